Background: an optimization exercise with open tools, aiming at small area. Do not read the settings as production practice.
Where RTL was checked, it was by simulation tests only, not by an equivalence proof against the original.
Runs are listed by start time; runs that overlapped did not see each other's results, and the first one shown may already differ from the original design.
The series may have gaps, and a smaller design here may also do less where the tests do not look.
The RTL of runs 9, 13, 15 and 20 was laid out without a check of its function.
Power figures rest on the tool's default switching activity, not on a simulated workload.

==> design/flow/design.v <==
module security
		#(
			parameter	MAIN_MEM_ADDR = 14,
			parameter	CACHE_ADDR = 7,
			parameter 	PREG_PROTECT_LOW = 384,
			parameter 	PREG_PROTECT_HIGH = 767
		)
		(
			input clock,
			input reset,
			input [MAIN_MEM_ADDR-1:0]	mainmem_address,
			input [CACHE_ADDR-1:0]		cache_address,
			input 						MemoryAccess,
			input 						cache_hit,
			input 						cache_miss,
			output	reg					IRQ,
			output	reg					VVV_STATE
		);
localparam	IDLE = 3'b000,
			FIRST_V = 3'b001,
			FIRST_A = 3'b010,			
			SECOND_V_VH = 3'b011,
			SECOND_V_AM = 3'b100,			
			SECOND_A_VM = 3'b101,
			SECOND_A_AH = 3'b110,
			ATTACK = 3'b111;
reg	 [2:0]	REG_STATES	[0:(2**CACHE_ADDR)-1];
reg	 [2:0]	next_state;
reg		VVV_STATE_Reached;
wire [2:0]	state;
wire		attack_space;
integer i;
always @(posedge clock, posedge reset)
begin
	if (reset)
		for(i=0;i<(2**CACHE_ADDR);i=i+1)
			REG_STATES[i] <= 0;
	else
		if (MemoryAccess) 
			REG_STATES[cache_address] <= next_state;
end 
assign state = REG_STATES[cache_address];
always @(posedge clock, posedge reset)
begin
	if (reset) begin
		IRQ 				<= 0;
		VVV_STATE			<= 0;
	end
	else
	begin
		IRQ					<= (next_state == ATTACK);
		VVV_STATE			<= VVV_STATE_Reached;
	end		
end 
assign attack_space = (mainmem_address < PREG_PROTECT_LOW) | (mainmem_address > PREG_PROTECT_HIGH);
always @*
begin
	VVV_STATE_Reached = 1'b0;
	case (state)
	IDLE: begin
			if (MemoryAccess) 
				if (attack_space)
					next_state = FIRST_A;
				else
					next_state = FIRST_V;
			else
				next_state = state;
	end
	FIRST_A: begin
				if (MemoryAccess) 
					if (attack_space)
						if (cache_hit)
							next_state = SECOND_A_AH;
						else
							next_state = IDLE;
					else
						if (cache_miss)
							next_state = SECOND_A_VM;
						else
							next_state = IDLE;
				else
					next_state = state;		
	end
	FIRST_V: begin
				if (MemoryAccess) 
					if (attack_space)
						if (cache_miss)
							next_state = SECOND_V_AM;
						else
							next_state = IDLE;
					else
						if (cache_hit)
							next_state = SECOND_V_VH;
						else
							next_state = IDLE;
				else
					next_state = state;			
	end
	SECOND_V_VH: begin
					if (MemoryAccess) 
						if (attack_space)
							if (cache_miss)
								next_state = ATTACK;
							else
								next_state = IDLE;
						else
							if (cache_hit) begin
								next_state = ATTACK;
								end
							else
								next_state = IDLE;
					else
						next_state = state;		
	end
	SECOND_V_AM:begin
					if (MemoryAccess) 
						if (attack_space)
							next_state = IDLE;
						else
							if (cache_miss)
								next_state = ATTACK;
							else
								next_state = IDLE;
					else
						next_state = state;		
	end
	SECOND_A_VM:begin
					if (MemoryAccess) 
						if (attack_space)
							if (cache_miss)
								next_state = ATTACK;
							else
								next_state = IDLE;
						else
							next_state = ATTACK;						
				else
					next_state = state;		
	end
	SECOND_A_AH:begin
					if (MemoryAccess) 
						if (attack_space)						
							next_state = IDLE;
					else
						if (cache_miss)
							next_state = ATTACK;
						else
							next_state = IDLE;
				else
					next_state = state;		
	end
	ATTACK: next_state = IDLE;	
	default: next_state = IDLE;
	endcase
end
endmodule
==> design/flow/run.sh <==
#!/bin/bash
# synth_recipe.tcl (not shown) runs the flow's synth.tcl, then flattens the netlist and writes it again
# the make line also repeats each setting of config.mk as NAME=value (left out here)
make -C /OpenROAD-flow-scripts/flow DESIGN_CONFIG=/design/flow/config.mk WORK_HOME=/design/flow/orfs CLKGATE_MAP_FILE= SYNTH_SCRIPT=/design/flow/synth_recipe.tcl finish
==> design/flow/config.mk <==
export PLATFORM = sky130hd
export DESIGN_NAME = security
export DESIGN_NICKNAME = security
export VERILOG_FILES = /design/flow/design.v
export SDC_FILE = /design/flow/constraint.sdc
export NUM_CORES = 4
export LEC_CHECK = 0
export CAP_MARGIN = 20
export CORE_MARGIN = 2
export CORE_UTILIZATION = 40
export SLEW_MARGIN = 20
==> design/flow/constraint.sdc <==
create_clock -name core_clock -period 6.0 [get_ports {clock}]
set_input_delay 1.2000 -clock core_clock [delete_from_list [all_inputs] [get_ports {clock}]]
set_output_delay 1.2000 -clock core_clock [all_outputs]
set_load 0.01 [all_outputs]
==> results of run 1 <==
==> flip-flops by register name, summed over array words and instances, names as in the netlist <==
name	cells
IRQ	1
REG_STATES	384
==> kinds of logic (layout without fill, tap and decap cells) <==
kind of cell	after synthesis	count (layout)	share of synthesized area
AOI/OAI and AO/OA	642	642	0.214
xor gates and xnor gates	1	1	0.000437
buffers and inverters	223	267	0.0535
DFF	385	385	0.481
muxes	45	45	0.0248
other	1	3	0.000187
and+or+nand+nor	982	982	0.226
==> per-layer routing <==
metal | up-vias | GRT usage | part of all wire
met1 | 9427 | 0.436 | 0.39
met4 | 4 | 0.178 | 0.064
li1 | 8358 | - | -
met2 | 1247 | 0.478 | 0.42
met3 | 319 | 0.0904 | 0.12
met5 | - | 0 | 0.00030
==> through the flow <==
stage / instances / setup TNS, ns
CTS: 2994 / 0
global route: 2995 / 0
detailed placement: 2917 / 0
finish: 2997 / 0
global placement: 2917 / 0
floorplan: 2279 / -144.74
==> critical path, delay by kind of cell <==
kind                   cells  cell delay (ns)
AO/OA/AOI/OAI              4             0.91
buffers and inverters      5             1.52
multiplexers               1             0.36
AND/OR/NAND/NOR            5             1.73
==> layout by cell type, fill, tap and decap left out, drive strengths merged, types with 6 or more instances in the layout <==
| master | netlist | routed |
|---|---|---|
| a211oi | 6 | 6 |
| a21oi | 60 | 60 |
| a221oi | 7 | 7 |
| a22o | 6 | 6 |
| a22oi | 62 | 62 |
| a31oi | 135 | 135 |
| a32oi | 15 | 15 |
| and2 | 7 | 7 |
| and3 | 15 | 15 |
| and3b | 8 | 8 |
| and4 | 6 | 6 |
| and4b | 8 | 8 |
| buf | 103 | 169 |
| clkbuf | 111 | 72 |
| clkdlybuf4s50 | 0 | 12 |
| dfrtp | 385 | 385 |
| inv | 9 | 8 |
| mux2 | 37 | 37 |
| mux2i | 8 | 8 |
| nand2 | 365 | 365 |
| nand3 | 104 | 104 |
| nand3b | 9 | 9 |
| nand4 | 27 | 27 |
| nor2 | 316 | 316 |
| nor2b | 14 | 14 |
| nor3 | 20 | 20 |
| nor3b | 15 | 15 |
| nor4 | 18 | 18 |
| nor4b | 11 | 11 |
| nor4bb | 7 | 7 |
| o211ai | 12 | 12 |
| o21ai | 146 | 146 |
| o221ai | 6 | 6 |
| o22ai | 12 | 12 |
| o31ai | 110 | 110 |
| o32ai | 8 | 8 |
| o41ai | 22 | 22 |
| or4 | 6 | 6 |
==> area by class of cell <==
cell class | instances | area share
clock buffer | 72 | 0.0579
antenna | 2 | 0.000217
multi-input combinational | 1671 | 0.411
timing repair buffer | 181 | 0.0737
tap | 672 | 0.0364
sequential | 385 | 0.417
clock inverter | 5 | 0.00217
inverter | 9 | 0.00162
==> worst paths after layout <==
kind	cells past startpoint	to	startpoint
setup / recovery	15	REG_STATES[54][0]$_DFFE_PP0P_	cache_address[5]
hold / removal	2	REG_STATES[36][1]$_DFFE_PP0P_	REG_STATES[36][1]$_DFFE_PP0P_
setup reg to reg	12	REG_STATES[54][0]$_DFFE_PP0P_	REG_STATES[121][1]$_DFFE_PP0P_
hold reg to reg	2	REG_STATES[36][1]$_DFFE_PP0P_	REG_STATES[36][1]$_DFFE_PP0P_
max in group asynchronous	3	REG_STATES[102][0]$_DFFE_PP0P_	reset
min in group asynchronous	3	REG_STATES[104][0]$_DFFE_PP0P_	reset
==> report_power, final <==
part / internal [mW] / switching (mW) / leakage (nW) / total [mW]
logic: 0.441 / 0.831 / 3.57 / 1.27
clock network: 1.55 / 1.12 / 0.682 / 2.67
registers: 2.89 / 0.198 / 5.21 / 3.09
total: 4.88 / 2.14 / 9.47 / 7.03
==> results.sh, run 1 <==
export IMPL_status="no timing/DRC/antenna violations"
export IMPL_hold_buffers=0
export IMPL_synthTopCellsByCount="dfrtp_1, nand2_1, nor2_1"
export IMPL_via_per_inst=6.46
export IMPL_cts_made_buffers=44
export IMPL_grt_overflow_total=0
export IMPL_skew_ns=0.0202
export IMPL_vias=19400
export IMPL_rows=82
export IMPL_hold_viol_final=0
export IMPL_pin_count=28
export IMPL_yosysTopAreaCellShare=0.481
export IMPL_synth_edf_count=0
export IMPL_dr_pass1_iters=9
export IMPL_hp_class="flip-flop to flip-flop"
export IMPL_post_cts_resized=0
export IMPL_fmaxAchievable_mhz=186
export IMPL_netlist_instances=2279
export IMPL_period_share=0.897
export IMPL_clock_latency_ns=0.58
export IMPL_dpl_hpwl_mm=58.4
export IMPL_rrSetupSlack_ns=1.86
export IMPL_placeableCoreArea_mm2=0.0498
export IMPL_htree_levels=2
export IMPL_fin_crit_ns=5.38
export IMPL_seq_area_mm2=0.00963
export IMPL_arrival_ns=5.86
export IMPL_p_leak_nw=9.47
export IMPL_total_power_mw=7.03
export IMPL_design_area_mm2=0.0231
export IMPL_cts_setup_buffers=0
export IMPL_seq_area_frac_synth=0.481
export IMPL_slowest_delay_ns=0.70
export IMPL_critPathMaxFanout=58
export IMPL_rsz0062_at_grt="false"
export IMPL_final_nets=2318
export IMPL_avgSynthCellArea_um2=8.79
export IMPL_critPathRequiredTime_ns=6.48
export IMPL_clock_sinks=385
export IMPL_setup_viol=0
export IMPL_synth_cell_types=79
export IMPL_max_slew_worst_pin_slew_ns=1.22
export IMPL_multi_input_area_mm2=0.00950
export IMPL_postPlaceCellArea_mm2=0.0217
export IMPL_power_density_mw_per_mm2=304
export IMPL_cp_start_kind="input port"
export IMPL_ys_top_cells_by_area="dfrtp_1, nand2_1, nor2_1, a31oi_1, o31ai_1"
export IMPL_wl_per_cell_um=28.7
export IMPL_drive_gt1_frac=0.131
export IMPL_fp_dieH_um=228
export IMPL_ctsLongestPathBuffers=3
export IMPL_netlist_area_mm2=0.0200
export IMPL_cp_cell_sequence="buf_2, buf_4, buf_4, mux2_2, a22oi_1, o32ai_1, nor4_1, nand4_1, nor3_1, a21oi_1, and2_1, nand4b_1, buf_12, buf_12, a31oi_1"
export IMPL_drtIter0Drc=2639
export IMPL_yosys_register_bits=385
export IMPL_irDropWorstVdd_mv=0.189
export IMPL_initial_core_util=0.403
export IMPL_grt_total_usage=0.326
export IMPL_finalMaxSlewViolations=0
export IMPL_cap_violations=0
export IMPL_yosysTopAreaCell="dfrtp_1"
export IMPL_ys_warnings_count=2
export IMPL_critPathCaptureType="flip-flop"
export IMPL_drc=0
export IMPL_grt_pass1_vias=18500
export IMPL_grt_first_pass_wirelength_mm=127
export IMPL_crit_type="input port to flip-flop"
export IMPL_portBuffers=19
export IMPL_drt_antenna_violating_nets=0
export IMPL_final_setup_worst_slack_ns=0.620
export IMPL_antenna_found_initial=4
export IMPL_cts_tree="built"
export IMPL_die_w_um=228
export IMPL_postLayoutCoreUtil=0.464
export IMPL_path_clk_slew_ns=0.06
export IMPL_pre_cts_ws_ns=0.314
export IMPL_hold_slack_ns=0.473
export IMPL_synth_flop_cell="dfrtp_1"
export IMPL_fill_cells=4791
export IMPL_area_growth_pct=15.3
export IMPL_slowest_stage="nor3_1"
export IMPL_dieArea_mm2=0.0519
export IMPL_synthArstFlopShare=1.00
export IMPL_wirelength_mm=86.0
export IMPL_grt_start_max_net_pins=149
export IMPL_cts_root_buffer="clkbuf_16"
export IMPL_gp_congestion=0.969
export IMPL_yosysMostFrequentCell="dfrtp_1"
export IMPL_slew_headroom=0.180
==> inputs of run 2 (changes only) <==
==> design/flow/design.v (replaced) <==
module security
		#(
			parameter	MAIN_MEM_ADDR = 14,
			parameter	CACHE_ADDR = 7,
			parameter 	PREG_PROTECT_LOW = 384,
			parameter 	PREG_PROTECT_HIGH = 767
		)
		(
			input clock,
			input reset,
			input [MAIN_MEM_ADDR-1:0]	mainmem_address,
			input [CACHE_ADDR-1:0]		cache_address,
			input 						MemoryAccess,
			input 						cache_hit,
			input 						cache_miss,
			output	reg					IRQ,
			output	wire				VVV_STATE
		);
localparam	NLINES = 2**CACHE_ADDR;
localparam	IDLE      = 3'b000,
			FIRST_A   = 3'b001,
			FIRST_V   = 3'b010,
			SECOND_VVH = 3'b011,
			SECOND_XAM = 3'b100,	 
			SECOND_AVM = 3'b101,
			ATTACK    = 3'b111;
assign VVV_STATE = 1'b0;
wire attack_space = (mainmem_address < PREG_PROTECT_LOW) | (mainmem_address > PREG_PROTECT_HIGH);
localparam	HI = CACHE_ADDR - CACHE_ADDR/2;
localparam	LO = CACHE_ADDR/2;
wire [(2**HI)-1:0] rsel;
wire [(2**LO)-1:0] csel;
wire [NLINES-1:0]  sel;
genvar gi, gj;
generate
	for (gi = 0; gi < 2**HI; gi = gi + 1) begin : g_row
		assign rsel[gi] = (MemoryAccess & (cache_address[CACHE_ADDR-1:LO] == gi)) | reset;
	end
	for (gj = 0; gj < 2**LO; gj = gj + 1) begin : g_col
		assign csel[gj] = (cache_address[LO-1:0] == gj) | reset;
	end
	for (gi = 0; gi < 2**HI; gi = gi + 1) begin : g_sr
		for (gj = 0; gj < 2**LO; gj = gj + 1) begin : g_sc
			assign sel[gi*(2**LO)+gj] = rsel[gi] & csel[gj];
		end
	end
endgenerate
reg [3*NLINES-1:0] REG_STATES;
reg [2:0] state;
reg [2:0] next_state;
wire [2:0] d = reset ? IDLE : next_state;
integer i;
always @* begin
	state = 3'b000;
	for (i = 0; i < NLINES; i = i + 1)
		state = state | (REG_STATES[3*i +: 3] & {3{sel[i]}});
end
generate
	for (gi = 0; gi < NLINES; gi = gi + 1) begin : g_line
		always @(posedge clock)
			if (sel[gi])
				REG_STATES[3*gi +: 3] <= d;
	end
endgenerate
always @* begin
	case (state)
	IDLE:       next_state = attack_space ? FIRST_A : FIRST_V;
	FIRST_A:    next_state = attack_space ? (cache_hit  ? SECOND_XAM : IDLE)
	                                      : (cache_miss ? SECOND_AVM : IDLE);
	FIRST_V:    next_state = attack_space ? (cache_miss ? SECOND_XAM : IDLE)
	                                      : (cache_hit  ? SECOND_VVH : IDLE);
	SECOND_VVH: next_state = (attack_space ? cache_miss : cache_hit) ? ATTACK : IDLE;
	SECOND_XAM: next_state = (!attack_space & cache_miss) ? ATTACK : IDLE;
	SECOND_AVM: next_state = (!attack_space | cache_miss) ? ATTACK : IDLE;
	default:    next_state = IDLE;
	endcase
end
always @(posedge clock, posedge reset)
	if (reset)
		IRQ <= 1'b0;
	else
		IRQ <= (next_state == ATTACK);
endmodule
==> run 2 against run 1 <==
- still clean
- design area is 17% lower
- die area is 19% lower
- synthesized cell count is 50% lower
- setup slack better by 0.14 ns
- flip-flop and latch count stayed put
- area after synthesis is 20% lower
- critical path type unchanged
- critical endpoint is now REG_STATES[65]$_DFFE_PP_
==> results.sh, run 2 <==
export IMPL_hold_buffers=0
export IMPL_placeableCoreArea_mm2=0.0397
export IMPL_antenna_found_initial=2
export IMPL_swShare=0.248
export IMPL_finalMaxSlewViolations=0
export IMPL_met3_usage=0.0682
export IMPL_setup_viol=0
export IMPL_synthArstFlopShare=0.00260
export IMPL_cts_tree="built"
export IMPL_yosys_register_bits=385
export IMPL_cts_setup_buffers=0
export IMPL_critPathRequiredTime_ns=6.40
export IMPL_largest_register="REG_STATES"
export IMPL_period_share=0.873
export IMPL_synth_edf_count=384
export IMPL_drt_antenna_violating_nets=0
export IMPL_synth_top_family_by_area="compound AO/OA/AOI/OAI gates"
export IMPL_synth_compound_area_frac=0.133
export IMPL_cts_root_buffer="clkbuf_16"
export IMPL_hp_class="input port to async pin"
export IMPL_drc=0
export IMPL_drtIter0Drc=1951
export IMPL_startpoint="cache_address[0]"
export IMPL_slew_headroom=0.215
export IMPL_critPathCaptureType="flip-flop"
export IMPL_netlist_instances=1134
export IMPL_dieArea_mm2=0.0418
export IMPL_dp_cells=1759
export IMPL_yosysTopAreaCellShare=0.717
export IMPL_total_power_mw=6.14
export IMPL_dr_pass1_iters=6
export IMPL_synth_cell_types=80
export IMPL_layout_cells_most_common="edfxtp_1"
export IMPL_fp_dieH_um=205
export IMPL_yosys_area_share_adder=0.000622
export IMPL_worstRegToRegCells=13
export IMPL_synthSimpleGateAreaFrac=0.112
export IMPL_via_per_inst=6.50
export IMPL_pin_count=28
export IMPL_netlist_area_mm2=0.0161
export IMPL_rsz0062_at_grt="false"
export IMPL_grt_overflow_total=0
export IMPL_synthMuxAreaShare=0.0135
export IMPL_grt_total_usage=0.296
export IMPL_pwr_share_seq=0.505
export IMPL_power_share_combinational=0.105
export IMPL_die_w_um=205
export IMPL_fin_cells=1829
export IMPL_avgSynthCellArea_um2=14.2
export IMPL_crit_type="input port to flip-flop"
export IMPL_clock_sinks=385
export IMPL_busiest_layer="met2"
export IMPL_grt_start_max_net_pins=64
export IMPL_cap_violations=0
export IMPL_p_int_mw=4.62
export IMPL_hold_viol_final=0
export IMPL_rows=73
export IMPL_post_cts_resized=0
export IMPL_p_leak_nw=6.68
export IMPL_vias=11900
export IMPL_postLayoutCoreUtil=0.485
export IMPL_irDropWorstVdd_mv=0.171
export IMPL_area_growth_pct=19.9
export IMPL_drive_gt1_frac=0.187
export IMPL_final_nets=1303
export IMPL_synth_xor_area_share=0.000545
export IMPL_fin_crit_ns=5.24
export IMPL_htree_levels=2
export IMPL_seq_area_frac_synth=0.719
export IMPL_rrSetupSlack_ns=2.29
export IMPL_clock_latency_ns=0.57
export IMPL_reg_top3="REG_STATES (384), IRQ (1)"
export IMPL_yosysTopAreaCell="edfxtp_1"
export IMPL_path_clk_slew_ns=0.06
export IMPL_yosysMostFrequentCell="edfxtp_1"
export IMPL_clock_power_share=0.390
export IMPL_skew_ns=0.0243
export IMPL_cp_start_kind="input port"
export IMPL_wirelength_mm=61.3
export IMPL_grtUsageMet1=0.423
export IMPL_dpl_hpwl_mm=43.4
export IMPL_p_sw_mw=1.52
export IMPL_fin_tns_setup_ns=0
export IMPL_reg2reg_from="REG_STATES[120]$_DFFE_PP_"
export IMPL_ys_warnings_count=1
export IMPL_ctsLongestPathBuffers=3
export IMPL_fmaxAchievable_mhz=191
export IMPL_status="no timing/DRC/antenna violations"
export IMPL_initial_core_util=0.405
export IMPL_arrival_ns=5.63
export IMPL_endpoint="REG_STATES[65]$_DFFE_PP_"
export IMPL_fill_cells=3420
export IMPL_gp_congestion=0.976
export IMPL_pre_cts_ws_ns=0.363
export IMPL_grt_pass1_vias=11100
export IMPL_final_setup_worst_slack_ns=0.763
export IMPL_final_cell_mix="edfxtp_1, nor2_1, buf_4"
export IMPL_reg2reg_to="REG_STATES[276]$_DFFE_PP_"
export IMPL_synthTopCellsByCount="edfxtp_1, nor2_1, nand3_1"
export IMPL_max_slew_worst_pin_slew_ns=1.18
export IMPL_critPathMaxFanout=33
export IMPL_grtUsageMet2=0.430
export IMPL_antennaDiodeCount=0
export IMPL_synth_flop_cell="edfxtp_1"
export IMPL_power_density_mw_per_mm2=318
export IMPL_grt_first_pass_wirelength_mm=85.6
export IMPL_largest_reg_flops=384
export IMPL_wl_per_cell_um=33.5
export IMPL_portBuffers=19
export IMPL_ys_top_cells_by_area="edfxtp_1, nor2_1, nand3_1, a22oi_1, o21ai_0"
export IMPL_cts_made_buffers=41
-- run 2: cell types whose count changed after synthesis, moves of 18 or more --
cell      before  now
dfrtp_1      385    1
o21ai_0      145   62
edfxtp_1       0  384
nor2_1       316  142
o41ai_1       22    3
buf_4         22    4
buf_2         70   21
o31ai_1      110    4
clkbuf_1     111   38
nand2_1      364   14
a31oi_1      135    5
mux2_2        35    3
-- run 2: worst min path at each step --
stage	to	cells past startpoint	start	slack, ns
final	IRQ$_DFF_PP0_	3	reset	0.95
after global routing	IRQ$_DFF_PP0_	3	reset	0.99
after CTS	IRQ$_DFF_PP0_	3	reset	0.91
after detailed placement	IRQ$_DFF_PP0_	6	REG_STATES[284]$_DFFE_PP_	1.13
after global placement	IRQ$_DFF_PP0_	6	REG_STATES[284]$_DFFE_PP_	1.11
after floorplan	IRQ$_DFF_PP0_	5	REG_STATES[82]$_DFFE_PP_	0.93
-- run 2: logic make-up (layout without fill, tap and decap cells) --
family / count (synthesis) / count (layout)
AO/OA/AOI/OAI: 298 / 298
XOR/XNOR: 1 / 1
adder cells (fa/ha/maj): 1 / 1
buffers and inverters: 73 / 243
flip-flops: 385 / 385
multiplexers: 20 / 20
other: 1 / 1
AND/OR/NAND/NOR: 355 / 355
-- run 2: power groups by stage --
stage / registers [mW] / logic [mW] / clock network (mW)
final: 3.10 / 0.644 / 2.40
after global placement: 3.15 / 0.612 / 0
after floorplan: 3.13 / 0.291 / 0
after global routing: 3.11 / 0.653 / 2.52
after detailed placement: 3.16 / 0.615 / 0
after CTS: 3.10 / 0.617 / 2.42
-- run 2: worst max-delay path, cell delays in order --
cell and delay [ns]:
buf_2 0.43, buf_4 0.32, nand3b_1 0.21, nand2_1 0.49, nand3_1 0.43, nand4_1 0.22, nor4_1 0.56, nand4_1 0.25
nor4_4 0.31, buf_4 0.22, nor2b_1 0.18, a32oi_1 0.11, o32ai_4 0.26, buf_12 0.20, buf_12 0.19
-- run 2: layer usage --
layer / part of all wire / up-vias
li1: - / 4840
met1: 0.40 / 5946
met2: 0.43 / 934
met3: 0.12 / 164
met4: 0.051 / 4
met5: 0.00047 / -
-- run 2: final cells by class --
type | count | area [um2] | area share
tap | 525 | 657 | 0.0341
inverter | 5 | 18.8 | 0.000973
clock buffer | 54 | 1100 | 0.0568
sequential | 385 | 11600 | 0.599
timing repair buffer | 168 | 1590 | 0.0823
multi-input combinational | 676 | 4240 | 0.220
clock inverter | 16 | 130 | 0.00675
-- run 2: stage by stage --
stage          area [um2]  hold WS (ns)
6_report            19300         0.948
5_1_grt             19300         0.991
4_1_cts             19300         0.912
3_5_place_dp        18100          1.13
3_3_place_gp        18100          1.11
2_1_floorplan       16100         0.927
==> inputs of run 3 (changes only) <==
--- a/design/flow/design.v
+++ b/design/flow/design.v
@@ -28,32 +28,47 @@
 wire attack_space = (mainmem_address < PREG_PROTECT_LOW) | (mainmem_address > PREG_PROTECT_HIGH);
 localparam	HI = CACHE_ADDR - CACHE_ADDR/2;
 localparam	LO = CACHE_ADDR/2;
-wire [(2**HI)-1:0] rsel;
-wire [(2**LO)-1:0] csel;
+localparam	NAOI = (NLINES + 2) / 3;
+wire [(2**HI)-1:0] rsel_n;
+wire [(2**LO)-1:0] csel_n;
 wire [NLINES-1:0]  sel;
-genvar gi, gj;
+wire [3*NLINES-1:0] REG_STATES_w;
+wire [3*NAOI-1:0]  rd_n;
+genvar gi, gj, gb;
 generate
 	for (gi = 0; gi < 2**HI; gi = gi + 1) begin : g_row
-		assign rsel[gi] = (MemoryAccess & (cache_address[CACHE_ADDR-1:LO] == gi)) | reset;
+		assign rsel_n[gi] = ~((MemoryAccess & (cache_address[CACHE_ADDR-1:LO] == gi)) | reset);
 	end
 	for (gj = 0; gj < 2**LO; gj = gj + 1) begin : g_col
-		assign csel[gj] = (cache_address[LO-1:0] == gj) | reset;
+		assign csel_n[gj] = ~((cache_address[LO-1:0] == gj) | reset);
 	end
 	for (gi = 0; gi < 2**HI; gi = gi + 1) begin : g_sr
 		for (gj = 0; gj < 2**LO; gj = gj + 1) begin : g_sc
-			assign sel[gi*(2**LO)+gj] = rsel[gi] & csel[gj];
+			security_nor2 u_sel (.a(rsel_n[gi]), .b(csel_n[gj]), .y(sel[gi*(2**LO)+gj]));
+		end
+	end
+	for (gb = 0; gb < 3; gb = gb + 1) begin : g_rb
+		for (gi = 0; gi < NAOI; gi = gi + 1) begin : g_ra
+			security_aoi222 u_rd (
+				.a1(sel[3*gi]),
+				.a2(REG_STATES_w[3*(3*gi)+gb]),
+				.b1((3*gi+1 < NLINES) ? sel[(3*gi+1) % NLINES] : 1'b0),
+				.b2((3*gi+1 < NLINES) ? REG_STATES_w[3*((3*gi+1) % NLINES)+gb] : 1'b0),
+				.c1((3*gi+2 < NLINES) ? sel[(3*gi+2) % NLINES] : 1'b0),
+				.c2((3*gi+2 < NLINES) ? REG_STATES_w[3*((3*gi+2) % NLINES)+gb] : 1'b0),
+				.y(rd_n[gb*NAOI+gi]));
 		end
 	end
 endgenerate
 reg [3*NLINES-1:0] REG_STATES;
+assign REG_STATES_w = REG_STATES;
 reg [2:0] state;
 reg [2:0] next_state;
 wire [2:0] d = reset ? IDLE : next_state;
-integer i;
 always @* begin
-	state = 3'b000;
-	for (i = 0; i < NLINES; i = i + 1)
-		state = state | (REG_STATES[3*i +: 3] & {3{sel[i]}});
+	state[0] = ~&rd_n[0*NAOI +: NAOI];
+	state[1] = ~&rd_n[1*NAOI +: NAOI];
+	state[2] = ~&rd_n[2*NAOI +: NAOI];
 end
 generate
 	for (gi = 0; gi < NLINES; gi = gi + 1) begin : g_line
@@ -81,3 +96,9 @@
 	else
 		IRQ <= (next_state == ATTACK);
 endmodule
+module security_nor2 (input a, input b, output y);
+assign y = ~(a | b);
+endmodule
+module security_aoi222 (input a1, input a2, input b1, input b2, input c1, input c2, output y);
+assign y = ~((a1 & a2) | (b1 & b2) | (c1 & c2));
+endmodule
--- a/design/flow/config.mk
+++ b/design/flow/config.mk
@@ -9,3 +9,5 @@
 export CORE_MARGIN = 2
 export CORE_UTILIZATION = 40
 export SLEW_MARGIN = 20
+export SYNTH_HIERARCHICAL = 1
+export SYNTH_MINIMUM_KEEP_SIZE = 0
==> run 3 against run 2 <==
- still clean on timing, DRC and antenna
- cell count shrank 26%
- combinational power is 48% lower
- utilization decreased by 0.88 points
- wire length shrank 51%
- via count down 33%
- critical endpoint is now REG_STATES[53]$_DFFE_PP_
- highest routed layer is now met4
==> results.sh, run 3 <==
export IMPL_status="no timing/DRC/antenna violations"
export IMPL_power_share_combinational=0.058
export IMPL_vias=7996
export IMPL_yosysMostFrequentCell="edfxtp_1"
export IMPL_critPathRequiredTime_ns=6.22
export IMPL_ys_warnings_count=7
export IMPL_layout_cells_most_common="edfxtp_1"
export IMPL_multi_input_area_mm2=0.00257
export IMPL_p_leak_nw=5.45
export IMPL_antennaDiodeCount=0
export IMPL_rsz0062_at_grt="false"
export IMPL_seq_area_mm2=0.0116
export IMPL_cts_made_buffers=40
export IMPL_largest_register="REG_STATES"
export IMPL_hold_viol_final=0
export IMPL_grt_pass1_vias=7783
export IMPL_wl_per_cell_um=22.3
export IMPL_fp_dieH_um=192
export IMPL_final_nets=893
export IMPL_yosysTopAreaCell="edfxtp_1"
export IMPL_grt_first_pass_wirelength_mm=46.1
export IMPL_clock_latency_ns=0.53
export IMPL_post_cts_resized=0
export IMPL_worstRegToRegCells=8
export IMPL_cap_violations=0
export IMPL_rows=68
export IMPL_critPathMaxFanout=65
export IMPL_wirelength_mm=30.1
export IMPL_ctsLongestPathBuffers=3
export IMPL_path_clk_slew_ns=0.06
export IMPL_placeableCoreArea_mm2=0.0346
export IMPL_drive_gt1_frac=0.123
export IMPL_die_w_um=192
export IMPL_area_growth_pct=17.0
export IMPL_finalMaxSlewViolations=0
export IMPL_grt_start_max_net_pins=89
export IMPL_crit_type="input port to flip-flop"
export IMPL_critPathCaptureType="flip-flop"
export IMPL_dr_pass1_iters=7
export IMPL_cp_start_kind="input port"
export IMPL_dieArea_mm2=0.0368
export IMPL_synthArstFlopShare=0.00260
export IMPL_antenna_found_initial=0
export IMPL_synth_edf_count=384
export IMPL_drtIter0Drc=1117
export IMPL_gp_congestion=0.776
export IMPL_power_density_mw_per_mm2=351
export IMPL_pwr_share_seq=0.533
export IMPL_fin_tns_setup_ns=0
export IMPL_p_sw_mw=1.23
export IMPL_postLayoutCoreUtil=0.477
export IMPL_arrival_ns=5.47
export IMPL_irDropWorstVdd_mv=0.217
export IMPL_cts_root_buffer="clkbuf_16"
export IMPL_reg_top3="REG_STATES (384), IRQ (1)"
export IMPL_htree_levels=2
export IMPL_fmaxAchievable_mhz=191
export IMPL_grt_overflow_total=0
export IMPL_ys_top_cells_by_area="edfxtp_1, a222oi_1, nor2_1, nand4_1, a21oi_1"
export IMPL_hold_buffers=0
export IMPL_synth_flop_cell="edfxtp_1"
export IMPL_initial_core_util=0.407
export IMPL_dpl_hpwl_mm=18.2
export IMPL_netlist_area_mm2=0.0141
export IMPL_whs_path_depth=6
export IMPL_p_int_mw=4.56
export IMPL_synthTopCellsByCount="edfxtp_1, nor2_1, a222oi_1"
export IMPL_pin_count=28
export IMPL_drt_antenna_violating_nets=0
export IMPL_cts_tree="built"
export IMPL_avgSynthCellArea_um2=18.3
export IMPL_via_per_inst=5.92
export IMPL_period_share=0.874
export IMPL_drc=0
export IMPL_slew_headroom=0.505
export IMPL_portBuffers=19
export IMPL_clock_power_share=0.409
export IMPL_largest_reg_flops=384
export IMPL_netlist_instances=769
export IMPL_max_slew_worst_pin_slew_ns=0.736
export IMPL_setup_viol=0
export IMPL_final_cell_mix="edfxtp_1, nor2_1, a222oi_1"
export IMPL_clock_sinks=385
export IMPL_grt_total_usage=0.164
export IMPL_seq_area_frac_synth=0.819
export IMPL_fin_crit_ns=5.24
export IMPL_yosys_register_bits=385
export IMPL_synth_cell_types=37
export IMPL_skew_ns=0.0220
export IMPL_cts_setup_buffers=0
export IMPL_swShare=0.213
export IMPL_fill_cells=2829
export IMPL_hp_class="flip-flop to flip-flop"
export IMPL_yosysTopAreaCellShare=0.818
## run 3: cell count changes after synthesis, moves of 18 or more
cell / delta
clkbuf_1: -33
nand3_1: -83
a22oi_1: -56
o21ai_0: -59
a222oi_1: +122
buf_2: -20
a21oi_1: -24
a32oi_1: -18
## run 3: worst paths after layout
check,slack (ns),start,end
min in group asynchronous,0.96,reset,IRQ$_DFF_PP0_
setup reg to reg,2.59,REG_STATES[369]$_DFFE_PP_,REG_STATES[53]$_DFFE_PP_
setup / recovery,0.76,cache_address[1],REG_STATES[53]$_DFFE_PP_
hold reg to reg,0.92,REG_STATES[212]$_DFFE_PP_,IRQ$_DFF_PP0_
hold / removal,0.92,REG_STATES[212]$_DFFE_PP_,IRQ$_DFF_PP0_
max in group asynchronous,4.81,reset,IRQ$_DFF_PP0_
## run 3: metrics by stage
step | setup slack [ns] | hold WS [ns] | total power [mW] | cells | area [um2]
floorplan | 0.0193 | 0.773 | 3.34 | 775 | 14200
detailed placement | 0.317 | 0.905 | 3.48 | 1280 | 15300
global placement | 0.365 | 0.910 | 3.47 | 1280 | 15300
global route | 0.453 | 0.985 | 5.99 | 1350 | 16500
finish | 0.757 | 0.916 | 5.80 | 1350 | 16500
CTS | 0.814 | 0.916 | 5.85 | 1350 | 16500
## run 3: final cells by class
| class | instances | share of cell area |
|---|---|---|
| clock buffer | 48 | 0.0625 |
| clock inverter | 22 | 0.0133 |
| inverter | 4 | 0.000910 |
| multi-input combinational | 378 | 0.155 |
| sequential | 385 | 0.700 |
| tap | 455 | 0.0345 |
| timing repair buffer | 58 | 0.0331 |
## run 3: metal layers
| layer | share of wire | global-route usage | routed length, um | vias up |
|---|---|---|---|---|
| li1 | - | - | - | 3598 |
| met1 | 0.46 | 0.240 | 13800 | 4092 |
| met2 | 0.46 | 0.253 | 13700 | 264 |
| met3 | 0.068 | 0.0334 | 2050 | 42 |
| met4 | 0.016 | 0.0399 | 484 | 0 |
| met5 | 0 | 0 | 0 | - |
## run 3: logic make-up (layout without fill, tap and decap cells)
kind of cell	count (synthesis)	in the layout	share of synthesized area
compound gates	168	168	0.109
fa+ha+maj	1	1	0.000798
buf+inv	12	132	0.00408
flops	385	385	0.819
mux	1	1	0.000798
other cells	1	7	0.000266
simple gates	201	201	0.0657
## run 3: power groups by stage
stage	registers, mW	logic, mW	clock network [mW]
final	3.09	0.335	2.37
after global routing	3.10	0.365	2.53
after CTS	3.09	0.336	2.42
after detailed placement	3.14	0.336	0
after global placement	3.14	0.329	0
after floorplan	3.13	0.207	0
## run 3: Yosys stat by module (local to each module, per instance)
module           flops+latches  cell area (um2)  cells  copies in the design
security_nor2                0             3.75      1                   128
security_aoi222              0             10.0      1                   129
security                   385            12300    512                     1
## run 3: worst max-delay path, cell delays in order
cell and delay, ns:
clkdlybuf4s50_1 0.65, inv_1 0.16, a31oi_2 0.19, buf_4 0.33
nor2_1 0.19, a222oi_1 0.43, nand4_1 0.20, nor4_1 0.70
nand3_1 0.43, and3_1 0.30, o211ai_1 0.24, o311ai_4 0.18
buf_12 0.23
==> inputs of run 4 (changes only) <==
--- a/design/flow/config.mk
+++ b/design/flow/config.mk
@@ -8,6 +8,10 @@
 export CAP_MARGIN = 20
 export CORE_MARGIN = 2
 export CORE_UTILIZATION = 40
+export CTS_BUF_LIST = sky130_fd_sc_hd__clkbuf_8
+export CTS_CLUSTER_DIAMETER = 60
+export CTS_CLUSTER_SIZE = 12
+export GPL_TIMING_DRIVEN = 0
 export SLEW_MARGIN = 20
 export SYNTH_HIERARCHICAL = 1
 export SYNTH_MINIMUM_KEEP_SIZE = 0
==> run 4 against run 3 <==
- utilization decreased by 1.3 points
- die area unchanged
- critical endpoint is now REG_STATES[26]$_DFFE_PP_
- flip-flop and latch count unchanged
- non-clock buffer count decreased by 3
- setup slack got worse by 0.48 ns
- highest routed layer unchanged
- count of clock-buffer cells in the layout decreased by 9
- sequential power about the same
- area after synthesis unchanged
==> results.sh, run 4 <==
export IMPL_arrival_ns=6.02
export IMPL_fill_cells=2881
export IMPL_synth_xor_area_share=0
export IMPL_dr_pass1_iters=5
export IMPL_synthSimpleGateAreaFrac=0.0657
export IMPL_synth_top_family_by_area="compound AO/OA/AOI/OAI gates"
export IMPL_setup_viol=0
export IMPL_hp_class="flip-flop to flip-flop"
export IMPL_ys_top_cells_by_area="edfxtp_1, a222oi_1, nor2_1, nand4_1, a21oi_1"
export IMPL_endpoint="REG_STATES[26]$_DFFE_PP_"
export IMPL_fmaxAchievable_mhz=175
export IMPL_reg2reg_to="REG_STATES[26]$_DFFE_PP_"
export IMPL_final_cell_mix="edfxtp_1, nor2_1, a222oi_1"
export IMPL_cts_tree="built"
export IMPL_design_area_mm2=0.0160
export IMPL_area_growth_pct=13.8
export IMPL_postLayoutCoreUtil=0.463
export IMPL_critPathRequiredTime_ns=6.30
export IMPL_cp_start_kind="input port"
export IMPL_drtIter0Drc=1017
export IMPL_reg2reg_from="REG_STATES[342]$_DFFE_PP_"
export IMPL_ctsLongestPathBuffers=3
export IMPL_crit_type="input port to flip-flop"
export IMPL_dieArea_mm2=0.0368
export IMPL_yosysTopAreaCell="edfxtp_1"
export IMPL_netlist_area_mm2=0.0141
export IMPL_portBuffers=16
export IMPL_seq_area_frac_synth=0.819
export IMPL_vias=7935
export IMPL_gp_congestion=0.731
export IMPL_slew_headroom=0.457
export IMPL_critPathCaptureType="flip-flop"
export IMPL_grt_pass1_vias=7693
export IMPL_grt_first_pass_wirelength_mm=46.2
export IMPL_irDropWorstVdd_mv=0.144
export IMPL_initial_core_util=0.407
export IMPL_pin_count=28
export IMPL_reg_top3="REG_STATES (384), IRQ (1)"
export IMPL_synthArstFlopShare=0.00260
export IMPL_placeableCoreArea_mm2=0.0346
export IMPL_rrSetupSlack_ns=2.25
export IMPL_cts_made_buffers=38
export IMPL_cts_root_buffer="clkbuf_8"
export IMPL_synthTopCellsByCount="edfxtp_1, nor2_1, a222oi_1"
export IMPL_largest_reg_flops=384
export IMPL_fp_dieH_um=192
export IMPL_final_setup_worst_slack_ns=0.281
export IMPL_clock_latency_ns=0.57
export IMPL_htree_levels=2
export IMPL_antenna_found_initial=1
export IMPL_max_slew_worst_pin_slew_ns=0.813
export IMPL_yosys_area_share_adder=0.000799
export IMPL_path_clk_slew_ns=0.08
export IMPL_drive_gt1_frac=0.128
export IMPL_hold_viol_final=0
export IMPL_synth_compound_area_frac=0.109
export IMPL_worstRegToRegCells=10
export IMPL_drc=0
export IMPL_layout_cells_most_common="edfxtp_1"
export IMPL_ys_warnings_count=7
export IMPL_synth_edf_count=384
export IMPL_yosys_register_bits=385
export IMPL_yosysTopAreaCellShare=0.818
export IMPL_pre_cts_ws_ns=-1.03
export IMPL_grt_overflow_total=0
export IMPL_via_per_inst=6.00
export IMPL_clock_sinks=385
export IMPL_status="no timing/DRC/antenna violations"
export IMPL_critPathMaxFanout=21
export IMPL_grt_start_max_net_pins=68
export IMPL_multi_input_area_mm2=0.00272
export IMPL_die_w_um=192
export IMPL_synth_flop_cell="edfxtp_1"
export IMPL_synthMuxAreaShare=0.000799
export IMPL_fin_crit_ns=5.72
export IMPL_postPlaceCellArea_mm2=0.0152
export IMPL_wirelength_mm=30.4
export IMPL_netlist_instances=769
export IMPL_skew_ns=0.0278
export IMPL_p_leak_nw=5.18
export IMPL_grt_total_usage=0.164
export IMPL_startpoint="cache_address[1]"
export IMPL_largest_register="REG_STATES"
export IMPL_synth_cell_types=37
export IMPL_wl_per_cell_um=23.0
export IMPL_yosysMostFrequentCell="edfxtp_1"
export IMPL_cap_violations=0
export IMPL_period_share=0.953
export IMPL_avgSynthCellArea_um2=18.3
export IMPL_finalMaxSlewViolations=0
export IMPL_final_nets=889
export IMPL_dpl_hpwl_mm=18.4
export IMPL_rows=68
export IMPL_power_density_mw_per_mm2=304
export IMPL_seq_area_mm2=0.0116
export IMPL_drt_antenna_violating_nets=0
run 4: how the worst min path moves through the flow:
stage,cells after the start,start,to
after floorplan,6,REG_STATES[212]$_DFFE_PP_,IRQ$_DFF_PP0_
after global placement,6,REG_STATES[212]$_DFFE_PP_,IRQ$_DFF_PP0_
after detailed placement,6,REG_STATES[212]$_DFFE_PP_,IRQ$_DFF_PP0_
after CTS,2,reset,IRQ$_DFF_PP0_
after global routing,2,reset,IRQ$_DFF_PP0_
final,6,REG_STATES[230]$_DFFE_PP_,IRQ$_DFF_PP0_
run 4: cells by family (layout without fill, tap and decap cells):
logic type | Yosys count | in the layout
AOI/OAI and AO/OA | 168 | 169
adders and majority gates | 1 | 1
buffers and inverters | 12 | 103
DFF | 385 | 385
muxes | 1 | 1
other | 1 | 8
and+or+nand+nor | 201 | 201
run 4: area by class of cell:
cell class,instances,area share
timing repair buffer,47,0.0342
tap,455,0.0355
antenna,1,0.000156
inverter,4,0.000936
clock buffer,39,0.0335
multi-input combinational,379,0.170
sequential,385,0.720
buffer,8,0.00265
clock inverter,5,0.00328
run 4: routing by layer:
metal	vias to the layer above	part of all wire	track usage
li1	3564	-	-
met1	4080	0.45	0.239
met2	244	0.47	0.252
met3	47	0.062	0.0336
met4	0	0.018	0.0459
met5	-	0	0
run 4: stage by stage:
stage          instances  hold slack, ns  total power, mW  TNS (ns)
5_1_grt             1322           0.987             5.06    -0.342
2_1_floorplan        775           0.773             3.34         0
3_5_place_dp        1260           0.885             3.47   -278.10
3_3_place_gp        1246           0.876             3.45  -1339.93
4_1_cts             1308           0.843             4.91         0
6_report            1323           0.909             4.88         0
run 4: critical path: stages:
cell and delay (ns):
clkdlybuf4s50_1 0.66, inv_1 0.35, o31a_4 0.41, nor2_1 0.21, a222oi_1 0.48, nand4_1 0.24, nor4_2 0.50, nand3_1 0.36
and3_1 0.28, o211ai_1 0.39, o311ai_4 0.32, buf_8 0.25, buf_6 0.17, buf_8 0.16
run 4: power by group:
| part | leakage [nW] | switching, mW | internal (mW) | total (mW) |
|---|---|---|---|---|
| sequential | 3.78 | 0.0277 | 3.05 | 3.08 |
| clock | 0.305 | 0.820 | 0.630 | 1.45 |
| combinational | 1.10 | 0.242 | 0.106 | 0.348 |
run 4: what timing repair did:
action                     CTS  global route
setup buffers                4            13
resized for setup            5            17
setup endpoints to repair  288           254
pin swaps                    2             5
hold buffers                 0             0
gates cloned                 0             1
run 4: per-module statistics from Yosys (local to each module, per instance):
module	cell area [um2]	copies in the design
security_nor2	3.75	128
security_aoi222	10.0	129
security	12300	1
==> inputs of run 5 (changes only) <==
--- a/design/flow/config.mk
+++ b/design/flow/config.mk
@@ -7,10 +7,10 @@
 export LEC_CHECK = 0
 export CAP_MARGIN = 20
 export CORE_MARGIN = 2
-export CORE_UTILIZATION = 40
+export CORE_UTILIZATION = 55
 export CTS_BUF_LIST = sky130_fd_sc_hd__clkbuf_8
-export CTS_CLUSTER_DIAMETER = 60
-export CTS_CLUSTER_SIZE = 12
+export CTS_CLUSTER_DIAMETER = 50
+export CTS_CLUSTER_SIZE = 16
 export GPL_TIMING_DRIVEN = 0
 export SLEW_MARGIN = 20
 export SYNTH_HIERARCHICAL = 1
==> run 5 against run 4 <==
- still clean
- clock power is 5% higher
- combinational power shrank 3%
- power is 1.3% higher
- die area down 27%
- maximum frequency up 0.27%
- setup slack better by 0.015 ns
- cell count is 9.5% lower
==> results.sh, run 5 <==
export IMPL_reg2reg_from="REG_STATES[81]$_DFFE_PP_"
export IMPL_rrSetupSlack_ns=2.24
export IMPL_rsz0062_at_grt="false"
export IMPL_critPathCaptureType="flip-flop"
export IMPL_ctsLongestPathBuffers=3
export IMPL_placeableCoreArea_mm2=0.0252
export IMPL_setup_viol=0
export IMPL_pwr_share_seq=0.624
export IMPL_rows=58
export IMPL_seq_area_mm2=0.0116
export IMPL_final_nets=874
export IMPL_largest_reg_flops=384
export IMPL_fin_crit_ns=5.70
export IMPL_area_growth_pct=12.4
export IMPL_wl_per_cell_um=25.6
export IMPL_largest_register="REG_STATES"
export IMPL_critPathMaxFanout=21
export IMPL_fill_cells=1749
export IMPL_status="no timing/DRC/antenna violations"
export IMPL_swShare=0.226
export IMPL_hold_viol_final=0
export IMPL_drt_antenna_violating_nets=0
export IMPL_synthArstFlopShare=0.00260
export IMPL_yosysMostFrequentCell="edfxtp_1"
export IMPL_slowest_delay_ns=0.66
export IMPL_cp_start_kind="input port"
export IMPL_skew_ns=0.0284
export IMPL_cpMostUsedCell="buf_8"
export IMPL_yosysTopAreaCell="edfxtp_1"
export IMPL_htree_levels=2
export IMPL_power_share_combinational=0.068
export IMPL_reg2reg_to="REG_STATES[70]$_DFFE_PP_"
export IMPL_critPathRequiredTime_ns=6.39
export IMPL_topRoutingLayerUsed="met5"
export IMPL_dpl_hpwl_mm=19.1
export IMPL_hold_slack_ns=0.833
export IMPL_layout_cells_most_common="edfxtp_1"
export IMPL_initial_core_util=0.560
export IMPL_dieArea_mm2=0.0269
export IMPL_cts_made_buffers=34
export IMPL_finalMaxSlewViolations=0
export IMPL_avgSynthCellArea_um2=18.3
export IMPL_route_met3_wl_mm=2.06
export IMPL_portBuffers=16
export IMPL_power_density_mw_per_mm2=312
export IMPL_reg_top3="REG_STATES (384), IRQ (1)"
export IMPL_netlist_instances=769
export IMPL_yosys_register_bits=385
export IMPL_worstRegToRegCells=11
export IMPL_slew_headroom=0.375
export IMPL_cap_violations=0
export IMPL_crit_type="input port to flip-flop"
export IMPL_p_int_mw=3.83
export IMPL_ys_warnings_count=7
export IMPL_synthTopCellsByCount="edfxtp_1, nor2_1, a222oi_1"
export IMPL_via_per_inst=6.66
export IMPL_cp_num_cells=16
export IMPL_drc=0
export IMPL_fp_dieH_um=164
export IMPL_wirelength_met1_mm=13.1
export IMPL_hold_buffers=0
export IMPL_cts_root_buffer="clkbuf_8"
export IMPL_period_share=0.951
export IMPL_grt_total_usage=0.230
export IMPL_die_w_um=164
export IMPL_clock_power_share=0.308
export IMPL_endpoint="REG_STATES[70]$_DFFE_PP_"
export IMPL_cts_tree="built"
export IMPL_multi_input_area_mm2=0.00267
export IMPL_synth_edf_count=384
export IMPL_p_sw_mw=1.12
export IMPL_dr_pass1_iters=8
export IMPL_critical_path_top_delay_family="buffers and inverters"
export IMPL_fmaxAchievable_mhz=175
export IMPL_final_cell_mix="edfxtp_1, nor2_1, a222oi_1"
export IMPL_startpoint="cache_address[2]"
export IMPL_cp_cell_sequence="clkdlybuf4s50_1, inv_1, a31oi_4, buf_16, nor2_1, a222oi_1, nand4_1, nor4_1, nand3_1, a21oi_1, a21oi_1, nor3_4, buf_8, buf_8, buf_8, buf_8"
export IMPL_pre_cts_ws_ns=-0.919
export IMPL_netlist_area_mm2=0.0141
export IMPL_grt_first_pass_wirelength_mm=46.0
export IMPL_yosysTopAreaCellShare=0.818
export IMPL_synth_flop_cell="edfxtp_1"
export IMPL_grt_overflow_total=0
export IMPL_drive_gt1_frac=0.117
export IMPL_arrival_ns=6.10
export IMPL_clock_sinks=385
export IMPL_ys_top_cells_by_area="edfxtp_1, a222oi_1, nor2_1, nand4_1, a21oi_1"
export IMPL_grt_pass1_vias=7783
export IMPL_max_slew_worst_pin_slew_ns=0.934
export IMPL_wirelength_mm=30.7
export IMPL_clock_latency_ns=0.55
export IMPL_vias=7970
export IMPL_hp_class="input port to async pin"
export IMPL_irDropWorstVdd_mv=0.247
export IMPL_drtIter0Drc=1262
export IMPL_synth_cell_types=37
export IMPL_path_clk_slew_ns=0.09
export IMPL_pin_count=28
export IMPL_gp_congestion=0.773
export IMPL_seq_area_frac_synth=0.819
export IMPL_p_leak_nw=5.17
export IMPL_met2_length_mm=14.6
export IMPL_cp_buffers_inverters=7
export IMPL_final_setup_worst_slack_ns=0.296
export IMPL_antenna_found_initial=2
export IMPL_grt_start_max_net_pins=70
export IMPL_slowest_stage="clkdlybuf4s50_1"
## run 5: cell counts after synthesis
No cell type changed its count.
## run 5: cell families after synthesis
| group | Yosys count | synth area share |
|---|---|---|
| AOI/OAI and AO/OA | 168 | 0.109 |
| adders and majority gates | 1 | 0.000798 |
| buffers and inverters | 12 | 0.00408 |
| DFF | 385 | 0.819 |
| muxes | 1 | 0.000798 |
| other | 1 | 0.000266 |
| and+or+nand+nor | 201 | 0.0657 |
## run 5: worst min-delay path by stage
stage / startpoint / to / slack, ns / cells past startpoint
CTS: reset / IRQ$_DFF_PP0_ / 0.80 / 2
global placement: REG_STATES[212]$_DFFE_PP_ / IRQ$_DFF_PP0_ / 0.88 / 6
floorplan: REG_STATES[212]$_DFFE_PP_ / IRQ$_DFF_PP0_ / 0.77 / 6
finish: reset / IRQ$_DFF_PP0_ / 0.83 / 2
global route: reset / IRQ$_DFF_PP0_ / 0.86 / 2
detailed placement: REG_STATES[212]$_DFFE_PP_ / IRQ$_DFF_PP0_ / 0.91 / 6
## run 5: cell type report
type | count | area share
flip-flops and latches | 385 | 0.729
multi-input cells | 378 | 0.168
clock buffers | 37 | 0.0321
repair buffers | 37 | 0.0305
well taps | 330 | 0.0260
clock inverters | 17 | 0.0103
plain buffers | 8 | 0.00268
inverters | 4 | 0.000947
diodes | 1 | 0.000158
## run 5: layer usage
layer	up-vias	GRT usage
li1	3552	-
met1	4050	0.330
met2	311	0.363
met3	55	0.0424
met4	2	0.0718
met5	-	0
## run 5: repair_timing
item / CTS / global route
pin swaps: 1 / 1
gates resized for setup: 2 / 12
buffers inserted: 4 / 0
setup endpoints to repair: 171 / 50
## run 5: Yosys stat by module, one instance, submodules excluded
module           flops+latches  copies in the design  area [um2]
security_aoi222              0                   129        10.0
security                   385                     1       12300
security_nor2                0                   128        3.75
## run 5: through the flow
| stage | power (mW) | TNS, ns | area [um2] | cells | util |
|---|---|---|---|---|---|
| floorplan | 3.34 | 0 | 14200 | 775 | - |
| global placement | 3.44 | -1379.47 | 14700 | 1121 | 0.585 |
| detailed placement | 3.47 | -211.83 | 15100 | 1138 | 0.599 |
| CTS | 4.97 | 0 | 15800 | 1196 | 0.627 |
| global route | 5.12 | 0 | 15900 | 1196 | 0.629 |
| finish | 4.95 | 0 | 15900 | 1197 | 0.630 |
## run 5: power groups by stage
stage / registers (mW) / logic, mW / clock network (mW)
5_1_grt: 3.09 / 0.363 / 1.66
3_5_place_dp: 3.15 / 0.327 / 0
4_1_cts: 3.09 / 0.332 / 1.56
6_report: 3.09 / 0.338 / 1.52
2_1_floorplan: 3.13 / 0.207 / 0
3_3_place_gp: 3.14 / 0.301 / 0
## run 5: worst reg2reg max path: cells and delay by family, from the launching register on
family | cells | cell delay (ns)
AOI/OAI and AO/OA | 3 | 0.75
buffers and inverters | 4 | 0.86
DFF | 1 | 0.40
and+or+nand+nor | 4 | 1.60
==> inputs of run 6 (changes only) <==
==> design/flow/flow/run.sh (new file) <==
#!/bin/bash
# Own layout flow: the standard flow (standard.sh, standard synthesis unchanged) with
# - input/output port buffers of the smallest buffer cell (resized later by repair_design),
# - clock tree from clkbuf_8 cells without dummy loads,
# - power (area) recovery on paths with positive slack after global routing.
set -euo pipefail
export BUFFER_PORTS_ARGS="-buffer_cell sky130_fd_sc_hd__buf_1"
export CTS_ARGS="-sink_clustering_enable -repair_clock_nets -buf_list sky130_fd_sc_hd__clkbuf_8 -sink_clustering_size 16 -sink_clustering_max_diameter 50 -dont_use_dummy_load"
export RECOVER_POWER=100
bash standard.sh > standard_flow.log 2>&1
==> design/flow/standard.sh (new file) <==
#!/bin/bash
# synth_recipe.tcl (not shown) runs the flow's synth.tcl, then flattens the netlist and writes it again
# the make line also repeats each setting of config.mk as NAME=value (left out here)
make -C /OpenROAD-flow-scripts/flow DESIGN_CONFIG=/design/flow/config.mk WORK_HOME=/design/flow/orfs CLKGATE_MAP_FILE= SYNTH_SCRIPT=/design/flow/synth_recipe.tcl "${@:-finish}"
removed: design/flow/run.sh
==> run 6 against run 5 <==
- clock power fell by 16%
- global-route usage shrank 0.57 points
- sequential share of layout area is 2.0 points higher
- die area unchanged
- area after synthesis is the same
- count of clock-buffer cells in the layout is 2 lower
==> results.sh, run 6 <==
export IMPL_synth_edf_count=384
export IMPL_max_slew_worst_pin_slew_ns=0.962
export IMPL_power_density_mw_per_mm2=304
export IMPL_layout_cells_most_common="edfxtp_1"
export IMPL_rsz0062_at_grt="false"
export IMPL_fmaxAchievable_mhz=180
export IMPL_slew_headroom=0.355
export IMPL_initial_core_util=0.560
export IMPL_synthTopCellsByCount="edfxtp_1, nor2_1, a222oi_1"
export IMPL_dieArea_mm2=0.0269
export IMPL_portBuffers=16
export IMPL_critPathCaptureType="flip-flop"
export IMPL_cp_cell_sequence="clkbuf_1, clkbuf_1, a21oi_1, nor2_1, a222oi_1, nand4_1, nor4_1, and3_1, clkbuf_1, o21ai_0, o21a_1, nor3_4, buf_8, buf_8, buf_8, buf_6, buf_8"
export IMPL_netlist_area_mm2=0.0141
export IMPL_drt_antenna_violating_nets=0
export IMPL_final_nets=874
export IMPL_path_clk_slew_ns=0.07
export IMPL_fin_crit_ns=5.56
export IMPL_vias=7955
export IMPL_netlist_instances=769
export IMPL_hp_class="input port to async pin"
export IMPL_crit_type="input port to flip-flop"
export IMPL_gp_congestion=0.757
export IMPL_drc=0
export IMPL_cp_start_kind="input port"
export IMPL_ys_warnings_count=7
export IMPL_grt_overflow_total=0
export IMPL_yosys_register_bits=385
export IMPL_cts_tree="built"
export IMPL_pin_count=28
export IMPL_grt_total_usage=0.224
export IMPL_cpMostUsedCell="buf_8"
export IMPL_ctsLongestPathBuffers=3
export IMPL_fin_tns_setup_ns=0
export IMPL_seq_area_frac_synth=0.819
export IMPL_reg_top3="REG_STATES (384), IRQ (1)"
export IMPL_yosysTopAreaCellShare=0.818
export IMPL_reg2reg_to="REG_STATES[128]$_DFFE_PP_"
export IMPL_period_share=0.926
export IMPL_ys_top_cells_by_area="edfxtp_1, a222oi_1, nor2_1, nand4_1, a21oi_1"
export IMPL_area_growth_pct=9.38
export IMPL_die_w_um=164
export IMPL_setup_viol=0
export IMPL_largest_reg_flops=384
export IMPL_worstRegToRegCells=10
export IMPL_hold_viol_final=0
export IMPL_postLayoutCoreUtil=0.613
export IMPL_largest_register="REG_STATES"
export IMPL_antenna_found_initial=1
export IMPL_hold_slack_ns=0.831
export IMPL_wl_per_cell_um=25.3
export IMPL_slowest_stage="a21oi_1"
export IMPL_placeableCoreArea_mm2=0.0252
export IMPL_fin_cells=1176
export IMPL_yosysMostFrequentCell="edfxtp_1"
export IMPL_p_leak_nw=4.98
export IMPL_cts_root_buffer="clkbuf_8"
export IMPL_synth_flop_cell="edfxtp_1"
export IMPL_status="no timing/DRC/antenna violations"
export IMPL_irDropWorstVdd_mv=0.180
export IMPL_rrSetupSlack_ns=2.34
export IMPL_critPathRequiredTime_ns=6.36
export IMPL_grt_start_max_net_pins=73
export IMPL_dpl_hpwl_mm=18.8
export IMPL_drtIter0Drc=1029
export IMPL_yosysTopAreaCell="edfxtp_1"
export IMPL_reg2reg_from="REG_STATES[369]$_DFFE_PP_"
export IMPL_skew_ns=0.0427
export IMPL_avgSynthCellArea_um2=18.3
export IMPL_rows=58
export IMPL_via_per_inst=6.76
export IMPL_clock_sinks=385
export IMPL_arrival_ns=5.91
export IMPL_synthArstFlopShare=0.00260
export IMPL_fp_dieH_um=164
export IMPL_htree_levels=2
export IMPL_grt_pass1_vias=7955
export IMPL_cp_buffers_inverters=8
export IMPL_dp_cells=1138
export IMPL_slowest_delay_ns=0.77
export IMPL_fill_cells=1829
export IMPL_drive_gt1_frac=0.0863
export IMPL_wirelength_mm=29.7
export IMPL_critPathMaxFanout=20
export IMPL_critical_path_top_delay_family="buffers and inverters"
export IMPL_cap_violations=0
export IMPL_cts_made_buffers=35
export IMPL_clock_latency_ns=0.54
export IMPL_antennaDiodeCount=0
export IMPL_final_cell_mix="edfxtp_1, nor2_1, a222oi_1"
export IMPL_grt_first_pass_wirelength_mm=45.4
export IMPL_dr_pass1_iters=8
export IMPL_finalMaxSlewViolations=0
export IMPL_synth_cell_types=37
==> run 6: cell counts after synthesis <==
No cell type changed its count.
==> run 6: through the flow <==
| step | power, mW | setup slack (ns) | area (um2) |
|---|---|---|---|
| after detailed placement | 3.47 | -0.734 | 15000 |
| after floorplan | 3.34 | 0.0193 | 14200 |
| after CTS | 4.72 | 0.00337 | 15400 |
| final | 4.69 | 0.444 | 15400 |
| after global placement | 3.44 | -3.60 | 14600 |
| after global routing | 4.85 | 0.0721 | 15400 |
==> run 6: cells by family after synthesis <==
family | Yosys count | share of synthesized area
buffers and inverters | 12 | 0.00408
adder cells (fa/ha/maj) | 1 | 0.000798
AND/OR/NAND/NOR | 201 | 0.0657
multiplexers | 1 | 0.000798
flip-flops | 385 | 0.819
other | 1 | 0.000266
AO/OA/AOI/OAI | 168 | 0.109
==> run 6: area by class of cell <==
cell class,instances,area (um2),area share
clock buffer,35,482,0.0312
sequential,385,11600,0.749
buffer,8,41.3,0.00268
inverter,4,15.0,0.000973
tap,330,413,0.0268
multi-input combinational,378,2600,0.168
timing repair buffer,36,319,0.0207
==> run 6: timing repair <==
action,in CTS,in global routing
pin swaps,0,1
endpoints found under the setup margin,45,79
gates resized for setup,2,8
buffers inserted,0,3
hold buffers,0,0
==> run 6: worst max path at each step <==
| stage | depth (start not counted) | startpoint | end | slack, ns |
|---|---|---|---|---|
| floorplan | 11 | reset | REG_STATES[101]$_DFFE_PP_ | 0.02 |
| global placement | 10 | reset | REG_STATES[84]$_DFFE_PP_ | -3.60 |
| detailed placement | 16 | reset | REG_STATES[61]$_DFFE_PP_ | -0.73 |
| CTS | 17 | reset | REG_STATES[31]$_DFFE_PP_ | 0.003 |
| global route | 14 | reset | REG_STATES[128]$_DFFE_PP_ | 0.07 |
| finish | 17 | reset | REG_STATES[31]$_DFFE_PP_ | 0.44 |
==> run 6: power breakdown <==
group	internal, mW	total, mW	leakage [nW]	switching, mW
clock	0.524	1.28	0.252	0.755
sequential	3.06	3.08	3.78	0.0295
combinational	0.0879	0.322	0.949	0.234
total	3.67	4.69	4.98	1.02
==> run 6: layer usage <==
layer  GRT usage  part of all wire  up-vias
met5           0                 0        -
met4      0.0730             0.026        0
met3      0.0399             0.062       58
met2       0.359              0.48      274
met1       0.316              0.43     4102
li1            -                 -     3521
==> run 6: modules after synthesis (local to each module, per instance) <==
module / area, um2 / copies in the design / cells / flip-flops and latches
security: 12300 / 1 / 512 / 385
security_aoi222: 10.0 / 129 / 1 / 0
security_nor2: 3.75 / 128 / 1 / 0
==> inputs of run 7 (changes only) <==
--- a/design/flow/design.v
+++ b/design/flow/design.v
@@ -28,6 +28,7 @@
 wire attack_space = (mainmem_address < PREG_PROTECT_LOW) | (mainmem_address > PREG_PROTECT_HIGH);
 localparam	HI = CACHE_ADDR - CACHE_ADDR/2;
 localparam	LO = CACHE_ADDR/2;
+localparam	NAOI3 = NLINES / 3;
 localparam	NAOI = (NLINES + 2) / 3;
 wire [(2**HI)-1:0] rsel_n;
 wire [(2**LO)-1:0] csel_n;
@@ -48,15 +49,21 @@
 		end
 	end
 	for (gb = 0; gb < 3; gb = gb + 1) begin : g_rb
-		for (gi = 0; gi < NAOI; gi = gi + 1) begin : g_ra
+		for (gi = 0; gi < NAOI3; gi = gi + 1) begin : g_ra
 			security_aoi222 u_rd (
-				.a1(sel[3*gi]),
-				.a2(REG_STATES_w[3*(3*gi)+gb]),
-				.b1((3*gi+1 < NLINES) ? sel[(3*gi+1) % NLINES] : 1'b0),
-				.b2((3*gi+1 < NLINES) ? REG_STATES_w[3*((3*gi+1) % NLINES)+gb] : 1'b0),
-				.c1((3*gi+2 < NLINES) ? sel[(3*gi+2) % NLINES] : 1'b0),
-				.c2((3*gi+2 < NLINES) ? REG_STATES_w[3*((3*gi+2) % NLINES)+gb] : 1'b0),
+				.a1(sel[3*gi]),   .a2(REG_STATES_w[3*(3*gi)+gb]),
+				.b1(sel[3*gi+1]), .b2(REG_STATES_w[3*(3*gi+1)+gb]),
+				.c1(sel[3*gi+2]), .c2(REG_STATES_w[3*(3*gi+2)+gb]),
 				.y(rd_n[gb*NAOI+gi]));
+		end
+		if (NLINES % 3 == 2) begin : g_r2
+			security_aoi22 u_rd (
+				.a1(sel[NLINES-2]), .a2(REG_STATES_w[3*(NLINES-2)+gb]),
+				.b1(sel[NLINES-1]), .b2(REG_STATES_w[3*(NLINES-1)+gb]),
+				.y(rd_n[gb*NAOI+NAOI3]));
+		end
+		if (NLINES % 3 == 1) begin : g_r1
+			assign rd_n[gb*NAOI+NAOI3] = ~(sel[NLINES-1] & REG_STATES_w[3*(NLINES-1)+gb]);
 		end
 	end
 endgenerate
@@ -99,6 +106,9 @@
 module security_nor2 (input a, input b, output y);
 assign y = ~(a | b);
 endmodule
+module security_aoi22 (input a1, input a2, input b1, input b2, output y);
+assign y = ~((a1 & a2) | (b1 & b2));
+endmodule
 module security_aoi222 (input a1, input a2, input b1, input b2, input c1, input c2, output y);
 assign y = ~((a1 & a2) | (b1 & b2) | (c1 & c2));
 endmodule
==> design/flow/config.mk (replaced) <==
export PLATFORM = sky130hd
export DESIGN_NAME = security
export DESIGN_NICKNAME = security
export VERILOG_FILES = /design/flow/design.v
export SDC_FILE = /design/flow/constraint.sdc
export NUM_CORES = 4
export LEC_CHECK = 0
export CAP_MARGIN = 10
export CORE_MARGIN = 2
export CORE_UTILIZATION = 55
export CTS_BUF_LIST = sky130_fd_sc_hd__clkbuf_8
export CTS_CLUSTER_DIAMETER = 50
export CTS_CLUSTER_SIZE = 16
export GPL_TIMING_DRIVEN = 0
export SLEW_MARGIN = 10
export SYNTH_HIERARCHICAL = 1
export SYNTH_MINIMUM_KEEP_SIZE = 0
==> run 7 against run 6 <==
- still clean on timing, DRC and antenna
- setup slack got worse by 0.25 ns
- register-to-register slack lost 0.11 ns
- non-clock buffer count is 7 lower
- sequential power is essentially flat
- largest power group unchanged
==> results.sh, run 7 <==
export IMPL_yosys_register_bits=385
export IMPL_cp_cell_sequence="clkbuf_1, clkbuf_1, a31oi_1, nor2_1, a222oi_1, nand4_1, nor4_1, nand3_1, and3_1, o211ai_1, o311ai_4, buf_8, clkbuf_4"
export IMPL_cp_start_kind="input port"
export IMPL_slowest_stage="a31oi_1"
export IMPL_wirelength_mm=30.0
export IMPL_power_share_combinational=0.068
export IMPL_synthTopCellsByCount="edfxtp_1, nor2_1, a222oi_1"
export IMPL_pwr_share_seq=0.669
export IMPL_p_leak_nw=4.88
export IMPL_finalMaxSlewViolations=0
export IMPL_ys_top_cells_by_area="edfxtp_1, a222oi_1, nor2_1, nand4_1, a21oi_1"
export IMPL_placeableCoreArea_mm2=0.0252
export IMPL_largest_reg_flops=384
export IMPL_final_nets=857
export IMPL_setup_viol=0
export IMPL_via_per_inst=6.75
export IMPL_clock_power_share=0.263
export IMPL_synthArstFlopShare=0.00260
export IMPL_htree_levels=1
export IMPL_drt_antenna_violating_nets=0
export IMPL_power_density_mw_per_mm2=302
export IMPL_grt_first_pass_wirelength_mm=45.7
export IMPL_wl_per_cell_um=25.8
export IMPL_cpMostUsedCell="clkbuf_1"
export IMPL_clock_latency_ns=0.60
export IMPL_portBuffers=16
export IMPL_drive_gt1_frac=0.0808
export IMPL_cts_tree="built"
export IMPL_layout_cells_most_common="edfxtp_1"
export IMPL_grt_total_usage=0.226
export IMPL_total_power_mw=4.61
export IMPL_critical_path_top_delay_family="compound AO/OA/AOI/OAI gates"
export IMPL_area_growth_pct=8.08
export IMPL_period_share=0.968
export IMPL_hold_buffers=0
export IMPL_p_sw_mw=1.01
export IMPL_vias=7854
export IMPL_yosysTopAreaCellShare=0.817
export IMPL_die_w_um=164
export IMPL_status="no timing/DRC/antenna violations"
export IMPL_hp_class="input port to async pin"
export IMPL_grt_overflow_total=0
export IMPL_yosysMostFrequentCell="edfxtp_1"
export IMPL_seq_area_frac_synth=0.819
export IMPL_antenna_found_initial=5
export IMPL_grt_start_max_net_pins=67
export IMPL_arrival_ns=6.09
export IMPL_irDropWorstVdd_mv=0.187
export IMPL_cap_violations=0
export IMPL_critPathMaxFanout=24
export IMPL_grt_pass1_vias=7805
export IMPL_drc=0
export IMPL_ctsLongestPathBuffers=3
export IMPL_dpl_hpwl_mm=18.6
export IMPL_slowest_delay_ns=0.78
export IMPL_netlist_area_mm2=0.0141
export IMPL_swShare=0.220
export IMPL_cp_buffers_inverters=4
export IMPL_dp_cells=1128
export IMPL_cts_root_buffer="clkbuf_8"
export IMPL_dr_pass1_iters=8
export IMPL_slew_headroom=0.296
export IMPL_critPathCaptureType="flip-flop"
export IMPL_fmaxAchievable_mhz=172
export IMPL_dieArea_mm2=0.0270
export IMPL_hold_viol_final=0
export IMPL_crit_type="input port to flip-flop"
export IMPL_ys_warnings_count=7
export IMPL_fin_crit_ns=5.81
export IMPL_critPathRequiredTime_ns=6.28
export IMPL_max_slew_worst_pin_slew_ns=1.05
export IMPL_synth_edf_count=384
export IMPL_clock_sinks=385
export IMPL_initial_core_util=0.560
export IMPL_yosysTopAreaCell="edfxtp_1"
export IMPL_final_cell_mix="edfxtp_1, nor2_1, a222oi_1"
export IMPL_synth_cell_types=38
export IMPL_netlist_instances=769
export IMPL_synth_flop_cell="edfxtp_1"
export IMPL_multi_input_area_mm2=0.00259
export IMPL_drtIter0Drc=1267
export IMPL_p_int_mw=3.60
export IMPL_seq_area_mm2=0.0116
export IMPL_pin_count=28
export IMPL_avgSynthCellArea_um2=18.3
export IMPL_gp_congestion=0.769
export IMPL_rows=58
export IMPL_fp_dieH_um=164
export IMPL_largest_register="REG_STATES"
export IMPL_rsz0062_at_grt="false"
export IMPL_fin_cells=1164
export IMPL_skew_ns=0.0452
export IMPL_fill_cells=1829
export IMPL_reg_top3="REG_STATES (384), IRQ (1)"
export IMPL_path_clk_slew_ns=0.09
export IMPL_cts_made_buffers=31
-- run 7: cells by family after synthesis --
logic type	count (synthesis)	synth area share
buffers and inverters	12	0.00408
DFF	385	0.819
and+or+nand+nor	201	0.0656
AOI/OAI and AO/OA	168	0.109
muxes	1	0.000798
other	1	0.000266
adders and majority gates	1	0.000798
-- run 7: worst register-to-register path, stage by stage, from the launching register on --
cell and delay, ns:
edfxtp_1 0.38, a222oi_1 0.48, nand4_1 0.22, nor4_1 0.62, nand3_1 0.40, and3_1 0.30, o211ai_1 0.28, o311ai_4 0.27
buf_8 0.24, clkbuf_4 0.26
-- run 7: routing by layer --
metal / share of wire / track usage
met5: 0 / 0
met4: 0.015 / 0.0502
met3: 0.072 / 0.0389
met2: 0.48 / 0.360
met1: 0.44 / 0.334
-- run 7: final timing paths --
kind	depth (start not counted)	slack [ns]	endpoint	from
min in group core_clock	6	0.87	IRQ$_DFF_PP0_	REG_STATES[212]$_DFFE_PP_
max in group asynchronous	2	4.94	IRQ$_DFF_PP0_	reset
worst max-delay path	13	0.19	REG_STATES[317]$_DFFE_PP_	reset
worst min-delay path	2	0.83	IRQ$_DFF_PP0_	reset
worst min register to register	6	0.87	IRQ$_DFF_PP0_	REG_STATES[212]$_DFFE_PP_
worst max register to register	9	2.23	REG_STATES[317]$_DFFE_PP_	REG_STATES[333]$_DFFE_PP_
-- run 7: power groups by stage --
| stage | combinational (mW) | clock, mW | sequential, mW |
|---|---|---|---|
| 2_1_floorplan | 0.207 | 0 | 3.13 |
| 3_3_place_gp | 0.295 | 0 | 3.14 |
| 3_5_place_dp | 0.313 | 0 | 3.15 |
| 4_1_cts | 0.313 | 1.24 | 3.09 |
| 5_1_grt | 0.341 | 1.34 | 3.09 |
| 6_report | 0.314 | 1.21 | 3.08 |
-- run 7: final cells by class --
cell class,count,area share
Multi-Input combinational cell,372,0.170
Antenna cell,5,0.000820
Clock buffer,31,0.0280
Buffer,8,0.00271
Sequential cell,385,0.758
Inverter,4,0.000985
Tap cell,330,0.0271
Timing Repair Buffer,29,0.0125
-- run 7: what timing repair did --
action	in CTS	in global routing
resized for setup	0	4
endpoints found under the setup margin	0	108
setup buffers	0	0
-- run 7: stage by stage --
| stage | setup WS, ns | hold WS [ns] | cell area (um2) | setup TNS (ns) | util |
|---|---|---|---|---|---|
| floorplan | 0.0193 | 0.773 | 14200 | 0 | - |
| global placement | -3.54 | 0.884 | 14600 | -1289.32 | 0.581 |
| detailed placement | -0.478 | 0.879 | 14900 | -89.36 | 0.591 |
| CTS | 0.127 | 0.788 | 15300 | 0 | 0.608 |
| global route | 0.0720 | 0.831 | 15200 | 0 | 0.605 |
| finish | 0.190 | 0.827 | 15200 | 0 | 0.606 |
-- run 7: per-module statistics from Yosys, one instance, submodules excluded --
module,area [um2],times used
security,12300,1
security_aoi222,10.0,126
security_aoi22,12.5,3
security_nor2,3.75,128
==> inputs of run 8 (changes only) <==
==> design/flow/flow/run.sh (replaced) <==
#!/bin/bash
# Own layout flow: the standard flow (standard.sh, standard synthesis unchanged) with
# - input/output port buffers of the smallest buffer cell (resized later by repair_design),
# - clock tree from clkbuf_4 and clkbuf_8 cells without dummy loads,
# - power (area) recovery on paths with positive slack after global routing.
set -euo pipefail
export BUFFER_PORTS_ARGS="-buffer_cell sky130_fd_sc_hd__buf_1"
export CTS_ARGS="-sink_clustering_enable -repair_clock_nets -buf_list {sky130_fd_sc_hd__clkbuf_4 sky130_fd_sc_hd__clkbuf_8} -sink_clustering_size 8 -sink_clustering_max_diameter 40 -dont_use_dummy_load"
export RECOVER_POWER=100
bash standard.sh > standard_flow.log 2>&1
==> run 8 against run 7 <==
- power increased by 9.6%
- global-route usage is 0.54 points higher
- via count is 1.7% higher
- wire length rose by 1.4%
- first-iteration DRC count down 2.8%
- worst hold slack improved by 0.022 ns
- die area is the same
- utilization is 1.4 points higher
- critical endpoint is now REG_STATES[87]$_DFFE_PP_
- largest cell class unchanged
- highest routed layer unchanged
==> results.sh, run 8 <==
export IMPL_status="no timing/DRC/antenna violations"
export IMPL_critPathMaxFanout=66
export IMPL_synth_cell_types=38
export IMPL_drt_antenna_violating_nets=0
export IMPL_netlist_instances=769
export IMPL_path_clk_slew_ns=0.05
export IMPL_grt_pass1_vias=8006
export IMPL_irDropWorstVdd_mv=0.189
export IMPL_wl_per_cell_um=25.6
export IMPL_yosysTopAreaCell="edfxtp_1"
export IMPL_initial_core_util=0.560
export IMPL_dr_pass1_iters=6
export IMPL_pwr_share_seq=0.612
export IMPL_rsz0062_at_grt="false"
export IMPL_rrSetupSlack_ns=2.29
export IMPL_synthTopCellsByCount="edfxtp_1, nor2_1, a222oi_1"
export IMPL_grt_overflow_total=0
export IMPL_crit_type="input port to flip-flop"
export IMPL_period_share=0.960
export IMPL_reg2reg_from="REG_STATES[333]$_DFFE_PP_"
export IMPL_antenna_found_initial=5
export IMPL_cts_setup_buffers=0
export IMPL_ys_warnings_count=7
export IMPL_yosysMostFrequentCell="edfxtp_1"
export IMPL_clock_sinks=385
export IMPL_gp_congestion=0.769
export IMPL_netlist_area_mm2=0.0141
export IMPL_synth_edf_count=384
export IMPL_cp_start_kind="input port"
export IMPL_drc=0
export IMPL_clock_power_share=0.326
export IMPL_fin_crit_ns=5.76
export IMPL_ys_top_cells_by_area="edfxtp_1, a222oi_1, nor2_1, nand4_1, a21oi_1"
export IMPL_skew_ns=0.0324
export IMPL_fp_dieH_um=164
export IMPL_hp_class="input port to async pin"
export IMPL_final_setup_worst_slack_ns=0.243
export IMPL_final_nets=881
export IMPL_grt_total_usage=0.232
export IMPL_power_density_mw_per_mm2=324
export IMPL_synth_flop_cell="edfxtp_1"
export IMPL_setup_viol=0
export IMPL_htree_levels=2
export IMPL_p_sw_mw=1.10
export IMPL_yosysTopAreaCellShare=0.817
export IMPL_via_per_inst=6.72
export IMPL_layout_cells_most_common="edfxtp_1"
export IMPL_hold_viol_final=0
export IMPL_critPathRequiredTime_ns=6.35
export IMPL_dpl_hpwl_mm=18.6
export IMPL_drive_gt1_frac=0.107
export IMPL_p_leak_nw=5.06
export IMPL_seq_area_frac_synth=0.819
export IMPL_synthArstFlopShare=0.00260
export IMPL_area_growth_pct=10.6
export IMPL_pre_cts_ws_ns=-0.478
export IMPL_die_w_um=164
export IMPL_grt_start_max_net_pins=67
export IMPL_largest_reg_flops=384
export IMPL_pin_count=28
export IMPL_postPlaceCellArea_mm2=0.0149
export IMPL_final_cell_mix="edfxtp_1, nor2_1, a222oi_1"
export IMPL_rows=58
export IMPL_critPathCaptureType="flip-flop"
export IMPL_avgSynthCellArea_um2=18.3
export IMPL_design_area_mm2=0.0156
export IMPL_drtIter0Drc=1231
export IMPL_cap_violations=0
export IMPL_fmaxAchievable_mhz=174
export IMPL_swShare=0.218
export IMPL_placeableCoreArea_mm2=0.0252
export IMPL_reg_top3="REG_STATES (384), IRQ (1)"
export IMPL_p_int_mw=3.95
export IMPL_cts_root_buffer="clkbuf_8"
export IMPL_reg2reg_to="REG_STATES[87]$_DFFE_PP_"
export IMPL_vias=7985
export IMPL_power_share_combinational=0.062
export IMPL_clock_latency_ns=0.58
export IMPL_dieArea_mm2=0.0270
export IMPL_finalMaxSlewViolations=0
export IMPL_cts_made_buffers=55
export IMPL_yosys_register_bits=385
export IMPL_cts_tree="built"
export IMPL_largest_register="REG_STATES"
export IMPL_wirelength_mm=30.5
export IMPL_slew_headroom=0.272
export IMPL_fin_tns_setup_ns=0
export IMPL_portBuffers=16
export IMPL_ctsLongestPathBuffers=3
export IMPL_worstRegToRegCells=7
export IMPL_grt_first_pass_wirelength_mm=46.5
export IMPL_arrival_ns=6.11
export IMPL_max_slew_worst_pin_slew_ns=1.09
run 8: Yosys stat by module, one instance, submodules excluded:
module,area [um2],flops+latches,cells,copies in the design
security_aoi222,10.0,0,1,126
security_aoi22,12.5,0,1,3
security_nor2,3.75,0,1,128
security,12300,385,512,1
run 8: worst max path at each step:
stage	startpoint	to	slack (ns)	cells past startpoint
finish	reset	REG_STATES[87]$_DFFE_PP_	0.24	11
CTS	reset	REG_STATES[87]$_DFFE_PP_	0.1	11
global placement	reset	REG_STATES[315]$_DFFE_PP_	-3.54	10
global route	reset	REG_STATES[26]$_DFFE_PP_	0.02	12
floorplan	reset	REG_STATES[101]$_DFFE_PP_	0.02	11
detailed placement	reset	REG_STATES[57]$_DFFE_PP_	-0.48	11
run 8: per-stage QoR:
stage	hold slack, ns	cells	utilization	power [mW]
final	0.849	1188	0.620	5.05
after global routing	0.875	1183	0.619	5.24
after CTS	0.822	1183	0.621	5.10
after detailed placement	0.879	1128	0.591	3.46
after global placement	0.884	1115	0.581	3.44
after floorplan	0.773	769	-	3.34
run 8: logic make-up after synthesis:
family / Yosys count / synth area share
buffers and inverters: 12 / 0.00408
multiplexers: 1 / 0.000798
flip-flops: 385 / 0.819
AND/OR/NAND/NOR: 201 / 0.0656
other: 1 / 0.000266
AO/OA/AOI/OAI: 168 / 0.109
adder cells (fa/ha/maj): 1 / 0.000798
run 8: power by group through the flow:
stage | registers, mW | logic [mW] | clock network [mW]
after floorplan | 3.13 | 0.207 | 0
after global placement | 3.14 | 0.295 | 0
after detailed placement | 3.15 | 0.313 | 0
after CTS | 3.09 | 0.313 | 1.69
after global routing | 3.10 | 0.341 | 1.80
final | 3.09 | 0.314 | 1.65
run 8: area by class of cell:
| class | count | area (um2) |
|---|---|---|
| Sequential cell | 385 | 11600 |
| Timing Repair Buffer | 29 | 216 |
| Inverter | 4 | 15.0 |
| Buffer | 8 | 42.5 |
| Antenna cell | 5 | 12.5 |
| Tap cell | 330 | 413 |
| Clock buffer | 55 | 757 |
| Fill cell | 1789 | 9580 |
| Multi-Input combinational cell | 372 | 2590 |
run 8: layer usage:
metal / GRT usage / wire length [um]
met1: 0.336 / 13400
met2: 0.364 / 14500
met3: 0.0465 / 2050
met4: 0.0642 / 533
met5: 0 / 0
run 8: what timing repair did:
item                       4_1_cts  5_1_grt
gates resized for setup          0        4
hold buffers                     0        0
setup endpoints to repair        0      108
run 8: worst max-delay path: stages:
cell and delay, ns:
clkbuf_1 0.26, clkbuf_1 0.37, a31oi_1 0.77, nor2_1 0.29, a222oi_1 0.56, nand4_1 0.22, nor4_1 0.61, nand3_1 0.40
o21ai_0 0.34, a32o_4 0.71, buf_16 0.32
==> inputs of run 9 (changes only) <==
==> design/flow/design.v (replaced) <==
module security
		#(
			parameter	MAIN_MEM_ADDR = 14,
			parameter	CACHE_ADDR = 7,
			parameter 	PREG_PROTECT_LOW = 384,
			parameter 	PREG_PROTECT_HIGH = 767
		)
		(
			input clock,
			input reset,
			input [MAIN_MEM_ADDR-1:0]	mainmem_address,
			input [CACHE_ADDR-1:0]		cache_address,
			input 						MemoryAccess,
			input 						cache_hit,
			input 						cache_miss,
			output	reg					IRQ,
			output	wire				VVV_STATE
		);
localparam	NLINES = 128;
localparam	IDLE       = 3'd0,
			FIRST_A    = 3'd1,
			FIRST_V    = 3'd2,
			SECOND_VVH = 3'd3,
			SECOND_XAM = 3'd4,	 
			SECOND_AVM = 3'd5,
			ATTACK     = 3'd7;
assign VVV_STATE = 1'b0;
wire attack_space = (mainmem_address < PREG_PROTECT_LOW) | (mainmem_address > PREG_PROTECT_HIGH);
wire [6:0] ca_n;
wire [7:0]  rsel_n;
wire [15:0] csel_n;
wire [NLINES-1:0] sel;
genvar gi, gj, gb;
generate
	for (gi = 0; gi < 7; gi = gi + 1) begin : g_inv
		security_inv u_inv (.a(cache_address[gi]), .y(ca_n[gi]));
	end
	for (gi = 0; gi < 8; gi = gi + 1) begin : g_row
		security_aoi41 u_dec (
			.a1(MemoryAccess),
			.a2(gi[2] ? cache_address[6] : ca_n[6]),
			.a3(gi[1] ? cache_address[5] : ca_n[5]),
			.a4(gi[0] ? cache_address[4] : ca_n[4]),
			.b(reset), .y(rsel_n[gi]));
	end
	for (gj = 0; gj < 16; gj = gj + 1) begin : g_col
		security_aoi41 u_dec (
			.a1(gj[3] ? cache_address[3] : ca_n[3]),
			.a2(gj[2] ? cache_address[2] : ca_n[2]),
			.a3(gj[1] ? cache_address[1] : ca_n[1]),
			.a4(gj[0] ? cache_address[0] : ca_n[0]),
			.b(reset), .y(csel_n[gj]));
	end
	for (gi = 0; gi < 8; gi = gi + 1) begin : g_sr
		for (gj = 0; gj < 16; gj = gj + 1) begin : g_sc
			security_nor2 u_sel (.a(rsel_n[gi]), .b(csel_n[gj]), .y(sel[gi*16+gj]));
		end
	end
endgenerate
reg  [3*NLINES-1:0] REG_STATES;
wire [3*NLINES-1:0] q = REG_STATES;
wire [2:0] state;
generate
	for (gb = 0; gb < 3; gb = gb + 1) begin : g_rb
		wire [42:0] t0;
		wire [10:0] t1;
		wire [2:0]  t2;
		for (gi = 0; gi < 42; gi = gi + 1) begin : g_ra
			security_aoi222 u_rd (
				.a1(sel[3*gi]),   .a2(q[3*(3*gi)+gb]),
				.b1(sel[3*gi+1]), .b2(q[3*(3*gi+1)+gb]),
				.c1(sel[3*gi+2]), .c2(q[3*(3*gi+2)+gb]),
				.y(t0[gi]));
		end
		security_aoi22 u_rd2 (
			.a1(sel[126]), .a2(q[3*126+gb]),
			.b1(sel[127]), .b2(q[3*127+gb]),
			.y(t0[42]));
		for (gi = 0; gi < 10; gi = gi + 1) begin : g_o1
			security_nand4 u_o1 (.a(t0[4*gi]), .b(t0[4*gi+1]), .c(t0[4*gi+2]), .d(t0[4*gi+3]), .y(t1[gi]));
		end
		security_nand3 u_o1b (.a(t0[40]), .b(t0[41]), .c(t0[42]), .y(t1[10]));
		security_nor4 u_o2a (.a(t1[0]), .b(t1[1]), .c(t1[2]),  .d(t1[3]), .y(t2[0]));
		security_nor4 u_o2b (.a(t1[4]), .b(t1[5]), .c(t1[6]),  .d(t1[7]), .y(t2[1]));
		security_nor3 u_o2c (.a(t1[8]), .b(t1[9]), .c(t1[10]), .y(t2[2]));
		security_nand3 u_o3 (.a(t2[0]), .b(t2[1]), .c(t2[2]), .y(state[gb]));
	end
endgenerate
reg [2:0] next_state;
always @* begin
	case (state)
	IDLE:       next_state = attack_space ? FIRST_A : FIRST_V;
	FIRST_A:    next_state = attack_space ? (cache_hit  ? SECOND_XAM : IDLE)
	                                      : (cache_miss ? SECOND_AVM : IDLE);
	FIRST_V:    next_state = attack_space ? (cache_miss ? SECOND_XAM : IDLE)
	                                      : (cache_hit  ? SECOND_VVH : IDLE);
	SECOND_VVH: next_state = (attack_space ? cache_miss : cache_hit) ? ATTACK : IDLE;
	SECOND_XAM: next_state = (!attack_space & cache_miss) ? ATTACK : IDLE;
	SECOND_AVM: next_state = (!attack_space | cache_miss) ? ATTACK : IDLE;
	default:    next_state = IDLE;
	endcase
end
wire [2:0] d = reset ? IDLE : next_state;
generate
	for (gi = 0; gi < NLINES; gi = gi + 1) begin : g_line
		always @(posedge clock)
			if (sel[gi])
				REG_STATES[3*gi +: 3] <= d;
	end
endgenerate
always @(posedge clock, posedge reset)
	if (reset)
		IRQ <= 1'b0;
	else
		IRQ <= (next_state == ATTACK);
endmodule
module security_inv (input a, output y);
assign y = ~a;
endmodule
module security_nor2 (input a, input b, output y);
assign y = ~(a | b);
endmodule
module security_nor3 (input a, input b, input c, output y);
assign y = ~(a | b | c);
endmodule
module security_nor4 (input a, input b, input c, input d, output y);
assign y = ~(a | b | c | d);
endmodule
module security_nand3 (input a, input b, input c, output y);
assign y = ~(a & b & c);
endmodule
module security_nand4 (input a, input b, input c, input d, output y);
assign y = ~(a & b & c & d);
endmodule
module security_aoi41 (input a1, input a2, input a3, input a4, input b, output y);
assign y = ~((a1 & a2 & a3 & a4) | b);
endmodule
module security_aoi22 (input a1, input a2, input b1, input b2, output y);
assign y = ~((a1 & a2) | (b1 & b2));
endmodule
module security_aoi222 (input a1, input a2, input b1, input b2, input c1, input c2, output y);
assign y = ~((a1 & a2) | (b1 & b2) | (c1 & c2));
endmodule
==> design/flow/flow/run.sh (replaced) <==
#!/bin/bash
# Own layout flow: the standard flow (standard.sh, standard synthesis unchanged) with
# - every combinational cell downsized to its smallest drive strength before floorplanning
#   (flow/downsize.tcl, a PRE_FLOORPLAN hook); repair sizes up what timing needs,
# - input/output port buffers of the smallest buffer cell (resized later by repair_design),
# - clock tree from clkbuf_8 cells without dummy loads,
# - power (area) recovery on paths with positive slack after global routing.
set -euo pipefail
here="$(cd "$(dirname "${BASH_SOURCE[0]}")" && pwd)"
export PRE_FLOORPLAN_TCL="$here/downsize.tcl"
export BUFFER_PORTS_ARGS="-buffer_cell sky130_fd_sc_hd__buf_1"
export CTS_ARGS="-sink_clustering_enable -repair_clock_nets -buf_list sky130_fd_sc_hd__clkbuf_8 -sink_clustering_size 16 -sink_clustering_max_diameter 50 -dont_use_dummy_load"
export RECOVER_POWER=100
bash standard.sh > standard_flow.log 2>&1
==> design/flow/flow/downsize.tcl (new file) <==
# PRE_FLOORPLAN hook: give every combinational cell of the synthesized netlist the
# smallest-area drive strength of its function. Registers, tie cells, clock cells,
# buffers and delay cells are left as synthesis made them. The later repair steps
# (repair_design, repair_timing) size cells back up where timing, slew or load need it.
set db [ord::get_db]
set block [ord::get_db_block]
array set best {}
foreach lib [$db getLibs] {
  foreach m [$lib getMasters] {
    set n [$m getName]
    if { [regexp {^(sky130_fd_sc_hd__[a-z0-9]+)_([0-9]+)$} $n -> base drv] } {
      if { [lsearch -exact $::env(DONT_USE_CELLS) $n] >= 0 } { continue }
      set a [expr { [$m getWidth] * [$m getHeight] }]
      if { ![info exists best($base)] || $a < [lindex $best($base) 1] } {
        set best($base) [list $n $a]
      }
    }
  }
}
set swapped 0
set saved 0
foreach inst [$block getInsts] {
  set m [$inst getMaster]
  set name [$m getName]
  if { ![regexp {^(sky130_fd_sc_hd__([a-z0-9]+))_([0-9]+)$} $name -> base func drv] } { continue }
  if { [regexp {^(df|edf|sdf|sedf|dl|conb|clk|buf|tap|fill|decap|diode|probe|lpflow|ebuf|einv)} $func] } {
    continue
  }
  if { ![info exists best($base)] } { continue }
  set a [expr { [$m getWidth] * [$m getHeight] }]
  if { [lindex $best($base) 1] < $a } {
    replace_cell [$inst getName] [lindex $best($base) 0]
    incr swapped
    set saved [expr { $saved + $a - [lindex $best($base) 1] }]
  }
}
puts "downsize: $swapped instances downsized, [format %.1f [expr { $saved / 1e6 }]] um2 saved"
==> run 9 against run 8 <==
- setup slack about the same
- still clean
- synthesized cell count shrank 1.7%
- highest routed layer unchanged
- utilization up 1.2 points
- flip-flop and latch count unchanged
- largest power group unchanged
- wire length increased by 3.3%
- critical endpoint is now REG_STATES[42]$_DFFE_PP_
==> results.sh, run 9 <==
export IMPL_postPlaceCellArea_mm2=0.0151
export IMPL_htree_levels=2
export IMPL_max_slew_worst_pin_slew_ns=1.11
export IMPL_critPathCaptureType="flip-flop"
export IMPL_crit_type="input port to flip-flop"
export IMPL_dr_pass1_iters=6
export IMPL_power_share_combinational=0.075
export IMPL_cp_cell_sequence="buf_2, inv_1, a41oi_4, nor2_1, a222oi_1, nand4_1, nor4_1, nand3_1, clkbuf_1, maj3_1, a21oi_1, o41a_1, a211oi_4, buf_8, buf_8, buf_8"
export IMPL_p_sw_mw=1.06
export IMPL_reg_top3="REG_STATES (384), IRQ (1)"
export IMPL_period_share=0.960
export IMPL_final_nets=878
export IMPL_power_density_mw_per_mm2=298
export IMPL_hp_class="input port to async pin"
export IMPL_cts_tree="built"
export IMPL_pin_count=28
export IMPL_clock_latency_ns=0.55
export IMPL_final_cell_mix="edfxtp_1, nor2_1, a222oi_1"
export IMPL_total_power_mw=4.74
export IMPL_fin_cells=1180
export IMPL_placeableCoreArea_mm2=0.0252
export IMPL_arrival_ns=6.02
export IMPL_netlist_instances=756
export IMPL_ctsLongestPathBuffers=3
export IMPL_pwr_share_seq=0.650
export IMPL_drtIter0Drc=1025
export IMPL_pre_cts_ws_ns=-1.22
export IMPL_rows=58
export IMPL_ys_warnings_count=7
export IMPL_grt_overflow_total=0
export IMPL_hold_viol_final=0
export IMPL_drive_gt1_frac=0.128
export IMPL_largest_register="REG_STATES"
export IMPL_grt_pass1_vias=7872
export IMPL_grt_start_max_net_pins=43
export IMPL_setup_viol=0
export IMPL_finalMaxSlewViolations=0
export IMPL_via_per_inst=6.82
export IMPL_portBuffers=19
export IMPL_cp_buffers_inverters=6
export IMPL_final_setup_worst_slack_ns=0.243
export IMPL_cts_made_buffers=35
export IMPL_die_w_um=164
export IMPL_fp_dieH_um=164
export IMPL_multi_input_area_mm2=0.00290
export IMPL_grt_total_usage=0.237
export IMPL_fin_tns_setup_ns=0
export IMPL_slowest_delay_ns=0.63
export IMPL_dpl_hpwl_mm=20.3
export IMPL_slew_headroom=0.263
export IMPL_layout_cells_most_common="edfxtp_1"
export IMPL_largest_reg_flops=384
export IMPL_antenna_found_initial=0
export IMPL_p_leak_nw=5.05
export IMPL_drt_antenna_violating_nets=0
export IMPL_grt_first_pass_wirelength_mm=47.0
export IMPL_skew_ns=0.0381
export IMPL_cts_root_buffer="clkbuf_8"
export IMPL_critPathMaxFanout=22
export IMPL_design_area_mm2=0.0159
export IMPL_fmaxAchievable_mhz=174
export IMPL_dieArea_mm2=0.0269
export IMPL_antennaDiodeCount=0
export IMPL_critPathRequiredTime_ns=6.26
export IMPL_hold_buffers=0
export IMPL_seq_area_mm2=0.0116
export IMPL_hold_slack_ns=1.03
export IMPL_fin_crit_ns=5.76
export IMPL_clock_sinks=385
export IMPL_postLayoutCoreUtil=0.632
export IMPL_cpMostUsedCell="buf_8"
export IMPL_swShare=0.224
export IMPL_cap_violations=0
export IMPL_vias=8053
export IMPL_status="no timing/DRC/antenna violations"
export IMPL_path_clk_slew_ns=0.07
export IMPL_fill_cells=1761
export IMPL_irDropWorstVdd_mv=0.189
export IMPL_rsz0062_at_grt="false"
export IMPL_gp_congestion=0.749
export IMPL_initial_core_util=0.559
export IMPL_drc=0
export IMPL_wirelength_mm=31.5
export IMPL_wl_per_cell_um=26.7
export IMPL_critical_path_top_delay_family="compound AO/OA/AOI/OAI gates"
export IMPL_clock_power_share=0.274
export IMPL_p_int_mw=3.68
export IMPL_cp_start_kind="input port"
export IMPL_dp_cells=1126
export IMPL_slowest_stage="a41oi_4"
[run 9: area by class of cell]
class	instances	share of cell area
Tap cell	330	0.0260
Clock buffer	35	0.0303
Buffer	4	0.00134
Inverter	11	0.00260
Timing Repair Buffer	59	0.0308
Multi-Input combinational cell	356	0.182
Sequential cell	385	0.727
[run 9: worst paths after layout]
| path | start | end | slack (ns) | cells after the start |
|---|---|---|---|---|
| max reg2reg | REG_STATES[36]$_DFFE_PP_ | REG_STATES[42]$_DFFE_PP_ | 2.16 | 12 |
| min | reset | IRQ$_DFF_PP0_ | 1.03 | 2 |
| max in group asynchronous | reset | IRQ$_DFF_PP0_ | 4.80 | 2 |
| max | cache_address[1] | REG_STATES[42]$_DFFE_PP_ | 0.24 | 16 |
| min in group core_clock | cache_hit | IRQ$_DFF_PP0_ | 1.19 | 4 |
| min reg2reg | REG_STATES[333]$_DFFE_PP_ | IRQ$_DFF_PP0_ | 1.21 | 6 |
[run 9: timing repair]
item | 4_1_cts | 5_1_grt
gates resized for setup | 15 | 13
pin swaps | 5 | 3
setup buffers | 12 | 7
endpoints found under the hold margin | 0 | 0
endpoints found under the setup margin | 366 | 180
[run 9: power by group through the flow]
stage,registers [mW],logic (mW),clock network [mW]
after CTS,3.08,0.343,1.33
after global placement,3.14,0.296,0
after detailed placement,3.14,0.325,0
after global routing,3.09,0.383,1.42
final,3.08,0.356,1.30
after floorplan,3.13,0.198,0
[run 9: per-layer routing]
layer | share of wire | track usage | vias up
met1 | 0.42 | 0.337 | 4125
met2 | 0.48 | 0.374 | 306
li1 | - | - | 3554
met5 | 0 | 0 | -
met3 | 0.069 | 0.0439 | 68
met4 | 0.033 | 0.0869 | 0
==> inputs of run 10 (changes only) <==
==> design/flow/design.v: back to that of run 7 <==
==> run 10 against run 9 <==
- still clean
- utilization fell by 1.7 points
- flip-flop and latch count did not move
- design area fell by 3.0%
- clock skew rose by 0.0070 ns
- largest power group unchanged
==> results.sh, run 10 <==
export IMPL_ys_top_cells_by_area="edfxtp_1, a222oi_1, nor2_1, nand4_1, a21oi_1"
export IMPL_synthTopCellsByCount="edfxtp_1, nor2_1, a222oi_1"
export IMPL_clock_sinks=385
export IMPL_hold_viol_final=0
export IMPL_status="no timing/DRC/antenna violations"
export IMPL_largest_register="REG_STATES"
export IMPL_p_int_mw=3.66
export IMPL_netlist_instances=769
export IMPL_synth_top_family_by_area="compound AO/OA/AOI/OAI gates"
export IMPL_seq_area_frac_synth=0.819
export IMPL_pwr_share_seq=0.659
export IMPL_grt_pass1_vias=7853
export IMPL_cts_tree="built"
export IMPL_fin_crit_ns=5.72
export IMPL_drive_gt1_frac=0.0802
export IMPL_crit_type="input port to flip-flop"
export IMPL_hp_class="input port to async pin"
export IMPL_ctsLongestPathBuffers=3
export IMPL_cap_violations=0
export IMPL_arrival_ns=6.01
export IMPL_critPathMaxFanout=17
export IMPL_fp_dieH_um=164
export IMPL_hold_buffers=0
export IMPL_fin_cells=1180
export IMPL_drc=0
export IMPL_yosysTopAreaCellShare=0.817
export IMPL_grt_first_pass_wirelength_mm=46.8
export IMPL_cp_start_kind="input port"
export IMPL_max_slew_worst_pin_slew_ns=0.945
export IMPL_layout_cells_most_common="edfxtp_1"
export IMPL_final_setup_worst_slack_ns=0.283
export IMPL_rows=58
export IMPL_yosysTopAreaCell="edfxtp_1"
export IMPL_antenna_found_initial=2
export IMPL_skew_ns=0.0452
export IMPL_dieArea_mm2=0.0268
export IMPL_clock_power_share=0.273
export IMPL_period_share=0.953
export IMPL_via_per_inst=6.81
export IMPL_synth_cell_types=38
export IMPL_wirelength_mm=31.0
export IMPL_hold_slack_ns=0.940
export IMPL_portBuffers=16
export IMPL_design_area_mm2=0.0154
export IMPL_power_density_mw_per_mm2=303
export IMPL_cts_made_buffers=35
export IMPL_startpoint="reset"
export IMPL_grt_total_usage=0.233
export IMPL_fin_tns_setup_ns=0
export IMPL_p_leak_nw=4.98
export IMPL_grt_overflow_total=0
export IMPL_pre_cts_ws_ns=-1.04
export IMPL_finalMaxSlewViolations=0
export IMPL_synth_flop_cell="edfxtp_1"
export IMPL_final_nets=876
export IMPL_ys_warnings_count=7
export IMPL_swShare=0.217
export IMPL_yosysMostFrequentCell="edfxtp_1"
export IMPL_gp_congestion=0.745
export IMPL_dp_cells=1129
export IMPL_htree_levels=2
export IMPL_critPathCaptureType="flip-flop"
export IMPL_setup_viol=0
export IMPL_critPathRequiredTime_ns=6.29
export IMPL_dr_pass1_iters=6
export IMPL_synth_edf_count=384
export IMPL_cts_root_buffer="clkbuf_8"
export IMPL_pin_count=28
export IMPL_synth_compound_area_frac=0.109
export IMPL_largest_reg_flops=384
export IMPL_grt_start_max_net_pins=75
export IMPL_initial_core_util=0.560
export IMPL_synthMuxAreaShare=0.000798
export IMPL_clock_latency_ns=0.54
export IMPL_wl_per_cell_um=26.2
export IMPL_drt_antenna_violating_nets=0
export IMPL_path_clk_slew_ns=0.07
export IMPL_synthArstFlopShare=0.00260
export IMPL_synth_chip_area_mm2=0.0141
export IMPL_irDropWorstVdd_mv=0.222
export IMPL_yosys_area_share_adder=0.000798
export IMPL_vias=8040
export IMPL_reg_top3="REG_STATES (384), IRQ (1)"
export IMPL_final_cell_mix="edfxtp_1, nor2_1, a222oi_1"
export IMPL_yosys_register_bits=385
export IMPL_placeableCoreArea_mm2=0.0251
export IMPL_die_w_um=164
export IMPL_slew_headroom=0.367
export IMPL_postPlaceCellArea_mm2=0.0149
export IMPL_rsz0062_at_grt="false"
export IMPL_reg2reg_from="REG_STATES[36]$_DFFE_PP_"
export IMPL_power_share_combinational=0.068
export IMPL_drtIter0Drc=1233
export IMPL_p_sw_mw=1.02
export IMPL_synthSimpleGateAreaFrac=0.0656
export IMPL_fmaxAchievable_mhz=175
export IMPL_synth_xor_area_share=0
export IMPL_dpl_hpwl_mm=19.7
run 10: power by group through the flow:
stage          Combinational [mW]  Clock (mW)  Sequential [mW]
2_1_floorplan               0.206           0             3.13
3_3_place_gp                0.294           0             3.14
3_5_place_dp                0.312           0             3.15
4_1_cts                     0.324        1.32             3.09
5_1_grt                     0.345        1.41             3.10
6_report                    0.317        1.28             3.09
run 10: through the flow:
| step | power, mW | util |
|---|---|---|
| 2_1_floorplan | 3.34 | - |
| 6_report | 4.68 | 0.615 |
| 3_3_place_gp | 3.44 | 0.582 |
| 3_5_place_dp | 3.46 | 0.593 |
| 4_1_cts | 4.73 | 0.618 |
| 5_1_grt | 4.85 | 0.614 |
run 10: worst max-delay path, cell delays in order:
cell	delay, ns
clkbuf_1	0.27
clkbuf_1	0.35
a21oi_1	0.69
nor2_1	0.27
a222oi_1	0.47
nand4_1	0.23
nor4_1	0.69
nand3_1	0.44
a21oi_1	0.26
a21oi_1	0.10
nor3_4	0.45
buf_16	0.22
clkbuf_2	0.33
run 10: what timing repair did:
| item | 4_1_cts | 5_1_grt |
|---|---|---|
| gates resized for setup | 7 | 2 |
| endpoints found under the setup margin | 227 | 104 |
| setup buffers | 12 | 2 |
| pin swaps | 0 | 1 |
run 10: path summary, 6_finish.rpt:
check | slack [ns] | endpoint | depth (start not counted)
max in group asynchronous | 4.80 | IRQ$_DFF_PP0_ | 2
max reg2reg | 2.22 | REG_STATES[94]$_DFFE_PP_ | 9
max | 0.28 | REG_STATES[94]$_DFFE_PP_ | 13
min | 0.94 | IRQ$_DFF_PP0_ | 2
min in group core_clock | 1.08 | IRQ$_DFF_PP0_ | 6
min reg2reg | 1.08 | IRQ$_DFF_PP0_ | 6
run 10: cells by family after synthesis:
family	after synthesis
AOI/OAI and AO/OA	168
adders and majority gates	1
buffers and inverters	12
DFF	385
muxes	1
other	1
and+or+nand+nor	201
run 10: per-module statistics from Yosys, one instance, submodules excluded:
module	cells	flip-flops and latches	times used
security	512	385	1
security_aoi22	1	0	3
security_aoi222	1	0	126
security_nor2	1	0	128
run 10: final cells by class:
class / instances / area (um2)
clock buffers: 35 / 482
repair buffers: 44 / 375
well taps: 330 / 413
fillers: 1897 / 9680
diodes: 2 / 5.00
flip-flops and latches: 385 / 11600
inverters: 4 / 15.0
multi-input cells: 372 / 2540
plain buffers: 8 / 42.5
run 10: metal layers:
| layer | GRT usage | share of wire | vias up |
|---|---|---|---|
| li1 | - | - | 3532 |
| met4 | 0.0586 | 0.015 | 0 |
| met5 | 0 | 0 | - |
| met2 | 0.361 | 0.47 | 342 |
| met3 | 0.0447 | 0.078 | 39 |
| met1 | 0.345 | 0.43 | 4127 |
==> inputs of run 11 (changes only) <==
==> design/flow/flow/run.sh (replaced) <==
#!/bin/bash
# Own layout flow: the standard flow (standard.sh, standard synthesis unchanged) with
# - input/output port buffers of the smallest buffer cell (resized later by repair_design),
# - clock tree from clkbuf_16 cells without dummy loads,
# - power (area) recovery on paths with positive slack after global routing.
set -euo pipefail
export BUFFER_PORTS_ARGS="-buffer_cell sky130_fd_sc_hd__buf_1"
export CTS_ARGS="-sink_clustering_enable -repair_clock_nets -buf_list sky130_fd_sc_hd__clkbuf_16 -sink_clustering_size 30 -sink_clustering_max_diameter 80 -dont_use_dummy_load"
export RECOVER_POWER=100
bash standard.sh > standard_flow.log 2>&1
removed: design/flow/flow/downsize.tcl
==> run 11 against run 10 <==
- cell count shrank 2.5%
- via count down 3.8%
- sequential power about the same
- synthesized cell count stayed put
- maximum frequency decreased by 0.69%
- setup slack lost 0.040 ns
- first-iteration DRC count decreased by 3.6%
- sequential share of layout area up 0.86 points
- register-to-register slack better by 0.10 ns
- critical endpoint is now REG_STATES[329]$_DFFE_PP_
==> results.sh, run 11 <==
export IMPL_status="no timing/DRC/antenna violations"
export IMPL_startpoint="reset"
export IMPL_reg2reg_from="REG_STATES[19]$_DFFE_PP_"
export IMPL_synthTopCellsByCount="edfxtp_1, nor2_1, a222oi_1"
export IMPL_avgSynthCellArea_um2=18.3
export IMPL_yosysTopAreaCellShare=0.817
export IMPL_irDropWorstVdd_mv=0.259
export IMPL_die_w_um=164
export IMPL_fill_cells=1820
export IMPL_drtIter0Drc=1189
export IMPL_ys_warnings_count=7
export IMPL_final_nets=843
export IMPL_final_setup_worst_slack_ns=0.243
export IMPL_yosysTopAreaCell="edfxtp_1"
export IMPL_placeableCoreArea_mm2=0.0252
export IMPL_grt_pass1_vias=7609
export IMPL_wl_per_cell_um=25.7
export IMPL_ys_top_cells_by_area="edfxtp_1, a222oi_1, nor2_1, nand4_1, a21oi_1"
export IMPL_dr_pass1_iters=5
export IMPL_slew_headroom=0.307
export IMPL_drc=0
export IMPL_clock_sinks=385
export IMPL_max_slew_worst_pin_slew_ns=1.03
export IMPL_reg_top3="REG_STATES (384), IRQ (1)"
export IMPL_fmaxAchievable_mhz=174
export IMPL_fin_crit_ns=5.76
export IMPL_reg2reg_to="REG_STATES[100]$_DFFE_PP_"
export IMPL_netlist_instances=769
export IMPL_initial_core_util=0.560
export IMPL_area_growth_pct=8.11
export IMPL_cts_setup_buffers=0
export IMPL_seq_area_frac_synth=0.819
export IMPL_clock_latency_ns=0.51
export IMPL_p_leak_nw=4.87
export IMPL_hold_viol_final=0
export IMPL_endpoint="REG_STATES[329]$_DFFE_PP_"
export IMPL_cts_root_buffer="clkbuf_16"
export IMPL_synthArstFlopShare=0.00260
export IMPL_critPathRequiredTime_ns=6.22
export IMPL_critPathMaxFanout=24
export IMPL_netlist_area_mm2=0.0141
export IMPL_cts_tree="built"
export IMPL_pin_count=28
export IMPL_wirelength_mm=29.5
export IMPL_cap_violations=0
export IMPL_yosys_register_bits=385
export IMPL_largest_register="REG_STATES"
export IMPL_ctsLongestPathBuffers=3
export IMPL_setup_viol=0
export IMPL_period_share=0.959
export IMPL_rrSetupSlack_ns=2.32
export IMPL_arrival_ns=5.97
export IMPL_worstRegToRegCells=10
export IMPL_synth_flop_cell="edfxtp_1"
export IMPL_dieArea_mm2=0.0270
export IMPL_dpl_hpwl_mm=18.6
export IMPL_cp_start_kind="input port"
export IMPL_grt_total_usage=0.223
export IMPL_finalMaxSlewViolations=0
export IMPL_yosysMostFrequentCell="edfxtp_1"
export IMPL_crit_type="input port to flip-flop"
export IMPL_critPathCaptureType="flip-flop"
export IMPL_rsz0062_at_grt="false"
export IMPL_portBuffers=16
export IMPL_cts_made_buffers=17
export IMPL_synth_edf_count=384
export IMPL_hp_class="input port to async pin"
export IMPL_grt_overflow_total=0
export IMPL_path_clk_slew_ns=0.10
export IMPL_rows=58
export IMPL_vias=7738
export IMPL_drt_antenna_violating_nets=0
export IMPL_layout_cells_most_common="edfxtp_1"
export IMPL_fin_cells=1150
export IMPL_drive_gt1_frac=0.0650
export IMPL_antenna_found_initial=5
export IMPL_fin_tns_setup_ns=0
export IMPL_gp_congestion=0.769
export IMPL_grt_first_pass_wirelength_mm=45.1
export IMPL_fp_dieH_um=164
export IMPL_skew_ns=0.0597
export IMPL_via_per_inst=6.73
export IMPL_synth_cell_types=38
export IMPL_final_cell_mix="edfxtp_1, nor2_1, a222oi_1"
export IMPL_largest_reg_flops=384
export IMPL_grt_start_max_net_pins=67
export IMPL_power_density_mw_per_mm2=303
export IMPL_pre_cts_ws_ns=-0.478
export IMPL_htree_levels=1
export IMPL_dp_cells=1128
==> run 11: critical path, cell delays in order <==
cell	delay, ns
clkbuf_1	0.26
clkbuf_1	0.37
a31oi_1	0.75
nor2_1	0.29
a222oi_1	0.53
nand4_1	0.21
nor4_1	0.60
nand3_1	0.39
and3_1	0.30
o211ai_1	0.29
o311ai_4	0.26
buf_8	0.24
clkbuf_4	0.26
==> run 11: layout make-up <==
class / instances / area [um2] / area share
inverter: 4 / 15.0 / 0.000984
buffer: 8 / 41.3 / 0.00271
timing repair buffer: 29 / 196 / 0.0129
antenna: 5 / 12.5 / 0.000820
tap: 330 / 413 / 0.0271
clock buffer: 17 / 425 / 0.0279
sequential: 385 / 11600 / 0.758
multi-input combinational: 372 / 2590 / 0.170
==> run 11: power breakdown <==
| part | switching [mW] | internal, mW |
|---|---|---|
| combinational | 0.229 | 0.0833 |
| clock | 0.722 | 0.512 |
| sequential | 0.0298 | 3.05 |
==> run 11: Yosys stat by module, one instance, submodules excluded <==
module,times used,cells inside,area [um2]
security_aoi22,3,1,12.5
security_aoi222,126,1,10.0
security_nor2,128,1,3.75
security,1,512,12300
==> run 11: repair_timing <==
action	CTS	global route
hold buffers	0	0
resized for setup	0	4
endpoints found under the setup margin	0	111
==> run 11: worst min-delay path by stage <==
stage / to
5_1_grt: IRQ$_DFF_PP0_
2_1_floorplan: IRQ$_DFF_PP0_
3_3_place_gp: IRQ$_DFF_PP0_
6_report: IRQ$_DFF_PP0_
3_5_place_dp: IRQ$_DFF_PP0_
4_1_cts: IRQ$_DFF_PP0_
==> run 11: layer usage <==
| metal | up-vias | wire (um) | GRT usage |
|---|---|---|---|
| met2 | 267 | 14100 | 0.359 |
| met5 | - | 0 | 0 |
| met3 | 28 | 2080 | 0.0366 |
| met4 | 0 | 398 | 0.0407 |
| li1 | 3480 | - | - |
| met1 | 3963 | 12900 | 0.330 |
==> run 11: through the flow <==
step | instance area (um2) | hold slack [ns] | power, mW | util
finish | 15300 | 0.892 | 4.63 | 0.606
global route | 15200 | 0.901 | 4.80 | 0.605
CTS | 15300 | 0.886 | 4.66 | 0.608
detailed placement | 14900 | 0.879 | 3.46 | 0.591
global placement | 14600 | 0.884 | 3.44 | 0.581
floorplan | 14200 | 0.773 | 3.34 | -
==> run 11: cell families after synthesis <==
family,count (synthesis),synth area share
flip-flops,385,0.819
AND/OR/NAND/NOR,201,0.0656
AO/OA/AOI/OAI,168,0.109
buffers and inverters,12,0.00408
multiplexers,1,0.000798
adder cells (fa/ha/maj),1,0.000798
other,1,0.000266
==> inputs of run 12 (changes only) <==
==> design/flow/flow/run.sh (replaced) <==
#!/bin/bash
# Own layout flow: the standard flow (standard.sh, standard synthesis unchanged) with
# - input/output port buffers of the smallest buffer cell (resized later by repair_design),
# - clock tree from clkbuf_8 cells without dummy loads,
# - power (area) recovery on paths with positive slack after global routing.
set -euo pipefail
export BUFFER_PORTS_ARGS="-buffer_cell sky130_fd_sc_hd__buf_1"
export CTS_ARGS="-sink_clustering_enable -repair_clock_nets -buf_list sky130_fd_sc_hd__clkbuf_8 -sink_clustering_size 18 -sink_clustering_max_diameter 50 -dont_use_dummy_load"
export RECOVER_POWER=100
bash standard.sh > standard_flow.log 2>&1
==> run 12 against run 11 <==
- still clean on timing, DRC and antenna
- synthesized cell count unchanged
- clock skew fell by 0.019 ns
- critical path depth unchanged
- design area decreased by 0.17%
- critical endpoint is now REG_STATES[362]$_DFFE_PP_
- largest cell class unchanged
- highest routed layer unchanged
==> results.sh, run 12 <==
export IMPL_postLayoutCoreUtil=0.605
export IMPL_clock_sinks=385
export IMPL_path_clk_slew_ns=0.09
export IMPL_slew_headroom=0.279
export IMPL_cts_made_buffers=30
export IMPL_cap_violations=0
export IMPL_slowest_stage="a31oi_1"
export IMPL_netlist_area_mm2=0.0141
export IMPL_hold_slack_ns=0.828
export IMPL_rsz0062_at_grt="false"
export IMPL_vias=7850
export IMPL_largest_register="REG_STATES"
export IMPL_arrival_ns=6.00
export IMPL_drt_antenna_violating_nets=0
export IMPL_clock_latency_ns=0.60
export IMPL_finalMaxSlewViolations=0
export IMPL_drtIter0Drc=1253
export IMPL_startpoint="reset"
export IMPL_cp_cell_sequence="clkbuf_1, clkbuf_1, a31oi_1, nor2_1, a222oi_1, nand4_1, nor4_1, nand3_1, and3_1, o211ai_1, o311ai_4, buf_8, clkbuf_4"
export IMPL_synth_compound_area_frac=0.109
export IMPL_dr_pass1_iters=7
export IMPL_area_growth_pct=7.93
export IMPL_power_density_mw_per_mm2=301
export IMPL_setup_viol=0
export IMPL_design_area_mm2=0.0152
export IMPL_fin_tns_setup_ns=0
export IMPL_final_nets=856
export IMPL_synth_edf_count=384
export IMPL_hp_class="input port to async pin"
export IMPL_cts_root_buffer="clkbuf_8"
export IMPL_htree_levels=1
export IMPL_dp_cells=1128
export IMPL_skew_ns=0.0402
export IMPL_p_leak_nw=4.87
export IMPL_reg2reg_from="REG_STATES[333]$_DFFE_PP_"
export IMPL_fp_dieH_um=164
export IMPL_irDropWorstVdd_mv=0.201
export IMPL_pin_count=28
export IMPL_portBuffers=16
export IMPL_grt_pass1_vias=7763
export IMPL_critPathMaxFanout=24
export IMPL_ctsLongestPathBuffers=3
export IMPL_slowest_delay_ns=0.78
export IMPL_critPathCaptureType="flip-flop"
export IMPL_dpl_hpwl_mm=18.6
export IMPL_yosysTopAreaCell="edfxtp_1"
export IMPL_synth_flop_cell="edfxtp_1"
export IMPL_layout_cells_most_common="edfxtp_1"
export IMPL_synth_top_family_by_area="compound AO/OA/AOI/OAI gates"
export IMPL_total_power_mw=4.58
export IMPL_cts_tree="built"
export IMPL_largest_reg_flops=384
export IMPL_hold_buffers=0
export IMPL_synthSimpleGateAreaFrac=0.0656
export IMPL_avgSynthCellArea_um2=18.3
export IMPL_synth_xor_area_share=0
export IMPL_initial_core_util=0.560
export IMPL_ys_top_cells_by_area="edfxtp_1, a222oi_1, nor2_1, nand4_1, a21oi_1"
export IMPL_grt_first_pass_wirelength_mm=45.4
export IMPL_max_slew_worst_pin_slew_ns=1.08
export IMPL_wl_per_cell_um=25.6
export IMPL_rows=58
export IMPL_drc=0
export IMPL_synthTopCellsByCount="edfxtp_1, nor2_1, a222oi_1"
export IMPL_yosys_register_bits=385
export IMPL_seq_area_frac_synth=0.819
export IMPL_critPathRequiredTime_ns=6.28
export IMPL_via_per_inst=6.75
export IMPL_grt_total_usage=0.225
export IMPL_netlist_instances=769
export IMPL_fin_crit_ns=5.72
export IMPL_yosysMostFrequentCell="edfxtp_1"
export IMPL_fill_cells=1836
export IMPL_placeableCoreArea_mm2=0.0252
export IMPL_die_w_um=164
export IMPL_fmaxAchievable_mhz=175
export IMPL_pre_cts_ws_ns=-0.478
export IMPL_reg_top3="REG_STATES (384), IRQ (1)"
export IMPL_ys_warnings_count=7
export IMPL_yosysTopAreaCellShare=0.817
export IMPL_yosys_area_share_adder=0.000798
export IMPL_antenna_found_initial=5
export IMPL_final_cell_mix="edfxtp_1, nor2_1, a222oi_1"
export IMPL_synth_cell_types=38
export IMPL_cpMostUsedCell="clkbuf_1"
export IMPL_cp_start_kind="input port"
export IMPL_grt_overflow_total=0
export IMPL_synthArstFlopShare=0.00260
export IMPL_crit_type="input port to flip-flop"
export IMPL_final_setup_worst_slack_ns=0.282
export IMPL_gp_congestion=0.769
export IMPL_dieArea_mm2=0.0270
export IMPL_grt_start_max_net_pins=67
export IMPL_drive_gt1_frac=0.0797
export IMPL_hold_viol_final=0
export IMPL_postPlaceCellArea_mm2=0.0149
export IMPL_period_share=0.953
export IMPL_fin_cells=1163
export IMPL_status="no timing/DRC/antenna violations"
export IMPL_wirelength_mm=29.8
export IMPL_synthMuxAreaShare=0.000798
[run 12: cell counts after synthesis]
Identical to the previous run, type by type.
[run 12: worst paths after layout]
kind / to / slack (ns) / cells after the start
max: REG_STATES[362]$_DFFE_PP_ / 0.28 / 13
min: IRQ$_DFF_PP0_ / 0.83 / 2
max reg2reg: REG_STATES[362]$_DFFE_PP_ / 2.30 / 9
min reg2reg: IRQ$_DFF_PP0_ / 0.88 / 6
max in group asynchronous: IRQ$_DFF_PP0_ / 4.94 / 2
min in group core_clock: IRQ$_DFF_PP0_ / 0.88 / 6
[run 12: worst max-delay path, delay by kind of cell]
kind / cells / cell delay [ns]
AOI/OAI and AO/OA: 4 / 1.90
buffers and inverters: 4 / 1.14
and+or+nand+nor: 5 / 1.74
[run 12: repair_timing]
item                                    4_1_cts  5_1_grt
setup buffers                                 0        0
gates resized for setup                       0        4
endpoints found under the setup margin        0      108
[run 12: kinds of logic (layout without fill, tap and decap cells)]
family / after synthesis / in the layout
adder cells (fa/ha/maj): 1 / 1
other: 1 / 6
multiplexers: 1 / 1
buffers and inverters: 12 / 71
AO/OA/AOI/OAI: 168 / 168
AND/OR/NAND/NOR: 201 / 201
flip-flops: 385 / 385
[run 12: cell type report]
type | count | area, um2 | share of cell area
buffer | 8 | 41.3 | 0.00271
tap | 330 | 413 | 0.0271
clock buffer | 30 | 413 | 0.0271
inverter | 4 | 15.0 | 0.000986
antenna | 5 | 12.5 | 0.000822
multi-input combinational | 372 | 2590 | 0.170
sequential | 385 | 11600 | 0.759
timing repair buffer | 29 | 183 | 0.0120
[run 12: per-layer routing]
metal | track usage | wire length [um] | vias up
met5 | 0 | 0 | -
met4 | 0.0522 | 549 | 0
met3 | 0.0379 | 2060 | 47
met2 | 0.359 | 14100 | 292
met1 | 0.331 | 13000 | 4019
li1 | - | - | 3492
[run 12: Yosys stat by module (local to each module, per instance)]
module / times used / flops+latches
security: 1 / 385
security_aoi22: 3 / 0
security_aoi222: 126 / 0
security_nor2: 128 / 0
[run 12: power by group]
part,internal (mW),leakage [nW],total (mW),switching [mW]
clock network,0.445,0.216,1.18,0.738
registers,3.05,3.78,3.08,0.0300
logic,0.0833,0.877,0.313,0.230
==> inputs of run 13 (changes only) <==
--- a/design/flow/design.v
+++ b/design/flow/design.v
@@ -18,12 +18,12 @@
 		);
 localparam	NLINES = 2**CACHE_ADDR;
 localparam	IDLE      = 3'b000,
-			FIRST_A   = 3'b001,
-			FIRST_V   = 3'b010,
-			SECOND_VVH = 3'b011,
-			SECOND_XAM = 3'b100,	 
-			SECOND_AVM = 3'b101,
-			ATTACK    = 3'b111;
+			FIRST_A   = 3'd2,
+			FIRST_V   = 3'd3,
+			SECOND_VVH = 3'd1,
+			SECOND_XAM = 3'd4,	 
+			SECOND_AVM = 3'd5,
+			ATTACK    = 3'd6;
 assign VVV_STATE = 1'b0;
 wire attack_space = (mainmem_address < PREG_PROTECT_LOW) | (mainmem_address > PREG_PROTECT_HIGH);
 localparam	HI = CACHE_ADDR - CACHE_ADDR/2;
==> run 13 against run 12 <==
- via count unchanged
- clock skew grew 0.017 ns
- highest routed layer unchanged
- area after synthesis fell by 0.26%
- critical endpoint is now REG_STATES[64]$_DFFE_PP_
- largest power group unchanged
- combinational power rose by 5%
- flip-flop and latch count unchanged
- design area grew 2.4%
- maximum frequency grew 3.9%
- still clean
- wire length grew 0.42%
==> results.sh, run 13 <==
export IMPL_wl_per_cell_um=25.5
export IMPL_netlist_instances=757
export IMPL_initial_core_util=0.559
export IMPL_yosys_area_share_adder=0
export IMPL_hold_viol_final=0
export IMPL_netlist_area_mm2=0.0141
export IMPL_grt_total_usage=0.228
export IMPL_dieArea_mm2=0.0269
export IMPL_skew_ns=0.0576
export IMPL_rsz0062_at_grt="false"
export IMPL_critPathMaxFanout=18
export IMPL_synth_edf_count=384
export IMPL_period_share=0.917
export IMPL_fill_cells=1818
export IMPL_die_w_um=164
export IMPL_cap_violations=0
export IMPL_htree_levels=2
export IMPL_rows=58
export IMPL_drive_gt1_frac=0.109
export IMPL_synth_compound_area_frac=0.108
export IMPL_hold_buffers=0
export IMPL_setup_viol=0
export IMPL_final_cell_mix="edfxtp_1, nor2_1, a222oi_1"
export IMPL_grt_start_max_net_pins=34
export IMPL_slew_headroom=0.424
export IMPL_dpl_hpwl_mm=19.3
export IMPL_drt_antenna_violating_nets=0
export IMPL_yosysTopAreaCellShare=0.819
export IMPL_vias=7850
export IMPL_gp_congestion=0.768
export IMPL_critPathCaptureType="flip-flop"
export IMPL_antenna_found_initial=0
export IMPL_finalMaxSlewViolations=0
export IMPL_cp_cell_sequence="clkbuf_1, clkbuf_1, a31oi_1, buf_4, nor2_1, a222oi_1, nand4_2, nor4_2, nand3_2, nor2_2, nor2_1, a211oi_4, buf_8, buf_8, buf_8, buf_6"
export IMPL_fmaxAchievable_mhz=182
export IMPL_cts_made_buffers=35
export IMPL_ctsLongestPathBuffers=3
export IMPL_synthMuxAreaShare=0.000800
export IMPL_postPlaceCellArea_mm2=0.0151
export IMPL_avgSynthCellArea_um2=18.6
export IMPL_pin_count=28
export IMPL_cpMostUsedCell="buf_8"
export IMPL_irDropWorstVdd_mv=0.211
export IMPL_yosys_register_bits=385
export IMPL_status="no timing/DRC/antenna violations"
export IMPL_drc=0
export IMPL_cts_setup_buffers=0
export IMPL_slowest_stage="a31oi_1"
export IMPL_synth_cell_types=35
export IMPL_hp_class="input port to async pin"
export IMPL_largest_register="REG_STATES"
export IMPL_placeableCoreArea_mm2=0.0252
export IMPL_cp_buffers_inverters=7
export IMPL_critical_path_top_delay_family="compound AO/OA/AOI/OAI gates"
export IMPL_arrival_ns=5.87
export IMPL_yosysMostFrequentCell="edfxtp_1"
export IMPL_design_area_mm2=0.0156
export IMPL_fp_dieH_um=164
export IMPL_synthTopCellsByCount="edfxtp_1, nor2_1, a222oi_1"
export IMPL_crit_type="input port to flip-flop"
export IMPL_seq_area_frac_synth=0.821
export IMPL_reg_top3="REG_STATES (384), IRQ (1)"
export IMPL_post_cts_resized=0
export IMPL_antennaDiodeCount=0
export IMPL_cts_root_buffer="clkbuf_8"
export IMPL_power_density_mw_per_mm2=300
export IMPL_grt_first_pass_wirelength_mm=45.6
export IMPL_p_leak_nw=4.99
export IMPL_grt_pass1_vias=7821
export IMPL_final_nets=869
export IMPL_yosysTopAreaCell="edfxtp_1"
export IMPL_area_growth_pct=10.8
export IMPL_layout_cells_most_common="edfxtp_1"
export IMPL_drtIter0Drc=1244
export IMPL_synth_top_family_by_area="compound AO/OA/AOI/OAI gates"
export IMPL_synth_flop_cell="edfxtp_1"
export IMPL_cp_start_kind="input port"
export IMPL_fin_crit_ns=5.50
export IMPL_clock_latency_ns=0.54
export IMPL_critPathRequiredTime_ns=6.37
export IMPL_synth_xor_area_share=0
export IMPL_synthArstFlopShare=0.00260
export IMPL_via_per_inst=6.70
export IMPL_cts_tree="built"
export IMPL_grt_overflow_total=0
export IMPL_synthSimpleGateAreaFrac=0.0680
export IMPL_path_clk_slew_ns=0.08
export IMPL_postLayoutCoreUtil=0.619
export IMPL_dr_pass1_iters=6
export IMPL_ys_top_cells_by_area="edfxtp_1, a222oi_1, nor2_1, nand4_1, nor4_2"
export IMPL_slowest_delay_ns=0.57
export IMPL_largest_reg_flops=384
export IMPL_ys_warnings_count=7
export IMPL_wirelength_mm=29.9
export IMPL_portBuffers=19
export IMPL_max_slew_worst_pin_slew_ns=0.860
export IMPL_clock_sinks=385
run 13: changes by cell type in the layout (fill, tap and decap cells not counted), moves of 4 or more:
cell      before  now
clkbuf_1       6   10
a21oi_1       17    9
diode_2        5    0
a21oi_2        0    5
clkbuf_8      30   35
buf_12         1    7
run 13: layout make-up:
class / instances / area [um2] / share of cell area
timing repair buffer: 49 / 490 / 0.0314
buffer: 3 / 16.3 / 0.00104
tap: 330 / 413 / 0.0265
multi-input combinational: 366 / 2630 / 0.169
clock buffer: 35 / 482 / 0.0309
inverter: 3 / 11.3 / 0.000722
sequential: 385 / 11600 / 0.741
run 13: final timing paths:
path | startpoint | end | slack (ns) | cells after the start
worst max-delay path | reset | REG_STATES[64]$_DFFE_PP_ | 0.50 | 16
worst min-delay path | reset | IRQ$_DFF_PP0_ | 0.74 | 2
worst max register to register | REG_STATES[288]$_DFFE_PP_ | REG_STATES[64]$_DFFE_PP_ | 2.23 | 11
worst min register to register | REG_STATES[211]$_DFFE_PP_ | IRQ$_DFF_PP0_ | 0.85 | 5
max in group asynchronous | reset | IRQ$_DFF_PP0_ | 5.03 | 2
min in group core_clock | REG_STATES[211]$_DFFE_PP_ | IRQ$_DFF_PP0_ | 0.85 | 5
run 13: cells by family (layout without fill, tap and decap cells):
kind of cell           after synthesis  in the layout
other                                1              1
AND/OR/NAND/NOR                    201            201
AO/OA/AOI/OAI                      163            163
multiplexers                         1              1
flip-flops                         385            385
buffers and inverters                6             90
run 13: metal layers:
| metal | routed length, um | global-route usage | part of all wire | vias to the layer above |
|---|---|---|---|---|
| met4 | 515 | 0.0694 | 0.017 | 0 |
| li1 | - | - | - | 3510 |
| met1 | 12700 | 0.321 | 0.43 | 4021 |
| met5 | 0 | 0 | 0 | - |
| met2 | 14800 | 0.369 | 0.49 | 281 |
| met3 | 1880 | 0.0389 | 0.063 | 38 |
run 13: per-stage QoR:
stage / setup slack [ns] / hold slack [ns] / TNS, ns / std cells / total power, mW
after floorplan: -0.0982 / 0.709 / -12.57 / 757 / 3.35
after global placement: -4.05 / 0.818 / -1377.04 / 1106 / 3.45
after detailed placement: -0.366 / 0.860 / -23.41 / 1125 / 3.47
after CTS: 0.177 / 0.719 / 0 / 1160 / 4.73
after global routing: 0.0940 / 0.732 / 0 / 1171 / 4.86
final: 0.498 / 0.737 / 0 / 1171 / 4.68
run 13: where the power goes:
group	total, mW	internal (mW)	switching (mW)	leakage, nW
logic	0.329	0.0939	0.235	0.960
clock network	1.27	0.523	0.747	0.252
registers	3.09	3.06	0.0301	3.78
run 13: modules after synthesis, one instance, submodules excluded:
module | cells | times used
security_aoi222 | 1 | 126
security | 500 | 1
security_aoi22 | 1 | 3
security_nor2 | 1 | 128
==> inputs of run 14 (changes only) <==
--- a/design/flow/design.v
+++ b/design/flow/design.v
@@ -18,12 +18,12 @@
 		);
 localparam	NLINES = 2**CACHE_ADDR;
 localparam	IDLE      = 3'b000,
-			FIRST_A   = 3'd2,
-			FIRST_V   = 3'd3,
-			SECOND_VVH = 3'd1,
-			SECOND_XAM = 3'd4,	 
-			SECOND_AVM = 3'd5,
-			ATTACK    = 3'd6;
+			FIRST_A   = 3'b001,
+			FIRST_V   = 3'b010,
+			SECOND_VVH = 3'b011,
+			SECOND_XAM = 3'b100,	 
+			SECOND_AVM = 3'b101,
+			ATTACK    = 3'b111;
 assign VVV_STATE = 1'b0;
 wire attack_space = (mainmem_address < PREG_PROTECT_LOW) | (mainmem_address > PREG_PROTECT_HIGH);
 localparam	HI = CACHE_ADDR - CACHE_ADDR/2;
==> design/flow/flow/run.sh (replaced) <==
#!/bin/bash
# Own layout flow: the standard flow (standard.sh, standard synthesis unchanged) with
# - synthesis buffers removed at floorplan instead of pre-placement timing repair
#   (sizing is left to the placement-aware repair steps),
# - input/output port buffers of the smallest buffer cell (resized later by repair_design),
# - clock tree from clkbuf_8 cells without dummy loads,
# - power (area) recovery on paths with positive slack after global routing.
set -euo pipefail
export REMOVE_ABC_BUFFERS=1
export BUFFER_PORTS_ARGS="-buffer_cell sky130_fd_sc_hd__buf_1"
export CTS_ARGS="-sink_clustering_enable -repair_clock_nets -buf_list sky130_fd_sc_hd__clkbuf_8 -sink_clustering_size 18 -sink_clustering_max_diameter 50 -dont_use_dummy_load"
export RECOVER_POWER=100
bash standard.sh > standard_flow.log 2>&1
==> run 14 against run 13 <==
- still clean
- wire length up 2.1%
- largest power group unchanged
- power down 1.5%
- first-iteration DRC count is 21% higher
- sequential power barely moved
- clock skew up 0.015 ns
- maximum frequency down 4.2%
- cell count is 1.3% lower
- clock power fell by 5%
- count of clock-buffer cells in the layout is 4 lower
- synthesized cell count up 1.6%
==> results.sh, run 14 <==
export IMPL_hold_viol_final=0
export IMPL_finalMaxSlewViolations=0
export IMPL_seq_area_frac_synth=0.819
export IMPL_gp_congestion=0.724
export IMPL_critPathRequiredTime_ns=6.37
export IMPL_max_slew_worst_pin_slew_ns=1.00
export IMPL_yosysTopAreaCellShare=0.817
export IMPL_ys_top_cells_by_area="edfxtp_1, a222oi_1, nor2_1, nand4_1, a21oi_1"
export IMPL_p_leak_nw=4.89
export IMPL_area_growth_pct=8.50
export IMPL_cap_violations=0
export IMPL_fp_dieH_um=164
export IMPL_largest_reg_flops=384
export IMPL_post_cts_resized=0
export IMPL_drc=0
export IMPL_path_clk_slew_ns=0.07
export IMPL_synthTopCellsByCount="edfxtp_1, nor2_1, a222oi_1"
export IMPL_final_nets=854
export IMPL_yosysTopAreaCell="edfxtp_1"
export IMPL_setup_viol=0
export IMPL_yosysMostFrequentCell="edfxtp_1"
export IMPL_synth_flop_cell="edfxtp_1"
export IMPL_die_w_um=164
export IMPL_cts_made_buffers=31
export IMPL_reg2reg_to="REG_STATES[50]$_DFFE_PP_"
export IMPL_cts_root_buffer="clkbuf_8"
export IMPL_grt_start_max_net_pins=78
export IMPL_layout_cells_most_common="edfxtp_1"
export IMPL_period_share=0.957
export IMPL_slowest_stage="a31oi_4"
export IMPL_wl_per_cell_um=26.4
export IMPL_reg_top3="REG_STATES (384), IRQ (1)"
export IMPL_dr_pass1_iters=6
export IMPL_placeableCoreArea_mm2=0.0252
export IMPL_clock_latency_ns=0.61
export IMPL_grt_first_pass_wirelength_mm=46.1
export IMPL_crit_type="input port to flip-flop"
export IMPL_hold_buffers=0
export IMPL_irDropWorstVdd_mv=0.217
export IMPL_fin_cells=1156
export IMPL_initial_core_util=0.560
export IMPL_skew_ns=0.0731
export IMPL_antenna_found_initial=0
export IMPL_htree_levels=1
export IMPL_synth_edf_count=384
export IMPL_hold_slack_ns=0.827
export IMPL_avgSynthCellArea_um2=18.3
export IMPL_vias=8024
export IMPL_fmaxAchievable_mhz=174
export IMPL_drtIter0Drc=1506
export IMPL_wirelength_mm=30.5
export IMPL_slowest_delay_ns=0.80
export IMPL_cp_start_kind="input port"
export IMPL_status="no timing/DRC/antenna violations"
export IMPL_drive_gt1_frac=0.0799
export IMPL_cpMostUsedCell="nor2_1"
export IMPL_rsz0062_at_grt="false"
export IMPL_rows=58
export IMPL_power_density_mw_per_mm2=301
export IMPL_clock_sinks=385
export IMPL_portBuffers=19
export IMPL_fin_crit_ns=5.74
export IMPL_rrSetupSlack_ns=2.20
export IMPL_yosys_register_bits=385
export IMPL_grt_overflow_total=0
export IMPL_critPathMaxFanout=24
export IMPL_grt_total_usage=0.229
export IMPL_ys_warnings_count=7
export IMPL_ctsLongestPathBuffers=3
export IMPL_drt_antenna_violating_nets=0
export IMPL_total_power_mw=4.61
export IMPL_worstRegToRegCells=8
export IMPL_via_per_inst=6.94
export IMPL_final_cell_mix="edfxtp_1, nor2_1, a222oi_1"
export IMPL_netlist_area_mm2=0.0141
export IMPL_dpl_hpwl_mm=19.1
export IMPL_synthArstFlopShare=0.00260
export IMPL_postLayoutCoreUtil=0.608
export IMPL_slew_headroom=0.330
export IMPL_synth_cell_types=38
export IMPL_cp_cell_sequence="clkbuf_1, inv_1, a31oi_4, nor2_1, a222oi_1, nand4_1, nor4_2, nand3_2, nor2_1, a21oi_1, o311ai_0, buf_8, clkbuf_4"
export IMPL_critPathCaptureType="flip-flop"
export IMPL_grt_pass1_vias=7852
export IMPL_antennaDiodeCount=0
export IMPL_arrival_ns=6.12
export IMPL_cts_tree="built"
export IMPL_reg2reg_from="REG_STATES[352]$_DFFE_PP_"
export IMPL_hp_class="input port to async pin"
export IMPL_dieArea_mm2=0.0270
export IMPL_netlist_instances=769
export IMPL_pin_count=28
export IMPL_dp_cells=1125
export IMPL_cts_setup_buffers=0
export IMPL_largest_register="REG_STATES"
[run 14: cell count changes after synthesis, sizes merged, moves of 2 or more]
cell and delta:
nor2 +2, clkbuf +3, o21ai +3, and2 +2, buf +2, nand2 -2, a21oi +3, nor3b -3
and3b -2, o211ai +2, a41oi -3
[run 14: cell families (layout without fill, tap and decap cells)]
family,count (synthesis),count (layout),share of synthesized area
AOI/OAI and AO/OA,168,168,0.109
adders and majority gates,1,1,0.000798
buffers and inverters,12,69,0.00408
DFF,385,385,0.819
muxes,1,1,0.000798
other,1,1,0.000266
and+or+nand+nor,201,201,0.0656
[run 14: stage by stage]
stage | TNS (ns) | instance area (um2) | worst slack, ns
6_report | 0 | 15300 | 0.255
5_1_grt | 0 | 15300 | 0.0618
4_1_cts | 0 | 15300 | 0.0209
3_5_place_dp | -116.95 | 14900 | -0.590
3_3_place_gp | -2280.42 | 14600 | -6.93
2_1_floorplan | -293.38 | 14100 | -1.29
[run 14: report_power, final]
part | switching (mW) | internal (mW)
clock network | 0.749 | 0.458
registers | 0.0309 | 3.05
logic | 0.234 | 0.0879
[run 14: Yosys stat by module, one instance, submodules excluded]
module	cell area, um2	flip-flops and latches	times used	cells inside
security	12300	385	1	512
security_aoi22	12.5	0	3	1
security_aoi222	10.0	0	126	1
security_nor2	3.75	0	128	1
[run 14: critical path: cells and delay by family]
family | cells | cell delay (ns)
AOI/OAI and AO/OA | 4 | 2.16
buffers and inverters | 4 | 1.16
and+or+nand+nor | 5 | 1.57
[run 14: worst max-delay path by stage]
stage	end	cells after the start	startpoint	slack [ns]
after CTS	REG_STATES[337]$_DFFE_PP_	13	reset	0.02
after global placement	REG_STATES[137]$_DFFE_PP_	9	reset	-6.93
after detailed placement	REG_STATES[307]$_DFFE_PP_	13	reset	-0.59
after global routing	REG_STATES[337]$_DFFE_PP_	13	cache_address[1]	0.06
after floorplan	REG_STATES[101]$_DFFE_PP_	10	cache_address[1]	-1.29
final	REG_STATES[50]$_DFFE_PP_	13	cache_address[1]	0.26
[run 14: area by class of cell]
cell class / instances / area [um2]
multi-input combinational: 372 / 2570
fill: 1789 / 9870
sequential: 385 / 11600
tap: 330 / 413
timing repair buffer: 34 / 329
clock buffer: 31 / 427
inverter: 4 / 15.0
[run 14: per-layer routing]
metal / global-route usage / wire (um) / vias to the layer above
met3: 0.0316 / 2260 / 40
li1: - / - / 3491
met5: 0 / 0 / -
met2: 0.350 / 14300 / 370
met4: 0.0638 / 556 / 0
met1: 0.349 / 13400 / 4123
==> inputs of run 15 (changes only) <==
--- a/design/flow/design.v
+++ b/design/flow/design.v
@@ -18,12 +18,12 @@
 		);
 localparam	NLINES = 2**CACHE_ADDR;
 localparam	IDLE      = 3'b000,
-			FIRST_A   = 3'b001,
-			FIRST_V   = 3'b010,
-			SECOND_VVH = 3'b011,
-			SECOND_XAM = 3'b100,	 
-			SECOND_AVM = 3'b101,
-			ATTACK    = 3'b111;
+			FIRST_A   = 3'd2,
+			FIRST_V   = 3'd3,
+			SECOND_VVH = 3'd1,
+			SECOND_XAM = 3'd4,	 
+			SECOND_AVM = 3'd5,
+			ATTACK    = 3'd6;
 assign VVV_STATE = 1'b0;
 wire attack_space = (mainmem_address < PREG_PROTECT_LOW) | (mainmem_address > PREG_PROTECT_HIGH);
 localparam	HI = CACHE_ADDR - CACHE_ADDR/2;
==> run 15 against run 14 <==
- power shrank 0.17%
- sequential share of layout area shrank 0.71 points
- register-to-register slack worse by 0.12 ns
- clock skew shrank 0.0023 ns
- global-route usage shrank 0.58 points
- largest power group unchanged
==> results.sh, run 15 <==
export IMPL_status="no timing/DRC/antenna violations"
export IMPL_synth_edf_count=384
export IMPL_portBuffers=19
export IMPL_synth_flop_cell="edfxtp_1"
export IMPL_dieArea_mm2=0.0269
export IMPL_ctsLongestPathBuffers=3
export IMPL_ys_top_cells_by_area="edfxtp_1, a222oi_1, nor2_1, nand4_1, nor4_2"
export IMPL_drt_antenna_violating_nets=0
export IMPL_wirelength_mm=29.9
export IMPL_cpMostUsedCell="buf_4"
export IMPL_grt_first_pass_wirelength_mm=45.1
export IMPL_htree_levels=1
export IMPL_yosysTopAreaCell="edfxtp_1"
export IMPL_grt_overflow_total=0
export IMPL_cts_tree="built"
export IMPL_pin_count=28
export IMPL_hold_viol_final=0
export IMPL_cp_start_kind="input port"
export IMPL_reg2reg_from="REG_STATES[37]$_DFFE_PP_"
export IMPL_avgSynthCellArea_um2=18.6
export IMPL_netlist_instances=757
export IMPL_gp_congestion=0.792
export IMPL_slowest_stage="a21oi_1"
export IMPL_vias=8035
export IMPL_max_slew_worst_pin_slew_ns=0.941
export IMPL_clock_latency_ns=0.62
export IMPL_clock_sinks=385
export IMPL_final_cell_mix="edfxtp_1, nor2_1, a222oi_1"
export IMPL_largest_reg_flops=384
export IMPL_endpoint="REG_STATES[339]$_DFFE_PP_"
export IMPL_initial_core_util=0.559
export IMPL_fill_cells=1794
export IMPL_slew_headroom=0.372
export IMPL_critPathRequiredTime_ns=6.44
export IMPL_period_share=0.940
export IMPL_met2_length_mm=14.3
export IMPL_netlist_area_mm2=0.0141
export IMPL_critPathCaptureType="flip-flop"
export IMPL_dr_pass1_iters=9
export IMPL_placeableCoreArea_mm2=0.0252
export IMPL_critPathMaxFanout=10
export IMPL_startpoint="cache_address[6]"
export IMPL_setup_viol=0
export IMPL_rrSetupSlack_ns=2.08
export IMPL_worstRegToRegCells=11
export IMPL_pre_cts_ws_ns=-0.845
export IMPL_reg_top3="REG_STATES (384), IRQ (1)"
export IMPL_wirelength_met1_mm=13.2
export IMPL_layout_cells_most_common="edfxtp_1"
export IMPL_antennaDiodeCount=0
export IMPL_fmaxAchievable_mhz=177
export IMPL_arrival_ns=6.08
export IMPL_antenna_found_initial=0
export IMPL_final_nets=867
export IMPL_final_setup_worst_slack_ns=0.362
export IMPL_cts_root_buffer="clkbuf_8"
export IMPL_seq_area_frac_synth=0.821
export IMPL_synthTopCellsByCount="edfxtp_1, nor2_1, a222oi_1"
export IMPL_cp_num_cells=15
export IMPL_largest_register="REG_STATES"
export IMPL_fp_dieH_um=164
export IMPL_yosysTopAreaCellShare=0.819
export IMPL_yosys_register_bits=385
export IMPL_path_clk_slew_ns=0.08
export IMPL_fin_crit_ns=5.64
export IMPL_synth_cell_types=35
export IMPL_area_growth_pct=9.81
export IMPL_reg2reg_to="REG_STATES[339]$_DFFE_PP_"
export IMPL_dpl_hpwl_mm=19.5
export IMPL_crit_type="input port to flip-flop"
export IMPL_synthArstFlopShare=0.00260
export IMPL_skew_ns=0.0708
export IMPL_total_power_mw=4.61
export IMPL_grt_pass1_vias=7712
export IMPL_cp_buffers_inverters=6
export IMPL_rsz0062_at_grt="false"
export IMPL_irDropWorstVdd_mv=0.178
export IMPL_grt_start_max_net_pins=30
export IMPL_wl_per_cell_um=25.6
export IMPL_ys_warnings_count=7
export IMPL_power_density_mw_per_mm2=298
export IMPL_yosysMostFrequentCell="edfxtp_1"
export IMPL_cts_made_buffers=31
export IMPL_topRoutingLayerUsed="met4"
export IMPL_cap_violations=0
export IMPL_critical_path_top_delay_family="compound AO/OA/AOI/OAI gates"
export IMPL_p_leak_nw=4.96
export IMPL_rows=58
export IMPL_route_met3_wl_mm=1.90
export IMPL_slowest_delay_ns=0.72
export IMPL_drc=0
export IMPL_drtIter0Drc=1382
export IMPL_finalMaxSlewViolations=0
export IMPL_via_per_inst=6.87
export IMPL_drive_gt1_frac=0.103
export IMPL_cp_cell_sequence="clkbuf_1, nor2b_1, a21oi_1, nor2_1, a222oi_1, nand4_1, nor4_1, and3_2, nor3_1, a2111oi_4, buf_4, buf_2, buf_4, buf_2, buf_4"
export IMPL_grt_total_usage=0.223
export IMPL_hp_class="input port to async pin"
export IMPL_die_w_um=164
export IMPL_postLayoutCoreUtil=0.614
run 15: kinds of logic (layout without fill, tap and decap cells):
logic type | after synthesis | count (layout) | synth area share
muxes | 1 | 1 | 0.000800
other | 1 | 1 | 0.000266
and+or+nand+nor | 201 | 201 | 0.0680
buffers and inverters | 6 | 88 | 0.00187
AOI/OAI and AO/OA | 163 | 163 | 0.108
DFF | 385 | 385 | 0.821
run 15: worst min-delay path by stage:
stage | start | to | slack (ns) | cells after the start
final | reset | IRQ$_DFF_PP0_ | 0.82 | 2
after global routing | reset | IRQ$_DFF_PP0_ | 0.80 | 2
after global placement | REG_STATES[382]$_DFFE_PP_ | IRQ$_DFF_PP0_ | 0.86 | 5
after detailed placement | REG_STATES[382]$_DFFE_PP_ | IRQ$_DFF_PP0_ | 0.89 | 5
after floorplan | REG_STATES[211]$_DFFE_PP_ | IRQ$_DFF_PP0_ | 0.71 | 5
after CTS | reset | IRQ$_DFF_PP0_ | 0.79 | 2
run 15: cell type report:
type	count	area [um2]	share of cell area
multi-input cells	366	2580	0.167
well taps	330	413	0.0267
inverters	3	11.3	0.000729
flip-flops and latches	385	11600	0.748
clock buffers	31	427	0.0276
repair buffers	54	467	0.0302
run 15: through the flow:
| step | TNS, ns | hold WS [ns] | cells | cell area (um2) |
|---|---|---|---|---|
| after CTS | 0 | 0.788 | 1162 | 15400 |
| final | 0 | 0.817 | 1169 | 15500 |
| after floorplan | -1659.66 | 0.709 | 754 | 14100 |
| after detailed placement | -117.80 | 0.890 | 1131 | 15000 |
| after global placement | -4802.75 | 0.855 | 1103 | 14500 |
| after global routing | 0 | 0.803 | 1169 | 15500 |
run 15: metal layers:
metal	track usage	up-vias
met2	0.353	336
li1	-	3511
met1	0.338	4140
met4	0.0546	0
met5	0	-
met3	0.0250	48
run 15: repair_timing:
item,4_1_cts,5_1_grt
gates cloned,0,0
setup buffers,0,7
hold buffers,0,0
resized for setup,2,3
pin swaps,0,3
endpoints found under the setup margin,23,33
run 15: power breakdown:
| group | internal [mW] | switching, mW | total [mW] |
|---|---|---|---|
| sequential | 3.05 | 0.0308 | 3.09 |
| clock | 0.458 | 0.741 | 1.20 |
| combinational | 0.0885 | 0.233 | 0.321 |
| total | 3.60 | 1.01 | 4.61 |
run 15: modules after synthesis, one instance, submodules excluded:
module           cell area [um2]  flops+latches
security_aoi222             10.0              0
security_nor2               3.75              0
security_aoi22              12.5              0
security                   12300            385
==> inputs of run 16 (changes only) <==
--- a/design/flow/design.v
+++ b/design/flow/design.v
@@ -18,12 +18,12 @@
 		);
 localparam	NLINES = 2**CACHE_ADDR;
 localparam	IDLE      = 3'b000,
-			FIRST_A   = 3'd2,
-			FIRST_V   = 3'd3,
-			SECOND_VVH = 3'd1,
-			SECOND_XAM = 3'd4,	 
-			SECOND_AVM = 3'd5,
-			ATTACK    = 3'd6;
+			FIRST_A   = 3'b001,
+			FIRST_V   = 3'b010,
+			SECOND_VVH = 3'b011,
+			SECOND_XAM = 3'b100,	 
+			SECOND_AVM = 3'b101,
+			ATTACK    = 3'b111;
 assign VVV_STATE = 1'b0;
 wire attack_space = (mainmem_address < PREG_PROTECT_LOW) | (mainmem_address > PREG_PROTECT_HIGH);
 localparam	HI = CACHE_ADDR - CACHE_ADDR/2;
==> design/flow/flow/run.sh (replaced) <==
#!/bin/bash
# Own layout flow: the standard flow (standard.sh, standard synthesis unchanged) with
# - input/output port buffers of the smallest buffer cell (resized later by repair_design),
# - clock tree from clkbuf_8 cells without dummy loads,
# - power (area) recovery on paths with positive slack after global routing.
set -euo pipefail
export BUFFER_PORTS_ARGS="-buffer_cell sky130_fd_sc_hd__buf_1"
export CTS_ARGS="-sink_clustering_enable -repair_clock_nets -buf_list sky130_fd_sc_hd__clkbuf_8 -sink_clustering_size 18 -sink_clustering_max_diameter 50 -dont_use_dummy_load"
export RECOVER_POWER=100
bash standard.sh > standard_flow.log 2>&1
--- a/design/flow/config.mk
+++ b/design/flow/config.mk
@@ -7,7 +7,7 @@
 export LEC_CHECK = 0
 export CAP_MARGIN = 10
 export CORE_MARGIN = 2
-export CORE_UTILIZATION = 55
+export CORE_UTILIZATION = 68
 export CTS_BUF_LIST = sky130_fd_sc_hd__clkbuf_8
 export CTS_CLUSTER_DIAMETER = 50
 export CTS_CLUSTER_SIZE = 16
==> run 16 against run 15 <==
- critical endpoint is now REG_STATES[47]$_DFFE_PP_
- clock skew rose by 0.0059 ns
- clock power barely moved
- via count shrank 1.4%
- flip-flop and latch count unchanged
- critical path depth shrank 3
- register-to-register slack improved by 0.17 ns
- combinational power down 3%
- largest power group unchanged
- highest routed layer unchanged
- still clean
==> results.sh, run 16 <==
export IMPL_layout_cells_most_common="edfxtp_1"
export IMPL_drtIter0Drc=1203
export IMPL_avgSynthCellArea_um2=18.3
export IMPL_via_per_inst=7.22
export IMPL_area_growth_pct=7.68
export IMPL_pin_count=28
export IMPL_grt_start_max_net_pins=69
export IMPL_critPathCaptureType="flip-flop"
export IMPL_critPathMaxFanout=21
export IMPL_fin_crit_ns=5.75
export IMPL_hold_slack_ns=0.842
export IMPL_design_area_mm2=0.0152
export IMPL_arrival_ns=6.02
export IMPL_drt_antenna_violating_nets=0
export IMPL_netlist_area_mm2=0.0141
export IMPL_rsz0062_at_grt="false"
export IMPL_pre_cts_ws_ns=-0.510
export IMPL_die_w_um=148
export IMPL_slew_headroom=0.103
export IMPL_portBuffers=16
export IMPL_cts_tree="built"
export IMPL_yosysMostFrequentCell="edfxtp_1"
export IMPL_cap_violations=0
export IMPL_yosysTopAreaCell="edfxtp_1"
export IMPL_largest_reg_flops=384
export IMPL_wl_per_cell_um=26.2
export IMPL_met3_usage=0.0488
export IMPL_grt_overflow_total=0
export IMPL_cts_made_buffers=30
export IMPL_placeableCoreArea_mm2=0.0203
export IMPL_initial_core_util=0.695
export IMPL_cts_root_buffer="clkbuf_8"
export IMPL_ys_top_cells_by_area="edfxtp_1, a222oi_1, nor2_1, nand4_1, a21oi_1"
export IMPL_reg_top3="REG_STATES (384), IRQ (1)"
export IMPL_yosys_register_bits=385
export IMPL_synth_edf_count=384
export IMPL_synthArstFlopShare=0.00260
export IMPL_largest_register="REG_STATES"
export IMPL_fp_dieH_um=148
export IMPL_vias=7924
export IMPL_dieArea_mm2=0.0219
export IMPL_hold_viol_final=0
export IMPL_power_density_mw_per_mm2=302
export IMPL_status="no timing/DRC/antenna violations"
export IMPL_period_share=0.958
export IMPL_grtUsageMet1=0.403
export IMPL_final_cell_mix="edfxtp_1, nor2_1, a222oi_1"
export IMPL_setup_viol=0
export IMPL_antenna_found_initial=0
export IMPL_post_cts_resized=0
export IMPL_crit_type="input port to flip-flop"
export IMPL_rows=52
export IMPL_grt_total_usage=0.265
export IMPL_path_clk_slew_ns=0.09
export IMPL_final_nets=856
export IMPL_max_slew_worst_pin_slew_ns=1.34
export IMPL_final_setup_worst_slack_ns=0.254
export IMPL_grtUsageMet2=0.410
export IMPL_clock_latency_ns=0.61
export IMPL_irDropWorstVdd_mv=0.206
export IMPL_clock_sinks=385
export IMPL_grt_first_pass_wirelength_mm=43.7
export IMPL_critPathRequiredTime_ns=6.28
export IMPL_synthTopCellsByCount="edfxtp_1, nor2_1, a222oi_1"
export IMPL_cts_setup_buffers=0
export IMPL_ys_warnings_count=7
export IMPL_skew_ns=0.0767
export IMPL_dr_pass1_iters=6
export IMPL_fmaxAchievable_mhz=174
export IMPL_synth_flop_cell="edfxtp_1"
export IMPL_netlist_instances=769
export IMPL_hold_buffers=0
export IMPL_synth_cell_types=38
export IMPL_gp_congestion=0.784
export IMPL_drc=0
export IMPL_yosysTopAreaCellShare=0.817
export IMPL_p_leak_nw=4.89
export IMPL_drive_gt1_frac=0.0809
export IMPL_dpl_hpwl_mm=18.2
export IMPL_antennaDiodeCount=0
export IMPL_ctsLongestPathBuffers=3
export IMPL_seq_area_frac_synth=0.819
export IMPL_hp_class="input port to async pin"
export IMPL_cp_start_kind="input port"
export IMPL_grt_pass1_vias=7670
export IMPL_busiest_layer="met2"
export IMPL_htree_levels=1
export IMPL_finalMaxSlewViolations=0
export IMPL_wirelength_mm=28.8
export IMPL_postPlaceCellArea_mm2=0.0148
[run 16: area by class of cell]
class	count	area, um2
Timing Repair Buffer	29	251
Fill cell	1173	5110
Multi-Input combinational cell	372	2580
Sequential cell	385	11600
Buffer	8	42.5
Clock buffer	30	413
Inverter	4	15.0
Tap cell	270	338
[run 16: stage by stage]
stage                     utilization  setup TNS (ns)  std cells  total power, mW
after detailed placement        0.730         -126.96       1067             3.45
after global routing            0.748               0       1098             4.72
after global placement          0.717        -1190.99       1055             3.43
final                           0.748               0       1098             4.58
after CTS                       0.750               0       1097             4.59
after floorplan                     -               0        769             3.34
[run 16: modules after synthesis (local to each module, per instance)]
| module | cells | area [um2] |
|---|---|---|
| security | 512 | 12300 |
| security_nor2 | 1 | 3.75 |
| security_aoi22 | 1 | 12.5 |
| security_aoi222 | 1 | 10.0 |
[run 16: logic make-up (layout without fill, tap and decap cells)]
kind of cell	count (synthesis)	in the layout	share of synthesized area
AOI/OAI and AO/OA	168	168	0.109
and+or+nand+nor	201	201	0.0656
adders and majority gates	1	1	0.000798
other	1	1	0.000266
DFF	385	385	0.819
buffers and inverters	12	71	0.00408
muxes	1	1	0.000798
[run 16: power breakdown]
| group | switching [mW] | internal (mW) | total [mW] | leakage [nW] |
|---|---|---|---|---|
| Sequential | 0.0316 | 3.06 | 3.09 | 3.78 |
| Combinational | 0.228 | 0.0838 | 0.312 | 0.899 |
| Clock | 0.738 | 0.445 | 1.18 | 0.216 |
| Total | 0.998 | 3.58 | 4.58 | 4.89 |
[run 16: path summary, 6_finish.rpt]
kind,cells past startpoint,end,slack [ns],start
worst max-delay path,12,REG_STATES[47]$_DFFE_PP_,0.25,reset
worst min-delay path,2,IRQ$_DFF_PP0_,0.84,reset
worst max register to register,9,REG_STATES[47]$_DFFE_PP_,2.25,REG_STATES[369]$_DFFE_PP_
worst min register to register,6,IRQ$_DFF_PP0_,0.96,REG_STATES[215]$_DFFE_PP_
max in group asynchronous,2,IRQ$_DFF_PP0_,4.91,reset
min in group core_clock,6,IRQ$_DFF_PP0_,0.96,REG_STATES[215]$_DFFE_PP_
[run 16: critical path: stages]
cell      delay (ns)
clkbuf_1        0.26
a31oi_2         1.11
nor2_1          0.36
a222oi_1        0.50
nand4_1         0.26
nor4_1          0.49
nand3_1         0.37
and3_1          0.30
o211ai_1        0.25
o311ai_4        0.20
clkbuf_2        0.34
clkbuf_4        0.35
[run 16: layer usage]
metal  wire [um]  part of all wire
met5           0                 0
met4         446             0.015
met3        2500             0.087
met2       13900              0.48
met1       12000              0.42
==> inputs of run 17 (changes only) <==
--- a/design/flow/config.mk
+++ b/design/flow/config.mk
@@ -7,7 +7,7 @@
 export LEC_CHECK = 0
 export CAP_MARGIN = 10
 export CORE_MARGIN = 2
-export CORE_UTILIZATION = 68
+export CORE_UTILIZATION = 45
 export CTS_BUF_LIST = sky130_fd_sc_hd__clkbuf_8
 export CTS_CLUSTER_DIAMETER = 50
 export CTS_CLUSTER_SIZE = 16
==> run 17 against run 16 <==
- sequential share of layout area fell by 1.3 points
- utilization decreased by 25 points
- maximum frequency decreased by 0.95%
- critical path type unchanged
- power rose by 2.2%
- cell count rose by 13%
- clock skew is 0.018 ns lower
- design area is 1.8% higher
- count of clock-buffer cells in the layout up 4
- critical endpoint is now REG_STATES[40]$_DFFE_PP_
- flip-flop and latch count is the same
==> results.sh, run 17 <==
export IMPL_largest_register="REG_STATES"
export IMPL_seq_area_frac_synth=0.819
export IMPL_hp_class="input port to async pin"
export IMPL_status="no timing/DRC/antenna violations"
export IMPL_max_slew_worst_pin_slew_ns=1.06
export IMPL_dr_pass1_iters=7
export IMPL_initial_core_util=0.459
export IMPL_antennaDiodeCount=0
export IMPL_postLayoutCoreUtil=0.503
export IMPL_grt_first_pass_wirelength_mm=46.1
export IMPL_slew_headroom=0.295
export IMPL_clock_latency_ns=0.54
export IMPL_yosysMostFrequentCell="edfxtp_1"
export IMPL_ys_warnings_count=7
export IMPL_grtUsageMet1=0.264
export IMPL_rrSetupSlack_ns=2.07
export IMPL_pin_count=28
export IMPL_power_density_mw_per_mm2=303
export IMPL_arrival_ns=6.11
export IMPL_fmaxAchievable_mhz=172
export IMPL_path_clk_slew_ns=0.07
export IMPL_grt_overflow_total=0
export IMPL_drc=0
export IMPL_yosysTopAreaCell="edfxtp_1"
export IMPL_critPathMaxFanout=22
export IMPL_clock_sinks=385
export IMPL_synthArstFlopShare=0.00260
export IMPL_netlist_instances=769
export IMPL_synthTopCellsByCount="edfxtp_1, nor2_1, a222oi_1"
export IMPL_drtIter0Drc=1286
export IMPL_final_cell_mix="edfxtp_1, nor2_1, a222oi_1"
export IMPL_cts_made_buffers=34
export IMPL_rows=64
export IMPL_critPathCaptureType="flip-flop"
export IMPL_rsz0062_at_grt="true"
export IMPL_via_per_inst=6.46
export IMPL_cap_violations=0
export IMPL_hold_buffers=0
export IMPL_vias=7989
export IMPL_portBuffers=16
export IMPL_cp_start_kind="input port"
export IMPL_yosys_register_bits=385
export IMPL_grt_start_max_net_pins=80
export IMPL_synth_flop_cell="edfxtp_1"
export IMPL_fin_crit_ns=5.80
export IMPL_dpl_hpwl_mm=19.3
export IMPL_grt_pass1_vias=7843
export IMPL_dieArea_mm2=0.0328
export IMPL_fin_tns_setup_ns=0
export IMPL_reg_top3="REG_STATES (384), IRQ (1)"
export IMPL_ctsLongestPathBuffers=3
export IMPL_drive_gt1_frac=0.0916
export IMPL_synth_cell_types=38
export IMPL_final_nets=869
export IMPL_avgSynthCellArea_um2=18.3
export IMPL_antenna_found_initial=0
export IMPL_fp_dieH_um=181
export IMPL_drt_antenna_violating_nets=0
export IMPL_cts_root_buffer="clkbuf_8"
export IMPL_p_leak_nw=4.95
export IMPL_htree_levels=2
export IMPL_grt_total_usage=0.184
export IMPL_synth_edf_count=384
export IMPL_setup_viol=0
export IMPL_critPathRequiredTime_ns=6.31
export IMPL_total_power_mw=4.68
export IMPL_ys_top_cells_by_area="edfxtp_1, a222oi_1, nor2_1, nand4_1, a21oi_1"
export IMPL_largest_reg_flops=384
export IMPL_die_w_um=181
export IMPL_hold_viol_final=0
export IMPL_skew_ns=0.0587
export IMPL_met3_usage=0.0280
export IMPL_hold_slack_ns=0.837
export IMPL_yosysTopAreaCellShare=0.817
export IMPL_busiest_layer="met2"
export IMPL_gp_congestion=0.721
export IMPL_grtUsageMet2=0.294
export IMPL_finalMaxSlewViolations=0
export IMPL_irDropWorstVdd_mv=0.161
export IMPL_netlist_area_mm2=0.0141
export IMPL_placeableCoreArea_mm2=0.0307
export IMPL_fill_cells=2503
export IMPL_area_growth_pct=9.59
export IMPL_cts_tree="built"
export IMPL_layout_cells_most_common="edfxtp_1"
export IMPL_period_share=0.967
export IMPL_wirelength_mm=31.1
export IMPL_crit_type="input port to flip-flop"
export IMPL_wl_per_cell_um=25.1
run 17: changes by cell type in the layout (fill, tap and decap cells not counted):
cell      change
a21oi_1       -2
a21oi_2       +2
a32o_2        +1
buf_12        +3
buf_16        -1
buf_4         +2
buf_8         -3
clkbuf_1      +5
clkbuf_2      -1
clkbuf_4      +3
clkbuf_8      +4
run 17: stage by stage:
stage / setup slack, ns / cell area [um2] / instances
3_3_place_gp: -3.48 / 14700 / 1181
2_1_floorplan: 0.0193 / 14200 / 769
6_report: 0.200 / 15500 / 1237
4_1_cts: 0.0673 / 15500 / 1229
3_5_place_dp: -0.651 / 15000 / 1195
5_1_grt: -0.0405 / 15500 / 1237
run 17: power by group:
| group | total, mW | internal, mW | switching, mW |
|---|---|---|---|
| Clock | 1.27 | 0.509 | 0.761 |
| Combinational | 0.327 | 0.0903 | 0.237 |
| Sequential | 3.09 | 3.05 | 0.0309 |
| Total | 4.68 | 3.65 | 1.03 |
run 17: layout make-up:
type	instances	area, um2	area share
plain buffers	8	42.5	0.00275
clock buffers	34	468	0.0303
inverters	4	15.0	0.000971
multi-input cells	373	2600	0.168
flip-flops and latches	385	11600	0.747
well taps	396	495	0.0320
repair buffers	37	290	0.0188
run 17: critical path: stages:
cell and delay, ns:
clkbuf_1 0.24, clkbuf_1 0.37, a21oi_1 0.67, nor2_1 0.27
a222oi_1 0.48, nand4_1 0.24, nor4_1 0.64, nand3_1 0.44
a21oi_1 0.25, a21oi_1 0.09, nor3_4 0.65, buf_16 0.24
clkbuf_4 0.29
run 17: cells by family after synthesis:
logic type / synth area share
buffers and inverters: 0.00408
multiplexers: 0.000798
AO/OA/AOI/OAI: 0.109
adder cells (fa/ha/maj): 0.000798
flip-flops: 0.819
other: 0.000266
AND/OR/NAND/NOR: 0.0656
run 17: repair_timing:
action	4_1_cts	5_1_grt
pin swaps	0	1
buffers inserted	0	7
gates cloned	0	1
setup endpoints to repair	98	98
resized for setup	3	5
endpoints found under the hold margin	0	0
run 17: layer usage:
layer,share of wire,vias to the layer above
li1,-,3527
met1,0.44,4105
met2,0.48,309
met3,0.064,48
met4,0.020,0
met5,0,-
run 17: path summary, 6_finish.rpt:
path	from	depth (start not counted)	end
worst max-delay path	reset	13	REG_STATES[40]$_DFFE_PP_
worst min-delay path	reset	2	IRQ$_DFF_PP0_
worst max register to register	REG_STATES[369]$_DFFE_PP_	9	REG_STATES[40]$_DFFE_PP_
worst min register to register	REG_STATES[221]$_DFFE_PP_	6	IRQ$_DFF_PP0_
max in group asynchronous	reset	2	IRQ$_DFF_PP0_
min in group core_clock	REG_STATES[221]$_DFFE_PP_	6	IRQ$_DFF_PP0_
run 17: Yosys stat by module (local to each module, per instance):
module           cells  cell area, um2  copies in the design
security_aoi222      1            10.0                   126
security           512           12300                     1
security_nor2        1            3.75                   128
security_aoi22       1            12.5                     3
==> inputs of run 18 (changes only) <==
==> design/flow/config.mk (replaced) <==
export PLATFORM = sky130hd
export DESIGN_NAME = security
export DESIGN_NICKNAME = security
export VERILOG_FILES = /design/flow/design.v
export SDC_FILE = /design/flow/constraint.sdc
export NUM_CORES = 4
export LEC_CHECK = 0
export CAP_MARGIN = 5
export CORE_MARGIN = 2
export CORE_UTILIZATION = 55
export CTS_BUF_LIST = sky130_fd_sc_hd__clkbuf_8
export CTS_CLUSTER_DIAMETER = 50
export CTS_CLUSTER_SIZE = 16
export GPL_TIMING_DRIVEN = 0
export SLEW_MARGIN = 5
export SYNTH_HIERARCHICAL = 1
export SYNTH_MINIMUM_KEEP_SIZE = 0
==> run 18 against run 17 <==
- global-route usage up 3.9 points
- first-iteration DRC count grew 1.2%
- register-to-register slack gained 0.22 ns
- flip-flop and latch count is the same
- sequential power barely moved
- setup slack better by 0.045 ns
- worst hold slack gained 0.044 ns
- power is 2.2% lower
- via count shrank 1.6%
- clock skew fell by 0.020 ns
- design area is 0.99% lower
==> results.sh, run 18 <==
export IMPL_netlist_instances=769
export IMPL_ys_warnings_count=7
export IMPL_seq_area_frac_synth=0.819
export IMPL_multi_input_area_mm2=0.00258
export IMPL_synth_cell_types=38
export IMPL_drtIter0Drc=1302
export IMPL_synth_flop_cell="edfxtp_1"
export IMPL_pin_count=28
export IMPL_yosys_register_bits=385
export IMPL_max_slew_worst_pin_slew_ns=1.02
export IMPL_avgSynthCellArea_um2=18.3
export IMPL_cap_violations=0
export IMPL_crit_type="input port to flip-flop"
export IMPL_slew_headroom=0.323
export IMPL_slowest_stage="a31oi_1"
export IMPL_grt_start_max_net_pins=67
export IMPL_grt_first_pass_wirelength_mm=45.0
export IMPL_hold_slack_ns=0.881
export IMPL_path_clk_slew_ns=0.09
export IMPL_dr_pass1_iters=7
export IMPL_ys_top_cells_by_area="edfxtp_1, a222oi_1, nor2_1, nand4_1, a21oi_1"
export IMPL_critPathRequiredTime_ns=6.26
export IMPL_synthArstFlopShare=0.00260
export IMPL_drt_antenna_violating_nets=0
export IMPL_yosysTopAreaCellShare=0.817
export IMPL_fill_cells=1812
export IMPL_synth_edf_count=384
export IMPL_hold_buffers=0
export IMPL_initial_core_util=0.560
export IMPL_grt_pass1_vias=7695
export IMPL_rsz0062_at_grt="false"
export IMPL_critPathCaptureType="flip-flop"
export IMPL_slowest_delay_ns=0.75
export IMPL_drive_gt1_frac=0.0817
export IMPL_seq_area_mm2=0.0116
export IMPL_clock_latency_ns=0.59
export IMPL_fp_dieH_um=164
export IMPL_power_density_mw_per_mm2=299
export IMPL_largest_reg_flops=384
export IMPL_cts_made_buffers=30
export IMPL_reg2reg_from="REG_STATES[333]$_DFFE_PP_"
export IMPL_wirelength_mm=29.8
export IMPL_finalMaxSlewViolations=0
export IMPL_synthTopCellsByCount="edfxtp_1, nor2_1, a222oi_1"
export IMPL_cp_num_cells=13
export IMPL_grt_total_usage=0.223
export IMPL_irDropWorstVdd_mv=0.189
export IMPL_area_growth_pct=8.51
export IMPL_reg2reg_to="REG_STATES[275]$_DFFE_PP_"
export IMPL_setup_viol=0
export IMPL_drc=0
export IMPL_critical_path_top_delay_family="simple AND/OR/NAND/NOR gates"
export IMPL_period_share=0.959
export IMPL_final_nets=860
export IMPL_arrival_ns=6.02
export IMPL_yosysTopAreaCell="edfxtp_1"
export IMPL_antenna_found_initial=5
export IMPL_vias=7862
export IMPL_htree_levels=1
export IMPL_cts_tree="built"
export IMPL_portBuffers=16
export IMPL_cp_cell_sequence="clkbuf_1, clkbuf_1, a31oi_1, nor2_1, a222oi_1, nand4_1, nor4_1, nand3_1, and3_1, o211ai_1, o311ai_4, clkbuf_2, buf_2"
export IMPL_die_w_um=164
export IMPL_cts_root_buffer="clkbuf_8"
export IMPL_postLayoutCoreUtil=0.608
export IMPL_placeableCoreArea_mm2=0.0252
export IMPL_ctsLongestPathBuffers=3
export IMPL_startpoint="reset"
export IMPL_clock_sinks=385
export IMPL_fin_crit_ns=5.76
export IMPL_wl_per_cell_um=25.6
export IMPL_worstRegToRegCells=9
export IMPL_rrSetupSlack_ns=2.29
export IMPL_via_per_inst=6.74
export IMPL_yosysMostFrequentCell="edfxtp_1"
export IMPL_status="no timing/DRC/antenna violations"
export IMPL_fmaxAchievable_mhz=174
export IMPL_dieArea_mm2=0.0270
export IMPL_gp_congestion=0.769
export IMPL_dpl_hpwl_mm=18.7
export IMPL_hp_class="flip-flop to flip-flop"
export IMPL_largest_register="REG_STATES"
export IMPL_layout_cells_most_common="edfxtp_1"
export IMPL_cp_start_kind="input port"
export IMPL_final_cell_mix="edfxtp_1, nor2_1, a222oi_1"
export IMPL_reg_top3="REG_STATES (384), IRQ (1)"
export IMPL_critPathMaxFanout=18
export IMPL_hold_viol_final=0
export IMPL_rows=58
export IMPL_p_leak_nw=4.90
export IMPL_min_from="REG_STATES[203]$_DFFE_PP_"
export IMPL_netlist_area_mm2=0.0141
export IMPL_cp_buffers_inverters=4
export IMPL_cpMostUsedCell="clkbuf_1"
export IMPL_skew_ns=0.0390
export IMPL_endpoint="REG_STATES[275]$_DFFE_PP_"
export IMPL_grt_overflow_total=0
==> run 18: cell counts after synthesis <==
No cell type changed its count.
==> run 18: cell families after synthesis <==
| kind of cell | synth area share |
|---|---|
| AND/OR/NAND/NOR | 0.0656 |
| adder cells (fa/ha/maj) | 0.000798 |
| flip-flops | 0.819 |
| multiplexers | 0.000798 |
| AO/OA/AOI/OAI | 0.109 |
| buffers and inverters | 0.00408 |
| other | 0.000266 |
==> run 18: report_power, final <==
part           internal (mW)  switching [mW]  total, mW
clock                  0.445           0.733       1.18
sequential              3.05          0.0299       3.08
combinational         0.0857           0.230      0.316
==> run 18: Yosys stat by module (local to each module, per instance) <==
module | flip-flops and latches | cells inside | times used
security_aoi222 | 0 | 1 | 126
security_nor2 | 0 | 1 | 128
security | 385 | 512 | 1
security_aoi22 | 0 | 1 | 3
==> run 18: layout make-up <==
| type | instances | area share |
|---|---|---|
| Clock buffer | 30 | 0.0270 |
| Antenna cell | 5 | 0.000817 |
| Inverter | 4 | 0.000981 |
| Multi-Input combinational cell | 373 | 0.169 |
| Timing Repair Buffer | 32 | 0.0181 |
| Tap cell | 330 | 0.0270 |
| Buffer | 8 | 0.00278 |
| Sequential cell | 385 | 0.755 |
==> run 18: how the worst min path moves through the flow <==
stage	endpoint	slack, ns	cells past startpoint
5_1_grt	IRQ$_DFF_PP0_	0.89	2
3_5_place_dp	IRQ$_DFF_PP0_	0.89	6
6_report	IRQ$_DFF_PP0_	0.88	6
2_1_floorplan	IRQ$_DFF_PP0_	0.77	6
4_1_cts	IRQ$_DFF_PP0_	0.80	2
3_3_place_gp	IRQ$_DFF_PP0_	0.88	6
==> run 18: repair_timing <==
item | CTS | global route
pin swaps | 0 | 2
setup buffers | 0 | 4
setup endpoints to repair | 92 | 186
cloned | 0 | 1
gates resized for setup | 3 | 4
==> run 18: worst reg2reg max path, stage by stage, from the launching register on <==
cell and delay, ns:
edfxtp_1 0.37, a222oi_1 0.48, nand4_1 0.23, nor4_1 0.58
nand3_1 0.39, and3_1 0.29, o211ai_1 0.26, o311ai_4 0.18
clkbuf_2 0.31, buf_2 0.31
==> run 18: per-layer routing <==
layer	GRT usage	routed length (um)	vias to the layer above
li1	-	-	3512
met1	0.329	13200	4047
met2	0.354	14100	268
met3	0.0379	2080	35
met5	0	0	-
met4	0.0478	449	0
==> run 18: per-stage QoR <==
stage	cell area (um2)	std cells	setup TNS (ns)	total power, mW	setup slack (ns)
2_1_floorplan	14200	769	0	3.34	0.0193
3_3_place_gp	14600	1115	-1289.32	3.44	-3.54
3_5_place_dp	14900	1127	-175.15	3.46	-0.749
4_1_cts	15300	1157	0	4.61	0.0277
5_1_grt	15300	1162	0	4.74	0.0774
6_report	15300	1167	0	4.58	0.245
==> inputs of run 19 (changes only) <==
--- a/design/flow/config.mk
+++ b/design/flow/config.mk
@@ -5,13 +5,13 @@
 export SDC_FILE = /design/flow/constraint.sdc
 export NUM_CORES = 4
 export LEC_CHECK = 0
-export CAP_MARGIN = 5
+export CAP_MARGIN = 0
 export CORE_MARGIN = 2
 export CORE_UTILIZATION = 55
 export CTS_BUF_LIST = sky130_fd_sc_hd__clkbuf_8
 export CTS_CLUSTER_DIAMETER = 50
 export CTS_CLUSTER_SIZE = 16
 export GPL_TIMING_DRIVEN = 0
-export SLEW_MARGIN = 5
+export SLEW_MARGIN = 0
 export SYNTH_HIERARCHICAL = 1
 export SYNTH_MINIMUM_KEEP_SIZE = 0
==> run 19 against run 18 <==
- largest cell class unchanged
- setup slack lost 0.030 ns
- still clean
- highest routed layer unchanged
- critical path type unchanged
- combinational power is essentially flat
- worst hold slack lost 0.034 ns
==> results.sh, run 19 <==
export IMPL_status="no timing/DRC/antenna violations"
export IMPL_crit_type="input port to flip-flop"
export IMPL_layout_cells_most_common="edfxtp_1"
export IMPL_fin_crit_ns=5.78
export IMPL_portBuffers=16
export IMPL_design_area_mm2=0.0153
export IMPL_rows=58
export IMPL_p_int_mw=3.58
export IMPL_slew_headroom=0.313
export IMPL_postPlaceCellArea_mm2=0.0149
export IMPL_grt_pass1_vias=7757
export IMPL_postLayoutCoreUtil=0.608
export IMPL_hold_slack_ns=0.847
export IMPL_rrSetupSlack_ns=2.20
export IMPL_grt_total_usage=0.224
export IMPL_initial_core_util=0.560
export IMPL_critPathRequiredTime_ns=6.30
export IMPL_rsz0062_at_grt="false"
export IMPL_synthArstFlopShare=0.00260
export IMPL_cap_violations=0
export IMPL_drtIter0Drc=1166
export IMPL_grt_first_pass_wirelength_mm=45.6
export IMPL_power_density_mw_per_mm2=299
export IMPL_die_w_um=164
export IMPL_cts_root_buffer="clkbuf_8"
export IMPL_netlist_area_mm2=0.0141
export IMPL_clock_sinks=385
export IMPL_hold_buffers=0
export IMPL_yosysMostFrequentCell="edfxtp_1"
export IMPL_wirelength_mm=29.9
export IMPL_largest_reg_flops=384
export IMPL_drc=0
export IMPL_dr_pass1_iters=6
export IMPL_avgSynthCellArea_um2=18.3
export IMPL_critPathMaxFanout=25
export IMPL_grt_start_max_net_pins=67
export IMPL_cts_tree="built"
export IMPL_reg_top3="REG_STATES (384), IRQ (1)"
export IMPL_p_leak_nw=4.90
export IMPL_drt_antenna_violating_nets=0
export IMPL_synthTopCellsByCount="edfxtp_1, nor2_1, a222oi_1"
export IMPL_max_slew_worst_pin_slew_ns=1.03
export IMPL_yosysTopAreaCellShare=0.817
export IMPL_worstRegToRegCells=10
export IMPL_netlist_instances=769
export IMPL_dpl_hpwl_mm=18.8
export IMPL_hp_class="input port to async pin"
export IMPL_placeableCoreArea_mm2=0.0252
export IMPL_critPathCaptureType="flip-flop"
export IMPL_area_growth_pct=8.59
export IMPL_clock_power_share=0.259
export IMPL_hold_viol_final=0
export IMPL_fin_tns_setup_ns=0
export IMPL_final_setup_worst_slack_ns=0.215
export IMPL_skew_ns=0.0339
export IMPL_reg2reg_from="REG_STATES[333]$_DFFE_PP_"
export IMPL_final_nets=855
export IMPL_arrival_ns=6.09
export IMPL_cp_start_kind="input port"
export IMPL_path_clk_slew_ns=0.07
export IMPL_setup_viol=0
export IMPL_finalMaxSlewViolations=0
export IMPL_largest_register="REG_STATES"
export IMPL_antenna_found_initial=5
export IMPL_yosys_register_bits=385
export IMPL_seq_area_frac_synth=0.819
export IMPL_grt_overflow_total=0
export IMPL_dieArea_mm2=0.0270
export IMPL_gp_congestion=0.769
export IMPL_ctsLongestPathBuffers=3
export IMPL_swShare=0.219
export IMPL_cts_made_buffers=30
export IMPL_drive_gt1_frac=0.0810
export IMPL_period_share=0.964
export IMPL_fmaxAchievable_mhz=173
export IMPL_final_cell_mix="edfxtp_1, nor2_1, a222oi_1"
export IMPL_htree_levels=1
export IMPL_pin_count=28
export IMPL_synth_cell_types=38
export IMPL_wl_per_cell_um=25.7
export IMPL_clock_latency_ns=0.59
export IMPL_ys_warnings_count=7
export IMPL_via_per_inst=6.76
export IMPL_power_share_combinational=0.068
export IMPL_synth_flop_cell="edfxtp_1"
export IMPL_reg2reg_to="REG_STATES[113]$_DFFE_PP_"
export IMPL_fp_dieH_um=164
export IMPL_ys_top_cells_by_area="edfxtp_1, a222oi_1, nor2_1, nand4_1, a21oi_1"
export IMPL_synth_edf_count=384
export IMPL_pwr_share_seq=0.673
export IMPL_irDropWorstVdd_mv=0.193
export IMPL_pre_cts_ws_ns=-0.806
export IMPL_yosysTopAreaCell="edfxtp_1"
export IMPL_p_sw_mw=1.00
export IMPL_vias=7858
-- run 19: cell types whose count changed in the layout (fill, tap and decap cells not counted), sizes merged --
| cell | change |
|---|---|
| buf | -4 |
| nor3 | -1 |
-- run 19: per-stage QoR --
stage | power [mW] | cells
6_report | 4.59 | 1162
5_1_grt | 4.75 | 1157
4_1_cts | 4.62 | 1156
3_5_place_dp | 3.46 | 1126
3_3_place_gp | 3.44 | 1115
2_1_floorplan | 3.34 | 769
-- run 19: layout make-up --
type,instances,area (um2)
plain buffers,8,42.5
diodes,5,12.5
multi-input cells,372,2600
fillers,1858,9860
clock buffers,30,413
inverters,4,15.0
repair buffers,28,269
flip-flops and latches,385,11600
well taps,330,413
-- run 19: Yosys stat by module, one instance, submodules excluded --
module           flip-flops and latches  times used  area (um2)  cells inside
security_nor2                         0         128        3.75             1
security_aoi222                       0         126        10.0             1
security_aoi22                        0           3        12.5             1
security                            385           1       12300           512
-- run 19: worst max path at each step --
stage	from	to	slack, ns	depth (start not counted)
after floorplan	reset	REG_STATES[101]$_DFFE_PP_	0.02	11
after global placement	reset	REG_STATES[315]$_DFFE_PP_	-3.54	10
after detailed placement	reset	REG_STATES[59]$_DFFE_PP_	-0.81	14
after CTS	reset	REG_STATES[113]$_DFFE_PP_	0.007	14
after global routing	reset	REG_STATES[199]$_DFFE_PP_	0.03	13
final	reset	REG_STATES[113]$_DFFE_PP_	0.22	14
-- run 19: logic make-up after synthesis --
kind of cell / after synthesis / share of synthesized area
DFF: 385 / 0.819
buffers and inverters: 12 / 0.00408
muxes: 1 / 0.000798
other: 1 / 0.000266
adders and majority gates: 1 / 0.000798
and+or+nand+nor: 201 / 0.0656
AOI/OAI and AO/OA: 168 / 0.109
-- run 19: critical path, stage by stage --
cell and delay (ns):
clkbuf_1 0.27, clkbuf_1 0.37, a31oi_4 0.75, nor2_1 0.29, a222oi_1 0.53, nand4_1 0.22
nor4_1 0.59, nand3_1 0.41, and3_1 0.31, o211ai_1 0.25, o311ai_4 0.18, buf_16 0.20
buf_2 0.27, buf_6 0.24
-- run 19: timing repair --
item / CTS / global route
gates resized for setup: 5 / 4
pin swaps: 0 / 1
setup buffers: 0 / 1
setup endpoints to repair: 80 / 168
-- run 19: per-layer routing --
| layer | vias up | GRT usage | part of all wire | wire [um] |
|---|---|---|---|---|
| li1 | 3497 | - | - | - |
| met1 | 4062 | 0.327 | 0.43 | 12900 |
| met2 | 256 | 0.359 | 0.48 | 14200 |
| met3 | 43 | 0.0414 | 0.074 | 2210 |
| met4 | 0 | 0.0494 | 0.018 | 548 |
| met5 | - | 0 | 0 | 0 |
-- run 19: power groups by stage --
stage | logic (mW) | registers, mW | clock network [mW]
after floorplan | 0.207 | 3.13 | 0
after global placement | 0.295 | 3.14 | 0
after detailed placement | 0.313 | 3.15 | 0
after CTS | 0.314 | 3.09 | 1.22
after global routing | 0.342 | 3.09 | 1.31
final | 0.314 | 3.09 | 1.19
==> inputs of run 20 (changes only) <==
--- a/design/flow/design.v
+++ b/design/flow/design.v
@@ -71,7 +71,15 @@
 assign REG_STATES_w = REG_STATES;
 reg [2:0] state;
 reg [2:0] next_state;
-wire [2:0] d = reset ? IDLE : next_state;
+localparam	NDCOPY = 4;
+wire [3*NDCOPY-1:0] dcopy;
+generate
+	for (gi = 0; gi < NDCOPY; gi = gi + 1) begin : g_d
+		for (gb = 0; gb < 3; gb = gb + 1) begin : g_db
+			security_andn u_d (.a(next_state[gb]), .b(reset), .y(dcopy[3*gi+gb]));
+		end
+	end
+endgenerate
 always @* begin
 	state[0] = ~&rd_n[0*NAOI +: NAOI];
 	state[1] = ~&rd_n[1*NAOI +: NAOI];
@@ -81,7 +89,7 @@
 	for (gi = 0; gi < NLINES; gi = gi + 1) begin : g_line
 		always @(posedge clock)
 			if (sel[gi])
-				REG_STATES[3*gi +: 3] <= d;
+				REG_STATES[3*gi +: 3] <= dcopy[3*(gi/(NLINES/NDCOPY)) +: 3];
 	end
 endgenerate
 always @* begin
@@ -103,6 +111,9 @@
 	else
 		IRQ <= (next_state == ATTACK);
 endmodule
+module security_andn (input a, input b, output y);
+assign y = a & ~b;
+endmodule
 module security_nor2 (input a, input b, output y);
 assign y = ~(a | b);
 endmodule
--- a/design/flow/config.mk
+++ b/design/flow/config.mk
@@ -5,13 +5,13 @@
 export SDC_FILE = /design/flow/constraint.sdc
 export NUM_CORES = 4
 export LEC_CHECK = 0
-export CAP_MARGIN = 0
+export CAP_MARGIN = 10
 export CORE_MARGIN = 2
 export CORE_UTILIZATION = 55
 export CTS_BUF_LIST = sky130_fd_sc_hd__clkbuf_8
 export CTS_CLUSTER_DIAMETER = 50
 export CTS_CLUSTER_SIZE = 16
 export GPL_TIMING_DRIVEN = 0
-export SLEW_MARGIN = 0
+export SLEW_MARGIN = 10
 export SYNTH_HIERARCHICAL = 1
 export SYNTH_MINIMUM_KEEP_SIZE = 0
==> run 20 against run 19 <==
- flip-flop and latch count unchanged
- still clean
- register-to-register slack improved by 0.10 ns
- critical path type unchanged
- design area increased by 2.1%
- setup slack improved by 0.043 ns
==> results.sh, run 20 <==
export IMPL_arrival_ns=5.95
export IMPL_whs_path_depth=5
export IMPL_reg2reg_from="REG_STATES[27]$_DFFE_PP_"
export IMPL_grt_first_pass_wirelength_mm=45.3
export IMPL_synth_flop_cell="edfxtp_1"
export IMPL_ys_warnings_count=7
export IMPL_netlist_instances=780
export IMPL_gp_congestion=0.788
export IMPL_cts_tree="built"
export IMPL_min_from="REG_STATES[210]$_DFFE_PP_"
export IMPL_synth_xor_area_share=0
export IMPL_clock_latency_ns=0.55
export IMPL_yosys_area_share_adder=0
export IMPL_yosys_register_bits=385
export IMPL_synthSimpleGateAreaFrac=0.0769
export IMPL_design_area_mm2=0.0157
export IMPL_period_share=0.957
export IMPL_htree_levels=2
export IMPL_pre_cts_ws_ns=-0.638
export IMPL_postPlaceCellArea_mm2=0.0149
export IMPL_seq_area_frac_synth=0.810
export IMPL_via_per_inst=6.84
export IMPL_grt_pass1_vias=7775
export IMPL_wl_per_cell_um=26.8
export IMPL_slowest_delay_ns=0.77
export IMPL_area_growth_pct=9.67
export IMPL_synth_edf_count=384
export IMPL_cp_cell_sequence="buf_2, clkbuf_1, a21oi_1, nor2_1, a222oi_1, nand4_1, nor3_1, nand3_2, nand2b_1, mux2i_1, a32o_1, nor2b_4"
export IMPL_synthTopCellsByCount="edfxtp_1, nor2_1, a222oi_1"
export IMPL_reg_top3="REG_STATES (384), IRQ (1)"
export IMPL_fp_dieH_um=165
export IMPL_placeableCoreArea_mm2=0.0253
export IMPL_route_met3_wl_mm=2.20
export IMPL_fmaxAchievable_mhz=174
export IMPL_antenna_found_initial=0
export IMPL_critPathCaptureType="flip-flop"
export IMPL_dieArea_mm2=0.0272
export IMPL_postLayoutCoreUtil=0.618
export IMPL_largest_reg_flops=384
export IMPL_cp_start_kind="input port"
export IMPL_topRoutingLayerUsed="met4"
export IMPL_grt_overflow_total=0
export IMPL_cp_buffers_inverters=2
export IMPL_drive_gt1_frac=0.120
export IMPL_rsz0062_at_grt="true"
export IMPL_synthArstFlopShare=0.00260
export IMPL_yosysMostFrequentCell="edfxtp_1"
export IMPL_pin_count=28
export IMPL_grt_start_max_net_pins=33
export IMPL_reg2reg_to="REG_STATES[66]$_DFFE_PP_"
export IMPL_irDropWorstVdd_mv=0.205
export IMPL_yosysTopAreaCellShare=0.808
export IMPL_dp_cells=1129
export IMPL_crit_type="input port to flip-flop"
export IMPL_path_clk_slew_ns=0.07
export IMPL_min_to="IRQ$_DFF_PP0_"
export IMPL_final_setup_worst_slack_ns=0.258
export IMPL_synth_compound_area_frac=0.109
export IMPL_hp_class="flip-flop to flip-flop"
export IMPL_synth_cell_types=39
export IMPL_vias=8071
export IMPL_fin_cells=1180
export IMPL_ys_top_cells_by_area="edfxtp_1, a222oi_1, nor2_1, nand4_1, nor2b_4"
export IMPL_die_w_um=165
export IMPL_drtIter0Drc=1366
export IMPL_critical_path_top_delay_family="simple AND/OR/NAND/NOR gates"
export IMPL_netlist_area_mm2=0.0143
export IMPL_hold_buffers=0
export IMPL_skew_ns=0.0465
export IMPL_slew_headroom=0.185
export IMPL_status="no timing/DRC/antenna violations"
export IMPL_met2_length_mm=15.2
export IMPL_worstRegToRegCells=8
export IMPL_hold_viol_final=0
export IMPL_drc=0
export IMPL_power_density_mw_per_mm2=301
export IMPL_rows=58
export IMPL_rrSetupSlack_ns=2.30
export IMPL_wirelength_met1_mm=13.7
export IMPL_avgSynthCellArea_um2=18.3
export IMPL_hold_slack_ns=0.915
export IMPL_critPathRequiredTime_ns=6.20
export IMPL_grt_total_usage=0.226
export IMPL_critPathMaxFanout=32
export IMPL_layout_cells_most_common="edfxtp_1"
export IMPL_clock_sinks=385
export IMPL_fin_crit_ns=5.74
export IMPL_cts_root_buffer="clkbuf_8"
export IMPL_dr_pass1_iters=8
export IMPL_initial_core_util=0.563
export IMPL_synth_top_family_by_area="compound AO/OA/AOI/OAI gates"
export IMPL_final_nets=877
export IMPL_p_leak_nw=4.93
export IMPL_setup_viol=0
export IMPL_finalMaxSlewViolations=0
export IMPL_yosysTopAreaCell="edfxtp_1"
export IMPL_portBuffers=17
export IMPL_ctsLongestPathBuffers=3
export IMPL_cap_violations=0
export IMPL_wirelength_mm=31.6
export IMPL_final_cell_mix="edfxtp_1, nor2_1, a222oi_1"
export IMPL_slowest_stage="a21oi_1"
export IMPL_drt_antenna_violating_nets=0
export IMPL_cts_made_buffers=34
export IMPL_max_slew_worst_pin_slew_ns=1.22
export IMPL_largest_register="REG_STATES"
export IMPL_dpl_hpwl_mm=18.4
export IMPL_synthMuxAreaShare=0.000701
-- run 20: through the flow --
step,setup TNS [ns],total power [mW]
2_1_floorplan,0,3.34
3_3_place_gp,-820.50,3.44
3_5_place_dp,-208.42,3.47
4_1_cts,0,4.71
5_1_grt,-0.358,4.86
6_report,0,4.70
-- run 20: per-module statistics from Yosys, one instance, submodules excluded --
module | cells inside | times used
security | 511 | 1
security_andn | 1 | 12
security_aoi22 | 1 | 3
security_aoi222 | 1 | 126
security_nor2 | 1 | 128
-- run 20: tightest hold or removal path, stage by stage, from the launching register on --
cell and delay, ns:
edfxtp_1 0.31, a222oi_1 0.07, nand3_1 0.08, nor3_1 0.06, nand3_2 0.17, a32o_1 0.19
-- run 20: area by class of cell --
class,count,area [um2]
multi-input combinational,393,2940
timing repair buffer,27,230
sequential,385,11600
tap,330,413
antenna,1,2.50
inverter,4,15.0
fill,1809,9680
buffer,6,30.0
clock buffer,34,468
-- run 20: routing by layer --
metal,vias up,GRT usage
met1,4133,0.326
li1,3561,-
met2,333,0.355
met3,44,0.0477
met5,-,0
met4,0,0.0601
-- run 20: worst max-delay path by stage --
stage	start	end	slack (ns)	cells past startpoint
after global routing	reset	REG_STATES[203]$_DFFE_PP_	-0.05	12
after CTS	reset	REG_STATES[204]$_DFFE_PP_	0.05	12
final	reset	REG_STATES[203]$_DFFE_PP_	0.26	12
after floorplan	cache_address[0]	REG_STATES[0]$_DFFE_PP_	1.48	11
after detailed placement	reset	REG_STATES[99]$_DFFE_PP_	-0.64	12
after global placement	reset	REG_STATES[27]$_DFFE_PP_	-2.20	12
-- run 20: kinds of logic (layout without fill, tap and decap cells) --
family / after synthesis / in the layout
compound gates: 167 / 167
buf+inv: 10 / 71
flops: 385 / 385
mux: 1 / 1
other cells: 1 / 2
simple gates: 216 / 224
-- run 20: repair_timing --
action / 4_1_cts / 5_1_grt
endpoints found under the setup margin: 133 / 384
cloned: 0 / 8
setup buffers: 0 / 8
gates resized for setup: 2 / 26
pin swaps: 0 / 0
-- run 20: where the power goes --
part,leakage [nW],switching [mW],internal (mW)
Clock,0.244,0.765,0.509
Sequential,3.78,0.0301,3.05
Combinational,0.910,0.247,0.0964
Total,4.93,1.04,3.66

separate check: timing with driven ports:
Ports are ideal in the flow. The routed layouts listed here were re-timed in OpenROAD.
Step 1: set_driving_cell puts a clkbuf_16 on clock and a buf_2 on each other input, an assumption about the parent block.
Step 2 moves the port delays by t, midway between the first and last clock arrival at a register: inputs arrive t later, outputs are due t later. That takes back most of the time a late clock gives input paths.
Slacks: no drivers / after step 1 / after step 2; pairs: no drivers / after step 1.
run | t (ns) | setup slack, ns | worst data-port slew with drivers (ns)
run 1 | 0.633 | 0.620 / 0.645 / 0.012 | 0.04
run 2 | 0.613 | 0.763 / 0.795 / 0.182 | 0.05
run 3 | 0.570 | 0.757 / 0.782 / 0.212 | 0.07
run 4 | 0.597 | 0.281 / 0.302 / -0.295 | 0.10
run 5 | 0.583 | 0.296 / 0.311 / -0.272 | 0.07
run 6 | 0.562 | 0.444 / 0.469 / -0.093 | 0.07
run 7 | 0.621 | 0.190 / 0.181 / -0.441 | 0.08
run 8 | 0.609 | 0.243 / 0.234 / -0.375 | 0.10
run 9 | 0.578 | 0.243 / 0.236 / -0.342 | 0.05
run 10 | 0.566 | 0.283 / 0.281 / -0.285 | 0.07
run 11 | 0.531 | 0.243 / 0.238 / -0.293 | 0.09
run 12 | 0.621 | 0.282 / 0.273 / -0.347 | 0.09
run 13 | 0.558 | 0.498 / 0.495 / -0.063 | 0.07
run 14 | 0.615 | 0.255 / 0.271 / -0.345 | 0.08
run 15 | 0.633 | 0.362 / 0.385 / -0.247 | 0.04
run 16 | 0.619 | 0.254 / 0.247 / -0.372 | 0.07
run 17 | 0.561 | 0.200 / 0.227 / -0.335 | 0.04
run 18 | 0.617 | 0.245 / 0.241 / -0.376 | 0.09
run 19 | 0.618 | 0.215 / 0.210 / -0.408 | 0.09
run 20 | 0.573 | 0.258 / 0.288 / -0.285 | 0.06
With both steps, setup timing fails in 17 of these runs, where it was met with ideal ports. For run 7, which loses most, drivers alone change the setup slack by -0.009 ns; drivers and shift together by -0.631 ns.
